This is an optimization exercise on Yosys and OpenROAD, whose aim is small area and a short achievable clock period, not a production implementation.
RTL that was checked went through simulation tests only; none was proved equivalent to the original.
Order is by start time. A run may have started before the one above it ended, and the first run may already hold edits.
Not every run is shown, and edits may drop behaviour that the tests do not exercise.
No functional check of the RTL was part of runs 2 to 4.
Power and IR drop assume default switching activity.

==> flow/design.v <==
`timescale 1ns / 100ps
module lzc_17bit (
    input  wire [16:0] in_val,
    output reg  [4:0]  shift_amt,
    output reg         is_zero
);
    always @(*) begin
        is_zero = 1'b0;
        if      (in_val[16]) shift_amt = 5'd0;
        else if (in_val[15]) shift_amt = 5'd1;
        else if (in_val[14]) shift_amt = 5'd2;
        else if (in_val[13]) shift_amt = 5'd3;
        else if (in_val[12]) shift_amt = 5'd4;
        else if (in_val[11]) shift_amt = 5'd5;
        else if (in_val[10]) shift_amt = 5'd6;
        else if (in_val[9])  shift_amt = 5'd7;
        else if (in_val[8])  shift_amt = 5'd8;
        else if (in_val[7])  shift_amt = 5'd9;
        else if (in_val[6])  shift_amt = 5'd10;
        else if (in_val[5])  shift_amt = 5'd11;
        else if (in_val[4])  shift_amt = 5'd12;
        else if (in_val[3])  shift_amt = 5'd13;
        else if (in_val[2])  shift_amt = 5'd14;
        else if (in_val[1])  shift_amt = 5'd15;
        else if (in_val[0])  shift_amt = 5'd16;
        else begin
            shift_amt = 5'd17;
            is_zero = 1'b1;
        end
    end
endmodule
module bf16_mac_core (
    input  wire        clk,
    input  wire        rst_n,
    input  wire        en,
    input  wire [15:0] a,         
    input  wire [15:0] b,         
    input  wire [15:0] c,         
    input  wire        do_relu,   
    output reg  [15:0] d,         
    output reg         valid_out
);
    reg  [15:0] s1_c;
    reg         s1_sign_mul;
    reg  [8:0]  s1_exp_mul; 
    reg  [15:0] s1_mant_mul;
    reg         s1_valid;
    reg         s1_do_relu;
    wire [7:0] mant_a = {1'b1, a[6:0]};  
    wire [7:0] mant_b = {1'b1, b[6:0]};
    always @(posedge clk or negedge rst_n) begin
        if (!rst_n) begin
            s1_valid <= 1'b0;
        end else if (en) begin
            s1_sign_mul <= a[15] ^ b[15];
            s1_exp_mul  <= a[14:7] + b[14:7] - 8'd127;
            s1_mant_mul <= mant_a * mant_b;
            s1_c        <= c;
            s1_do_relu  <= do_relu;
            s1_valid    <= 1'b1;
        end else begin
            s1_valid <= 1'b0;
        end
    end
    reg         s2_sign_res;
    reg  [8:0]  s2_exp_res;
    reg  [16:0] s2_mant_sum; 
    reg         s2_valid;
    reg         s2_do_relu;
    wire        c_sign = s1_c[15];
    wire [8:0]  c_exp  = {1'b0, s1_c[14:7]};
    wire [15:0] c_mant = {1'b1, s1_c[6:0], 8'b0};  
    reg [8:0]  exp_diff;
    reg [8:0]  larger_exp;
    reg [15:0] aligned_mul_mant;
    reg [15:0] aligned_c_mant;
    always @(*) begin
        if (s1_exp_mul > c_exp) begin
            exp_diff         = s1_exp_mul - c_exp;
            larger_exp       = s1_exp_mul;
            aligned_mul_mant = s1_mant_mul;
            aligned_c_mant   = c_mant >> exp_diff;
        end else begin
            exp_diff         = c_exp - s1_exp_mul;
            larger_exp       = c_exp;
            aligned_mul_mant = s1_mant_mul >> exp_diff;
            aligned_c_mant   = c_mant;
        end
    end
    always @(posedge clk or negedge rst_n) begin
        if (!rst_n) begin
            s2_valid <= 1'b0;
        end else begin
            s2_exp_res <= larger_exp;
            if (s1_sign_mul == c_sign) begin
                s2_mant_sum <= aligned_mul_mant + aligned_c_mant;
                s2_sign_res <= s1_sign_mul;
            end else begin
                if (aligned_mul_mant > aligned_c_mant) begin
                    s2_mant_sum <= aligned_mul_mant - aligned_c_mant;
                    s2_sign_res <= s1_sign_mul;
                end else begin
                    s2_mant_sum <= aligned_c_mant - aligned_mul_mant;
                    s2_sign_res <= c_sign;
                end
            end
            s2_do_relu <= s1_do_relu;
            s2_valid   <= s1_valid;
        end
    end
    wire [4:0] shift_amount;
    wire       mant_is_zero;
    lzc_17bit u_lzc (
        .in_val(s2_mant_sum),
        .shift_amt(shift_amount),
        .is_zero(mant_is_zero)
    );
    wire [16:0] norm_mant = s2_mant_sum << shift_amount;
    wire [8:0]  norm_exp  = s2_exp_res - {4'b0, shift_amount};
    always @(posedge clk or negedge rst_n) begin
        if (!rst_n) begin
            valid_out <= 1'b0;
            d         <= 16'b0;
        end else begin
            if (s2_valid) begin
                valid_out <= 1'b1;
                if (mant_is_zero) begin
                    d <= 16'b0;
                end else begin
                    d[15]   <= s2_sign_res;
                    d[14:7] <= norm_exp[7:0];
                    d[6:0]  <= norm_mant[15:9];  
                end
                if (s2_do_relu && s2_sign_res) begin
                    d <= 16'b0;
                end
            end else begin
                valid_out <= 1'b0;
            end
        end
    end
endmodule
module tensor_unit_64bit (
    input  wire        clk,
    input  wire        rst_n,
    input  wire        en,
    input  wire [63:0] vector_a,
    input  wire [63:0] vector_b,
    input  wire [63:0] vector_c,
    input  wire        do_relu,
    output wire [63:0] vector_out,
    output wire        valid_out
);
    wire v0, v1, v2, v3;
    assign valid_out = v0 & v1 & v2 & v3;
    bf16_mac_core lane0 (
        .clk(clk), .rst_n(rst_n), .en(en), .do_relu(do_relu),
        .a(vector_a[15:0]), .b(vector_b[15:0]), .c(vector_c[15:0]),
        .d(vector_out[15:0]), .valid_out(v0)
    );
    bf16_mac_core lane1 (
        .clk(clk), .rst_n(rst_n), .en(en), .do_relu(do_relu),
        .a(vector_a[31:16]), .b(vector_b[31:16]), .c(vector_c[31:16]),
        .d(vector_out[31:16]), .valid_out(v1)
    );
    bf16_mac_core lane2 (
        .clk(clk), .rst_n(rst_n), .en(en), .do_relu(do_relu),
        .a(vector_a[47:32]), .b(vector_b[47:32]), .c(vector_c[47:32]),
        .d(vector_out[47:32]), .valid_out(v2)
    );
    bf16_mac_core lane3 (
        .clk(clk), .rst_n(rst_n), .en(en), .do_relu(do_relu),
        .a(vector_a[63:48]), .b(vector_b[63:48]), .c(vector_c[63:48]),
        .d(vector_out[63:48]), .valid_out(v3)
    );
endmodule
==> flow/run.sh <==
#!/bin/bash
# synth_recipe.tcl (not shown) runs the flow's synth.tcl, then flattens the netlist and writes it again
# the make line also repeats each setting of config.mk as NAME=value (left out here)
make -C /OpenROAD-flow-scripts/flow DESIGN_CONFIG=/design/flow/config.mk WORK_HOME=/design/flow/orfs CLKGATE_MAP_FILE= SYNTH_SCRIPT=/design/flow/synth_recipe.tcl finish
==> flow/config.mk <==
export PLATFORM = sky130hd
export DESIGN_NAME = tensor_unit_64bit
export DESIGN_NICKNAME = tensor_unit_64bit
export VERILOG_FILES = /design/flow/design.v
export SDC_FILE = /design/flow/constraint.sdc
export NUM_CORES = 4
export LEC_CHECK = 0
export CAP_MARGIN = 20
export CORE_MARGIN = 2
export CORE_UTILIZATION = 40
export SLEW_MARGIN = 20
==> flow/constraint.sdc <==
create_clock -name core_clock -period 7.0 [get_ports {clk}]
set_input_delay 1.4000 -clock core_clock [delete_from_list [all_inputs] [get_ports {clk}]]
set_output_delay 1.4000 -clock core_clock [all_outputs]
set_load 0.01 [all_outputs]
==> flow_metrics.tcl, run 1 <==
set metrics [dict create \
    numCtsBuffers 45 \
    dp_hpwl_um 92600 \
    ys_ff_latch 341 \
    total_power_mw 15.3 \
    ys_types 95 \
    yosysTopAreaCell "edfxtp_1" \
    synth_top_area_share_pct 20.1 \
    wire_per_inst_um 18.4 \
    rows 117 \
    rsz0062_at_grt "false" \
    nNetsFinal 5713 \
    initial_core_util_pct 40.2 \
    drt_wl_total_um 115000 \
    cts_tree "yes" \
    drive_above_1_share_pct 5.38 \
    power.density_nw_per_um2 328 \
    cts_setup_buffers 0 \
    drtIter0Drc 2508 \
    async_flop_share_pct 19.6 \
    end_kind "register" \
    max-clock-path-buffers 3 \
    final_util_pct 45.8 \
    firstDrtPassIters 6 \
    fillers 10000 \
    clkLatencyLatePin_ps 620 \
    syn2layout_area_growth_pct 13.8 \
    synth.area.top_cells "edfxtp_1 20%, ha_1 15%, fa_1 8.4%" \
    port_buffers 260 \
    place_congestion 0.944 \
    synth_edf_count 274 \
    io_pins 261 \
    fin_crit_sh_pct 92.6 \
    leakagePower_nw 20.2 \
    grt_max_degree 82 \
    clk_pin_slew_ps 60 \
    die-area_um2 105000 \
    die_y_um 324 \
    hold_class "register to register" \
    syn_area_um2 40900 \
    ir_drop_v 0.000179 \
    fin_crit_ps 6480 \
    final_common_cell "inv_1" \
    holdWs_ps 349 \
    finalSetupViolations 0 \
    drcViolationCount 0 \
    avgSynthCellArea_um2 8.75 \
    ff_latch_area_um2 9900 \
    yosysSeqAreaShare_pct 24.2 \
    slew_headroom_pct 28.7 \
    min_delay_path_depth 0 \
    r2r_cells 24 \
    cts_sinks 341 \
    cp_data_arrival_time_ps 6800 \
    synthesis.nets 5511 \
    cp_max_fo 25 \
    viasPerCell 5.51 \
    cts_root_buf "clkbuf_16" \
    synthCells 4667 \
    postRouteAntennaNets 0 \
    layout_common_cells "521 x inv_1, 476 x ha_1, 359 x nand2_1" \
    fmax_mhz 154 \
    first_global_vias 33200 \
    cts_resized 0 \
    antenna_found_initial 1 \
    die_w_um 324 \
    overflow 0 \
    ys_warn_count 2 \
    hold_viol_final 0 \
    status "no timing/DRC/antenna violations" \
    multi_input_area_um2 28300 \
    htreeDepth 2 \
    synth_flop_cell "edfxtp_1" \
    postCtsHoldBufs 0 \
    grtUsageTotal_pct 21.6 \
    fin_tns_setup_ps 0 \
    slew_viol_final 0 \
    path_class "register to register" \
    fin_skew_ps 15.1 \
    worstSetupStartpointType "register" \
    tightest_slew_ps 1060 \
    grt_pass1_wl_um 182000 \
    num_vias 34500 \
    drv_cap 0 \
    worstPathRequired_ps 7310 \
    core_um2 102000 \
]
==> cells by family after synthesis <==
logic type | synth area share [%]
flip-flops | 24.2
XOR/XNOR | 4.33
adder cells (fa/ha/maj) | 23.0
AND/OR/NAND/NOR | 15.1
multiplexers | 6.01
AO/OA/AOI/OAI | 20.6
buffers and inverters | 6.70
==> layout make-up <==
| cell class | count | area share, % |
|---|---|---|
| flip-flops and latches | 341 | 21.3 |
| clock inverters | 18 | 0.396 |
| repair buffers | 332 | 6.82 |
| well taps | 1368 | 3.68 |
| inverters | 526 | 4.25 |
| clock buffers | 63 | 2.75 |
| multi-input cells | 3623 | 60.8 |
| diodes | 2 | 0.0108 |
==> per-layer routing <==
layer  global-route usage, %  up-vias  part of all wire [%]
met5                       0        -                 0.011
met4                    5.68        2                   2.4
met3                    3.26      141                   5.9
met2                    35.2      910                    45
met1                    29.8    16600                    46
li1                        -    16900                     -
==> power by group <==
| group | internal (mW) | leakage (nW) | total (mW) | switching (mW) |
|---|---|---|---|---|
| Sequential | 3.00 | 3.46 | 3.61 | 0.608 |
| Clock | 1.38 | 0.709 | 2.33 | 0.952 |
| Combinational | 3.97 | 16.0 | 9.32 | 5.35 |
==> metrics by stage <==
step | instance area [um2] | cells | worst slack [ps]
2_1_floorplan | 40900 | 4667 | 1020
6_report | 46500 | 6273 | 519
3_5_place_dp | 45000 | 6190 | 357
5_1_grt | 46500 | 6271 | 59.1
4_1_cts | 46500 | 6271 | 348
3_3_place_gp | 45000 | 6190 | 500
==> worst max-delay path, stage by stage, from the launching register on <==
cell	delay [ps]
edfxtp_1	380
inv_1	50
ha_1	220
fa_1	440
nor2b_4	160
o21ai_4	70
a21o_1	200
a21oi_1	140
a21oi_1	60
o21a_1	180
or4_4	540
or2_1	350
or3_4	410
o211ai_1	270
ha_1	350
nor4b_1	450
o311ai_0	220
nand2_1	170
o211ai_1	150
o21ai_0	260
o31a_1	290
buf_12	220
mux2_2	350
o211ai_1	160
o22ai_1	100
==> registers in the layout (all words and copies together), names as in the netlist, 9 cells and up <==
signal,cells
lane0.d,16
lane0.s1_c,16
lane0.s1_exp_mul,9
lane0.s1_mant_mul,16
lane0.s2_mant_sum,17
lane1.d,16
lane1.s1_c,16
lane1.s1_exp_mul,9
lane1.s1_mant_mul,16
lane1.s2_mant_sum,17
lane2.d,16
lane2.s1_c,16
lane2.s1_exp_mul,9
lane2.s1_mant_mul,16
lane2.s2_mant_sum,17
lane3.d,16
lane3.s1_c,16
lane3.s1_exp_mul,9
lane3.s1_mant_mul,16
lane3.s2_mant_sum,17
==> cells in the mapped netlist (23+ instances only) <==
cell       instances
o21a_1            54
dfrtp_1           67
mux2i_1          151
nor3_1           106
xnor2_1          148
o21ai_0          293
inv_1            522
a31oi_1           41
fa_1             172
nor2b_1           70
nand3_1           49
a21oi_1          327
nor2_1           314
o211ai_1          39
a211oi_1          42
a22o_1            32
ha_1             476
nor4_1            28
mux2_2            52
a21o_1            72
nand2_1          359
o21bai_1          62
xor2_1            54
and2_1           183
and3_1            28
edfxtp_1         274
or3_1             23
o2bb2ai_1         42
clkbuf_1         138
o31ai_1           34
nand2b_1          50
==> final timing paths <==
path	start	end	slack, ps
setup / recovery	lane1.s1_c[7]	lane1.s2_mant_sum[16]	520
hold / removal	lane0.s1_valid	lane0.s2_valid	350
setup reg to reg	lane1.s1_c[7]	lane1.s2_mant_sum[16]	520
hold reg to reg	lane0.s1_valid	lane0.s2_valid	350
max in group asynchronous	rst_n	lane0.d[7]	5010
min in group asynchronous	rst_n	lane2.d[3]	760
==> inputs of run 2 (changes only) <==
==> flow/design.v (replaced) <==
`timescale 1ns / 100ps
module bf16_mac_lane (
    input  wire        clk,
    input  wire [15:0] a,
    input  wire [15:0] b,
    input  wire [15:0] c,
    input  wire        relu,
    output reg  [15:0] d
);
    reg        r0_sp;
    reg  [8:0] r0_es;        
    reg  [6:0] r0_ma, r0_mb;
    reg [15:0] r0_c;
    reg        r0_relu;
    always @(posedge clk) begin
        r0_sp   <= a[15] ^ b[15];
        r0_es   <= {1'b0, a[14:7]} + {1'b0, b[14:7]} + 9'd1;
        r0_ma   <= a[6:0];
        r0_mb   <= b[6:0];
        r0_c    <= c;
        r0_relu <= relu;
    end
    wire [15:0] prod = {1'b1, r0_ma} * {1'b1, r0_mb};
    wire  [8:0] ep   = r0_es - 9'd128;           
    wire  [8:0] ec   = {1'b0, r0_c[14:7]};
    wire        gt   = ep > ec;
    wire  [8:0] dpc  = ep - ec;
    wire  [8:0] dcp  = ec - ep;
    wire  [8:0] dd   = gt ? dpc : dcp;
    wire  [4:0] sh   = (dd[8:4] != 5'd0) ? 5'd16 : {1'b0, dd[3:0]};
    reg [15:0] r1_p;
    reg  [6:0] r1_mc;
    reg  [4:0] r1_sh;
    reg        r1_gt;
    reg  [7:0] r1_e;
    reg        r1_sp, r1_sc, r1_relu;
    always @(posedge clk) begin
        r1_p    <= prod;
        r1_mc   <= r0_c[6:0];
        r1_sh   <= sh;
        r1_gt   <= gt;
        r1_e    <= gt ? ep[7:0] : ec[7:0];
        r1_sp   <= r0_sp;
        r1_sc   <= r0_c[15];
        r1_relu <= r0_relu;
    end
    wire [15:0] cm = {1'b1, r1_mc, 8'b0};
    wire [15:0] x  = r1_gt ? r1_p : (r1_p >> r1_sh);
    wire [15:0] y  = r1_gt ? (cm >> r1_sh) : cm;
    wire        sub = r1_sp ^ r1_sc;
    wire [16:0] dxy = {1'b0, x} - {1'b0, y};
    wire        neg = dxy[16];
    wire [16:0] sum = sub ? (neg ? ({1'b0, y} - {1'b0, x}) : dxy) : ({1'b0, x} + {1'b0, y});
    wire        sgn = (sub & neg) ? r1_sc : r1_sp;
    reg [4:0] lz;
    integer i;
    always @(*) begin
        lz = 5'd16;
        for (i = 0; i < 17; i = i + 1)
            if (sum[i]) lz = 16 - i;
    end
    wire [16:0] nm   = sum << lz;
    wire  [7:0] ne   = r1_e - {3'b0, lz};
    wire        zero = (sum == 17'd0) | (r1_relu & sgn);
    always @(posedge clk) begin
        d <= zero ? 16'd0 : {sgn, ne, nm[15:9]};
    end
endmodule
module tensor_unit_64bit (
    input  wire        clk,
    input  wire        rst_n,
    input  wire        en,
    input  wire [63:0] vector_a,
    input  wire [63:0] vector_b,
    input  wire [63:0] vector_c,
    input  wire        do_relu,
    output wire [63:0] vector_out,
    output wire        valid_out
);
    reg v0, v1, v2;
    always @(posedge clk or negedge rst_n) begin
        if (!rst_n) begin
            v0 <= 1'b0;
            v1 <= 1'b0;
            v2 <= 1'b0;
        end else begin
            v0 <= en;
            v1 <= v0;
            v2 <= v1;
        end
    end
    assign valid_out = v2;
    genvar g;
    generate
        for (g = 0; g < 4; g = g + 1) begin : lane
            bf16_mac_lane u (
                .clk(clk), .relu(do_relu),
                .a(vector_a[16*g +: 16]), .b(vector_b[16*g +: 16]), .c(vector_c[16*g +: 16]),
                .d(vector_out[16*g +: 16])
            );
        end
    endgenerate
endmodule
==> run 2 against run 1 <==
Critical path depth up 3. Synthesized area down 1.3%. Die area down 1.3%. Non-clock buffer count up 103. Sequential share of layout area down 4.8 points. Global-route usage up 0.72 points. Synthesized cell count up 7.5%.
==> flow_metrics.tcl, run 2 <==
set metrics [dict create \
    ys_ff_latch 385 \
    crit_family "compound AO/OA/AOI/OAI gates" \
    drt_wl_total_um 117000 \
    overflow 0 \
    synthXorXnorAreaFrac_pct 3.69 \
    setup_slack_ps 403 \
    synth_top_area_share_pct 19.0 \
    place_area_um2 45000 \
    clkLatencyLatePin_ps 620 \
    ys_warn_count 2 \
    worstSetupStartpointType "register" \
    cp.depth 27 \
    drive_above_1_share_pct 8.33 \
    finalSetupViolations 0 \
    synthCells 5016 \
    first_global_vias 35200 \
    firstDrtPassIters 6 \
    rsz0062_at_grt "true" \
    antenna_found_initial 0 \
    die_w_um 321 \
    ys_types 122 \
    fin_crit_ps 6600 \
    viasPerCell 5.50 \
    postRouteAntennaNets 0 \
    cp_data_arrival_time_ps 7070 \
    die_y_um 321 \
    hold_class "register to register" \
    grt_max_degree 39 \
    layout_common_cells "580 x inv_1, 452 x ha_1, 380 x dfxtp_1" \
    fmax_mhz 152 \
    worst_path_max_delay_cell "or3_1" \
    drv_cap 0 \
    status "no timing/DRC/antenna violations" \
    path_class "register to register" \
    avgSynthCellArea_um2 8.04 \
    reg_top3 "lane.u.d (64), lane.u.r0_c (64), lane.u.r1_p (64)" \
    netlist_top_cells_count "580 x inv_1, 454 x ha_1, 382 x dfxtp_1" \
    grt_pass1_wl_um 189000 \
    hold_viol_final 0 \
    slew_viol_final 0 \
    dp_slack_ps 156 \
    nNetsFinal 6109 \
    postCtsHoldBufs 0 \
    clk_pin_slew_ps 60 \
    dp_hpwl_um 95200 \
    synth.area.top_cells "dfxtp_1 19%, ha_1 14%, fa_1 8.2%" \
    initial_core_util_pct 40.3 \
    r2r_cells 27 \
    synthMuxAreaShare_pct 5.56 \
    min_delay_path_depth 0 \
    num_vias 36500 \
    end_kind "register" \
    cts_root_buf "clkbuf_16" \
    port_buffers 260 \
    synth_flop_cell "dfxtp_1" \
    async_flop_share_pct 0.779 \
    slew_headroom_pct 40.4 \
    final_common_cell "inv_1" \
    holdWs_ps 322 \
    io_pins 261 \
    drtIter0Drc 2723 \
    synthAdderAreaFrac_pct 22.3 \
    place_congestion 0.950 \
    drcViolationCount 0 \
    yosysSeqAreaShare_pct 19.2 \
    grtUsageTotal_pct 22.3 \
    tightest_slew_ps 894 \
    fin_crit_sh_pct 94.2 \
    fin_area_um2 46800 \
    synthesis.nets 5832 \
    cp_num_buf_inv 3 \
    synth_compound_area_share_pct 22.4 \
    synth_top_family_by_area "compound AO/OA/AOI/OAI gates" \
    numCtsBuffers 47 \
    crit_top_cell "ha_1" \
    wire_per_inst_um 17.7 \
    core_um2 100000 \
    worstPathRequired_ps 7480 \
    cts_tree "yes" \
    cts_sinks 385 \
    fin_skew_ps 25.9 \
    syn2layout_area_growth_pct 16.0 \
    yosysMostFrequentCell "inv_1" \
    synth_edf_count 0 \
    die-area_um2 103000 \
    syn_area_um2 40300 \
    cp_max_fo 34 \
    critPathMaxStageDelay_ps 440 \
    max-clock-path-buffers 3 \
    synth-simple-area-share_pct 19.1 \
    htreeDepth 2 \
    rows 116 \
    yosysTopAreaCell "dfxtp_1" \
]
[run 2: layer usage]
layer | global-route usage (%) | routed length, um | share of wire [%] | vias up
met1 | 30.4 | 54100 | 46 | 17200
li1 | - | - | - | 18100
met2 | 36.8 | 54200 | 46 | 1038
met5 | 0 | 0 | 0 | -
met3 | 3.55 | 6540 | 5.6 | 172
met4 | 5.50 | 2610 | 2.2 | 0
[run 2: kinds of logic after synthesis]
family / count (synthesis)
xor gates and xnor gates: 169
AOI/OAI and AO/OA: 1330
muxes: 203
DFF: 385
and+or+nand+nor: 1512
adders and majority gates: 620
buffers and inverters: 797
[run 2: final timing paths]
path | from | slack, ps | to
worst max-delay path | lane[2].u.r1_sh[0] | 400 | lane[2].u.d[14]
worst min-delay path | lane[1].u.r0_c[3] | 320 | lane[1].u.r1_mc[3]
worst max register to register | lane[2].u.r1_sh[0] | 400 | lane[2].u.d[14]
worst min register to register | lane[1].u.r0_c[3] | 320 | lane[1].u.r1_mc[3]
max in group asynchronous | rst_n | 5900 | v0
min in group asynchronous | rst_n | 970 | v2
[run 2: cell type report]
cell class                      count  area (um2)
Fill cell                        9863       53200
Multi-Input combinational cell   3834       29700
Sequential cell                   385        7720
Timing Repair Buffer              435        3950
Inverter                          590        2210
Tap cell                         1298        1620
Clock buffer                       61        1310
Clock inverter                     24         298
Antenna cell                        1        2.50
[run 2: repair_timing]
action / 4_1_cts / 5_1_grt
setup endpoints to repair: 0 / 21
gates resized for setup: 0 / 28
buffers inserted: 0 / 6
[run 2: per-stage QoR]
step           std cells  utilization (%)  setup TNS, ps
6_report            6628             46.8              0
3_5_place_dp        6536             45.0              0
3_3_place_gp        6536             45.0              0
2_1_floorplan       5016                -              0
4_1_cts             6621             46.6              0
5_1_grt             6627             46.8          -54.6
Power of run 2 is not shown: the default activity estimate is doubtful for this run.
==> inputs of run 3 (changes only) <==
==> flow/design.v (replaced) <==
`timescale 1ns / 100ps
module bf16_mant_mul (
    input  wire [6:0]  ma,
    input  wire [6:0]  mb,
    output wire [15:0] p
);
  wire m_1 = (ma[0] & mb[6]) ^ (ma[1] & mb[5]);
  wire m_2 = (ma[0] & mb[6]) & (ma[1] & mb[5]);
  wire m_3 = (ma[1] & mb[6]) ^ (ma[2] & mb[5]);
  wire m_4 = m_3 ^ (ma[3] & mb[4]);
  wire m_5 = ((ma[1] & mb[6]) & (ma[2] & mb[5])) | (m_3 & (ma[3] & mb[4]));
  wire m_6 = (ma[4] & mb[3]) ^ (ma[5] & mb[2]);
  wire m_7 = (ma[4] & mb[3]) & (ma[5] & mb[2]);
  wire m_8 = (ma[2] & mb[6]) ^ (ma[3] & mb[5]);
  wire m_9 = m_8 ^ (ma[4] & mb[4]);
  wire m_10 = ((ma[2] & mb[6]) & (ma[3] & mb[5])) | (m_8 & (ma[4] & mb[4]));
  wire m_11 = (ma[5] & mb[3]) ^ (ma[6] & mb[2]);
  wire m_12 = (ma[5] & mb[3]) & (ma[6] & mb[2]);
  wire m_13 = (ma[3] & mb[6]) ^ (ma[4] & mb[5]);
  wire m_14 = m_13 ^ (ma[5] & mb[4]);
  wire m_15 = ((ma[3] & mb[6]) & (ma[4] & mb[5])) | (m_13 & (ma[5] & mb[4]));
  wire m_16 = (ma[0] & mb[4]) ^ (ma[1] & mb[3]);
  wire m_17 = (ma[0] & mb[4]) & (ma[1] & mb[3]);
  wire m_18 = (ma[0] & mb[5]) ^ (ma[1] & mb[4]);
  wire m_19 = m_18 ^ (ma[2] & mb[3]);
  wire m_20 = ((ma[0] & mb[5]) & (ma[1] & mb[4])) | (m_18 & (ma[2] & mb[3]));
  wire m_21 = (ma[3] & mb[2]) ^ (ma[4] & mb[1]);
  wire m_22 = (ma[3] & mb[2]) & (ma[4] & mb[1]);
  wire m_23 = (ma[2] & mb[4]) ^ (ma[3] & mb[3]);
  wire m_24 = m_23 ^ (ma[4] & mb[2]);
  wire m_25 = ((ma[2] & mb[4]) & (ma[3] & mb[3])) | (m_23 & (ma[4] & mb[2]));
  wire m_26 = (ma[5] & mb[1]) ^ (ma[6] & mb[0]);
  wire m_27 = m_26 ^ m_1;
  wire m_28 = ((ma[5] & mb[1]) & (ma[6] & mb[0])) | (m_26 & m_1);
  wire m_29 = (ma[6] & mb[1]) ^ ma[0];
  wire m_30 = m_29 ^ mb[0];
  wire m_31 = ((ma[6] & mb[1]) & ma[0]) | (m_29 & mb[0]);
  wire m_32 = m_2 ^ m_4;
  wire m_33 = m_32 ^ m_6;
  wire m_34 = (m_2 & m_4) | (m_32 & m_6);
  wire m_35 = ma[1] ^ mb[1];
  wire m_36 = m_35 ^ m_5;
  wire m_37 = (ma[1] & mb[1]) | (m_35 & m_5);
  wire m_38 = m_7 ^ m_9;
  wire m_39 = m_38 ^ m_11;
  wire m_40 = (m_7 & m_9) | (m_38 & m_11);
  wire m_41 = (ma[6] & mb[3]) ^ ma[2];
  wire m_42 = m_41 ^ mb[2];
  wire m_43 = ((ma[6] & mb[3]) & ma[2]) | (m_41 & mb[2]);
  wire m_44 = m_10 ^ m_12;
  wire m_45 = m_44 ^ m_14;
  wire m_46 = (m_10 & m_12) | (m_44 & m_14);
  wire m_47 = (ma[4] & mb[6]) ^ (ma[5] & mb[5]);
  wire m_48 = m_47 ^ (ma[6] & mb[4]);
  wire m_49 = ((ma[4] & mb[6]) & (ma[5] & mb[5])) | (m_47 & (ma[6] & mb[4]));
  wire m_50 = ma[3] ^ mb[3];
  wire m_51 = m_50 ^ m_15;
  wire m_52 = (ma[3] & mb[3]) | (m_50 & m_15);
  wire m_53 = (ma[5] & mb[6]) ^ (ma[6] & mb[5]);
  wire m_54 = m_53 ^ ma[4];
  wire m_55 = ((ma[5] & mb[6]) & (ma[6] & mb[5])) | (m_53 & ma[4]);
  wire m_56 = (ma[0] & mb[3]) ^ (ma[1] & mb[2]);
  wire m_57 = (ma[0] & mb[3]) & (ma[1] & mb[2]);
  wire m_58 = (ma[2] & mb[2]) ^ (ma[3] & mb[1]);
  wire m_59 = m_58 ^ (ma[4] & mb[0]);
  wire m_60 = ((ma[2] & mb[2]) & (ma[3] & mb[1])) | (m_58 & (ma[4] & mb[0]));
  wire m_61 = (ma[5] & mb[0]) ^ m_17;
  wire m_62 = m_61 ^ m_19;
  wire m_63 = ((ma[5] & mb[0]) & m_17) | (m_61 & m_19);
  wire m_64 = m_20 ^ m_22;
  wire m_65 = m_64 ^ m_24;
  wire m_66 = (m_20 & m_22) | (m_64 & m_24);
  wire m_67 = m_25 ^ m_28;
  wire m_68 = m_67 ^ m_30;
  wire m_69 = (m_25 & m_28) | (m_67 & m_30);
  wire m_70 = m_31 ^ m_34;
  wire m_71 = m_70 ^ m_36;
  wire m_72 = (m_31 & m_34) | (m_70 & m_36);
  wire m_73 = m_37 ^ m_40;
  wire m_74 = m_73 ^ m_42;
  wire m_75 = (m_37 & m_40) | (m_73 & m_42);
  wire m_76 = m_43 ^ m_46;
  wire m_77 = m_76 ^ m_48;
  wire m_78 = (m_43 & m_46) | (m_76 & m_48);
  wire m_79 = mb[4] ^ m_49;
  wire m_80 = m_79 ^ m_52;
  wire m_81 = (mb[4] & m_49) | (m_79 & m_52);
  wire m_82 = (ma[6] & mb[6]) ^ ma[5];
  wire m_83 = m_82 ^ mb[5];
  wire m_84 = ((ma[6] & mb[6]) & ma[5]) | (m_82 & mb[5]);
  wire m_85 = (ma[0] & mb[2]) ^ (ma[1] & mb[1]);
  wire m_86 = (ma[0] & mb[2]) & (ma[1] & mb[1]);
  wire m_87 = (ma[2] & mb[1]) ^ (ma[3] & mb[0]);
  wire m_88 = m_87 ^ m_56;
  wire m_89 = ((ma[2] & mb[1]) & (ma[3] & mb[0])) | (m_87 & m_56);
  wire m_90 = m_16 ^ m_57;
  wire m_91 = m_90 ^ m_59;
  wire m_92 = (m_16 & m_57) | (m_90 & m_59);
  wire m_93 = m_21 ^ m_60;
  wire m_94 = m_93 ^ m_62;
  wire m_95 = (m_21 & m_60) | (m_93 & m_62);
  wire m_96 = m_27 ^ m_63;
  wire m_97 = m_96 ^ m_65;
  wire m_98 = (m_27 & m_63) | (m_96 & m_65);
  wire m_99 = m_33 ^ m_66;
  wire m_100 = m_99 ^ m_68;
  wire m_101 = (m_33 & m_66) | (m_99 & m_68);
  wire m_102 = m_39 ^ m_69;
  wire m_103 = m_102 ^ m_71;
  wire m_104 = (m_39 & m_69) | (m_102 & m_71);
  wire m_105 = m_45 ^ m_72;
  wire m_106 = m_105 ^ m_74;
  wire m_107 = (m_45 & m_72) | (m_105 & m_74);
  wire m_108 = m_51 ^ m_75;
  wire m_109 = m_108 ^ m_77;
  wire m_110 = (m_51 & m_75) | (m_108 & m_77);
  wire m_111 = m_54 ^ m_78;
  wire m_112 = m_111 ^ m_80;
  wire m_113 = (m_54 & m_78) | (m_111 & m_80);
  wire m_114 = m_55 ^ m_81;
  wire m_115 = m_114 ^ m_83;
  wire m_116 = (m_55 & m_81) | (m_114 & m_83);
  wire m_117 = ma[6] ^ mb[6];
  wire m_118 = m_117 ^ m_84;
  wire m_119 = (ma[6] & mb[6]) | (m_117 & m_84);
  wire m_120 = (ma[0] & mb[1]) ^ (ma[1] & mb[0]);
  wire m_121 = (ma[0] & mb[1]) & (ma[1] & mb[0]);
  wire m_122 = (ma[2] & mb[0]) ^ m_85;
  wire m_123 = (ma[2] & mb[0]) & m_85;
  wire m_124 = m_86 ^ m_88;
  wire m_125 = m_86 & m_88;
  wire m_126 = m_89 ^ m_91;
  wire m_127 = m_89 & m_91;
  wire m_128 = m_92 ^ m_94;
  wire m_129 = m_92 & m_94;
  wire m_130 = m_95 ^ m_97;
  wire m_131 = m_95 & m_97;
  wire m_132 = m_98 ^ m_100;
  wire m_133 = m_98 & m_100;
  wire m_134 = m_101 ^ m_103;
  wire m_135 = m_101 & m_103;
  wire m_136 = m_104 ^ m_106;
  wire m_137 = m_104 & m_106;
  wire m_138 = m_107 ^ m_109;
  wire m_139 = m_107 & m_109;
  wire m_140 = m_110 ^ m_112;
  wire m_141 = m_110 & m_112;
  wire m_142 = m_113 ^ m_115;
  wire m_143 = m_113 & m_115;
  wire m_144 = m_116 ^ m_118;
  wire m_145 = m_116 & m_118;
  wire m_146 = 1'b1 ^ m_119;
  wire m_147 = 1'b1 & m_119;
  wire m_148 = m_121 | (m_120 & 1'b0);
  wire m_149 = m_120 & (ma[0] & mb[0]);
  wire m_150 = m_125 | (m_124 & m_123);
  wire m_151 = m_124 & m_122;
  wire m_152 = m_129 | (m_128 & m_127);
  wire m_153 = m_128 & m_126;
  wire m_154 = m_133 | (m_132 & m_131);
  wire m_155 = m_132 & m_130;
  wire m_156 = m_137 | (m_136 & m_135);
  wire m_157 = m_136 & m_134;
  wire m_158 = m_141 | (m_140 & m_139);
  wire m_159 = m_140 & m_138;
  wire m_160 = m_145 | (m_144 & m_143);
  wire m_161 = m_144 & m_142;
  wire m_162 = 1'b0 | (1'b0 & m_147);
  wire m_163 = 1'b0 & m_146;
  wire m_164 = m_123 | (m_122 & m_148);
  wire m_165 = m_122 & m_149;
  wire m_166 = m_150 | (m_151 & m_148);
  wire m_167 = m_151 & m_149;
  wire m_168 = m_131 | (m_130 & m_152);
  wire m_169 = m_130 & m_153;
  wire m_170 = m_154 | (m_155 & m_152);
  wire m_171 = m_155 & m_153;
  wire m_172 = m_139 | (m_138 & m_156);
  wire m_173 = m_138 & m_157;
  wire m_174 = m_158 | (m_159 & m_156);
  wire m_175 = m_159 & m_157;
  wire m_176 = m_147 | (m_146 & m_160);
  wire m_177 = m_146 & m_161;
  wire m_178 = m_162 | (m_163 & m_160);
  wire m_179 = m_163 & m_161;
  wire m_180 = m_127 | (m_126 & m_166);
  wire m_181 = m_126 & m_167;
  wire m_182 = m_152 | (m_153 & m_166);
  wire m_183 = m_153 & m_167;
  wire m_184 = m_168 | (m_169 & m_166);
  wire m_185 = m_169 & m_167;
  wire m_186 = m_170 | (m_171 & m_166);
  wire m_187 = m_171 & m_167;
  wire m_188 = m_143 | (m_142 & m_174);
  wire m_189 = m_142 & m_175;
  wire m_190 = m_160 | (m_161 & m_174);
  wire m_191 = m_161 & m_175;
  wire m_192 = m_176 | (m_177 & m_174);
  wire m_193 = m_177 & m_175;
  wire m_194 = m_178 | (m_179 & m_174);
  wire m_195 = m_179 & m_175;
  wire m_196 = m_135 | (m_134 & m_186);
  wire m_197 = m_134 & m_187;
  wire m_198 = m_156 | (m_157 & m_186);
  wire m_199 = m_157 & m_187;
  wire m_200 = m_172 | (m_173 & m_186);
  wire m_201 = m_173 & m_187;
  wire m_202 = m_174 | (m_175 & m_186);
  wire m_203 = m_175 & m_187;
  wire m_204 = m_188 | (m_189 & m_186);
  wire m_205 = m_189 & m_187;
  wire m_206 = m_190 | (m_191 & m_186);
  wire m_207 = m_191 & m_187;
  wire m_208 = m_192 | (m_193 & m_186);
  wire m_209 = m_193 & m_187;
  wire m_210 = m_194 | (m_195 & m_186);
  wire m_211 = m_195 & m_187;
  wire m_212 = m_120 ^ 1'b0;
  wire m_213 = m_122 ^ m_148;
  wire m_214 = m_124 ^ m_164;
  wire m_215 = m_126 ^ m_166;
  wire m_216 = m_128 ^ m_180;
  wire m_217 = m_130 ^ m_182;
  wire m_218 = m_132 ^ m_184;
  wire m_219 = m_134 ^ m_186;
  wire m_220 = m_136 ^ m_196;
  wire m_221 = m_138 ^ m_198;
  wire m_222 = m_140 ^ m_200;
  wire m_223 = m_142 ^ m_202;
  wire m_224 = m_144 ^ m_204;
  wire m_225 = m_146 ^ m_206;
  wire m_226 = 1'b0 ^ m_208;
  assign p = {m_226,m_225,m_224,m_223,m_222,m_221,m_220,m_219,m_218,m_217,m_216,m_215,m_214,m_213,m_212,(ma[0] & mb[0])};
endmodule
module bf16_mac_lane (
    input  wire        clk,
    input  wire [15:0] a,
    input  wire [15:0] b,
    input  wire [15:0] c,
    input  wire        relu2,     
    output wire [15:0] d
);
    wire [8:0] ep0  = {1'b0, a[14:7]} + {1'b0, b[14:7]} + 9'h181;    
    wire [8:0] ec0  = {1'b0, c[14:7]};
    wire [9:0] dpc  = {1'b0, ep0} - {1'b0, ec0};
    wire       gt0  = ~dpc[9] & (dpc[8:0] != 9'd0);
    wire [8:0] dcp  = ec0 - ep0;
    wire [8:0] dd   = gt0 ? dpc[8:0] : dcp;
    wire [4:0] sh0  = (dd[8:4] != 5'd0) ? 5'd16 : {1'b0, dd[3:0]};
    reg  [6:0] r0_ma, r0_mb, r0_mc;
    reg  [4:0] r0_sh;
    reg        r0_gt;
    reg  [7:0] r0_e;
    reg        r0_sp, r0_sc;
    always @(posedge clk) begin
        r0_ma <= a[6:0];
        r0_mb <= b[6:0];
        r0_mc <= c[6:0];
        r0_sh <= sh0;
        r0_gt <= gt0;
        r0_e  <= gt0 ? ep0[7:0] : c[14:7];
        r0_sp <= a[15] ^ b[15];
        r0_sc <= c[15];
    end
    wire [15:0] prod;
    bf16_mant_mul u_mul (.ma(r0_ma), .mb(r0_mb), .p(prod));
    reg [15:0] r1_p;
    reg  [6:0] r1_mc;
    reg  [4:0] r1_sh;
    reg        r1_gt;
    reg  [7:0] r1_e;
    reg        r1_sp, r1_sc;
    always @(posedge clk) begin
        r1_p  <= prod;
        r1_mc <= r0_mc;
        r1_sh <= r0_sh;
        r1_gt <= r0_gt;
        r1_e  <= r0_e;
        r1_sp <= r0_sp;
        r1_sc <= r0_sc;
    end
    wire [15:0] cm  = {1'b1, r1_mc, 8'b0};
    wire [15:0] x   = r1_gt ? r1_p : (r1_p >> r1_sh);
    wire [15:0] y   = r1_gt ? (cm >> r1_sh) : cm;
    wire        sub = r1_sp ^ r1_sc;
    wire [16:0] dxy = {1'b0, x} - {1'b0, y};
    wire [16:0] dyx = {1'b0, y} - {1'b0, x};
    wire        neg = dxy[16];
    wire [16:0] sum = sub ? (neg ? dyx : dxy) : ({1'b0, x} + {1'b0, y});
    reg [16:0] r2_s;
    reg  [7:0] r2_e;
    reg        r2_sg;
    always @(posedge clk) begin
        r2_s  <= sum;
        r2_e  <= r1_e;
        r2_sg <= (sub & neg) ? r1_sc : r1_sp;
    end
    reg [4:0] lz;
    integer i;
    always @(*) begin
        lz = 5'd16;
        for (i = 0; i < 17; i = i + 1)
            if (r2_s[i]) lz = 16 - i;
    end
    wire [16:0] nm   = r2_s << lz;
    wire  [7:0] ne   = r2_e - {3'b0, lz};
    wire        zero = (r2_s == 17'd0) | (relu2 & r2_sg);
    assign d = zero ? 16'd0 : {r2_sg, ne, nm[15:9]};
endmodule
module tensor_unit_64bit (
    input  wire        clk,
    input  wire        rst_n,
    input  wire        en,
    input  wire [63:0] vector_a,
    input  wire [63:0] vector_b,
    input  wire [63:0] vector_c,
    input  wire        do_relu,
    output wire [63:0] vector_out,
    output wire        valid_out
);
    reg v0, v1, v2;
    always @(posedge clk or negedge rst_n) begin
        if (!rst_n) begin
            v0 <= 1'b0;
            v1 <= 1'b0;
            v2 <= 1'b0;
        end else begin
            v0 <= en;
            v1 <= v0;
            v2 <= v1;
        end
    end
    assign valid_out = v2;
    reg relu0, relu1, relu2;
    always @(posedge clk) begin
        relu0 <= do_relu;
        relu1 <= relu0;
        relu2 <= relu1;
    end
    genvar g;
    generate
        for (g = 0; g < 4; g = g + 1) begin : lane
            bf16_mac_lane u (
                .clk(clk), .relu2(relu2),
                .a(vector_a[16*g +: 16]), .b(vector_b[16*g +: 16]), .c(vector_c[16*g +: 16]),
                .d(vector_out[16*g +: 16])
            );
        end
    endgenerate
endmodule
==> run 3 against run 2 <==
Still clean on timing, DRC and antenna. Critical path depth down 11. Sequential share of layout area up 2.3 points. Routed wire length down 16%. Fmax up 6.7%. First-iteration DRC count down 25%. Via count down 10%. Clock skew up 1.7 ps. Die area down 4.1%. Synthesized cell count down 5.7%. Largest cell class unchanged.
==> flow_metrics.tcl, run 3 <==
set metrics [dict create \
    clk_pin_slew_ps 60 \
    yosysTopAreaCell "dfxtp_1" \
    viasPerCell 5.28 \
    synth_edf_count 0 \
    synthesis.nets 5537 \
    dp_slack_ps 1150 \
    worst_path_max_delay_cell "clkdlybuf4s50_1" \
    numCtsBuffers 50 \
    die_w_um 315 \
    io_pins 261 \
    clockPowerShare_pct 13.1 \
    fin_skew_ps 27.6 \
    cp_num_buf_inv 2 \
    drt_wl_total_um 99000 \
    grtUsageTotal_pct 19.7 \
    synth_top_area_share_pct 21.3 \
    core_um2 96300 \
    finalSetupViolations 0 \
    cp_max_fo 17 \
    netlist_top_cells_count "622 x inv_1, 432 x ha_1, 411 x dfxtp_1" \
    cp_data_arrival_time_ps 4780 \
    fin_crit_ps 6180 \
    drcViolationCount 0 \
    worstSetupStartpointType "register" \
    initial_core_util_pct 40.1 \
    busiest_layer "met2" \
    ir_drop_v 0.000250 \
    cts_tree "yes" \
    synth_flop_cell "dfxtp_1" \
    fin_area_um2 44100 \
    port_buffers 260 \
    rows 114 \
    wire_per_inst_um 15.9 \
    firstDrtPassIters 6 \
    final_common_cell "inv_1" \
    first_global_vias 31500 \
    drive_above_1_share_pct 5.05 \
    cts_resized 0 \
    nNetsFinal 5703 \
    ys_types 105 \
    overflow 0 \
    avgSynthCellArea_um2 8.17 \
    hold_viol_final 0 \
    tightest_slew_ps 1060 \
    largest_register "lane.u.r2_s" \
    grt_pass1_wl_um 162000 \
    antenna_found_initial 11 \
    die-area_um2 99100 \
    gr-usage-met1_pct 26.9 \
    ys_ff_latch 414 \
    syn_area_um2 38600 \
    power.density_nw_per_um2 461 \
    place_congestion 0.917 \
    setup_slack_ps 816 \
    grt_util_met3_pct 3.19 \
    power.share.switching_pct 47.5 \
    num_vias 32800 \
    critPathMaxStageDelay_ps 600 \
    use_met2_pct 32.3 \
    cts_setup_buffers 0 \
    intPower_mw 10.7 \
    place_area_um2 42300 \
    synthCells 4729 \
    syn2layout_area_growth_pct 14.0 \
    worstPathRequired_ps 5600 \
    cts_root_buf "clkbuf_16" \
    fin_tns_setup_ps 0 \
    total_power_mw 20.3 \
    ys_warn_count 2 \
    postCtsHoldBufs 0 \
    cts_sinks 414 \
    reg_top3 "lane.u.r2_s (68), lane.u.r1_p (64)" \
    drtIter0Drc 2054 \
    dp_hpwl_um 79800 \
    die_y_um 315 \
    path_class "register to primary output" \
    crit_family "compound AO/OA/AOI/OAI gates" \
    slew_viol_final 0 \
    combinationalPowerShare_pct 67.5 \
    htreeDepth 2 \
    layout_common_cells "622 x inv_1, 432 x ha_1, 409 x dfxtp_1" \
    fin_crit_sh_pct 88.3 \
    hold_class "register to register" \
    status "no timing/DRC/antenna violations" \
    clkLatencyLatePin_ps 630 \
    cp_cell_sequence "nor2_1 -> o31ai_1 -> a211oi_1 -> or3_1 -> a211oi_2 -> inv_2 -> ha_1 -> nor2b_1 -> o21ai_0 -> nand2b_1 -> a21o_1 -> a21o_1 -> nor3_1 -> xnor2_1 -> nor2_1 -> clkdlybuf4s50_1" \
    drv_cap 0 \
    synth.area.top_cells "dfxtp_1 21%, ha_1 14%, fa_1 9.3%" \
    p_switching_mw 9.64 \
    end_kind "primary output" \
    fmax_mhz 162 \
    leakagePower_nw 19.9 \
    yosysSeqAreaShare_pct 21.5 \
    max-clock-path-buffers 3 \
    seqPwrFrac_pct 19.3 \
    postRouteAntennaNets 0 \
    yosysMostFrequentCell "inv_1" \
    slew_headroom_pct 29.0 \
    rsz0062_at_grt "false" \
    largest_reg_flops 68 \
    grt_max_degree 37 \
    async_flop_share_pct 0.725 \
]
-- run 3: cell count changes in the layout (fill, tap and decap cells not counted), moves of 28 or more --
cell / delta
nor2_1: +59
o21ai_0: -33
nor3_1: -37
inv_1: +42
nand2_1: -35
buf_4: -141
dfxtp_1: +29
nand2b_1: -28
mux2i_1: +49
a21o_1: -35
a22oi_1: -28
-- run 3: path summary, 6_finish.rpt --
path	startpoint	endpoint	slack (ps)	cells after the start
setup / recovery	lane[1].u.r2_s[2]	vector_out[30]	820	16
hold / removal	lane[1].u.r0_mc[5]	lane[1].u.r1_mc[5]	320	0
hold reg to reg	lane[1].u.r0_mc[5]	lane[1].u.r1_mc[5]	320	0
setup reg to reg	lane[2].u.r1_sh[0]	lane[2].u.r2_s[14]	1360	18
max in group asynchronous	rst_n	v0	5890	1
min in group asynchronous	rst_n	v1	960	1
-- run 3: worst reg2reg max path, delay by kind of cell, from the launching register on --
kind | cells | cell delay (ps)
AO/OA/AOI/OAI | 8 | 2050
multiplexers | 2 | 1030
buffers and inverters | 3 | 890
adder cells (fa/ha/maj) | 2 | 720
AND/OR/NAND/NOR | 2 | 440
flip-flops | 1 | 310
XOR/XNOR | 1 | 130
-- run 3: cells by family (layout without fill, tap and decap cells) --
group / count (synthesis) / in the layout / share of synthesized area, %
compound gates: 1137 / 1137 / 19.3
xor+xnor: 171 / 171 / 4.02
fa+ha+maj: 612 / 612 / 23.3
buf+inv: 810 / 1015 / 8.11
flops: 414 / 414 / 21.5
mux: 251 / 251 / 7.08
other cells: 0 / 1 / 0
simple gates: 1334 / 1334 / 16.7
-- run 3: power groups by stage --
stage	clock, mW	combinational [mW]	sequential, mW
after floorplan	0	10.3	3.60
after global placement	0	13.5	3.96
after detailed placement	0	13.6	3.96
after CTS	2.77	13.6	3.92
after global routing	2.86	15.2	4.04
final	2.67	13.7	3.92
-- run 3: per-layer routing --
layer  share of wire [%]  up-vias
li1                    -    16500
met1                  47    15300
met2                  45      869
met3                 5.9      130
met4                 2.0       16
met5                0.10        -
-- run 3: cell type report --
class,count,area [um2]
clock buffers,60,1350
flip-flops and latches,414,8310
multi-input cells,3505,27200
well taps,1276,1600
fillers,9550,52200
inverters,633,2380
repair buffers,291,2840
diodes,1,2.50
clock inverters,31,349
-- run 3: metrics by stage --
stage | cells | utilization (%) | hold WS [ps]
CTS | 6210 | 45.7 | 325
global placement | 6119 | 44.0 | 310
floorplan | 4729 | - | 310
finish | 6211 | 45.8 | 323
global route | 6210 | 45.8 | 329
detailed placement | 6119 | 44.0 | 312
==> inputs of run 4 (changes only) <==
--- a/flow/config.mk
+++ b/flow/config.mk
@@ -10,2 +10,3 @@
 export CORE_UTILIZATION = 40
+export SETUP_SLACK_MARGIN = 3.2
 export SLEW_MARGIN = 20
==> run 4 against run 3 <==
Non-clock buffer count up 534. Design area up 27%. Synthesized area unchanged. Via count up 11%. Highest routed layer unchanged.
==> flow_metrics.tcl, run 4 <==
set metrics [dict create \
    ys_warn_count 2 \
    port_buffers 260 \
    crit_family "compound AO/OA/AOI/OAI gates" \
    rr_endpoint "lane[2].u.r2_s[14]" \
    grt_pass1_wl_um 183000 \
    initial_core_util_pct 40.1 \
    fin_crit_ps 4910 \
    largest_register "lane.u.r2_s" \
    status "no timing/DRC/antenna violations" \
    synthesis.nets 5537 \
    final_common_cell "inv_1" \
    fin_tns_setup_ps 0 \
    r2r_cells 17 \
    cp_num_buf_inv 3 \
    cts_root_buf "clkbuf_16" \
    numCtsBuffers 48 \
    finalSetupViolations 0 \
    yosysMostFrequentCell "inv_1" \
    hold_viol_final 0 \
    path_class "register to primary output" \
    place_congestion 0.914 \
    fin_crit_sh_pct 70.1 \
    drcViolationCount 0 \
    first_global_vias 35300 \
    syn2layout_area_growth_pct 44.7 \
    die_w_um 315 \
    grt_max_degree 37 \
    drt_wl_total_um 121000 \
    antenna_found_initial 2 \
    cp_max_fo 2 \
    ys_types 105 \
    layout_common_cells "560 x inv_1, 382 x buf_4, 329 x nor2_1" \
    hold_class "register to register" \
    end_kind "primary output" \
    firstDrtPassIters 6 \
    yosysTopAreaCell "dfxtp_1" \
    die_y_um 315 \
    clk_pin_slew_ps 60 \
    io_pins 261 \
    cp_cell_sequence "nor2_2 -> o31ai_4 -> a211oi_2 -> or3_4 -> a211oi_4 -> buf_6 -> inv_6 -> ha_4 -> nor2b_1 -> o21ai_1 -> nand2b_1 -> a21o_1 -> a21o_1 -> nor3_2 -> xnor2_1 -> nor2_1 -> buf_2" \
    core_um2 96300 \
    yosysSeqAreaShare_pct 21.5 \
    avgSynthCellArea_um2 8.17 \
    critPathMaxStageDelay_ps 360 \
    cp.depth 17 \
    netlist_top_cells_count "622 x inv_1, 432 x ha_1, 411 x dfxtp_1" \
    num_vias 36500 \
    slew_viol_final 0 \
    cts_tree "yes" \
    slew_headroom_pct 34.4 \
    die-area_um2 99100 \
    drv_cap 0 \
    worst_path_max_delay_cell "or3_4" \
    holdWs_ps 319 \
    synth_flop_cell "dfxtp_1" \
    synth.area.top_cells "dfxtp_1 21%, ha_1 14%, fa_1 9.3%" \
    drtIter0Drc 2076 \
    fmax_mhz 204 \
    drive_above_1_share_pct 34.7 \
    rows 114 \
    rsz0062_at_grt "true" \
    worstSetupStartpointType "register" \
    tightest_slew_ps 977 \
    overflow 0 \
    r2r_setup_slack_ps 2680 \
    cts_sinks 414 \
    critical_path.startpoint "lane[1].u.r2_s[1]" \
    cp_data_arrival_time_ps 3510 \
    crit_top_cell "a21o_1" \
    min_delay_path_depth 0 \
    dp_hpwl_um 81600 \
    rr_startpoint "lane[2].u.r1_sh[1]" \
    grtUsageTotal_pct 22.4 \
    async_flop_share_pct 0.725 \
    nNetsFinal 6244 \
    largest_reg_flops 68 \
    reg_top3 "lane.u.r2_s (68), lane.u.r1_p (64)" \
    wire_per_inst_um 17.9 \
    clkLatencyLatePin_ps 640 \
    fin_skew_ps 18.0 \
    synth_top_area_share_pct 21.3 \
    worstPathRequired_ps 5600 \
    endpoint "vector_out[30]" \
    postRouteAntennaNets 0 \
    max-clock-path-buffers 3 \
    synth_edf_count 0 \
    htreeDepth 2 \
    viasPerCell 5.41 \
    ys_ff_latch 414 \
    synthCells 4729 \
    syn_area_um2 38600 \
]
==> run 4: cell counts after synthesis <==
Identical to the previous run, type by type.
==> run 4: what timing repair did <==
action	4_1_cts	5_1_grt
cloned	16	4
pin swaps	462	379
setup endpoints to repair	203	208
hold endpoints to repair	0	0
hold buffers	0	0
buffers inserted	350	176
gates resized for setup	1342	586
==> run 4: final cells by class <==
cell class	count	area [um2]
diodes	2	5.00
clock buffers	61	1310
clock inverters	28	374
fillers	8235	40400
inverters	633	2480
multi-input cells	3514	33900
flip-flops and latches	414	8550
well taps	1276	1600
repair buffers	825	7680
==> run 4: worst min-delay path by stage <==
stage	end	start
detailed placement	lane[0].u.r2_e[6]	lane[0].u.r1_e[6]
global placement	lane[1].u.r2_e[5]	lane[1].u.r1_e[5]
finish	lane[3].u.r1_sh[1]	lane[3].u.r0_sh[1]
floorplan	lane[1].u.r1_sh[1]	lane[1].u.r0_sh[1]
global route	lane[3].u.r1_sh[0]	lane[3].u.r0_sh[0]
CTS	lane[3].u.r1_sh[0]	lane[3].u.r0_sh[0]
==> run 4: stage by stage <==
step	instances	utilization, %	setup WS [ps]	instance area [um2]
final	6753	58.1	2090	55900
after global routing	6751	58.1	1910	55900
after CTS	6571	53.8	2030	51800
after detailed placement	6116	44.9	1110	43300
after global placement	6116	44.9	1120	43300
after floorplan	4729	-	2510	39900
==> run 4: cells by family after synthesis <==
| kind of cell | synth area share, % |
|---|---|
| muxes | 7.08 |
| AOI/OAI and AO/OA | 19.3 |
| buffers and inverters | 8.11 |
| adders and majority gates | 23.3 |
| and+or+nand+nor | 16.7 |
| DFF | 21.5 |
| xor gates and xnor gates | 4.02 |
==> run 4: routing by layer <==
metal  track usage [%]  vias to the layer above  part of all wire [%]
met2              39.8                     1092                    50
li1                  -                    17600                     -
met3              2.92                      304                   4.5
met5                 0                        -                 0.011
met1              27.7                    17500                    41
met4              8.21                        2                   3.6
Power of run 4 is not shown: the default activity estimate is doubtful for this run.
==> inputs of run 5 (changes only) <==
==> flow/design.v (replaced) <==
`timescale 1ns / 100ps
module bf16_mul_tree (
    input  wire [6:0]  ma,
    input  wire [6:0]  mb,
    output wire [15:0] ps,
    output wire [15:0] pc
);
  wire t_1 = (ma[0] & mb[6]) ^ (ma[1] & mb[5]);
  wire t_2 = (ma[0] & mb[6]) & (ma[1] & mb[5]);
  wire t_3 = (ma[1] & mb[6]) ^ (ma[2] & mb[5]);
  wire t_4 = t_3 ^ (ma[3] & mb[4]);
  wire t_5 = ((ma[1] & mb[6]) & (ma[2] & mb[5])) | (t_3 & (ma[3] & mb[4]));
  wire t_6 = (ma[4] & mb[3]) ^ (ma[5] & mb[2]);
  wire t_7 = (ma[4] & mb[3]) & (ma[5] & mb[2]);
  wire t_8 = (ma[2] & mb[6]) ^ (ma[3] & mb[5]);
  wire t_9 = t_8 ^ (ma[4] & mb[4]);
  wire t_10 = ((ma[2] & mb[6]) & (ma[3] & mb[5])) | (t_8 & (ma[4] & mb[4]));
  wire t_11 = (ma[5] & mb[3]) ^ (ma[6] & mb[2]);
  wire t_12 = (ma[5] & mb[3]) & (ma[6] & mb[2]);
  wire t_13 = (ma[3] & mb[6]) ^ (ma[4] & mb[5]);
  wire t_14 = t_13 ^ (ma[5] & mb[4]);
  wire t_15 = ((ma[3] & mb[6]) & (ma[4] & mb[5])) | (t_13 & (ma[5] & mb[4]));
  wire t_16 = (ma[0] & mb[4]) ^ (ma[1] & mb[3]);
  wire t_17 = (ma[0] & mb[4]) & (ma[1] & mb[3]);
  wire t_18 = (ma[0] & mb[5]) ^ (ma[1] & mb[4]);
  wire t_19 = t_18 ^ (ma[2] & mb[3]);
  wire t_20 = ((ma[0] & mb[5]) & (ma[1] & mb[4])) | (t_18 & (ma[2] & mb[3]));
  wire t_21 = (ma[3] & mb[2]) ^ (ma[4] & mb[1]);
  wire t_22 = (ma[3] & mb[2]) & (ma[4] & mb[1]);
  wire t_23 = (ma[2] & mb[4]) ^ (ma[3] & mb[3]);
  wire t_24 = t_23 ^ (ma[4] & mb[2]);
  wire t_25 = ((ma[2] & mb[4]) & (ma[3] & mb[3])) | (t_23 & (ma[4] & mb[2]));
  wire t_26 = (ma[5] & mb[1]) ^ (ma[6] & mb[0]);
  wire t_27 = t_26 ^ t_1;
  wire t_28 = ((ma[5] & mb[1]) & (ma[6] & mb[0])) | (t_26 & t_1);
  wire t_29 = (ma[6] & mb[1]) ^ ma[0];
  wire t_30 = t_29 ^ mb[0];
  wire t_31 = ((ma[6] & mb[1]) & ma[0]) | (t_29 & mb[0]);
  wire t_32 = t_2 ^ t_4;
  wire t_33 = t_32 ^ t_6;
  wire t_34 = (t_2 & t_4) | (t_32 & t_6);
  wire t_35 = ma[1] ^ mb[1];
  wire t_36 = t_35 ^ t_5;
  wire t_37 = (ma[1] & mb[1]) | (t_35 & t_5);
  wire t_38 = t_7 ^ t_9;
  wire t_39 = t_38 ^ t_11;
  wire t_40 = (t_7 & t_9) | (t_38 & t_11);
  wire t_41 = (ma[6] & mb[3]) ^ ma[2];
  wire t_42 = t_41 ^ mb[2];
  wire t_43 = ((ma[6] & mb[3]) & ma[2]) | (t_41 & mb[2]);
  wire t_44 = t_10 ^ t_12;
  wire t_45 = t_44 ^ t_14;
  wire t_46 = (t_10 & t_12) | (t_44 & t_14);
  wire t_47 = (ma[4] & mb[6]) ^ (ma[5] & mb[5]);
  wire t_48 = t_47 ^ (ma[6] & mb[4]);
  wire t_49 = ((ma[4] & mb[6]) & (ma[5] & mb[5])) | (t_47 & (ma[6] & mb[4]));
  wire t_50 = ma[3] ^ mb[3];
  wire t_51 = t_50 ^ t_15;
  wire t_52 = (ma[3] & mb[3]) | (t_50 & t_15);
  wire t_53 = (ma[5] & mb[6]) ^ (ma[6] & mb[5]);
  wire t_54 = t_53 ^ ma[4];
  wire t_55 = ((ma[5] & mb[6]) & (ma[6] & mb[5])) | (t_53 & ma[4]);
  wire t_56 = (ma[0] & mb[3]) ^ (ma[1] & mb[2]);
  wire t_57 = (ma[0] & mb[3]) & (ma[1] & mb[2]);
  wire t_58 = (ma[2] & mb[2]) ^ (ma[3] & mb[1]);
  wire t_59 = t_58 ^ (ma[4] & mb[0]);
  wire t_60 = ((ma[2] & mb[2]) & (ma[3] & mb[1])) | (t_58 & (ma[4] & mb[0]));
  wire t_61 = (ma[5] & mb[0]) ^ t_17;
  wire t_62 = t_61 ^ t_19;
  wire t_63 = ((ma[5] & mb[0]) & t_17) | (t_61 & t_19);
  wire t_64 = t_20 ^ t_22;
  wire t_65 = t_64 ^ t_24;
  wire t_66 = (t_20 & t_22) | (t_64 & t_24);
  wire t_67 = t_25 ^ t_28;
  wire t_68 = t_67 ^ t_30;
  wire t_69 = (t_25 & t_28) | (t_67 & t_30);
  wire t_70 = t_31 ^ t_34;
  wire t_71 = t_70 ^ t_36;
  wire t_72 = (t_31 & t_34) | (t_70 & t_36);
  wire t_73 = t_37 ^ t_40;
  wire t_74 = t_73 ^ t_42;
  wire t_75 = (t_37 & t_40) | (t_73 & t_42);
  wire t_76 = t_43 ^ t_46;
  wire t_77 = t_76 ^ t_48;
  wire t_78 = (t_43 & t_46) | (t_76 & t_48);
  wire t_79 = mb[4] ^ t_49;
  wire t_80 = t_79 ^ t_52;
  wire t_81 = (mb[4] & t_49) | (t_79 & t_52);
  wire t_82 = (ma[6] & mb[6]) ^ ma[5];
  wire t_83 = t_82 ^ mb[5];
  wire t_84 = ((ma[6] & mb[6]) & ma[5]) | (t_82 & mb[5]);
  wire t_85 = (ma[0] & mb[2]) ^ (ma[1] & mb[1]);
  wire t_86 = (ma[0] & mb[2]) & (ma[1] & mb[1]);
  wire t_87 = (ma[2] & mb[1]) ^ (ma[3] & mb[0]);
  wire t_88 = t_87 ^ t_56;
  wire t_89 = ((ma[2] & mb[1]) & (ma[3] & mb[0])) | (t_87 & t_56);
  wire t_90 = t_16 ^ t_57;
  wire t_91 = t_90 ^ t_59;
  wire t_92 = (t_16 & t_57) | (t_90 & t_59);
  wire t_93 = t_21 ^ t_60;
  wire t_94 = t_93 ^ t_62;
  wire t_95 = (t_21 & t_60) | (t_93 & t_62);
  wire t_96 = t_27 ^ t_63;
  wire t_97 = t_96 ^ t_65;
  wire t_98 = (t_27 & t_63) | (t_96 & t_65);
  wire t_99 = t_33 ^ t_66;
  wire t_100 = t_99 ^ t_68;
  wire t_101 = (t_33 & t_66) | (t_99 & t_68);
  wire t_102 = t_39 ^ t_69;
  wire t_103 = t_102 ^ t_71;
  wire t_104 = (t_39 & t_69) | (t_102 & t_71);
  wire t_105 = t_45 ^ t_72;
  wire t_106 = t_105 ^ t_74;
  wire t_107 = (t_45 & t_72) | (t_105 & t_74);
  wire t_108 = t_51 ^ t_75;
  wire t_109 = t_108 ^ t_77;
  wire t_110 = (t_51 & t_75) | (t_108 & t_77);
  wire t_111 = t_54 ^ t_78;
  wire t_112 = t_111 ^ t_80;
  wire t_113 = (t_54 & t_78) | (t_111 & t_80);
  wire t_114 = t_55 ^ t_81;
  wire t_115 = t_114 ^ t_83;
  wire t_116 = (t_55 & t_81) | (t_114 & t_83);
  wire t_117 = ma[6] ^ mb[6];
  wire t_118 = t_117 ^ t_84;
  wire t_119 = (ma[6] & mb[6]) | (t_117 & t_84);
  assign ps = {1'b0, 1'b1, t_116, t_113, t_110, t_107, t_104, t_101, t_98, t_95, t_92, t_89, t_86, (ma[2] & mb[0]), (ma[0] & mb[1]), (ma[0] & mb[0])};
  assign pc = {1'b0, t_119, t_118, t_115, t_112, t_109, t_106, t_103, t_100, t_97, t_94, t_91, t_88, t_85, (ma[1] & mb[0]), 1'b0};
endmodule
module bf16_mul_cpa (
    input  wire [15:0] ps,
    input  wire [15:0] pc,
    output wire [15:0] p
);
  wire c_1 = ps[0] ^ pc[0];
  wire c_2 = ps[0] & pc[0];
  wire c_3 = ps[1] ^ pc[1];
  wire c_4 = ps[1] & pc[1];
  wire c_5 = ps[2] ^ pc[2];
  wire c_6 = ps[2] & pc[2];
  wire c_7 = ps[3] ^ pc[3];
  wire c_8 = ps[3] & pc[3];
  wire c_9 = ps[4] ^ pc[4];
  wire c_10 = ps[4] & pc[4];
  wire c_11 = ps[5] ^ pc[5];
  wire c_12 = ps[5] & pc[5];
  wire c_13 = ps[6] ^ pc[6];
  wire c_14 = ps[6] & pc[6];
  wire c_15 = ps[7] ^ pc[7];
  wire c_16 = ps[7] & pc[7];
  wire c_17 = ps[8] ^ pc[8];
  wire c_18 = ps[8] & pc[8];
  wire c_19 = ps[9] ^ pc[9];
  wire c_20 = ps[9] & pc[9];
  wire c_21 = ps[10] ^ pc[10];
  wire c_22 = ps[10] & pc[10];
  wire c_23 = ps[11] ^ pc[11];
  wire c_24 = ps[11] & pc[11];
  wire c_25 = ps[12] ^ pc[12];
  wire c_26 = ps[12] & pc[12];
  wire c_27 = ps[13] ^ pc[13];
  wire c_28 = ps[13] & pc[13];
  wire c_29 = ps[14] ^ pc[14];
  wire c_30 = ps[14] & pc[14];
  wire c_31 = ps[15] ^ pc[15];
  wire c_32 = ps[15] & pc[15];
  wire c_33 = c_4 | (c_3 & c_2);
  wire c_34 = c_3 & c_1;
  wire c_35 = c_8 | (c_7 & c_6);
  wire c_36 = c_7 & c_5;
  wire c_37 = c_12 | (c_11 & c_10);
  wire c_38 = c_11 & c_9;
  wire c_39 = c_16 | (c_15 & c_14);
  wire c_40 = c_15 & c_13;
  wire c_41 = c_20 | (c_19 & c_18);
  wire c_42 = c_19 & c_17;
  wire c_43 = c_24 | (c_23 & c_22);
  wire c_44 = c_23 & c_21;
  wire c_45 = c_28 | (c_27 & c_26);
  wire c_46 = c_27 & c_25;
  wire c_47 = c_32 | (c_31 & c_30);
  wire c_48 = c_31 & c_29;
  wire c_49 = c_6 | (c_5 & c_33);
  wire c_50 = c_5 & c_34;
  wire c_51 = c_35 | (c_36 & c_33);
  wire c_52 = c_36 & c_34;
  wire c_53 = c_14 | (c_13 & c_37);
  wire c_54 = c_13 & c_38;
  wire c_55 = c_39 | (c_40 & c_37);
  wire c_56 = c_40 & c_38;
  wire c_57 = c_22 | (c_21 & c_41);
  wire c_58 = c_21 & c_42;
  wire c_59 = c_43 | (c_44 & c_41);
  wire c_60 = c_44 & c_42;
  wire c_61 = c_30 | (c_29 & c_45);
  wire c_62 = c_29 & c_46;
  wire c_63 = c_47 | (c_48 & c_45);
  wire c_64 = c_48 & c_46;
  wire c_65 = c_10 | (c_9 & c_51);
  wire c_66 = c_9 & c_52;
  wire c_67 = c_37 | (c_38 & c_51);
  wire c_68 = c_38 & c_52;
  wire c_69 = c_53 | (c_54 & c_51);
  wire c_70 = c_54 & c_52;
  wire c_71 = c_55 | (c_56 & c_51);
  wire c_72 = c_56 & c_52;
  wire c_73 = c_26 | (c_25 & c_59);
  wire c_74 = c_25 & c_60;
  wire c_75 = c_45 | (c_46 & c_59);
  wire c_76 = c_46 & c_60;
  wire c_77 = c_61 | (c_62 & c_59);
  wire c_78 = c_62 & c_60;
  wire c_79 = c_63 | (c_64 & c_59);
  wire c_80 = c_64 & c_60;
  wire c_81 = c_18 | (c_17 & c_71);
  wire c_82 = c_17 & c_72;
  wire c_83 = c_41 | (c_42 & c_71);
  wire c_84 = c_42 & c_72;
  wire c_85 = c_57 | (c_58 & c_71);
  wire c_86 = c_58 & c_72;
  wire c_87 = c_59 | (c_60 & c_71);
  wire c_88 = c_60 & c_72;
  wire c_89 = c_73 | (c_74 & c_71);
  wire c_90 = c_74 & c_72;
  wire c_91 = c_75 | (c_76 & c_71);
  wire c_92 = c_76 & c_72;
  wire c_93 = c_77 | (c_78 & c_71);
  wire c_94 = c_78 & c_72;
  wire c_95 = c_79 | (c_80 & c_71);
  wire c_96 = c_80 & c_72;
  wire c_97 = c_3 ^ c_2;
  wire c_98 = c_5 ^ c_33;
  wire c_99 = c_7 ^ c_49;
  wire c_100 = c_9 ^ c_51;
  wire c_101 = c_11 ^ c_65;
  wire c_102 = c_13 ^ c_67;
  wire c_103 = c_15 ^ c_69;
  wire c_104 = c_17 ^ c_71;
  wire c_105 = c_19 ^ c_81;
  wire c_106 = c_21 ^ c_83;
  wire c_107 = c_23 ^ c_85;
  wire c_108 = c_25 ^ c_87;
  wire c_109 = c_27 ^ c_89;
  wire c_110 = c_29 ^ c_91;
  wire c_111 = c_31 ^ c_93;
  assign p = {c_111, c_110, c_109, c_108, c_107, c_106, c_105, c_104, c_103, c_102, c_101, c_100, c_99, c_98, c_97, c_1};
endmodule
module bf16_exp_diff (
    input  wire [7:0] ea,
    input  wire [7:0] eb,
    input  wire [7:0] ec,
    output wire [9:0] xm,
    output wire [9:0] xd,
    output wire [8:0] t
);
  wire e_1 = ea[0] ^ eb[0];
  wire e_2 = ea[0] & eb[0];
  wire e_3 = ea[1] ^ eb[1];
  wire e_4 = ea[1] & eb[1];
  wire e_5 = ea[2] ^ eb[2];
  wire e_6 = ea[2] & eb[2];
  wire e_7 = ea[3] ^ eb[3];
  wire e_8 = ea[3] & eb[3];
  wire e_9 = ea[4] ^ eb[4];
  wire e_10 = ea[4] & eb[4];
  wire e_11 = ea[5] ^ eb[5];
  wire e_12 = ea[5] & eb[5];
  wire e_13 = ea[6] ^ eb[6];
  wire e_14 = ea[6] & eb[6];
  wire e_15 = ea[7] ^ eb[7];
  wire e_16 = e_15 ^ ~ec[7];
  wire e_17 = (ea[7] & eb[7]) | (e_15 & ~ec[7]);
  wire e_18 = ~ec[0] ^ 1'b1;
  wire e_19 = ~ec[0] & 1'b1;
  wire e_20 = ~ec[1] ^ e_2;
  wire e_21 = e_20 ^ e_3;
  wire e_22 = (~ec[1] & e_2) | (e_20 & e_3);
  wire e_23 = ~ec[2] ^ e_4;
  wire e_24 = e_23 ^ e_5;
  wire e_25 = (~ec[2] & e_4) | (e_23 & e_5);
  wire e_26 = ~ec[3] ^ e_6;
  wire e_27 = e_26 ^ e_7;
  wire e_28 = (~ec[3] & e_6) | (e_26 & e_7);
  wire e_29 = ~ec[4] ^ e_8;
  wire e_30 = e_29 ^ e_9;
  wire e_31 = (~ec[4] & e_8) | (e_29 & e_9);
  wire e_32 = ~ec[5] ^ e_10;
  wire e_33 = e_32 ^ e_11;
  wire e_34 = (~ec[5] & e_10) | (e_32 & e_11);
  wire e_35 = ~ec[6] ^ e_12;
  wire e_36 = e_35 ^ e_13;
  wire e_37 = (~ec[6] & e_12) | (e_35 & e_13);
  wire e_38 = 1'b1 ^ e_14;
  wire e_39 = e_38 ^ e_16;
  wire e_40 = (1'b1 & e_14) | (e_38 & e_16);
  wire e_41 = e_1 ^ e_18;
  wire e_42 = e_1 & e_18;
  wire e_43 = e_19 ^ e_21;
  wire e_44 = e_19 & e_21;
  wire e_45 = e_22 ^ e_24;
  wire e_46 = e_22 & e_24;
  wire e_47 = e_25 ^ e_27;
  wire e_48 = e_25 & e_27;
  wire e_49 = e_28 ^ e_30;
  wire e_50 = e_28 & e_30;
  wire e_51 = e_31 ^ e_33;
  wire e_52 = e_31 & e_33;
  wire e_53 = e_34 ^ e_36;
  wire e_54 = e_34 & e_36;
  wire e_55 = e_37 ^ e_39;
  wire e_56 = e_37 & e_39;
  wire e_57 = e_17 ^ e_40;
  wire e_58 = e_17 & e_40;
  wire e_59 = 1'b1 ^ 1'b0;
  wire e_60 = 1'b1 & 1'b0;
  wire e_61 = e_44 | (e_43 & e_42);
  wire e_62 = e_43 & e_41;
  wire e_63 = e_48 | (e_47 & e_46);
  wire e_64 = e_47 & e_45;
  wire e_65 = e_52 | (e_51 & e_50);
  wire e_66 = e_51 & e_49;
  wire e_67 = e_56 | (e_55 & e_54);
  wire e_68 = e_55 & e_53;
  wire e_69 = e_60 | (e_59 & e_58);
  wire e_70 = e_59 & e_57;
  wire e_71 = e_46 | (e_45 & e_61);
  wire e_72 = e_45 & e_62;
  wire e_73 = e_63 | (e_64 & e_61);
  wire e_74 = e_64 & e_62;
  wire e_75 = e_54 | (e_53 & e_65);
  wire e_76 = e_53 & e_66;
  wire e_77 = e_67 | (e_68 & e_65);
  wire e_78 = e_68 & e_66;
  wire e_79 = e_50 | (e_49 & e_73);
  wire e_80 = e_49 & e_74;
  wire e_81 = e_65 | (e_66 & e_73);
  wire e_82 = e_66 & e_74;
  wire e_83 = e_75 | (e_76 & e_73);
  wire e_84 = e_76 & e_74;
  wire e_85 = e_77 | (e_78 & e_73);
  wire e_86 = e_78 & e_74;
  wire e_87 = e_58 | (e_57 & e_85);
  wire e_88 = e_57 & e_86;
  wire e_89 = e_69 | (e_70 & e_85);
  wire e_90 = e_70 & e_86;
  wire e_91 = ~e_41;
  wire e_92 = e_43 ^ e_42;
  wire e_93 = e_43 ^ (e_42 | e_41);
  wire e_94 = e_45 ^ e_61;
  wire e_95 = e_45 ^ (e_61 | e_62);
  wire e_96 = e_47 ^ e_71;
  wire e_97 = e_47 ^ (e_71 | e_72);
  wire e_98 = e_49 ^ e_73;
  wire e_99 = e_49 ^ (e_73 | e_74);
  wire e_100 = e_51 ^ e_79;
  wire e_101 = e_51 ^ (e_79 | e_80);
  wire e_102 = e_53 ^ e_81;
  wire e_103 = e_53 ^ (e_81 | e_82);
  wire e_104 = e_55 ^ e_83;
  wire e_105 = e_55 ^ (e_83 | e_84);
  wire e_106 = e_57 ^ e_85;
  wire e_107 = e_57 ^ (e_85 | e_86);
  wire e_108 = e_59 ^ e_87;
  wire e_109 = e_59 ^ (e_87 | e_88);
  wire e_110 = e_89 | e_90;
  wire e_111 = ea[0] ^ eb[0];
  wire e_112 = ea[0] & eb[0];
  wire e_113 = ea[1] ^ eb[1];
  wire e_114 = ea[1] & eb[1];
  wire e_115 = ea[2] ^ eb[2];
  wire e_116 = ea[2] & eb[2];
  wire e_117 = ea[3] ^ eb[3];
  wire e_118 = ea[3] & eb[3];
  wire e_119 = ea[4] ^ eb[4];
  wire e_120 = ea[4] & eb[4];
  wire e_121 = ea[5] ^ eb[5];
  wire e_122 = ea[5] & eb[5];
  wire e_123 = ea[6] ^ eb[6];
  wire e_124 = ea[6] & eb[6];
  wire e_125 = ea[7] ^ eb[7];
  wire e_126 = ea[7] & eb[7];
  wire e_127 = e_112 | (e_111 & 1'b1);
  wire e_128 = e_114 | (e_113 & e_127);
  wire e_129 = e_113 & e_111;
  wire e_130 = e_118 | (e_117 & e_116);
  wire e_131 = e_117 & e_115;
  wire e_132 = e_122 | (e_121 & e_120);
  wire e_133 = e_121 & e_119;
  wire e_134 = e_126 | (e_125 & e_124);
  wire e_135 = e_125 & e_123;
  wire e_136 = e_116 | (e_115 & e_128);
  wire e_137 = e_115 & e_129;
  wire e_138 = e_130 | (e_131 & e_128);
  wire e_139 = e_131 & e_129;
  wire e_140 = e_124 | (e_123 & e_132);
  wire e_141 = e_123 & e_133;
  wire e_142 = e_134 | (e_135 & e_132);
  wire e_143 = e_135 & e_133;
  wire e_144 = e_120 | (e_119 & e_138);
  wire e_145 = e_119 & e_139;
  wire e_146 = e_132 | (e_133 & e_138);
  wire e_147 = e_133 & e_139;
  wire e_148 = e_140 | (e_141 & e_138);
  wire e_149 = e_141 & e_139;
  wire e_150 = e_142 | (e_143 & e_138);
  wire e_151 = e_143 & e_139;
  wire e_152 = e_111 ^ 1'b1;
  wire e_153 = e_113 ^ e_127;
  wire e_154 = e_115 ^ e_128;
  wire e_155 = e_117 ^ e_136;
  wire e_156 = e_119 ^ e_138;
  wire e_157 = e_121 ^ e_144;
  wire e_158 = e_123 ^ e_146;
  wire e_159 = e_125 ^ e_148;
  assign xm = {e_108, e_106, e_104, e_102, e_100, e_98, e_96, e_94, e_92, e_41};
  assign xd = {e_109, e_107, e_105, e_103, e_101, e_99, e_97, e_95, e_93, e_91};
  assign t = {e_150, e_159, e_158, e_157, e_156, e_155, e_154, e_153, e_152};
endmodule
module bf16_addsub (
    input  wire [15:0] x,
    input  wire [15:0] yb,
    output wire [15:0] s0,
    output wire [15:0] s1,
    output wire        c0
);
  wire a_1 = x[0] ^ yb[0];
  wire a_2 = x[0] & yb[0];
  wire a_3 = x[1] ^ yb[1];
  wire a_4 = x[1] & yb[1];
  wire a_5 = x[2] ^ yb[2];
  wire a_6 = x[2] & yb[2];
  wire a_7 = x[3] ^ yb[3];
  wire a_8 = x[3] & yb[3];
  wire a_9 = x[4] ^ yb[4];
  wire a_10 = x[4] & yb[4];
  wire a_11 = x[5] ^ yb[5];
  wire a_12 = x[5] & yb[5];
  wire a_13 = x[6] ^ yb[6];
  wire a_14 = x[6] & yb[6];
  wire a_15 = x[7] ^ yb[7];
  wire a_16 = x[7] & yb[7];
  wire a_17 = x[8] ^ yb[8];
  wire a_18 = x[8] & yb[8];
  wire a_19 = x[9] ^ yb[9];
  wire a_20 = x[9] & yb[9];
  wire a_21 = x[10] ^ yb[10];
  wire a_22 = x[10] & yb[10];
  wire a_23 = x[11] ^ yb[11];
  wire a_24 = x[11] & yb[11];
  wire a_25 = x[12] ^ yb[12];
  wire a_26 = x[12] & yb[12];
  wire a_27 = x[13] ^ yb[13];
  wire a_28 = x[13] & yb[13];
  wire a_29 = x[14] ^ yb[14];
  wire a_30 = x[14] & yb[14];
  wire a_31 = x[15] ^ yb[15];
  wire a_32 = x[15] & yb[15];
  wire a_33 = a_4 | (a_3 & a_2);
  wire a_34 = a_3 & a_1;
  wire a_35 = a_8 | (a_7 & a_6);
  wire a_36 = a_7 & a_5;
  wire a_37 = a_12 | (a_11 & a_10);
  wire a_38 = a_11 & a_9;
  wire a_39 = a_16 | (a_15 & a_14);
  wire a_40 = a_15 & a_13;
  wire a_41 = a_20 | (a_19 & a_18);
  wire a_42 = a_19 & a_17;
  wire a_43 = a_24 | (a_23 & a_22);
  wire a_44 = a_23 & a_21;
  wire a_45 = a_28 | (a_27 & a_26);
  wire a_46 = a_27 & a_25;
  wire a_47 = a_32 | (a_31 & a_30);
  wire a_48 = a_31 & a_29;
  wire a_49 = a_6 | (a_5 & a_33);
  wire a_50 = a_5 & a_34;
  wire a_51 = a_35 | (a_36 & a_33);
  wire a_52 = a_36 & a_34;
  wire a_53 = a_14 | (a_13 & a_37);
  wire a_54 = a_13 & a_38;
  wire a_55 = a_39 | (a_40 & a_37);
  wire a_56 = a_40 & a_38;
  wire a_57 = a_22 | (a_21 & a_41);
  wire a_58 = a_21 & a_42;
  wire a_59 = a_43 | (a_44 & a_41);
  wire a_60 = a_44 & a_42;
  wire a_61 = a_30 | (a_29 & a_45);
  wire a_62 = a_29 & a_46;
  wire a_63 = a_47 | (a_48 & a_45);
  wire a_64 = a_48 & a_46;
  wire a_65 = a_10 | (a_9 & a_51);
  wire a_66 = a_9 & a_52;
  wire a_67 = a_37 | (a_38 & a_51);
  wire a_68 = a_38 & a_52;
  wire a_69 = a_53 | (a_54 & a_51);
  wire a_70 = a_54 & a_52;
  wire a_71 = a_55 | (a_56 & a_51);
  wire a_72 = a_56 & a_52;
  wire a_73 = a_26 | (a_25 & a_59);
  wire a_74 = a_25 & a_60;
  wire a_75 = a_45 | (a_46 & a_59);
  wire a_76 = a_46 & a_60;
  wire a_77 = a_61 | (a_62 & a_59);
  wire a_78 = a_62 & a_60;
  wire a_79 = a_63 | (a_64 & a_59);
  wire a_80 = a_64 & a_60;
  wire a_81 = a_18 | (a_17 & a_71);
  wire a_82 = a_17 & a_72;
  wire a_83 = a_41 | (a_42 & a_71);
  wire a_84 = a_42 & a_72;
  wire a_85 = a_57 | (a_58 & a_71);
  wire a_86 = a_58 & a_72;
  wire a_87 = a_59 | (a_60 & a_71);
  wire a_88 = a_60 & a_72;
  wire a_89 = a_73 | (a_74 & a_71);
  wire a_90 = a_74 & a_72;
  wire a_91 = a_75 | (a_76 & a_71);
  wire a_92 = a_76 & a_72;
  wire a_93 = a_77 | (a_78 & a_71);
  wire a_94 = a_78 & a_72;
  wire a_95 = a_79 | (a_80 & a_71);
  wire a_96 = a_80 & a_72;
  wire a_97 = ~a_1;
  wire a_98 = a_3 ^ a_2;
  wire a_99 = a_3 ^ (a_2 | a_1);
  wire a_100 = a_5 ^ a_33;
  wire a_101 = a_5 ^ (a_33 | a_34);
  wire a_102 = a_7 ^ a_49;
  wire a_103 = a_7 ^ (a_49 | a_50);
  wire a_104 = a_9 ^ a_51;
  wire a_105 = a_9 ^ (a_51 | a_52);
  wire a_106 = a_11 ^ a_65;
  wire a_107 = a_11 ^ (a_65 | a_66);
  wire a_108 = a_13 ^ a_67;
  wire a_109 = a_13 ^ (a_67 | a_68);
  wire a_110 = a_15 ^ a_69;
  wire a_111 = a_15 ^ (a_69 | a_70);
  wire a_112 = a_17 ^ a_71;
  wire a_113 = a_17 ^ (a_71 | a_72);
  wire a_114 = a_19 ^ a_81;
  wire a_115 = a_19 ^ (a_81 | a_82);
  wire a_116 = a_21 ^ a_83;
  wire a_117 = a_21 ^ (a_83 | a_84);
  wire a_118 = a_23 ^ a_85;
  wire a_119 = a_23 ^ (a_85 | a_86);
  wire a_120 = a_25 ^ a_87;
  wire a_121 = a_25 ^ (a_87 | a_88);
  wire a_122 = a_27 ^ a_89;
  wire a_123 = a_27 ^ (a_89 | a_90);
  wire a_124 = a_29 ^ a_91;
  wire a_125 = a_29 ^ (a_91 | a_92);
  wire a_126 = a_31 ^ a_93;
  wire a_127 = a_31 ^ (a_93 | a_94);
  wire a_128 = a_95 | a_96;
  assign s0 = {a_126, a_124, a_122, a_120, a_118, a_116, a_114, a_112, a_110, a_108, a_106, a_104, a_102, a_100, a_98, a_1};
  assign s1 = {a_127, a_125, a_123, a_121, a_119, a_117, a_115, a_113, a_111, a_109, a_107, a_105, a_103, a_101, a_99, a_97};
  assign c0 = a_95;
endmodule
module bf16_mac_lane (
    input  wire        clk,
    input  wire [15:0] a,
    input  wire [15:0] b,
    input  wire [15:0] c,
    input  wire        relu1,     
    output wire [15:0] d
);
    wire [15:0] ps0, pc0;
    bf16_mul_tree u_tree (.ma(a[6:0]), .mb(b[6:0]), .ps(ps0), .pc(pc0));
    wire [9:0] xm, xd;
    wire [8:0] t;
    bf16_exp_diff u_exp (.ea(a[14:7]), .eb(b[14:7]), .ec(c[14:7]), .xm(xm), .xd(xd), .t(t));
    wire       wrap = (t[8:7] == 2'b00);           
    wire       gt0  = wrap | ~xm[9];               
    wire [8:0] dd   = gt0 ? xd[8:0] : ~xm[8:0];    
    wire       big0 = wrap | (dd[8:4] != 5'd0);    
    reg [15:0] r0_ps, r0_pc;
    reg  [6:0] r0_mc;
    reg  [3:0] r0_sh;
    reg        r0_big, r0_gt;
    reg  [7:0] r0_e;
    reg        r0_sp, r0_sc;
    always @(posedge clk) begin
        r0_ps  <= ps0;
        r0_pc  <= pc0;
        r0_mc  <= c[6:0];
        r0_sh  <= dd[3:0];
        r0_big <= big0;
        r0_gt  <= gt0;
        r0_e   <= gt0 ? {~t[7], t[6:0]} : c[14:7];
        r0_sp  <= a[15] ^ b[15];
        r0_sc  <= c[15];
    end
    wire [15:0] prod;
    bf16_mul_cpa u_cpa (.ps(r0_ps), .pc(r0_pc), .p(prod));
    wire [15:0] cm  = {1'b1, r0_mc, 8'b0};
    wire [15:0] x1  = r0_gt ? prod : (r0_big ? 16'd0 : (prod >> r0_sh));
    wire [15:0] y1  = r0_gt ? (r0_big ? 16'd0 : (cm >> r0_sh)) : cm;
    wire        sub1 = r0_sp ^ r0_sc;
    reg [15:0] r1_x, r1_yb;
    reg  [7:0] r1_e;
    reg        r1_sp, r1_sc, r1_sub;
    always @(posedge clk) begin
        r1_x   <= x1;
        r1_yb  <= sub1 ? ~y1 : y1;
        r1_e   <= r0_e;
        r1_sp  <= r0_sp;
        r1_sc  <= r0_sc;
        r1_sub <= sub1;
    end
    wire [15:0] s0, s1;
    wire        c0;
    bf16_addsub u_add (.x(r1_x), .yb(r1_yb), .s0(s0), .s1(s1), .c0(c0));
    wire [16:0] sum = ~r1_sub ? {c0, s0} : (c0 ? {1'b0, s1} : {1'b0, ~s0});
    wire        sg2 = (r1_sub & ~c0) ? r1_sc : r1_sp;
    reg [4:0] lz;
    integer i;
    always @(*) begin
        lz = 5'd16;
        for (i = 0; i < 17; i = i + 1)
            if (sum[i]) lz = 16 - i;
    end
    wire zero2 = (sum == 17'd0);
    reg [15:0] r2_s;
    reg  [4:0] r2_lz;
    reg  [7:0] r2_e;
    reg        r2_sg, r2_kill;
    always @(posedge clk) begin
        r2_s    <= sum[15:0];
        r2_lz   <= lz;
        r2_e    <= r1_e;
        r2_sg   <= sg2;
        r2_kill <= zero2 | (relu1 & sg2);
    end
    wire [15:0] nm = r2_s << r2_lz;
    wire  [7:0] ne = r2_e - {3'b0, r2_lz};
    assign d = r2_kill ? 16'd0 : {r2_sg, ne, nm[15:9]};
endmodule
module tensor_unit_64bit (
    input  wire        clk,
    input  wire        rst_n,
    input  wire        en,
    input  wire [63:0] vector_a,
    input  wire [63:0] vector_b,
    input  wire [63:0] vector_c,
    input  wire        do_relu,
    output wire [63:0] vector_out,
    output wire        valid_out
);
    reg v0, v1, v2;
    always @(posedge clk or negedge rst_n) begin
        if (!rst_n) begin
            v0 <= 1'b0;
            v1 <= 1'b0;
            v2 <= 1'b0;
        end else begin
            v0 <= en;
            v1 <= v0;
            v2 <= v1;
        end
    end
    assign valid_out = v2;
    reg relu0, relu1;
    always @(posedge clk) begin
        relu0 <= do_relu;
        relu1 <= relu0;
    end
    genvar g;
    generate
        for (g = 0; g < 4; g = g + 1) begin : lane
            bf16_mac_lane u (
                .clk(clk), .relu1(relu1),
                .a(vector_a[16*g +: 16]), .b(vector_b[16*g +: 16]), .c(vector_c[16*g +: 16]),
                .d(vector_out[16*g +: 16])
            );
        end
    endgenerate
endmodule
--- a/flow/config.mk
+++ b/flow/config.mk
@@ -10,3 +10,3 @@
 export CORE_UTILIZATION = 40
-export SETUP_SLACK_MARGIN = 3.2
+export SETUP_SLACK_MARGIN = 2.8
 export SLEW_MARGIN = 20
==> run 5 against run 4 <==
Global-route usage shrank 3.6 points. Via count shrank 19%. Design area shrank 22%. Critical path type is now primary input to register. Cell count shrank 16%. Still clean. Routed wire length shrank 26%. Hold slack gained 1.1 ps. Register-to-register slack gained 380 ps. Worst setup slack gained 690 ps.
==> flow_metrics.tcl, run 5 <==
set metrics [dict create \
    drt_wl_total_um 89700 \
    ys_ff_latch 505 \
    firstDrtPassIters 8 \
    power.density_nw_per_um2 458 \
    antenna_found_initial 1 \
    synth_edf_count 0 \
    cp_max_fo 3 \
    m1WireLength_um 41200 \
    synth_top_area_share_pct 27.3 \
    syn_area_um2 36800 \
    nNetsFinal 5104 \
    first_global_vias 29100 \
    wire_per_inst_um 15.9 \
    rows 111 \
    min_delay_path_depth 0 \
    yosysMostFrequentCell "dfxtp_1" \
    htreeDepth 2 \
    drv_cap 0 \
    synthesis.nets 4848 \
    viasPerCell 5.24 \
    tightest_slew_ps 952 \
    ys_types 102 \
    fin_crit_sh_pct 60.2 \
    port_buffers 260 \
    cts_root_buf "clkbuf_16" \
    hold_class "register to register" \
    status "no timing/DRC/antenna violations" \
    netlist_top_cells_count "502 x dfxtp_1, 491 x inv_1, 328 x nand2_1" \
    layout_common_cells "486 x dfxtp_1, 478 x inv_1, 326 x nand2_1" \
    hold_viol_final 0 \
    crit_top_cell "buf_4" \
    drtIter0Drc 1566 \
    fin_skew_ps 28.9 \
    path_class "primary input to register" \
    grtUsageTotal_pct 18.8 \
    slew_viol_final 0 \
    cts_tree "yes" \
    holdWs_ps 320 \
    rr_endpoint "lane[3].u.r2_lz[0]" \
    reg_top3 "lane.u.r1_x (64), lane.u.r1_yb (64), lane.u.r2_s (64)" \
    rsz0062_at_grt "true" \
    fin_tns_setup_ps 0 \
    worstPathRequired_ps 7490 \
    min_to "lane[0].u.r2_e[1]" \
    fmax_mhz 237 \
    fillers 8734 \
    wl_met2_um 43300 \
    final_util_pct 47.7 \
    r2r_cells 14 \
    met3WireLength_um 3580 \
    highest_layer "met4" \
    critPathMaxStageDelay_ps 620 \
    synth.area.top_cells "dfxtp_1 27%, fa_1 12%, ha_1 8.8%" \
    core_um2 91400 \
    r2r_setup_slack_ps 3060 \
    drive_above_1_share_pct 10.7 \
    overflow 0 \
    leakagePower_nw 19.1 \
    clkLatencyLatePin_ps 630 \
    final_common_cell "dfxtp_1" \
    die_w_um 307 \
    cts_sinks 505 \
    ys_warn_count 2 \
    yosysTopAreaCell "dfxtp_1" \
    dp_hpwl_um 69400 \
    slew_headroom_pct 36.4 \
    max-clock-path-buffers 3 \
    synth_flop_cell "dfxtp_1" \
    synthCells 4164 \
    yosysSeqAreaShare_pct 27.5 \
    numCtsBuffers 58 \
    drcViolationCount 0 \
    die_y_um 307 \
    avgSynthCellArea_um2 8.84 \
    clk_pin_slew_ps 60 \
    rr_startpoint "lane[3].u.r1_yb[0]" \
    io_pins 261 \
    cp_cell_sequence "clkdlybuf4s50_1 -> inv_1 -> fa_2 -> ha_4 -> a21o_1 -> a21oi_2 -> inv_1 -> a21o_1 -> a21oi_2 -> buf_4 -> buf_4 -> buf_4 -> o21ai_0 -> a21oi_1 -> a21boi_1 -> o41ai_2 -> o311ai_1" \
    ir_drop_v 0.000217 \
    finalSetupViolations 0 \
    async_flop_share_pct 0.594 \
    num_vias 29600 \
    min_from "lane[0].u.r1_e[1]" \
    grt_pass1_wl_um 149000 \
    die-area_um2 94500 \
    place_congestion 0.894 \
    syn2layout_area_growth_pct 18.4 \
    worstSetupStartpointType "primary input" \
    postRouteAntennaNets 0 \
    initial_core_util_pct 40.3 \
    grt_max_degree 51 \
    fin_area_um2 43600 \
    end_kind "register" \
    fin_crit_ps 4220 \
    cp_data_arrival_time_ps 4710 \
    place_area_um2 40600 \
    worst_path_max_delay_cell "fa_2" \
]
-- run 5: cell types whose count changed after synthesis, moves of 48 or more --
cell and delta:
ha_1 -172, inv_1 -131, nor2_1 -92, dfxtp_1 +91, a21oi_1 -86, mux2i_1 -78, o21ai_0 -70, xnor2_1 +56
fa_1 +48
-- run 5: layer usage --
layer | track usage (%) | vias up
met4 | 4.40 | 0
met1 | 25.3 | 14100
met2 | 32.2 | 587
met5 | 0 | -
li1 | - | 14800
met3 | 2.26 | 113
-- run 5: what timing repair did --
action                     in CTS  in global routing
hold buffers                    0                  0
pin swaps                      65                 56
gates resized for setup       168                 75
gates cloned                    4                  1
buffers inserted               46                 13
setup endpoints to repair     106                 46
-- run 5: worst max path at each step --
stage	slack, ps	depth (start not counted)	to	start
final	2780	17	lane[3].u.r0_big	vector_c[57]
after floorplan	2520	15	lane[2].u.r0_big	vector_a[40]
after detailed placement	1740	17	lane[3].u.r0_sh[3]	vector_a[56]
after global placement	1800	17	lane[3].u.r0_sh[3]	vector_a[56]
after CTS	2720	9	vector_out[62]	lane[3].u.r2_lz[1]
after global routing	2620	17	lane[3].u.r0_big	vector_c[57]
-- run 5: cell families (layout without fill, tap and decap cells) --
group / Yosys count / after routing / synth area share, %
AOI/OAI and AO/OA: 932 / 933 / 16.9
xor gates and xnor gates: 243 / 243 / 5.78
adders and majority gates: 488 / 488 / 21.2
buffers and inverters: 658 / 962 / 6.84
DFF: 505 / 505 / 27.5
muxes: 197 / 197 / 6.89
other: 0 / 1 / 0
and+or+nand+nor: 1141 / 1142 / 14.9
-- run 5: metrics by stage --
step,cells,worst slack (ps),power [mW]
after global routing,5657,2620,21.7
after floorplan,4164,2520,13.3
final,5657,2780,20.0
after CTS,5642,2720,20.0
after detailed placement,5482,1740,16.5
after global placement,5482,1800,16.5
-- run 5: worst max-delay path, delay by kind of cell --
kind	cells	cell delay [ps]
fa+ha+maj	2	850
buf+inv	6	930
compound gates	9	1530
-- run 5: report_power, final --
group | internal (mW) | switching (mW) | total [mW]
sequential | 3.87 | 0.587 | 4.46
combinational | 5.44 | 6.99 | 12.4
clock | 1.82 | 1.27 | 3.09
total | 11.1 | 8.85 | 20.0
-- run 5: layout make-up --
class / instances / area (um2) / share of cell area (%)
flip-flops and latches: 505 / 10200 / 23.3
diodes: 1 / 2.50 / 0.00574
clock inverters: 34 / 367 / 0.841
clock buffers: 76 / 1610 / 3.69
well taps: 1186 / 1480 / 3.40
inverters: 506 / 1920 / 4.40
multi-input cells: 3003 / 24800 / 56.9
repair buffers: 346 / 3230 / 7.40
==> inputs of run 6 (changes only) <==
--- a/flow/design.v
+++ b/flow/design.v
@@ -317,106 +317,174 @@
   wire e_62 = e_43 & e_41;
-  wire e_63 = e_48 | (e_47 & e_46);
-  wire e_64 = e_47 & e_45;
-  wire e_65 = e_52 | (e_51 & e_50);
-  wire e_66 = e_51 & e_49;
-  wire e_67 = e_56 | (e_55 & e_54);
-  wire e_68 = e_55 & e_53;
-  wire e_69 = e_60 | (e_59 & e_58);
-  wire e_70 = e_59 & e_57;
-  wire e_71 = e_46 | (e_45 & e_61);
-  wire e_72 = e_45 & e_62;
-  wire e_73 = e_63 | (e_64 & e_61);
-  wire e_74 = e_64 & e_62;
-  wire e_75 = e_54 | (e_53 & e_65);
-  wire e_76 = e_53 & e_66;
-  wire e_77 = e_67 | (e_68 & e_65);
-  wire e_78 = e_68 & e_66;
-  wire e_79 = e_50 | (e_49 & e_73);
-  wire e_80 = e_49 & e_74;
-  wire e_81 = e_65 | (e_66 & e_73);
-  wire e_82 = e_66 & e_74;
-  wire e_83 = e_75 | (e_76 & e_73);
-  wire e_84 = e_76 & e_74;
-  wire e_85 = e_77 | (e_78 & e_73);
-  wire e_86 = e_78 & e_74;
-  wire e_87 = e_58 | (e_57 & e_85);
-  wire e_88 = e_57 & e_86;
-  wire e_89 = e_69 | (e_70 & e_85);
-  wire e_90 = e_70 & e_86;
-  wire e_91 = ~e_41;
-  wire e_92 = e_43 ^ e_42;
-  wire e_93 = e_43 ^ (e_42 | e_41);
-  wire e_94 = e_45 ^ e_61;
-  wire e_95 = e_45 ^ (e_61 | e_62);
-  wire e_96 = e_47 ^ e_71;
-  wire e_97 = e_47 ^ (e_71 | e_72);
-  wire e_98 = e_49 ^ e_73;
-  wire e_99 = e_49 ^ (e_73 | e_74);
-  wire e_100 = e_51 ^ e_79;
-  wire e_101 = e_51 ^ (e_79 | e_80);
-  wire e_102 = e_53 ^ e_81;
-  wire e_103 = e_53 ^ (e_81 | e_82);
-  wire e_104 = e_55 ^ e_83;
-  wire e_105 = e_55 ^ (e_83 | e_84);
-  wire e_106 = e_57 ^ e_85;
-  wire e_107 = e_57 ^ (e_85 | e_86);
-  wire e_108 = e_59 ^ e_87;
-  wire e_109 = e_59 ^ (e_87 | e_88);
-  wire e_110 = e_89 | e_90;
-  wire e_111 = ea[0] ^ eb[0];
-  wire e_112 = ea[0] & eb[0];
-  wire e_113 = ea[1] ^ eb[1];
-  wire e_114 = ea[1] & eb[1];
-  wire e_115 = ea[2] ^ eb[2];
-  wire e_116 = ea[2] & eb[2];
-  wire e_117 = ea[3] ^ eb[3];
-  wire e_118 = ea[3] & eb[3];
-  wire e_119 = ea[4] ^ eb[4];
-  wire e_120 = ea[4] & eb[4];
-  wire e_121 = ea[5] ^ eb[5];
-  wire e_122 = ea[5] & eb[5];
-  wire e_123 = ea[6] ^ eb[6];
-  wire e_124 = ea[6] & eb[6];
-  wire e_125 = ea[7] ^ eb[7];
-  wire e_126 = ea[7] & eb[7];
-  wire e_127 = e_112 | (e_111 & 1'b1);
-  wire e_128 = e_114 | (e_113 & e_127);
-  wire e_129 = e_113 & e_111;
-  wire e_130 = e_118 | (e_117 & e_116);
-  wire e_131 = e_117 & e_115;
-  wire e_132 = e_122 | (e_121 & e_120);
-  wire e_133 = e_121 & e_119;
-  wire e_134 = e_126 | (e_125 & e_124);
-  wire e_135 = e_125 & e_123;
-  wire e_136 = e_116 | (e_115 & e_128);
-  wire e_137 = e_115 & e_129;
-  wire e_138 = e_130 | (e_131 & e_128);
-  wire e_139 = e_131 & e_129;
-  wire e_140 = e_124 | (e_123 & e_132);
-  wire e_141 = e_123 & e_133;
-  wire e_142 = e_134 | (e_135 & e_132);
-  wire e_143 = e_135 & e_133;
-  wire e_144 = e_120 | (e_119 & e_138);
-  wire e_145 = e_119 & e_139;
-  wire e_146 = e_132 | (e_133 & e_138);
-  wire e_147 = e_133 & e_139;
-  wire e_148 = e_140 | (e_141 & e_138);
-  wire e_149 = e_141 & e_139;
-  wire e_150 = e_142 | (e_143 & e_138);
-  wire e_151 = e_143 & e_139;
-  wire e_152 = e_111 ^ 1'b1;
-  wire e_153 = e_113 ^ e_127;
-  wire e_154 = e_115 ^ e_128;
-  wire e_155 = e_117 ^ e_136;
-  wire e_156 = e_119 ^ e_138;
-  wire e_157 = e_121 ^ e_144;
-  wire e_158 = e_123 ^ e_146;
-  wire e_159 = e_125 ^ e_148;
-  assign xm = {e_108, e_106, e_104, e_102, e_100, e_98, e_96, e_94, e_92, e_41};
-  assign xd = {e_109, e_107, e_105, e_103, e_101, e_99, e_97, e_95, e_93, e_91};
-  assign t = {e_150, e_159, e_158, e_157, e_156, e_155, e_154, e_153, e_152};
+  wire e_63 = e_46 | (e_45 & e_44);
+  wire e_64 = e_45 & e_43;
+  wire e_65 = e_48 | (e_47 & e_46);
+  wire e_66 = e_47 & e_45;
+  wire e_67 = e_50 | (e_49 & e_48);
+  wire e_68 = e_49 & e_47;
+  wire e_69 = e_52 | (e_51 & e_50);
+  wire e_70 = e_51 & e_49;
+  wire e_71 = e_54 | (e_53 & e_52);
+  wire e_72 = e_53 & e_51;
+  wire e_73 = e_56 | (e_55 & e_54);
+  wire e_74 = e_55 & e_53;
+  wire e_75 = e_58 | (e_57 & e_56);
+  wire e_76 = e_57 & e_55;
+  wire e_77 = e_60 | (e_59 & e_58);
+  wire e_78 = e_59 & e_57;
+  wire e_79 = e_63 | (e_64 & e_42);
+  wire e_80 = e_64 & e_41;
+  wire e_81 = e_65 | (e_66 & e_61);
+  wire e_82 = e_66 & e_62;
+  wire e_83 = e_67 | (e_68 & e_63);
+  wire e_84 = e_68 & e_64;
+  wire e_85 = e_69 | (e_70 & e_65);
+  wire e_86 = e_70 & e_66;
+  wire e_87 = e_71 | (e_72 & e_67);
+  wire e_88 = e_72 & e_68;
+  wire e_89 = e_73 | (e_74 & e_69);
+  wire e_90 = e_74 & e_70;
+  wire e_91 = e_75 | (e_76 & e_71);
+  wire e_92 = e_76 & e_72;
+  wire e_93 = e_77 | (e_78 & e_73);
+  wire e_94 = e_78 & e_74;
+  wire e_95 = e_83 | (e_84 & e_42);
+  wire e_96 = e_84 & e_41;
+  wire e_97 = e_85 | (e_86 & e_61);
+  wire e_98 = e_86 & e_62;
+  wire e_99 = e_87 | (e_88 & e_79);
+  wire e_100 = e_88 & e_80;
+  wire e_101 = e_89 | (e_90 & e_81);
+  wire e_102 = e_90 & e_82;
+  wire e_103 = e_91 | (e_92 & e_83);
+  wire e_104 = e_92 & e_84;
+  wire e_105 = e_93 | (e_94 & e_85);
+  wire e_106 = e_94 & e_86;
+  wire e_107 = e_103 | (e_104 & e_42);
+  wire e_108 = e_104 & e_41;
+  wire e_109 = e_105 | (e_106 & e_61);
+  wire e_110 = e_106 & e_62;
+  wire e_111 = ~e_41;
+  wire e_112 = e_43 ^ e_42;
+  wire e_113 = e_43 ^ (e_42 | e_41);
+  wire e_114 = e_45 ^ e_61;
+  wire e_115 = e_45 ^ (e_61 | e_62);
+  wire e_116 = e_47 ^ e_79;
+  wire e_117 = e_47 ^ (e_79 | e_80);
+  wire e_118 = e_49 ^ e_81;
+  wire e_119 = e_49 ^ (e_81 | e_82);
+  wire e_120 = e_51 ^ e_95;
+  wire e_121 = e_51 ^ (e_95 | e_96);
+  wire e_122 = e_53 ^ e_97;
+  wire e_123 = e_53 ^ (e_97 | e_98);
+  wire e_124 = e_55 ^ e_99;
+  wire e_125 = e_55 ^ (e_99 | e_100);
+  wire e_126 = e_57 ^ e_101;
+  wire e_127 = e_57 ^ (e_101 | e_102);
+  wire e_128 = e_59 ^ e_107;
+  wire e_129 = e_59 ^ (e_107 | e_108);
+  wire e_130 = e_109 | e_110;
+  wire e_131 = ea[0] ^ eb[0];
+  wire e_132 = ea[0] & eb[0];
+  wire e_133 = ea[1] ^ eb[1];
+  wire e_134 = ea[1] & eb[1];
+  wire e_135 = ea[2] ^ eb[2];
+  wire e_136 = ea[2] & eb[2];
+  wire e_137 = ea[3] ^ eb[3];
+  wire e_138 = ea[3] & eb[3];
+  wire e_139 = ea[4] ^ eb[4];
+  wire e_140 = ea[4] & eb[4];
+  wire e_141 = ea[5] ^ eb[5];
+  wire e_142 = ea[5] & eb[5];
+  wire e_143 = ea[6] ^ eb[6];
+  wire e_144 = ea[6] & eb[6];
+  wire e_145 = ea[7] ^ eb[7];
+  wire e_146 = ea[7] & eb[7];
+  wire e_147 = e_132 | (e_131 & 1'b1);
+  wire e_148 = e_134 | (e_133 & e_147);
+  wire e_149 = e_133 & e_131;
+  wire e_150 = e_136 | (e_135 & e_134);
+  wire e_151 = e_135 & e_133;
+  wire e_152 = e_138 | (e_137 & e_136);
+  wire e_153 = e_137 & e_135;
+  wire e_154 = e_140 | (e_139 & e_138);
+  wire e_155 = e_139 & e_137;
+  wire e_156 = e_142 | (e_141 & e_140);
+  wire e_157 = e_141 & e_139;
+  wire e_158 = e_144 | (e_143 & e_142);
+  wire e_159 = e_143 & e_141;
+  wire e_160 = e_146 | (e_145 & e_144);
+  wire e_161 = e_145 & e_143;
+  wire e_162 = e_150 | (e_151 & e_147);
+  wire e_163 = e_151 & e_131;
+  wire e_164 = e_152 | (e_153 & e_148);
+  wire e_165 = e_153 & e_149;
+  wire e_166 = e_154 | (e_155 & e_150);
+  wire e_167 = e_155 & e_151;
+  wire e_168 = e_156 | (e_157 & e_152);
+  wire e_169 = e_157 & e_153;
+  wire e_170 = e_158 | (e_159 & e_154);
+  wire e_171 = e_159 & e_155;
+  wire e_172 = e_160 | (e_161 & e_156);
+  wire e_173 = e_161 & e_157;
+  wire e_174 = e_166 | (e_167 & e_147);
+  wire e_175 = e_167 & e_131;
+  wire e_176 = e_168 | (e_169 & e_148);
+  wire e_177 = e_169 & e_149;
+  wire e_178 = e_170 | (e_171 & e_162);
+  wire e_179 = e_171 & e_163;
+  wire e_180 = e_172 | (e_173 & e_164);
+  wire e_181 = e_173 & e_165;
+  wire e_182 = e_131 ^ 1'b1;
+  wire e_183 = e_133 ^ e_147;
+  wire e_184 = e_135 ^ e_148;
+  wire e_185 = e_137 ^ e_162;
+  wire e_186 = e_139 ^ e_164;
+  wire e_187 = e_141 ^ e_174;
+  wire e_188 = e_143 ^ e_176;
+  wire e_189 = e_145 ^ e_178;
+  assign xm = {e_128, e_126, e_124, e_122, e_120, e_118, e_116, e_114, e_112, e_41};
+  assign xd = {e_129, e_127, e_125, e_123, e_121, e_119, e_117, e_115, e_113, e_111};
+  assign t = {e_180, e_189, e_188, e_187, e_186, e_185, e_184, e_183, e_182};
+endmodule
+module bf16_exp_norm (
+    input  wire [7:0] e,
+    input  wire [4:0] lz,
+    output wire [7:0] ne
+);
+  wire n_1 = ~lz[0];
+  wire n_2 = ~lz[1];
+  wire n_3 = ~lz[2];
+  wire n_4 = ~lz[3];
+  wire n_5 = ~lz[4];
+  wire n_6 = e[0] & n_1;
+  wire n_7 = e[1] & n_2;
+  wire n_8 = e[2] & n_3;
+  wire n_9 = e[3] & n_4;
+  wire n_10 = e[4] & n_5;
+  wire n_11 = e[0] | n_1;
+  wire n_12 = e[1] | n_2;
+  wire n_13 = e[2] | n_3;
+  wire n_14 = e[3] | n_4;
+  wire n_15 = e[4] | n_5;
+  wire n_16 = e[0] ^ n_1;
+  wire n_17 = e[1] ^ n_2;
+  wire n_18 = e[2] ^ n_3;
+  wire n_19 = e[3] ^ n_4;
+  wire n_20 = e[4] ^ n_5;
+  wire n_21 = (n_6) | (n_11);
+  wire n_22 = (n_7) | (n_12 & n_6) | (n_12 & n_11);
+  wire n_23 = (n_8) | (n_13 & n_7) | (n_13 & n_12 & n_6) | (n_13 & n_12 & n_11);
+  wire n_24 = (n_9) | (n_14 & n_8) | (n_14 & n_13 & n_7) | (n_14 & n_13 & n_12 & n_6) | (n_14 & n_13 & n_12 & n_11);
+  wire n_25 = (n_10) | (n_15 & n_9) | (n_15 & n_14 & n_8) | (n_15 & n_14 & n_13 & n_7) | (n_15 & n_14 & n_13 & n_12 & n_6) | (n_15 & n_14 & n_13 & n_12 & n_11);
+  wire n_26 = n_16 ^ 1'b1;
+  wire n_27 = n_17 ^ n_21;
+  wire n_28 = n_18 ^ n_22;
+  wire n_29 = n_19 ^ n_23;
+  wire n_30 = n_20 ^ n_24;
+  wire [2:0] eh1 = e[7:5] - 3'd1;
+  assign ne = {n_25 ? e[7:5] : eh1, {n_30, n_29, n_28, n_27, n_26}};
 endmodule
 module bf16_addsub (
-    input  wire [15:0] x,
-    input  wire [15:0] yb,
+    input  wire [15:0] p,
+    input  wire [15:0] g,
     output wire [15:0] s0,
@@ -425,133 +493,135 @@
 );
-  wire a_1 = x[0] ^ yb[0];
-  wire a_2 = x[0] & yb[0];
-  wire a_3 = x[1] ^ yb[1];
-  wire a_4 = x[1] & yb[1];
-  wire a_5 = x[2] ^ yb[2];
-  wire a_6 = x[2] & yb[2];
-  wire a_7 = x[3] ^ yb[3];
-  wire a_8 = x[3] & yb[3];
-  wire a_9 = x[4] ^ yb[4];
-  wire a_10 = x[4] & yb[4];
-  wire a_11 = x[5] ^ yb[5];
-  wire a_12 = x[5] & yb[5];
-  wire a_13 = x[6] ^ yb[6];
-  wire a_14 = x[6] & yb[6];
-  wire a_15 = x[7] ^ yb[7];
-  wire a_16 = x[7] & yb[7];
-  wire a_17 = x[8] ^ yb[8];
-  wire a_18 = x[8] & yb[8];
-  wire a_19 = x[9] ^ yb[9];
-  wire a_20 = x[9] & yb[9];
-  wire a_21 = x[10] ^ yb[10];
-  wire a_22 = x[10] & yb[10];
-  wire a_23 = x[11] ^ yb[11];
-  wire a_24 = x[11] & yb[11];
-  wire a_25 = x[12] ^ yb[12];
-  wire a_26 = x[12] & yb[12];
-  wire a_27 = x[13] ^ yb[13];
-  wire a_28 = x[13] & yb[13];
-  wire a_29 = x[14] ^ yb[14];
-  wire a_30 = x[14] & yb[14];
-  wire a_31 = x[15] ^ yb[15];
-  wire a_32 = x[15] & yb[15];
-  wire a_33 = a_4 | (a_3 & a_2);
-  wire a_34 = a_3 & a_1;
-  wire a_35 = a_8 | (a_7 & a_6);
-  wire a_36 = a_7 & a_5;
-  wire a_37 = a_12 | (a_11 & a_10);
-  wire a_38 = a_11 & a_9;
-  wire a_39 = a_16 | (a_15 & a_14);
-  wire a_40 = a_15 & a_13;
-  wire a_41 = a_20 | (a_19 & a_18);
-  wire a_42 = a_19 & a_17;
-  wire a_43 = a_24 | (a_23 & a_22);
-  wire a_44 = a_23 & a_21;
-  wire a_45 = a_28 | (a_27 & a_26);
-  wire a_46 = a_27 & a_25;
-  wire a_47 = a_32 | (a_31 & a_30);
-  wire a_48 = a_31 & a_29;
-  wire a_49 = a_6 | (a_5 & a_33);
-  wire a_50 = a_5 & a_34;
-  wire a_51 = a_35 | (a_36 & a_33);
-  wire a_52 = a_36 & a_34;
-  wire a_53 = a_14 | (a_13 & a_37);
-  wire a_54 = a_13 & a_38;
-  wire a_55 = a_39 | (a_40 & a_37);
-  wire a_56 = a_40 & a_38;
-  wire a_57 = a_22 | (a_21 & a_41);
-  wire a_58 = a_21 & a_42;
-  wire a_59 = a_43 | (a_44 & a_41);
-  wire a_60 = a_44 & a_42;
-  wire a_61 = a_30 | (a_29 & a_45);
-  wire a_62 = a_29 & a_46;
-  wire a_63 = a_47 | (a_48 & a_45);
-  wire a_64 = a_48 & a_46;
-  wire a_65 = a_10 | (a_9 & a_51);
-  wire a_66 = a_9 & a_52;
-  wire a_67 = a_37 | (a_38 & a_51);
-  wire a_68 = a_38 & a_52;
-  wire a_69 = a_53 | (a_54 & a_51);
-  wire a_70 = a_54 & a_52;
-  wire a_71 = a_55 | (a_56 & a_51);
-  wire a_72 = a_56 & a_52;
-  wire a_73 = a_26 | (a_25 & a_59);
-  wire a_74 = a_25 & a_60;
-  wire a_75 = a_45 | (a_46 & a_59);
-  wire a_76 = a_46 & a_60;
-  wire a_77 = a_61 | (a_62 & a_59);
-  wire a_78 = a_62 & a_60;
-  wire a_79 = a_63 | (a_64 & a_59);
-  wire a_80 = a_64 & a_60;
-  wire a_81 = a_18 | (a_17 & a_71);
-  wire a_82 = a_17 & a_72;
-  wire a_83 = a_41 | (a_42 & a_71);
-  wire a_84 = a_42 & a_72;
-  wire a_85 = a_57 | (a_58 & a_71);
-  wire a_86 = a_58 & a_72;
-  wire a_87 = a_59 | (a_60 & a_71);
-  wire a_88 = a_60 & a_72;
-  wire a_89 = a_73 | (a_74 & a_71);
-  wire a_90 = a_74 & a_72;
-  wire a_91 = a_75 | (a_76 & a_71);
-  wire a_92 = a_76 & a_72;
-  wire a_93 = a_77 | (a_78 & a_71);
-  wire a_94 = a_78 & a_72;
-  wire a_95 = a_79 | (a_80 & a_71);
-  wire a_96 = a_80 & a_72;
-  wire a_97 = ~a_1;
-  wire a_98 = a_3 ^ a_2;
-  wire a_99 = a_3 ^ (a_2 | a_1);
-  wire a_100 = a_5 ^ a_33;
-  wire a_101 = a_5 ^ (a_33 | a_34);
-  wire a_102 = a_7 ^ a_49;
-  wire a_103 = a_7 ^ (a_49 | a_50);
-  wire a_104 = a_9 ^ a_51;
-  wire a_105 = a_9 ^ (a_51 | a_52);
-  wire a_106 = a_11 ^ a_65;
-  wire a_107 = a_11 ^ (a_65 | a_66);
-  wire a_108 = a_13 ^ a_67;
-  wire a_109 = a_13 ^ (a_67 | a_68);
-  wire a_110 = a_15 ^ a_69;
-  wire a_111 = a_15 ^ (a_69 | a_70);
-  wire a_112 = a_17 ^ a_71;
-  wire a_113 = a_17 ^ (a_71 | a_72);
-  wire a_114 = a_19 ^ a_81;
-  wire a_115 = a_19 ^ (a_81 | a_82);
-  wire a_116 = a_21 ^ a_83;
-  wire a_117 = a_21 ^ (a_83 | a_84);
-  wire a_118 = a_23 ^ a_85;
-  wire a_119 = a_23 ^ (a_85 | a_86);
-  wire a_120 = a_25 ^ a_87;
-  wire a_121 = a_25 ^ (a_87 | a_88);
-  wire a_122 = a_27 ^ a_89;
-  wire a_123 = a_27 ^ (a_89 | a_90);
-  wire a_124 = a_29 ^ a_91;
-  wire a_125 = a_29 ^ (a_91 | a_92);
-  wire a_126 = a_31 ^ a_93;
-  wire a_127 = a_31 ^ (a_93 | a_94);
-  wire a_128 = a_95 | a_96;
-  assign s0 = {a_126, a_124, a_122, a_120, a_118, a_116, a_114, a_112, a_110, a_108, a_106, a_104, a_102, a_100, a_98, a_1};
-  assign s1 = {a_127, a_125, a_123, a_121, a_119, a_117, a_115, a_113, a_111, a_109, a_107, a_105, a_103, a_101, a_99, a_97};
-  assign c0 = a_95;
+  wire a_1 = g[1] | (p[1] & g[0]);
+  wire a_2 = p[1] & p[0];
+  wire a_3 = g[2] | (p[2] & g[1]);
+  wire a_4 = p[2] & p[1];
+  wire a_5 = g[3] | (p[3] & g[2]);
+  wire a_6 = p[3] & p[2];
+  wire a_7 = g[4] | (p[4] & g[3]);
+  wire a_8 = p[4] & p[3];
+  wire a_9 = g[5] | (p[5] & g[4]);
+  wire a_10 = p[5] & p[4];
+  wire a_11 = g[6] | (p[6] & g[5]);
+  wire a_12 = p[6] & p[5];
+  wire a_13 = g[7] | (p[7] & g[6]);
+  wire a_14 = p[7] & p[6];
+  wire a_15 = g[8] | (p[8] & g[7]);
+  wire a_16 = p[8] & p[7];
+  wire a_17 = g[9] | (p[9] & g[8]);
+  wire a_18 = p[9] & p[8];
+  wire a_19 = g[10] | (p[10] & g[9]);
+  wire a_20 = p[10] & p[9];
+  wire a_21 = g[11] | (p[11] & g[10]);
+  wire a_22 = p[11] & p[10];
+  wire a_23 = g[12] | (p[12] & g[11]);
+  wire a_24 = p[12] & p[11];
+  wire a_25 = g[13] | (p[13] & g[12]);
+  wire a_26 = p[13] & p[12];
+  wire a_27 = g[14] | (p[14] & g[13]);
+  wire a_28 = p[14] & p[13];
+  wire a_29 = g[15] | (p[15] & g[14]);
+  wire a_30 = p[15] & p[14];
+  wire a_31 = a_3 | (a_4 & g[0]);
+  wire a_32 = a_4 & p[0];
+  wire a_33 = a_5 | (a_6 & a_1);
+  wire a_34 = a_6 & a_2;
+  wire a_35 = a_7 | (a_8 & a_3);
+  wire a_36 = a_8 & a_4;
+  wire a_37 = a_9 | (a_10 & a_5);
+  wire a_38 = a_10 & a_6;
+  wire a_39 = a_11 | (a_12 & a_7);
+  wire a_40 = a_12 & a_8;
+  wire a_41 = a_13 | (a_14 & a_9);
+  wire a_42 = a_14 & a_10;
+  wire a_43 = a_15 | (a_16 & a_11);
+  wire a_44 = a_16 & a_12;
+  wire a_45 = a_17 | (a_18 & a_13);
+  wire a_46 = a_18 & a_14;
+  wire a_47 = a_19 | (a_20 & a_15);
+  wire a_48 = a_20 & a_16;
+  wire a_49 = a_21 | (a_22 & a_17);
+  wire a_50 = a_22 & a_18;
+  wire a_51 = a_23 | (a_24 & a_19);
+  wire a_52 = a_24 & a_20;
+  wire a_53 = a_25 | (a_26 & a_21);
+  wire a_54 = a_26 & a_22;
+  wire a_55 = a_27 | (a_28 & a_23);
+  wire a_56 = a_28 & a_24;
+  wire a_57 = a_29 | (a_30 & a_25);
+  wire a_58 = a_30 & a_26;
+  wire a_59 = a_35 | (a_36 & g[0]);
+  wire a_60 = a_36 & p[0];
+  wire a_61 = a_37 | (a_38 & a_1);
+  wire a_62 = a_38 & a_2;
+  wire a_63 = a_39 | (a_40 & a_31);
+  wire a_64 = a_40 & a_32;
+  wire a_65 = a_41 | (a_42 & a_33);
+  wire a_66 = a_42 & a_34;
+  wire a_67 = a_43 | (a_44 & a_35);
+  wire a_68 = a_44 & a_36;
+  wire a_69 = a_45 | (a_46 & a_37);
+  wire a_70 = a_46 & a_38;
+  wire a_71 = a_47 | (a_48 & a_39);
+  wire a_72 = a_48 & a_40;
+  wire a_73 = a_49 | (a_50 & a_41);
+  wire a_74 = a_50 & a_42;
+  wire a_75 = a_51 | (a_52 & a_43);
+  wire a_76 = a_52 & a_44;
+  wire a_77 = a_53 | (a_54 & a_45);
+  wire a_78 = a_54 & a_46;
+  wire a_79 = a_55 | (a_56 & a_47);
+  wire a_80 = a_56 & a_48;
+  wire a_81 = a_57 | (a_58 & a_49);
+  wire a_82 = a_58 & a_50;
+  wire a_83 = a_67 | (a_68 & g[0]);
+  wire a_84 = a_68 & p[0];
+  wire a_85 = a_69 | (a_70 & a_1);
+  wire a_86 = a_70 & a_2;
+  wire a_87 = a_71 | (a_72 & a_31);
+  wire a_88 = a_72 & a_32;
+  wire a_89 = a_73 | (a_74 & a_33);
+  wire a_90 = a_74 & a_34;
+  wire a_91 = a_75 | (a_76 & a_59);
+  wire a_92 = a_76 & a_60;
+  wire a_93 = a_77 | (a_78 & a_61);
+  wire a_94 = a_78 & a_62;
+  wire a_95 = a_79 | (a_80 & a_63);
+  wire a_96 = a_80 & a_64;
+  wire a_97 = a_81 | (a_82 & a_65);
+  wire a_98 = a_82 & a_66;
+  wire a_99 = ~p[0];
+  wire a_100 = p[1] ^ g[0];
+  wire a_101 = p[1] ^ (g[0] | p[0]);
+  wire a_102 = p[2] ^ a_1;
+  wire a_103 = p[2] ^ (a_1 | a_2);
+  wire a_104 = p[3] ^ a_31;
+  wire a_105 = p[3] ^ (a_31 | a_32);
+  wire a_106 = p[4] ^ a_33;
+  wire a_107 = p[4] ^ (a_33 | a_34);
+  wire a_108 = p[5] ^ a_59;
+  wire a_109 = p[5] ^ (a_59 | a_60);
+  wire a_110 = p[6] ^ a_61;
+  wire a_111 = p[6] ^ (a_61 | a_62);
+  wire a_112 = p[7] ^ a_63;
+  wire a_113 = p[7] ^ (a_63 | a_64);
+  wire a_114 = p[8] ^ a_65;
+  wire a_115 = p[8] ^ (a_65 | a_66);
+  wire a_116 = p[9] ^ a_83;
+  wire a_117 = p[9] ^ (a_83 | a_84);
+  wire a_118 = p[10] ^ a_85;
+  wire a_119 = p[10] ^ (a_85 | a_86);
+  wire a_120 = p[11] ^ a_87;
+  wire a_121 = p[11] ^ (a_87 | a_88);
+  wire a_122 = p[12] ^ a_89;
+  wire a_123 = p[12] ^ (a_89 | a_90);
+  wire a_124 = p[13] ^ a_91;
+  wire a_125 = p[13] ^ (a_91 | a_92);
+  wire a_126 = p[14] ^ a_93;
+  wire a_127 = p[14] ^ (a_93 | a_94);
+  wire a_128 = p[15] ^ a_95;
+  wire a_129 = p[15] ^ (a_95 | a_96);
+  wire a_130 = a_97 | a_98;
+  assign s0 = {a_128, a_126, a_124, a_122, a_120, a_118, a_116, a_114, a_112, a_110, a_108, a_106, a_104, a_102, a_100, p[0]};
+  assign s1 = {a_129, a_127, a_125, a_123, a_121, a_119, a_117, a_115, a_113, a_111, a_109, a_107, a_105, a_103, a_101, a_99};
+  assign c0 = a_97;
 endmodule
@@ -597,3 +667,4 @@
     wire        sub1 = r0_sp ^ r0_sc;
-    reg [15:0] r1_x, r1_yb;
+    wire [15:0] yb1  = sub1 ? ~y1 : y1;
+    reg [15:0] r1_p, r1_g;
     reg  [7:0] r1_e;
@@ -601,4 +672,4 @@
     always @(posedge clk) begin
-        r1_x   <= x1;
-        r1_yb  <= sub1 ? ~y1 : y1;
+        r1_p   <= x1 ^ yb1;
+        r1_g   <= x1 & yb1;
         r1_e   <= r0_e;
@@ -610,3 +681,3 @@
     wire        c0;
-    bf16_addsub u_add (.x(r1_x), .yb(r1_yb), .s0(s0), .s1(s1), .c0(c0));
+    bf16_addsub u_add (.p(r1_p), .g(r1_g), .s0(s0), .s1(s1), .c0(c0));
     wire [16:0] sum = ~r1_sub ? {c0, s0} : (c0 ? {1'b0, s1} : {1'b0, ~s0});
@@ -633,3 +704,4 @@
     wire [15:0] nm = r2_s << r2_lz;
-    wire  [7:0] ne = r2_e - {3'b0, r2_lz};
+    wire  [7:0] ne;
+    bf16_exp_norm u_enorm (.e(r2_e), .lz(r2_lz), .ne(ne));
     assign d = r2_kill ? 16'd0 : {r2_sg, ne, nm[15:9]};
==> flow/flow/run.sh (new file) <==
#!/bin/bash
# The standard layout, with plain sky130_fd_sc_hd__buf_2 cells as the input and output
# port buffers instead of the delay buffers the resizer picks by default.
set -euo pipefail
bash standard.sh synth > synth.log 2>&1
bash standard.sh "BUFFER_PORTS_ARGS=-buffer_cell sky130_fd_sc_hd__buf_2" finish > layout.log 2>&1
==> flow/standard.sh (new file) <==
#!/bin/bash
# synth_recipe.tcl (not shown) runs the flow's synth.tcl, then flattens the netlist and writes it again
# the make line also repeats each setting of config.mk as NAME=value (left out here)
make -C /OpenROAD-flow-scripts/flow DESIGN_CONFIG=/design/flow/config.mk WORK_HOME=/design/flow/orfs CLKGATE_MAP_FILE= SYNTH_SCRIPT=/design/flow/synth_recipe.tcl "${@:-finish}"
--- a/flow/config.mk
+++ b/flow/config.mk
@@ -10,3 +10,3 @@
 export CORE_UTILIZATION = 40
-export SETUP_SLACK_MARGIN = 2.8
+export SETUP_SLACK_MARGIN = 3.2
 export SLEW_MARGIN = 20
removed: flow/run.sh
==> run 6 against run 5 <==
Die area up 0.81%. Largest power group unchanged. Synthesized cell count up 2.7%. Critical endpoint is now vector_out[12]. Count of clock-buffer cells in the layout down 2. Flip-flop and latch count unchanged. Still clean on timing, DRC and antenna. Design area up 1.7%. Clock skew down 6.1 ps. Combinational power down 5%.
==> flow_metrics.tcl, run 6 <==
set metrics [dict create \
    synth_edf_count 0 \
    highest_layer "met5" \
    viasPerCell 5.27 \
    grt_pass1_wl_um 155000 \
    hold_class "register to register" \
    drt_wl_total_um 96400 \
    avgSynthCellArea_um2 8.68 \
    r2r_cells 14 \
    worstPathRequired_ps 5600 \
    critPathMaxStageDelay_ps 380 \
    overflow 0 \
    wl_met2_um 45400 \
    syn2layout_area_growth_pct 19.3 \
    final_common_cell "dfxtp_1" \
    ys_types 105 \
    netlist_top_cells_count "502 x dfxtp_1, 447 x inv_1, 367 x nor2_1" \
    reg_top3 "lane.u.r1_g (64), lane.u.r1_p (64), lane.u.r2_s (64)" \
    path_class "register to primary output" \
    r2r_setup_slack_ps 3300 \
    leakagePower_nw 19.9 \
    port_buffers 260 \
    grtUsageTotal_pct 19.7 \
    htreeDepth 2 \
    rows 111 \
    rsz0062_at_grt "true" \
    tightest_slew_ps 1240 \
    die-area_um2 95300 \
    slew_viol_final 0 \
    drive_above_1_share_pct 19.2 \
    endpoint "vector_out[12]" \
    first_global_vias 30300 \
    worst_path_max_delay_cell "dfxtp_4" \
    grt_max_degree 42 \
    synth_flop_cell "dfxtp_1" \
    dp_hpwl_um 72300 \
    syn_area_um2 37100 \
    power.share.switching_pct 44.4 \
    cts_sinks 505 \
    die_w_um 309 \
    io_pins 261 \
    met3WireLength_um 4850 \
    m1WireLength_um 43500 \
    max-clock-path-buffers 3 \
    end_kind "primary output" \
    drtIter0Drc 1932 \
    fin_tns_setup_ps 0 \
    synthCells 4275 \
    synth.area.top_cells "dfxtp_1 27%, fa_1 10%, ha_1 9.6%" \
    clockPowerShare_pct 16.5 \
    fmax_mhz 254 \
    cts_tree "yes" \
    total_power_mw 20.2 \
    synthesis.nets 4943 \
    finalSetupViolations 0 \
    critical_path.startpoint "lane[0].u.r2_lz[0]" \
    cts_root_buf "clkbuf_16" \
    intPower_mw 11.2 \
    ys_ff_latch 505 \
    yosysMostFrequentCell "dfxtp_1" \
    initial_core_util_pct 40.4 \
    cp_cell_sequence "buf_6 -> ha_4 -> nor2b_4 -> o21bai_4 -> a21oi_2 -> nor2_1 -> nor2_2 -> nor2_2 -> nor2_4 -> buf_6 -> xnor2_2 -> nor2_1 -> buf_2" \
    yosysSeqAreaShare_pct 27.3 \
    core_um2 91800 \
    antenna_found_initial 17 \
    clkLatencyLatePin_ps 670 \
    fin_skew_ps 22.8 \
    rr_endpoint "lane[2].u.r1_p[4]" \
    place_congestion 0.897 \
    ys_warn_count 2 \
    hold_viol_final 0 \
    async_flop_share_pct 0.594 \
    drv_cap 0 \
    synth_top_area_share_pct 27.1 \
    wire_per_inst_um 16.4 \
    rr_startpoint "lane[2].u.r0_pc[2]" \
    final_util_pct 48.3 \
    slew_headroom_pct 16.5 \
    num_vias 31000 \
    postRouteAntennaNets 0 \
    cp_max_fo 4 \
    fin_crit_ps 3940 \
    fillers 8787 \
    yosysTopAreaCell "dfxtp_1" \
    worstSetupStartpointType "register" \
    clk_pin_slew_ps 70 \
    p_switching_mw 8.96 \
    seqPwrFrac_pct 24.9 \
    drcViolationCount 0 \
    nNetsFinal 5259 \
    cp_data_arrival_time_ps 2540 \
    power.density_nw_per_um2 455 \
    combinationalPowerShare_pct 58.6 \
    firstDrtPassIters 6 \
    numCtsBuffers 59 \
    layout_common_cells "481 x dfxtp_1, 433 x inv_1, 356 x nor2_1" \
    ir_drop_v 0.000238 \
    fin_crit_sh_pct 56.3 \
    die_y_um 309 \
    status "no timing/DRC/antenna violations" \
]
==> run 6: worst max-delay path, delay by kind of cell (launching register included) <==
kind | cells | cell delay, ps
flops | 1 | 380
compound gates | 2 | 240
buf+inv | 3 | 390
fa+ha+maj | 1 | 120
simple gates | 6 | 640
xor+xnor | 1 | 100
==> run 6: metrics by stage <==
stage | cell area [um2] | setup slack (ps) | std cells | hold WS [ps]
finish | 44300 | 3060 | 5888 | 323
global route | 44300 | 2860 | 5886 | 327
CTS | 43000 | 2900 | 5812 | 324
detailed placement | 39600 | 1690 | 5630 | 312
global placement | 39600 | 1710 | 5630 | 310
floorplan | 37400 | 2620 | 4275 | 310
==> run 6: per-layer routing <==
layer | global-route usage (%) | up-vias
li1 | - | 15400
met1 | 25.6 | 14700
met2 | 33.4 | 719
met3 | 3.47 | 188
met4 | 5.41 | 22
met5 | 0 | -
==> run 6: what timing repair did <==
| action | 4_1_cts | 5_1_grt |
|---|---|---|
| endpoints found under the setup margin | 112 | 127 |
| cloned | 4 | 0 |
| buffers inserted | 67 | 72 |
| gates resized for setup | 153 | 156 |
| hold buffers | 0 | 0 |
| pin swaps | 50 | 118 |
==> run 6: cell type report <==
class	count	area, um2	share of cell area [%]
Tap cell	1243	1560	3.51
Antenna cell	4	10.0	0.0226
Multi-Input combinational cell	3146	25900	58.5
Sequential cell	505	10200	23.0
Clock buffer	74	1630	3.69
Clock inverter	37	514	1.16
Timing Repair Buffer	418	2750	6.22
Inverter	461	1750	3.95
==> run 6: worst min path at each step <==
stage          cells past startpoint  slack (ps)                end         startpoint
6_report                           0         320  lane[1].u.r2_e[4]  lane[1].u.r1_e[4]
2_1_floorplan                      0         310  lane[0].u.r1_e[0]  lane[0].u.r0_e[0]
3_3_place_gp                       0         310  lane[0].u.r2_e[5]  lane[0].u.r1_e[5]
4_1_cts                            0         320  lane[1].u.r2_e[4]  lane[1].u.r1_e[4]
5_1_grt                            0         330  lane[1].u.r2_e[4]  lane[1].u.r1_e[4]
3_5_place_dp                       0         310  lane[1].u.r2_e[1]  lane[1].u.r1_e[1]
==> run 6: power by group through the flow <==
stage | Clock, mW | Combinational, mW | Sequential (mW)
2_1_floorplan | 0 | 8.41 | 4.40
3_3_place_gp | 0 | 10.3 | 5.11
3_5_place_dp | 0 | 10.3 | 5.11
4_1_cts | 3.43 | 11.1 | 4.99
5_1_grt | 3.55 | 13.1 | 5.16
6_report | 3.33 | 11.8 | 5.02
==> run 6: logic make-up after synthesis <==
| group | after synthesis | share of synthesized area (%) |
|---|---|---|
| simple gates | 1170 | 15.1 |
| xor+xnor | 255 | 6.02 |
| mux | 224 | 7.37 |
| fa+ha+maj | 472 | 19.7 |
| compound gates | 1022 | 18.1 |
| buf+inv | 627 | 6.46 |
| flops | 505 | 27.3 |
==> inputs of run 7 (changes only) <==
--- a/flow/design.v
+++ b/flow/design.v
@@ -252,3 +252,2 @@
     output wire [9:0] xm,
-    output wire [9:0] xd,
     output wire [8:0] t
@@ -365,84 +364,72 @@
   wire e_110 = e_106 & e_62;
-  wire e_111 = ~e_41;
-  wire e_112 = e_43 ^ e_42;
-  wire e_113 = e_43 ^ (e_42 | e_41);
-  wire e_114 = e_45 ^ e_61;
-  wire e_115 = e_45 ^ (e_61 | e_62);
-  wire e_116 = e_47 ^ e_79;
-  wire e_117 = e_47 ^ (e_79 | e_80);
-  wire e_118 = e_49 ^ e_81;
-  wire e_119 = e_49 ^ (e_81 | e_82);
-  wire e_120 = e_51 ^ e_95;
-  wire e_121 = e_51 ^ (e_95 | e_96);
-  wire e_122 = e_53 ^ e_97;
-  wire e_123 = e_53 ^ (e_97 | e_98);
-  wire e_124 = e_55 ^ e_99;
-  wire e_125 = e_55 ^ (e_99 | e_100);
-  wire e_126 = e_57 ^ e_101;
-  wire e_127 = e_57 ^ (e_101 | e_102);
-  wire e_128 = e_59 ^ e_107;
-  wire e_129 = e_59 ^ (e_107 | e_108);
-  wire e_130 = e_109 | e_110;
-  wire e_131 = ea[0] ^ eb[0];
-  wire e_132 = ea[0] & eb[0];
-  wire e_133 = ea[1] ^ eb[1];
-  wire e_134 = ea[1] & eb[1];
-  wire e_135 = ea[2] ^ eb[2];
-  wire e_136 = ea[2] & eb[2];
-  wire e_137 = ea[3] ^ eb[3];
-  wire e_138 = ea[3] & eb[3];
-  wire e_139 = ea[4] ^ eb[4];
-  wire e_140 = ea[4] & eb[4];
-  wire e_141 = ea[5] ^ eb[5];
-  wire e_142 = ea[5] & eb[5];
-  wire e_143 = ea[6] ^ eb[6];
-  wire e_144 = ea[6] & eb[6];
-  wire e_145 = ea[7] ^ eb[7];
-  wire e_146 = ea[7] & eb[7];
-  wire e_147 = e_132 | (e_131 & 1'b1);
-  wire e_148 = e_134 | (e_133 & e_147);
-  wire e_149 = e_133 & e_131;
-  wire e_150 = e_136 | (e_135 & e_134);
-  wire e_151 = e_135 & e_133;
-  wire e_152 = e_138 | (e_137 & e_136);
-  wire e_153 = e_137 & e_135;
-  wire e_154 = e_140 | (e_139 & e_138);
-  wire e_155 = e_139 & e_137;
-  wire e_156 = e_142 | (e_141 & e_140);
-  wire e_157 = e_141 & e_139;
-  wire e_158 = e_144 | (e_143 & e_142);
-  wire e_159 = e_143 & e_141;
-  wire e_160 = e_146 | (e_145 & e_144);
-  wire e_161 = e_145 & e_143;
-  wire e_162 = e_150 | (e_151 & e_147);
-  wire e_163 = e_151 & e_131;
-  wire e_164 = e_152 | (e_153 & e_148);
-  wire e_165 = e_153 & e_149;
-  wire e_166 = e_154 | (e_155 & e_150);
-  wire e_167 = e_155 & e_151;
-  wire e_168 = e_156 | (e_157 & e_152);
-  wire e_169 = e_157 & e_153;
-  wire e_170 = e_158 | (e_159 & e_154);
-  wire e_171 = e_159 & e_155;
-  wire e_172 = e_160 | (e_161 & e_156);
-  wire e_173 = e_161 & e_157;
-  wire e_174 = e_166 | (e_167 & e_147);
-  wire e_175 = e_167 & e_131;
-  wire e_176 = e_168 | (e_169 & e_148);
-  wire e_177 = e_169 & e_149;
-  wire e_178 = e_170 | (e_171 & e_162);
-  wire e_179 = e_171 & e_163;
-  wire e_180 = e_172 | (e_173 & e_164);
-  wire e_181 = e_173 & e_165;
-  wire e_182 = e_131 ^ 1'b1;
-  wire e_183 = e_133 ^ e_147;
-  wire e_184 = e_135 ^ e_148;
-  wire e_185 = e_137 ^ e_162;
-  wire e_186 = e_139 ^ e_164;
-  wire e_187 = e_141 ^ e_174;
-  wire e_188 = e_143 ^ e_176;
-  wire e_189 = e_145 ^ e_178;
-  assign xm = {e_128, e_126, e_124, e_122, e_120, e_118, e_116, e_114, e_112, e_41};
-  assign xd = {e_129, e_127, e_125, e_123, e_121, e_119, e_117, e_115, e_113, e_111};
-  assign t = {e_180, e_189, e_188, e_187, e_186, e_185, e_184, e_183, e_182};
+  wire e_111 = e_43 ^ e_42;
+  wire e_112 = e_45 ^ e_61;
+  wire e_113 = e_47 ^ e_79;
+  wire e_114 = e_49 ^ e_81;
+  wire e_115 = e_51 ^ e_95;
+  wire e_116 = e_53 ^ e_97;
+  wire e_117 = e_55 ^ e_99;
+  wire e_118 = e_57 ^ e_101;
+  wire e_119 = e_59 ^ e_107;
+  wire e_120 = ea[0] ^ eb[0];
+  wire e_121 = ea[0] & eb[0];
+  wire e_122 = ea[1] ^ eb[1];
+  wire e_123 = ea[1] & eb[1];
+  wire e_124 = ea[2] ^ eb[2];
+  wire e_125 = ea[2] & eb[2];
+  wire e_126 = ea[3] ^ eb[3];
+  wire e_127 = ea[3] & eb[3];
+  wire e_128 = ea[4] ^ eb[4];
+  wire e_129 = ea[4] & eb[4];
+  wire e_130 = ea[5] ^ eb[5];
+  wire e_131 = ea[5] & eb[5];
+  wire e_132 = ea[6] ^ eb[6];
+  wire e_133 = ea[6] & eb[6];
+  wire e_134 = ea[7] ^ eb[7];
+  wire e_135 = ea[7] & eb[7];
+  wire e_136 = e_121 | (e_120 & 1'b1);
+  wire e_137 = e_123 | (e_122 & e_136);
+  wire e_138 = e_122 & e_120;
+  wire e_139 = e_125 | (e_124 & e_123);
+  wire e_140 = e_124 & e_122;
+  wire e_141 = e_127 | (e_126 & e_125);
+  wire e_142 = e_126 & e_124;
+  wire e_143 = e_129 | (e_128 & e_127);
+  wire e_144 = e_128 & e_126;
+  wire e_145 = e_131 | (e_130 & e_129);
+  wire e_146 = e_130 & e_128;
+  wire e_147 = e_133 | (e_132 & e_131);
+  wire e_148 = e_132 & e_130;
+  wire e_149 = e_135 | (e_134 & e_133);
+  wire e_150 = e_134 & e_132;
+  wire e_151 = e_139 | (e_140 & e_136);
+  wire e_152 = e_140 & e_120;
+  wire e_153 = e_141 | (e_142 & e_137);
+  wire e_154 = e_142 & e_138;
+  wire e_155 = e_143 | (e_144 & e_139);
+  wire e_156 = e_144 & e_140;
+  wire e_157 = e_145 | (e_146 & e_141);
+  wire e_158 = e_146 & e_142;
+  wire e_159 = e_147 | (e_148 & e_143);
+  wire e_160 = e_148 & e_144;
+  wire e_161 = e_149 | (e_150 & e_145);
+  wire e_162 = e_150 & e_146;
+  wire e_163 = e_155 | (e_156 & e_136);
+  wire e_164 = e_156 & e_120;
+  wire e_165 = e_157 | (e_158 & e_137);
+  wire e_166 = e_158 & e_138;
+  wire e_167 = e_159 | (e_160 & e_151);
+  wire e_168 = e_160 & e_152;
+  wire e_169 = e_161 | (e_162 & e_153);
+  wire e_170 = e_162 & e_154;
+  wire e_171 = e_120 ^ 1'b1;
+  wire e_172 = e_122 ^ e_136;
+  wire e_173 = e_124 ^ e_137;
+  wire e_174 = e_126 ^ e_151;
+  wire e_175 = e_128 ^ e_153;
+  wire e_176 = e_130 ^ e_163;
+  wire e_177 = e_132 ^ e_165;
+  wire e_178 = e_134 ^ e_167;
+  assign xm = {e_119, e_118, e_117, e_116, e_115, e_114, e_113, e_112, e_111, e_41};
+  assign t = {e_169, e_178, e_177, e_176, e_175, e_174, e_173, e_172, e_171};
 endmodule
@@ -451,2 +438,3 @@
     input  wire [4:0] lz,
+    input  wire       cy,
     output wire [7:0] ne
@@ -477,10 +465,9 @@
   wire n_24 = (n_9) | (n_14 & n_8) | (n_14 & n_13 & n_7) | (n_14 & n_13 & n_12 & n_6) | (n_14 & n_13 & n_12 & n_11);
-  wire n_25 = (n_10) | (n_15 & n_9) | (n_15 & n_14 & n_8) | (n_15 & n_14 & n_13 & n_7) | (n_15 & n_14 & n_13 & n_12 & n_6) | (n_15 & n_14 & n_13 & n_12 & n_11);
-  wire n_26 = n_16 ^ 1'b1;
-  wire n_27 = n_17 ^ n_21;
-  wire n_28 = n_18 ^ n_22;
-  wire n_29 = n_19 ^ n_23;
-  wire n_30 = n_20 ^ n_24;
+  wire n_25 = n_16 ^ 1'b1;
+  wire n_26 = n_17 ^ n_21;
+  wire n_27 = n_18 ^ n_22;
+  wire n_28 = n_19 ^ n_23;
+  wire n_29 = n_20 ^ n_24;
   wire [2:0] eh1 = e[7:5] - 3'd1;
-  assign ne = {n_25 ? e[7:5] : eh1, {n_30, n_29, n_28, n_27, n_26}};
+  assign ne = {cy ? e[7:5] : eh1, {n_29, n_28, n_27, n_26, n_25}};
 endmodule
@@ -637,8 +624,8 @@
     bf16_mul_tree u_tree (.ma(a[6:0]), .mb(b[6:0]), .ps(ps0), .pc(pc0));
-    wire [9:0] xm, xd;
+    wire [9:0] xm;
     wire [8:0] t;
-    bf16_exp_diff u_exp (.ea(a[14:7]), .eb(b[14:7]), .ec(c[14:7]), .xm(xm), .xd(xd), .t(t));
+    bf16_exp_diff u_exp (.ea(a[14:7]), .eb(b[14:7]), .ec(c[14:7]), .xm(xm), .t(t));
     wire       wrap = (t[8:7] == 2'b00);           
     wire       gt0  = wrap | ~xm[9];               
-    wire [8:0] dd   = gt0 ? xd[8:0] : ~xm[8:0];    
+    wire [8:0] dd   = gt0 ? xm[8:0] : ~xm[8:0];
     wire       big0 = wrap | (dd[8:4] != 5'd0);    
@@ -649,3 +636,3 @@
     reg  [7:0] r0_e;
-    reg        r0_sp, r0_sc;
+    reg        r0_sp, r0_sub;
     always @(posedge clk) begin
@@ -659,3 +646,3 @@
         r0_sp  <= a[15] ^ b[15];
-        r0_sc  <= c[15];
+        r0_sub <= a[15] ^ b[15] ^ c[15];
     end
@@ -665,4 +652,4 @@
     wire [15:0] x1  = r0_gt ? prod : (r0_big ? 16'd0 : (prod >> r0_sh));
-    wire [15:0] y1  = r0_gt ? (r0_big ? 16'd0 : (cm >> r0_sh)) : cm;
-    wire        sub1 = r0_sp ^ r0_sc;
+    wire [15:0] y1  = r0_gt ? (r0_big ? 16'd0 : ({1'b0, cm[15:1]} >> r0_sh)) : cm;
+    wire        sub1 = r0_sub;
     wire [15:0] yb1  = sub1 ? ~y1 : y1;
@@ -670,3 +657,3 @@
     reg  [7:0] r1_e;
-    reg        r1_sp, r1_sc, r1_sub;
+    reg        r1_sp, r1_sub;
     always @(posedge clk) begin
@@ -676,3 +663,2 @@
         r1_sp  <= r0_sp;
-        r1_sc  <= r0_sc;
         r1_sub <= sub1;
@@ -683,3 +669,3 @@
     wire [16:0] sum = ~r1_sub ? {c0, s0} : (c0 ? {1'b0, s1} : {1'b0, ~s0});
-    wire        sg2 = (r1_sub & ~c0) ? r1_sc : r1_sp;
+    wire        sg2 = r1_sp ^ (r1_sub & ~c0);    
     reg [4:0] lz;
@@ -692,2 +678,7 @@
     wire zero2 = (sum == 17'd0);
+    reg [16:0] emask;
+    always @(*)
+        for (i = 0; i < 17; i = i + 1)
+            emask[i] = ({1'b0, r1_e[4:0]} >= 6'd16 - i);
+    wire cy2 = r1_e[4] | (|(sum & emask));
     reg [15:0] r2_s;
@@ -695,3 +686,3 @@
     reg  [7:0] r2_e;
-    reg        r2_sg, r2_kill;
+    reg        r2_sg, r2_kill, r2_cy;
     always @(posedge clk) begin
@@ -702,2 +693,3 @@
         r2_kill <= zero2 | (relu1 & sg2);
+        r2_cy   <= cy2;
     end
@@ -705,3 +697,3 @@
     wire  [7:0] ne;
-    bf16_exp_norm u_enorm (.e(r2_e), .lz(r2_lz), .ne(ne));
+    bf16_exp_norm u_enorm (.e(r2_e), .lz(r2_lz), .cy(r2_cy), .ne(ne));
     assign d = r2_kill ? 16'd0 : {r2_sg, ne, nm[15:9]};
==> flow/flow/run.sh (replaced) <==
#!/bin/bash
# The standard layout, with plain sky130_fd_sc_hd__buf_1 cells as the input and output
# port buffers instead of the delay buffers the resizer picks by default.
set -euo pipefail
bash standard.sh synth > synth.log 2>&1
bash standard.sh "BUFFER_PORTS_ARGS=-buffer_cell sky130_fd_sc_hd__buf_1" finish > layout.log 2>&1
==> run 7 against run 6 <==
Power is 0.96% higher. Largest power group unchanged. Sequential power is 2% higher. Routed wire length fell by 4.2%. Design area fell by 3.3%. Still clean on timing, DRC and antenna. Hold slack improved by 0.85 ps. First-iteration DRC count is 2.8% lower.
==> flow_metrics.tcl, run 7 <==
set metrics [dict create \
    worstPathRequired_ps 7520 \
    overflow 0 \
    cp_num_buf_inv 2 \
    yosysMostFrequentCell "dfxtp_1" \
    worstSetupStartpointType "primary input" \
    cp_cell_sequence "buf_8 -> ha_4 -> fa_1 -> ha_1 -> a21o_1 -> a21oi_2 -> o21bai_1 -> a21oi_2 -> o21bai_1 -> a21oi_2 -> buf_4 -> xnor2_2 -> or4_4 -> a221o_1" \
    syn_area_um2 36700 \
    grt_max_degree 45 \
    dp_hpwl_um 70800 \
    cp.depth 14 \
    synth_flop_cell "dfxtp_1" \
    drive_above_1_share_pct 12.1 \
    clkLatencyLatePin_ps 630 \
    rsz0062_at_grt "true" \
    io_pins 261 \
    die-area_um2 94200 \
    cts_tree "yes" \
    leakagePower_nw 18.9 \
    cp_data_arrival_time_ps 4440 \
    drcViolationCount 0 \
    async_flop_share_pct 0.594 \
    core_um2 91200 \
    hold_class "register to register" \
    tightest_slew_ps 1100 \
    rows 111 \
    holdWs_ps 324 \
    fin_area_um2 42800 \
    nNetsFinal 5210 \
    postRouteAntennaNets 0 \
    first_global_vias 29500 \
    synth.area.top_cells "dfxtp_1 27%, fa_1 10%, ha_1 9.3%" \
    synth_edf_count 0 \
    hold_viol_final 0 \
    busiest_layer "met2" \
    place_area_um2 38900 \
    netlist_top_cells_count "502 x dfxtp_1, 435 x inv_1, 408 x nor2_1" \
    use_met2_pct 31.9 \
    power.density_nw_per_um2 475 \
    synthCells 4279 \
    numCtsBuffers 58 \
    final_common_cell "dfxtp_1" \
    antenna_found_initial 15 \
    gr-usage-met1_pct 24.5 \
    synthesis.nets 4935 \
    num_vias 30500 \
    drtIter0Drc 1877 \
    fin_crit_sh_pct 56.0 \
    postCtsHoldBufs 0 \
    ys_types 96 \
    htreeDepth 2 \
    path_class "primary input to register" \
    fin_tns_setup_ps 0 \
    finalSetupViolations 0 \
    wire_per_inst_um 15.9 \
    setup_slack_ps 3080 \
    viasPerCell 5.27 \
    crit_family "compound AO/OA/AOI/OAI gates" \
    min_delay_path_depth 0 \
    place_congestion 0.904 \
    r2r_setup_slack_ps 3380 \
    synth_top_area_share_pct 27.4 \
    drv_cap 0 \
    die_y_um 307 \
    cts_root_buf "clkbuf_16" \
    slew_viol_final 0 \
    fin_skew_ps 16.1 \
    reg_top3 "lane.u.r1_g (64), lane.u.r1_p (64), lane.u.r2_s (64)" \
    layout_common_cells "482 x dfxtp_1, 421 x inv_1, 394 x nor2_1" \
    grtUsageTotal_pct 19.0 \
    avgSynthCellArea_um2 8.58 \
    cp_max_fo 2 \
    syn2layout_area_growth_pct 16.7 \
    critPathMaxStageDelay_ps 510 \
    fmax_mhz 255 \
    status "no timing/DRC/antenna violations" \
    worst_path_max_delay_cell "or4_4" \
    clk_pin_slew_ps 60 \
    yosysTopAreaCell "dfxtp_1" \
    max-clock-path-buffers 3 \
    yosysSeqAreaShare_pct 27.6 \
    die_w_um 307 \
    end_kind "register" \
    r2r_cells 13 \
    ys_ff_latch 505 \
    firstDrtPassIters 8 \
    cts_sinks 505 \
    slew_headroom_pct 26.5 \
    ys_warn_count 2 \
    crit_top_cell "a21oi_2" \
    grt_pass1_wl_um 149000 \
    initial_core_util_pct 40.2 \
    ir_drop_v 0.000382 \
    fin_crit_ps 3920 \
    drt_wl_total_um 92300 \
    dp_slack_ps 2130 \
    grt_util_met3_pct 3.82 \
    port_buffers 260 \
    total_power_mw 20.4 \
]
## run 7: power by group
group	internal, mW	total, mW	switching, mW	leakage [nW]
Sequential	3.95	5.13	1.17	4.25
Combinational	5.11	12.0	6.90	13.6
Clock	1.95	3.22	1.28	0.999
## run 7: cell families after synthesis
logic type	after synthesis	synth area share, %
AOI/OAI and AO/OA	994	17.6
xor gates and xnor gates	269	6.44
adders and majority gates	462	19.6
buffers and inverters	626	6.47
DFF	505	27.6
muxes	200	6.79
and+or+nand+nor	1223	15.5
## run 7: through the flow
| stage | utilization (%) | cells |
|---|---|---|
| finish | 46.9 | 5793 |
| global route | 46.9 | 5791 |
| CTS | 45.7 | 5726 |
| detailed placement | 42.6 | 5568 |
| global placement | 42.6 | 5568 |
| floorplan | - | 4279 |
## run 7: final timing paths
check | from | end
min in group asynchronous | rst_n | v0
worst max register to register | lane[2].u.r1_p[1] | lane[2].u.r2_lz[0]
worst min register to register | lane[1].u.r1_e[6] | lane[1].u.r2_e[6]
worst max-delay path | vector_a[40] | lane[2].u.r0_big
max in group asynchronous | rst_n | v1
worst min-delay path | lane[1].u.r1_e[6] | lane[1].u.r2_e[6]
## run 7: final cells by class
cell class | instances | area, um2
fillers | 8750 | 48400
repair buffers | 389 | 2230
flip-flops and latches | 505 | 10200
clock inverters | 35 | 467
multi-input cells | 3149 | 25100
well taps | 1186 | 1480
diodes | 4 | 10.0
clock buffers | 74 | 1610
inverters | 451 | 1710
## run 7: routing by layer
| layer | part of all wire [%] | vias up | routed length [um] |
|---|---|---|---|
| li1 | - | 15200 | - |
| met3 | 5.3 | 164 | 4910 |
| met5 | 0.065 | - | 60 |
| met4 | 2.7 | 10 | 2450 |
| met2 | 48 | 718 | 43900 |
| met1 | 44 | 14400 | 41000 |
## run 7: repair_timing
| action | 4_1_cts | 5_1_grt |
|---|---|---|
| hold endpoints to repair | 0 | 0 |
| endpoints found under the setup margin | 143 | 140 |
| pin swaps | 28 | 114 |
| buffers inserted | 48 | 62 |
| resized for setup | 96 | 189 |
| cloned | 1 | 1 |
==> inputs of run 8 (changes only) <==
--- a/flow/design.v
+++ b/flow/design.v
@@ -629,9 +629,7 @@
     wire       gt0  = wrap | ~xm[9];               
-    wire [8:0] dd   = gt0 ? xm[8:0] : ~xm[8:0];
-    wire       big0 = wrap | (dd[8:4] != 5'd0);    
     reg [15:0] r0_ps, r0_pc;
     reg  [6:0] r0_mc;
-    reg  [3:0] r0_sh;
-    reg        r0_big, r0_gt;
-    reg  [7:0] r0_e;
+    reg  [8:0] r0_xm;
+    reg        r0_wrap, r0_gt;
+    reg  [7:0] r0_ep, r0_ec;
     reg        r0_sp, r0_sub;
@@ -641,6 +639,7 @@
         r0_mc  <= c[6:0];
-        r0_sh  <= dd[3:0];
-        r0_big <= big0;
+        r0_xm  <= xm[8:0];
+        r0_wrap <= wrap;
         r0_gt  <= gt0;
-        r0_e   <= gt0 ? {~t[7], t[6:0]} : c[14:7];
+        r0_ep  <= {~t[7], t[6:0]};
+        r0_ec  <= c[14:7];
         r0_sp  <= a[15] ^ b[15];
@@ -648,2 +647,5 @@
     end
+    wire [8:0] dd     = r0_gt ? r0_xm : ~r0_xm;
+    wire       r0_big = r0_wrap | (dd[8:4] != 5'd0);    
+    wire [3:0] r0_sh  = dd[3:0];
     wire [15:0] prod;
@@ -661,3 +663,3 @@
         r1_g   <= x1 & yb1;
-        r1_e   <= r0_e;
+        r1_e   <= r0_gt ? r0_ep : r0_ec;
         r1_sp  <= r0_sp;
@@ -683,3 +685,3 @@
     wire cy2 = r1_e[4] | (|(sum & emask));
-    reg [15:0] r2_s;
+    reg [15:2] r2_s;
     reg  [4:0] r2_lz;
@@ -688,3 +690,3 @@
     always @(posedge clk) begin
-        r2_s    <= sum[15:0];
+        r2_s    <= lz[4] ? 14'd0 : (lz[3] ? {sum[7:0], 6'd0} : sum[15:2]);
         r2_lz   <= lz;
@@ -695,3 +697,3 @@
     end
-    wire [15:0] nm = r2_s << r2_lz;
+    wire [15:2] nm = r2_s << r2_lz[2:0];
     wire  [7:0] ne;
==> run 8 against run 7 <==
Global-route usage increased by 1.3 points. Hold slack improved by 1.6 ps. Combinational power up 7%. Non-clock buffer count shrank 65. Critical endpoint is now vector_out[59]. Largest power group unchanged.
==> flow_metrics.tcl, run 8 <==
set metrics [dict create \
    ir_drop_v 0.000238 \
    dp_hpwl_um 82700 \
    m1WireLength_um 48700 \
    cp_data_arrival_time_ps 2500 \
    drv_cap 0 \
    hold_class "register to register" \
    synth_top_area_share_pct 27.1 \
    leakagePower_nw 19.5 \
    fin_tns_setup_ps 0 \
    ys_types 119 \
    postRouteAntennaNets 0 \
    setup_slack_ps 3100 \
    fmax_mhz 257 \
    drive_above_1_share_pct 9.44 \
    ys_warn_count 2 \
    cts_root_buf "clkbuf_16" \
    synthesis.nets 5337 \
    end_kind "primary output" \
    worstPathRequired_ps 5600 \
    critPathMaxStageDelay_ps 390 \
    slew_viol_final 0 \
    wire_per_inst_um 17.2 \
    tightest_slew_ps 961 \
    syn_area_um2 40300 \
    clk_pin_slew_ps 70 \
    die_w_um 321 \
    place_congestion 0.948 \
    hold_viol_final 0 \
    synth_flop_cell "dfxtp_1" \
    cp_max_fo 3 \
    yosysMostFrequentCell "dfxtp_1" \
    fin_crit_ps 3900 \
    die_y_um 321 \
    async_flop_share_pct 0.546 \
    final_util_pct 45.3 \
    finalNonFillerCells 6225 \
    drtIter0Drc 2599 \
    dp.cells 6077 \
    reg_top3 "lane.u.r1_g (64), lane.u.r1_p (64)" \
    grtUsageTotal_pct 20.3 \
    fin_skew_ps 78.2 \
    status "no timing/DRC/antenna violations" \
    worst_path_max_delay_cell "dfxtp_4" \
    power.density_nw_per_um2 479 \
    dp_slack_ps 2810 \
    total_power_mw 21.7 \
    holdWs_ps 326 \
    layout_common_cells "525 x dfxtp_1, 492 x inv_1, 373 x nor2_1" \
    io_pins 261 \
    die-area_um2 103000 \
    max-clock-path-buffers 3 \
    yosysTopAreaCell "dfxtp_1" \
    drcViolationCount 0 \
    ys_ff_latch 549 \
    numCtsBuffers 60 \
    initial_core_util_pct 40.3 \
    cts_sinks 549 \
    path_class "register to primary output" \
    nNetsFinal 5531 \
    highest_layer "met4" \
    drt_wl_total_um 107000 \
    rsz0062_at_grt "true" \
    port_buffers 260 \
    rows 116 \
    slew_headroom_pct 35.9 \
    finalSetupViolations 0 \
    synthCells 4681 \
    cp_cell_sequence "ha_2 -> a21oi_2 -> nor2_2 -> nor2_2 -> nor2_2 -> nor2_2 -> or3_4 -> a21oi_4 -> buf_6" \
    grt_max_degree 52 \
    avgSynthCellArea_um2 8.61 \
    core_um2 100000 \
    met3WireLength_um 5630 \
    fin_area_um2 45300 \
    synth.area.top_cells "dfxtp_1 27%, fa_1 9.3%, ha_1 8.4%" \
    viasPerCell 5.49 \
    num_vias 34200 \
    netlist_top_cells_count "546 x dfxtp_1, 502 x inv_1, 384 x nor2_1" \
    clkLatencyLatePin_ps 700 \
    synth_edf_count 0 \
    htreeDepth 2 \
    wl_met2_um 49500 \
    syn2layout_area_growth_pct 12.4 \
    crit_top_cell "nor2_2" \
    worstSetupStartpointType "register" \
    place_area_um2 42400 \
    grt_pass1_wl_um 173000 \
    final_common_cell "dfxtp_1" \
    first_global_vias 33000 \
    firstDrtPassIters 6 \
    cts_tree "yes" \
    antenna_found_initial 1 \
    fin_crit_sh_pct 55.7 \
    yosysSeqAreaShare_pct 27.3 \
    overflow 0 \
]
==> run 8: cell types whose count changed after synthesis, moves of 25 or more <==
| cell | delta |
|---|---|
| nand3_1 | +35 |
| mux2i_1 | -58 |
| dfxtp_1 | +44 |
| o21a_1 | +25 |
| a31oi_1 | +31 |
| nor3_1 | +47 |
| inv_1 | +67 |
| o211ai_1 | +34 |
==> run 8: repair_timing <==
item,in CTS,in global routing
gates resized for setup,49,71
setup endpoints to repair,80,114
setup buffers,18,16
hold buffers,0,0
pin swaps,18,34
==> run 8: cell families (layout without fill, tap and decap cells) <==
group | count (synthesis) | after routing | share of synthesized area, %
and+or+nand+nor | 1371 | 1371 | 16.8
buffers and inverters | 697 | 942 | 6.78
DFF | 549 | 549 | 27.3
adders and majority gates | 461 | 461 | 17.8
other | 0 | 1 | 0
xor gates and xnor gates | 268 | 268 | 5.83
AOI/OAI and AO/OA | 1180 | 1180 | 20.1
muxes | 155 | 155 | 5.38
==> run 8: metal layers <==
layer / GRT usage [%] / vias to the layer above
li1: - / 16800
met2: 33.2 / 996
met3: 3.03 / 186
met4: 6.39 / 0
met1: 27.5 / 16200
met5: 0 / -
==> run 8: critical path, delay by kind of cell (launching register included) <==
kind,cells,cell delay (ps)
AO/OA/AOI/OAI,2,300
AND/OR/NAND/NOR,5,760
flip-flops,1,390
buffers and inverters,1,140
adder cells (fa/ha/maj),1,210
==> run 8: report_power, final <==
part           internal, mW  leakage [nW]  switching, mW  total (mW)
Sequential             4.18          4.62           1.28        5.47
Combinational          5.13          13.8           7.64        12.8
Clock                  2.09          1.08           1.36        3.45
Total                  11.4          19.5           10.3        21.7
==> run 8: path summary, 6_finish.rpt <==
path / slack [ps] / startpoint / endpoint / cells after the start
worst min-delay path: 330 / lane[1].u.r1_e[6] / lane[1].u.r2_e[6] / 0
worst min register to register: 330 / lane[1].u.r1_e[6] / lane[1].u.r2_e[6] / 0
worst max register to register: 3350 / lane[1].u.r0_ps[2] / lane[1].u.r1_p[0] / 12
min in group asynchronous: 520 / rst_n / v2 / 1
max in group asynchronous: 6330 / rst_n / v1 / 1
worst max-delay path: 3100 / lane[3].u.r2_lz[0] / vector_out[59] / 9
==> run 8: final cells by class <==
type / instances / area, um2
antenna: 1 / 2.50
tap: 1298 / 1620
timing repair buffer: 324 / 1480
clock buffer: 79 / 1690
clock inverter: 34 / 533
fill: 9798 / 54700
sequential: 549 / 11100
multi-input combinational: 3435 / 27000
inverter: 505 / 1910
==> inputs of run 9 (changes only) <==
--- a/flow/design.v
+++ b/flow/design.v
@@ -168,80 +168,114 @@
   wire c_34 = c_3 & c_1;
-  wire c_35 = c_8 | (c_7 & c_6);
-  wire c_36 = c_7 & c_5;
-  wire c_37 = c_12 | (c_11 & c_10);
-  wire c_38 = c_11 & c_9;
-  wire c_39 = c_16 | (c_15 & c_14);
-  wire c_40 = c_15 & c_13;
-  wire c_41 = c_20 | (c_19 & c_18);
-  wire c_42 = c_19 & c_17;
-  wire c_43 = c_24 | (c_23 & c_22);
-  wire c_44 = c_23 & c_21;
-  wire c_45 = c_28 | (c_27 & c_26);
-  wire c_46 = c_27 & c_25;
-  wire c_47 = c_32 | (c_31 & c_30);
-  wire c_48 = c_31 & c_29;
-  wire c_49 = c_6 | (c_5 & c_33);
-  wire c_50 = c_5 & c_34;
-  wire c_51 = c_35 | (c_36 & c_33);
-  wire c_52 = c_36 & c_34;
-  wire c_53 = c_14 | (c_13 & c_37);
-  wire c_54 = c_13 & c_38;
-  wire c_55 = c_39 | (c_40 & c_37);
-  wire c_56 = c_40 & c_38;
-  wire c_57 = c_22 | (c_21 & c_41);
-  wire c_58 = c_21 & c_42;
-  wire c_59 = c_43 | (c_44 & c_41);
-  wire c_60 = c_44 & c_42;
-  wire c_61 = c_30 | (c_29 & c_45);
-  wire c_62 = c_29 & c_46;
-  wire c_63 = c_47 | (c_48 & c_45);
-  wire c_64 = c_48 & c_46;
-  wire c_65 = c_10 | (c_9 & c_51);
-  wire c_66 = c_9 & c_52;
-  wire c_67 = c_37 | (c_38 & c_51);
-  wire c_68 = c_38 & c_52;
-  wire c_69 = c_53 | (c_54 & c_51);
-  wire c_70 = c_54 & c_52;
-  wire c_71 = c_55 | (c_56 & c_51);
-  wire c_72 = c_56 & c_52;
-  wire c_73 = c_26 | (c_25 & c_59);
-  wire c_74 = c_25 & c_60;
-  wire c_75 = c_45 | (c_46 & c_59);
-  wire c_76 = c_46 & c_60;
-  wire c_77 = c_61 | (c_62 & c_59);
-  wire c_78 = c_62 & c_60;
-  wire c_79 = c_63 | (c_64 & c_59);
-  wire c_80 = c_64 & c_60;
-  wire c_81 = c_18 | (c_17 & c_71);
-  wire c_82 = c_17 & c_72;
-  wire c_83 = c_41 | (c_42 & c_71);
-  wire c_84 = c_42 & c_72;
-  wire c_85 = c_57 | (c_58 & c_71);
-  wire c_86 = c_58 & c_72;
-  wire c_87 = c_59 | (c_60 & c_71);
-  wire c_88 = c_60 & c_72;
-  wire c_89 = c_73 | (c_74 & c_71);
-  wire c_90 = c_74 & c_72;
-  wire c_91 = c_75 | (c_76 & c_71);
-  wire c_92 = c_76 & c_72;
-  wire c_93 = c_77 | (c_78 & c_71);
-  wire c_94 = c_78 & c_72;
-  wire c_95 = c_79 | (c_80 & c_71);
-  wire c_96 = c_80 & c_72;
-  wire c_97 = c_3 ^ c_2;
-  wire c_98 = c_5 ^ c_33;
-  wire c_99 = c_7 ^ c_49;
-  wire c_100 = c_9 ^ c_51;
-  wire c_101 = c_11 ^ c_65;
-  wire c_102 = c_13 ^ c_67;
-  wire c_103 = c_15 ^ c_69;
-  wire c_104 = c_17 ^ c_71;
-  wire c_105 = c_19 ^ c_81;
-  wire c_106 = c_21 ^ c_83;
-  wire c_107 = c_23 ^ c_85;
-  wire c_108 = c_25 ^ c_87;
-  wire c_109 = c_27 ^ c_89;
-  wire c_110 = c_29 ^ c_91;
-  wire c_111 = c_31 ^ c_93;
-  assign p = {c_111, c_110, c_109, c_108, c_107, c_106, c_105, c_104, c_103, c_102, c_101, c_100, c_99, c_98, c_97, c_1};
+  wire c_35 = c_6 | (c_5 & c_4);
+  wire c_36 = c_5 & c_3;
+  wire c_37 = c_8 | (c_7 & c_6);
+  wire c_38 = c_7 & c_5;
+  wire c_39 = c_10 | (c_9 & c_8);
+  wire c_40 = c_9 & c_7;
+  wire c_41 = c_12 | (c_11 & c_10);
+  wire c_42 = c_11 & c_9;
+  wire c_43 = c_14 | (c_13 & c_12);
+  wire c_44 = c_13 & c_11;
+  wire c_45 = c_16 | (c_15 & c_14);
+  wire c_46 = c_15 & c_13;
+  wire c_47 = c_18 | (c_17 & c_16);
+  wire c_48 = c_17 & c_15;
+  wire c_49 = c_20 | (c_19 & c_18);
+  wire c_50 = c_19 & c_17;
+  wire c_51 = c_22 | (c_21 & c_20);
+  wire c_52 = c_21 & c_19;
+  wire c_53 = c_24 | (c_23 & c_22);
+  wire c_54 = c_23 & c_21;
+  wire c_55 = c_26 | (c_25 & c_24);
+  wire c_56 = c_25 & c_23;
+  wire c_57 = c_28 | (c_27 & c_26);
+  wire c_58 = c_27 & c_25;
+  wire c_59 = c_30 | (c_29 & c_28);
+  wire c_60 = c_29 & c_27;
+  wire c_61 = c_32 | (c_31 & c_30);
+  wire c_62 = c_31 & c_29;
+  wire c_63 = c_35 | (c_36 & c_2);
+  wire c_64 = c_36 & c_1;
+  wire c_65 = c_37 | (c_38 & c_33);
+  wire c_66 = c_38 & c_34;
+  wire c_67 = c_39 | (c_40 & c_35);
+  wire c_68 = c_40 & c_36;
+  wire c_69 = c_41 | (c_42 & c_37);
+  wire c_70 = c_42 & c_38;
+  wire c_71 = c_43 | (c_44 & c_39);
+  wire c_72 = c_44 & c_40;
+  wire c_73 = c_45 | (c_46 & c_41);
+  wire c_74 = c_46 & c_42;
+  wire c_75 = c_47 | (c_48 & c_43);
+  wire c_76 = c_48 & c_44;
+  wire c_77 = c_49 | (c_50 & c_45);
+  wire c_78 = c_50 & c_46;
+  wire c_79 = c_51 | (c_52 & c_47);
+  wire c_80 = c_52 & c_48;
+  wire c_81 = c_53 | (c_54 & c_49);
+  wire c_82 = c_54 & c_50;
+  wire c_83 = c_55 | (c_56 & c_51);
+  wire c_84 = c_56 & c_52;
+  wire c_85 = c_57 | (c_58 & c_53);
+  wire c_86 = c_58 & c_54;
+  wire c_87 = c_59 | (c_60 & c_55);
+  wire c_88 = c_60 & c_56;
+  wire c_89 = c_61 | (c_62 & c_57);
+  wire c_90 = c_62 & c_58;
+  wire c_91 = c_67 | (c_68 & c_2);
+  wire c_92 = c_68 & c_1;
+  wire c_93 = c_69 | (c_70 & c_33);
+  wire c_94 = c_70 & c_34;
+  wire c_95 = c_71 | (c_72 & c_63);
+  wire c_96 = c_72 & c_64;
+  wire c_97 = c_73 | (c_74 & c_65);
+  wire c_98 = c_74 & c_66;
+  wire c_99 = c_75 | (c_76 & c_67);
+  wire c_100 = c_76 & c_68;
+  wire c_101 = c_77 | (c_78 & c_69);
+  wire c_102 = c_78 & c_70;
+  wire c_103 = c_79 | (c_80 & c_71);
+  wire c_104 = c_80 & c_72;
+  wire c_105 = c_81 | (c_82 & c_73);
+  wire c_106 = c_82 & c_74;
+  wire c_107 = c_83 | (c_84 & c_75);
+  wire c_108 = c_84 & c_76;
+  wire c_109 = c_85 | (c_86 & c_77);
+  wire c_110 = c_86 & c_78;
+  wire c_111 = c_87 | (c_88 & c_79);
+  wire c_112 = c_88 & c_80;
+  wire c_113 = c_89 | (c_90 & c_81);
+  wire c_114 = c_90 & c_82;
+  wire c_115 = c_99 | (c_100 & c_2);
+  wire c_116 = c_100 & c_1;
+  wire c_117 = c_101 | (c_102 & c_33);
+  wire c_118 = c_102 & c_34;
+  wire c_119 = c_103 | (c_104 & c_63);
+  wire c_120 = c_104 & c_64;
+  wire c_121 = c_105 | (c_106 & c_65);
+  wire c_122 = c_106 & c_66;
+  wire c_123 = c_107 | (c_108 & c_91);
+  wire c_124 = c_108 & c_92;
+  wire c_125 = c_109 | (c_110 & c_93);
+  wire c_126 = c_110 & c_94;
+  wire c_127 = c_111 | (c_112 & c_95);
+  wire c_128 = c_112 & c_96;
+  wire c_129 = c_113 | (c_114 & c_97);
+  wire c_130 = c_114 & c_98;
+  wire c_131 = c_3 ^ c_2;
+  wire c_132 = c_5 ^ c_33;
+  wire c_133 = c_7 ^ c_63;
+  wire c_134 = c_9 ^ c_65;
+  wire c_135 = c_11 ^ c_91;
+  wire c_136 = c_13 ^ c_93;
+  wire c_137 = c_15 ^ c_95;
+  wire c_138 = c_17 ^ c_97;
+  wire c_139 = c_19 ^ c_115;
+  wire c_140 = c_21 ^ c_117;
+  wire c_141 = c_23 ^ c_119;
+  wire c_142 = c_25 ^ c_121;
+  wire c_143 = c_27 ^ c_123;
+  wire c_144 = c_29 ^ c_125;
+  wire c_145 = c_31 ^ c_127;
+  assign p = {c_145, c_144, c_143, c_142, c_141, c_140, c_139, c_138, c_137, c_136, c_135, c_134, c_133, c_132, c_131, c_1};
 endmodule
@@ -435,40 +469,2 @@
 endmodule
-module bf16_exp_norm (
-    input  wire [7:0] e,
-    input  wire [4:0] lz,
-    input  wire       cy,
-    output wire [7:0] ne
-);
-  wire n_1 = ~lz[0];
-  wire n_2 = ~lz[1];
-  wire n_3 = ~lz[2];
-  wire n_4 = ~lz[3];
-  wire n_5 = ~lz[4];
-  wire n_6 = e[0] & n_1;
-  wire n_7 = e[1] & n_2;
-  wire n_8 = e[2] & n_3;
-  wire n_9 = e[3] & n_4;
-  wire n_10 = e[4] & n_5;
-  wire n_11 = e[0] | n_1;
-  wire n_12 = e[1] | n_2;
-  wire n_13 = e[2] | n_3;
-  wire n_14 = e[3] | n_4;
-  wire n_15 = e[4] | n_5;
-  wire n_16 = e[0] ^ n_1;
-  wire n_17 = e[1] ^ n_2;
-  wire n_18 = e[2] ^ n_3;
-  wire n_19 = e[3] ^ n_4;
-  wire n_20 = e[4] ^ n_5;
-  wire n_21 = (n_6) | (n_11);
-  wire n_22 = (n_7) | (n_12 & n_6) | (n_12 & n_11);
-  wire n_23 = (n_8) | (n_13 & n_7) | (n_13 & n_12 & n_6) | (n_13 & n_12 & n_11);
-  wire n_24 = (n_9) | (n_14 & n_8) | (n_14 & n_13 & n_7) | (n_14 & n_13 & n_12 & n_6) | (n_14 & n_13 & n_12 & n_11);
-  wire n_25 = n_16 ^ 1'b1;
-  wire n_26 = n_17 ^ n_21;
-  wire n_27 = n_18 ^ n_22;
-  wire n_28 = n_19 ^ n_23;
-  wire n_29 = n_20 ^ n_24;
-  wire [2:0] eh1 = e[7:5] - 3'd1;
-  assign ne = {cy ? e[7:5] : eh1, {n_29, n_28, n_27, n_26, n_25}};
-endmodule
 module bf16_addsub (
@@ -680,22 +676,21 @@
     wire zero2 = (sum == 17'd0);
-    reg [16:0] emask;
-    always @(*)
-        for (i = 0; i < 17; i = i + 1)
-            emask[i] = ({1'b0, r1_e[4:0]} >= 6'd16 - i);
-    wire cy2 = r1_e[4] | (|(sum & emask));
+    wire [4:0] eh1 = r1_e[7:3] - 5'd1;
+    wire [4:0] eh2 = r1_e[7:3] - 5'd2;
+    wire [7:0] ec2 = {lz[4] ? eh2 : (lz[3] ? eh1 : r1_e[7:3]), r1_e[2:0]};
     reg [15:2] r2_s;
-    reg  [4:0] r2_lz;
+    reg  [2:0] r2_f;
     reg  [7:0] r2_e;
-    reg        r2_sg, r2_kill, r2_cy;
+    reg        r2_sg, r2_kill;
     always @(posedge clk) begin
         r2_s    <= lz[4] ? 14'd0 : (lz[3] ? {sum[7:0], 6'd0} : sum[15:2]);
-        r2_lz   <= lz;
-        r2_e    <= r1_e;
+        r2_f    <= lz[2:0];
+        r2_e    <= ec2;
         r2_sg   <= sg2;
         r2_kill <= zero2 | (relu1 & sg2);
-        r2_cy   <= cy2;
     end
-    wire [15:2] nm = r2_s << r2_lz[2:0];
-    wire  [7:0] ne;
-    bf16_exp_norm u_enorm (.e(r2_e), .lz(r2_lz), .cy(r2_cy), .ne(ne));
+    wire [15:2] nm  = r2_s << r2_f;
+    wire        bw  = r2_e[2:0] < r2_f;
+    wire  [2:0] nlo = r2_e[2:0] - r2_f;
+    wire  [4:0] nhi = bw ? (r2_e[7:3] - 5'd1) : r2_e[7:3];
+    wire  [7:0] ne  = {nhi, nlo};
     assign d = r2_kill ? 16'd0 : {r2_sg, ne, nm[15:9]};
==> run 9 against run 8 <==
Still clean. Global-route usage is essentially flat. Fmax grew 3.2%. Via count shrank 3.9%. Clock skew shrank 13 ps. Critical path depth shrank 1. Design area shrank 1.5%. Worst setup slack gained 120 ps. Critical path type unchanged.
==> flow_metrics.tcl, run 9 <==
set metrics [dict create \
    use_met2_pct 32.0 \
    finalSetupViolations 0 \
    multi_input_area_um2 26700 \
    total_power_mw 21.2 \
    intPower_mw 11.3 \
    wire_per_inst_um 17.1 \
    postCtsHoldBufs 0 \
    drcViolationCount 0 \
    cts_tree "yes" \
    dp_hpwl_um 80800 \
    core_um2 98000 \
    leakagePower_nw 19.3 \
    cp_data_arrival_time_ps 2370 \
    num_vias 32900 \
    path_class "register to primary output" \
    end_kind "primary output" \
    final_util_pct 45.5 \
    ff_latch_area_um2 10800 \
    fin_skew_ps 64.8 \
    power.share.switching_pct 46.9 \
    power.density_nw_per_um2 475 \
    ys_types 124 \
    slew_headroom_pct 32.6 \
    syn_area_um2 39400 \
    firstDrtPassIters 8 \
    antenna_found_initial 21 \
    viasPerCell 5.40 \
    synthCells 4536 \
    cts_root_buf "clkbuf_16" \
    clockPowerShare_pct 16.0 \
    die-area_um2 101000 \
    yosysTopAreaCell "dfxtp_1" \
    grt_pass1_wl_um 169000 \
    io_pins 261 \
    worstSetupStartpointType "register" \
    cp_max_fo 4 \
    place_area_um2 41600 \
    reg_top3 "lane.u.r1_g (64), lane.u.r1_p (64)" \
    gr-usage-met1_pct 27.7 \
    synthesis.nets 5180 \
    busiest_layer "met2" \
    worst_path_max_delay_cell "dfxtp_4" \
    ys_warn_count 2 \
    port_buffers 260 \
    yosysMostFrequentCell "dfxtp_1" \
    synth_flop_cell "dfxtp_1" \
    die_y_um 318 \
    rows 115 \
    drtIter0Drc 2474 \
    avgSynthCellArea_um2 8.68 \
    ys_ff_latch 537 \
    layout_common_cells "509 x dfxtp_1, 460 x inv_1, 368 x nor2_1" \
    grt_max_degree 58 \
    ir_drop_v 0.000229 \
    postRouteAntennaNets 0 \
    drive_above_1_share_pct 10.1 \
    place_congestion 0.950 \
    fillers 9588 \
    first_global_vias 31600 \
    async_flop_share_pct 0.559 \
    synth_edf_count 0 \
    synth.area.top_cells "dfxtp_1 27%, fa_1 9.4%, ha_1 8.4%" \
    die_w_um 318 \
    hold_viol_final 0 \
    seqPwrFrac_pct 25.3 \
    numCtsBuffers 61 \
    slew_viol_final 0 \
    fin_crit_ps 3770 \
    max-clock-path-buffers 3 \
    synth_top_area_share_pct 27.2 \
    final_common_cell "dfxtp_1" \
    cts_sinks 537 \
    clk_pin_slew_ps 60 \
    critPathMaxStageDelay_ps 360 \
    cp_cell_sequence "ha_4 -> a21o_1 -> a21oi_4 -> nand2_2 -> nor3_2 -> xnor2_1 -> nor2_2 -> buf_2" \
    fin_area_um2 44600 \
    drt_wl_total_um 104000 \
    drv_cap 0 \
    netlist_top_cells_count "534 x dfxtp_1, 472 x inv_1, 375 x nor2_1" \
    combinationalPowerShare_pct 58.7 \
    fin_crit_sh_pct 53.9 \
    htreeDepth 2 \
    clkLatencyLatePin_ps 690 \
    p_switching_mw 9.93 \
    tightest_slew_ps 1010 \
    hold_class "register to register" \
    grtUsageTotal_pct 20.3 \
    worstPathRequired_ps 5600 \
    rsz0062_at_grt "true" \
    grt_util_met3_pct 3.99 \
    nNetsFinal 5378 \
    status "no timing/DRC/antenna violations" \
    fin_tns_setup_ps 0 \
    syn2layout_area_growth_pct 13.3 \
    initial_core_util_pct 40.2 \
    yosysSeqAreaShare_pct 27.4 \
    overflow 0 \
    fmax_mhz 265 \
]
run 9: what timing repair did:
action / CTS / global route
endpoints found under the setup margin: 86 / 91
resized for setup: 64 / 77
hold endpoints to repair: 0 / 0
pin swaps: 13 / 27
buffers inserted: 15 / 17
run 9: worst paths after layout:
| kind | startpoint | to | slack [ps] | depth (start not counted) |
|---|---|---|---|---|
| max | lane[3].u.r2_e[1] | vector_out[62] | 3230 | 8 |
| min | lane[3].u.r0_sp | lane[3].u.r1_sp | 330 | 0 |
| max in group asynchronous | rst_n | v2 | 6310 | 1 |
| min in group asynchronous | rst_n | v0 | 550 | 1 |
| min reg2reg | lane[3].u.r0_sp | lane[3].u.r1_sp | 330 | 0 |
| max reg2reg | lane[0].u.r0_pc[2] | lane[0].u.r1_p[4] | 3310 | 11 |
run 9: layer usage:
metal,routed length (um),up-vias
met5,141,-
met4,3460,22
met3,6910,244
met2,46500,966
met1,47200,15400
li1,-,16300
run 9: power groups by stage:
stage	clock (mW)	sequential, mW	combinational (mW)
final	3.38	5.36	12.4
after global routing	3.62	5.52	13.8
after CTS	3.49	5.33	12.0
after detailed placement	0	5.45	11.8
after global placement	0	5.43	11.7
after floorplan	0	4.61	9.55
run 9: area by class of cell:
cell class | count | area share (%)
Timing Repair Buffer | 328 | 3.36
Sequential cell | 537 | 24.3
Clock buffer | 76 | 3.66
Antenna cell | 13 | 0.0730
Multi-Input combinational cell | 3331 | 59.8
Tap cell | 1287 | 3.61
Clock inverter | 39 | 1.19
Inverter | 475 | 4.02
run 9: cells by family after synthesis:
| logic type | Yosys count | synth area share [%] |
|---|---|---|
| and+or+nand+nor | 1351 | 17.1 |
| AOI/OAI and AO/OA | 1068 | 18.5 |
| buffers and inverters | 668 | 6.60 |
| DFF | 537 | 27.4 |
| adders and majority gates | 448 | 17.8 |
| xor gates and xnor gates | 278 | 6.23 |
| muxes | 186 | 6.41 |
run 9: worst max-delay path: cells and delay by family, from the launching register on:
kind | cells | cell delay [ps]
buffers and inverters | 1 | 160
DFF | 1 | 360
adders and majority gates | 1 | 230
AOI/OAI and AO/OA | 2 | 380
xor gates and xnor gates | 1 | 110
and+or+nand+nor | 3 | 440
run 9: stage by stage:
step	hold WS, ps	std cells	worst slack, ps
3_5_place_dp	312	5926	2620
5_1_grt	330	6080	3090
6_report	326	6086	3230
2_1_floorplan	310	4536	2980
3_3_place_gp	310	5926	2660
4_1_cts	326	6056	3140
==> inputs of run 10 (changes only) <==
--- a/flow/design.v
+++ b/flow/design.v
@@ -627,4 +627,4 @@
     reg  [6:0] r0_mc;
-    reg  [8:0] r0_xm;
-    reg        r0_wrap, r0_gt;
+    reg  [3:0] r0_xm;
+    reg        r0_bigp, r0_bigc, r0_gt;
     reg  [7:0] r0_ep, r0_ec;
@@ -635,4 +635,5 @@
         r0_mc  <= c[6:0];
-        r0_xm  <= xm[8:0];
-        r0_wrap <= wrap;
+        r0_xm  <= xm[3:0];
+        r0_bigp <= wrap | (xm[8:4] != 5'd0);       
+        r0_bigc <= (xm[8:4] != 5'b11111);          
         r0_gt  <= gt0;
@@ -643,5 +644,4 @@
     end
-    wire [8:0] dd     = r0_gt ? r0_xm : ~r0_xm;
-    wire       r0_big = r0_wrap | (dd[8:4] != 5'd0);    
-    wire [3:0] r0_sh  = dd[3:0];
+    wire       r0_big = r0_gt ? r0_bigp : r0_bigc;       
+    wire [3:0] r0_sh  = r0_gt ? r0_xm : ~r0_xm;
     wire [15:0] prod;
==> run 10 against run 9 <==
Synthesized area down 2.2%. Clock power shrank 7.4%. Hold slack worse by 2.8 ps. Die area decreased by 2.2%. Still clean on timing, DRC and antenna. Combinational power about the same. Critical path type is now register to register. Largest cell class unchanged. Power decreased by 2.6%. Highest routed layer unchanged. Largest power group unchanged. Fmax rose by 1.1%. Critical endpoint is now lane[1].u.r1_p[6]. Register-to-register slack worse by 40 ps.
==> flow_metrics.tcl, run 10 <==
set metrics [dict create \
    multi_input_area_um2 26200 \
    num_vias 31800 \
    yosysTopAreaCell "dfxtp_1" \
    drcViolationCount 0 \
    synth_top_family_by_area "adder cells" \
    core_um2 95200 \
    setup_slack_ps 3270 \
    hold_viol_final 0 \
    highest_layer "met5" \
    cp_data_arrival_time_ps 4250 \
    max-clock-path-buffers 3 \
    p_switching_mw 9.69 \
    combinationalPowerShare_pct 60.0 \
    final_common_cell "dfxtp_1" \
    worstSetupStartpointType "register" \
    drive_above_1_share_pct 8.73 \
    clk_pin_slew_ps 60 \
    total_power_mw 20.6 \
    antenna_found_initial 6 \
    tightest_slew_ps 1030 \
    cp_max_fo 4 \
    viasPerCell 5.36 \
    path_class "register to register" \
    reg_top3 "lane.u.r1_g (64), lane.u.r1_p (64)" \
    synthXorXnorAreaFrac_pct 6.71 \
    fillers 9425 \
    grtUsageTotal_pct 19.7 \
    htreeDepth 2 \
    wl_met2_um 45900 \
    netlist_top_cells_count "518 x dfxtp_1, 428 x inv_1, 359 x nor2_1" \
    syn2layout_area_growth_pct 12.4 \
    end_kind "register" \
    syn_area_um2 38500 \
    fmax_mhz 268 \
    synthMuxAreaShare_pct 7.02 \
    drv_cap 0 \
    rows 113 \
    m1WireLength_um 45300 \
    drtIter0Drc 1971 \
    power.share.switching_pct 47.0 \
    fin_skew_ps 28.2 \
    ys_warn_count 2 \
    yosysSeqAreaShare_pct 27.1 \
    ff_latch_area_um2 10500 \
    initial_core_util_pct 40.4 \
    fin_crit_sh_pct 53.3 \
    grt_max_degree 41 \
    ir_drop_v 0.000278 \
    firstDrtPassIters 5 \
    layout_common_cells "504 x dfxtp_1, 420 x inv_1, 356 x nor2_1" \
    drt_wl_total_um 98500 \
    leakagePower_nw 18.6 \
    postRouteAntennaNets 0 \
    intPower_mw 10.9 \
    synthesis.nets 5066 \
    synthAdderAreaFrac_pct 18.2 \
    cts_tree "yes" \
    clockPowerShare_pct 15.2 \
    dp_hpwl_um 77300 \
    numCtsBuffers 58 \
    wire_per_inst_um 16.6 \
    grt_pass1_wl_um 161000 \
    first_global_vias 31100 \
    synth-simple-area-share_pct 16.7 \
    synth.area.top_cells "dfxtp_1 27%, fa_1 9.6%, ha_1 8.6%" \
    async_flop_share_pct 0.576 \
    seqPwrFrac_pct 24.8 \
    synth_edf_count 0 \
    synthCells 4422 \
    slew_headroom_pct 31.0 \
    die_w_um 314 \
    fin_crit_ps 3730 \
    finalSetupViolations 0 \
    power.density_nw_per_um2 477 \
    ys_types 110 \
    avgSynthCellArea_um2 8.70 \
    synth_compound_area_share_pct 18.1 \
    ys_ff_latch 521 \
    die-area_um2 98700 \
    io_pins 261 \
    cts_root_buf "clkbuf_16" \
    met3WireLength_um 5070 \
    synth_flop_cell "dfxtp_1" \
    slew_viol_final 0 \
    cts_sinks 521 \
    fin_tns_setup_ps 0 \
    dp_slack_ps 2800 \
    status "no timing/DRC/antenna violations" \
    die_y_um 314 \
    overflow 0 \
    place_congestion 0.906 \
    hold_class "register to register" \
    rsz0062_at_grt "true" \
    yosysMostFrequentCell "dfxtp_1" \
    final_util_pct 45.4 \
    synth_top_area_share_pct 26.9 \
    port_buffers 260 \
    worstPathRequired_ps 7520 \
    clkLatencyLatePin_ps 660 \
    nNetsFinal 5268 \
]
-- run 10: cell count changes after synthesis, sizes merged, moves of 12 or more --
cell / change
inv: -45
o22ai: +28
nor3: -25
a21oi: -22
nand2: +22
xnor2: +22
clkbuf: -19
mux2i: +19
nor2: -17
dfxtp: -16
a31oi: -14
nand3: -13
o31ai: -12
-- run 10: cell type report --
cell class | count | share of cell area (%)
Clock buffer | 80 | 3.78
Tap cell | 1265 | 3.66
Sequential cell | 521 | 24.3
Inverter | 431 | 3.76
Antenna cell | 1 | 0.00579
Timing Repair Buffer | 319 | 3.30
Clock inverter | 29 | 0.770
Multi-Input combinational cell | 3293 | 60.5
-- run 10: per-layer routing --
metal  up-vias  track usage (%)
met5         -                0
met4        10             4.73
met3       145             3.32
met2       770             32.6
met1     15100             26.6
li1      15800                -
-- run 10: worst max-delay path, cell delays in order (launching register included) --
cell and delay, ps:
dfxtp_1 300, ha_1 340, and3_1 200, a2111o_1 480, a221o_1 340, nand2_1 100, nor4bb_1 70, nor3_1 520
mux2_2 320, a31oi_1 90, o41ai_1 500, ha_1 330
-- run 10: worst paths after layout --
check                              startpoint           endpoint  slack [ps]  cells after the start
max in group asynchronous               rst_n                 v2        6280                      1
min in group asynchronous               rst_n                 v0         550                      1
min                           lane[2].u.r0_sp    lane[2].u.r1_sp         320                      0
min reg2reg                   lane[2].u.r0_sp    lane[2].u.r1_sp         320                      0
max reg2reg                lane[1].u.r0_pc[4]  lane[1].u.r1_p[6]        3270                     11
max                        lane[1].u.r0_pc[4]  lane[1].u.r1_p[6]        3270                     11
-- run 10: kinds of logic after synthesis --
kind of cell / count (synthesis)
mux: 205
fa+ha+maj: 448
buf+inv: 609
simple gates: 1306
flops: 521
xor+xnor: 295
compound gates: 1038
-- run 10: power by group through the flow --
stage	Sequential (mW)	Clock [mW]	Combinational (mW)
after floorplan	4.45	0	9.50
after global placement	5.21	0	11.7
after detailed placement	5.22	0	11.8
after CTS	5.08	3.23	12.1
after global routing	5.27	3.35	13.8
final	5.11	3.13	12.4
-- run 10: per-stage QoR --
stage                     area (um2)  std cells  hold slack (ps)
after detailed placement       40600       5800              312
after CTS                      42900       5929              325
after global routing           43200       5938              331
final                          43200       5939              323
after floorplan                38500       4422              310
after global placement         40600       5800              311
-- run 10: what timing repair did --
action	CTS	global route
buffers inserted	20	8
cloned	0	1
setup endpoints to repair	114	124
gates resized for setup	60	62
hold buffers	0	0
pin swaps	17	20

==> afterwards: timing with drivers on the ports <==
The flow's constraints put no driver on any port. The routed layouts listed below were extracted and timed again, unchanged, in two steps.
Step 1 assumes that a clkbuf_16 drives the clock port and a buf_2 every other input.
Step 2, shift: input delay + t, output delay - t, t = (earliest + latest rising clock arrival at the registers) / 2. This alone moves slack from input paths to output paths.
Three values: ideal, step 1, step 2; two values: the first two.
run	t (ns)	slack for setup (ns)	hold slack, ns	clock arrival spread, ns	worst data-port slew with drivers (ns)
run 1	0.677	0.519 / 0.519 / 0.519	0.349 / 0.349 / 0.349	0.024 / 0.024	0.15
run 2	0.678	0.403 / 0.403 / 0.403	0.322 / 0.322 / 0.322	0.028 / 0.028	0.08
run 3	0.684	0.816 / 0.750 / 1.163	0.323 / 0.323 / 0.323	0.029 / 0.029	0.15
run 4	0.688	2.093 / 2.035 / 2.057	0.319 / 0.319 / 0.319	0.028 / 0.028	0.07
run 5	0.680	2.784 / 2.802 / 2.141	0.320 / 0.320 / 0.320	0.031 / 0.030	0.08
run 6	0.724	3.057 / 2.993 / 2.468	0.323 / 0.323 / 0.323	0.027 / 0.027	0.13
run 7	0.688	3.081 / 3.074 / 2.402	0.324 / 0.324 / 0.324	0.020 / 0.020	0.12
run 8	0.733	3.104 / 3.037 / 2.818	0.326 / 0.326 / 0.326	0.078 / 0.078	0.08
run 9	0.729	3.226 / 3.157 / 2.688	0.326 / 0.326 / 0.326	0.066 / 0.066	0.15
run 10	0.706	3.266 / 3.266 / 2.790	0.323 / 0.323 / 0.323	0.030 / 0.030	0.17
After both steps setup and hold are still met in every run listed. For run 7, which loses most, drivers alone change the setup slack by -0.007 ns; drivers and shift together by -0.679 ns.
